From an optimization exercise on the open Yosys and OpenROAD flow, aimed at small area; shortcuts taken in it are not production practice.
Where RTL was checked, it was by simulation tests only, not by an equivalence proof against the original.
Order is by start time. A run may have started before the one above it ended, and the first run may already hold edits.
Some runs may be left out. An edit can pass the tests and still lose a function that they never use.
The RTL of runs 6 and 7 was laid out without a check of its function.
The clock cells of runs 8 to 21 come from the design's own scripts or RTL, not from TritonCTS.
No driver is modelled on the clock port, so clock power and skew are understated where the tree is cut down; a real chip needs a root buffer or a tree.
Power and IR drop assume default switching activity.

==> flow/design.v <==
module uartwb_top #(
  parameter [7:0] ADDR_WID = 32,
  parameter [7:0] DATA_WID = 32,
  parameter       BAUD_PER = 99
  )(
  input  wire clk_i,
  input  wire nrst_i,
  input  wire uart_rx,
  output wire uart_tx,
  output wire [ADDR_WID-1:0] m_wb_addr_o,
  output wire [DATA_WID-1:0] m_wb_data_o,
  input  wire [DATA_WID-1:0] m_wb_data_i,
  output wire                m_wb_we_o,
  output wire                m_wb_cyc_o,
  output wire                m_wb_stb_o,
  input  wire                m_wb_ack_i
  );
  wire [DATA_WID-1 : 0] uartwb_data_o;  
  wire [DATA_WID-1 : 0] uartwb_data_i;  
  wire [ADDR_WID-1 : 0] uartwb_addr_o;  
  wire wrapper_valid_o;
  wire wrapper_en_i;
  wire wrapper_wr_i;
  wire fifo_push_i;
  wire [7:0] fifo_data_i;
  wire [7:0] uartrx_data_o;
  wire uartrx_valid_o;
  uartrx #(
    .BAUD_PER (BAUD_PER)
    ) RX(
    .clk   (clk_i),
    .nrst  (nrst_i),
    .en    (1'b1),
    .rx    (uart_rx),
    .dout  (uartrx_data_o),
    .valid (uartrx_valid_o)
    );
  uartwb_control #(
    .ADDR_WID (ADDR_WID),
    .DATA_WID (DATA_WID)
    ) CONTROL(
    .clk_i           (clk_i),
    .nrst_i          (nrst_i),
    .uartrx_valid_i  (uartrx_valid_o),
    .uartrx_data_i   (uartrx_data_o),
    .uarttx_en_o     (fifo_push_i),
    .uarttx_data_o   (fifo_data_i),
    .wrapper_wr_o    (wrapper_wr_i),
    .wrapper_en_o    (wrapper_en_i),
    .wrapper_valid_i (wrapper_valid_o),
    .wrapper_addr_o  (uartwb_addr_o),
    .wrapper_data_o  (uartwb_data_o),
    .wrapper_data_i  (uartwb_data_i)
    );
  wb_wrapper_master #(
    .ADDR_WID (ADDR_WID),
    .DATA_WID (DATA_WID)
    ) WB(
    .clk_i       (clk_i),
    .nrst_i      (nrst_i),
    .wr          (wrapper_wr_i),
    .en          (wrapper_en_i),
    .addr        (uartwb_addr_o),
    .dout        (uartwb_data_o),
    .din         (uartwb_data_i),
    .valid       (wrapper_valid_o),
    .m_wb_clk_o  (),
    .m_wb_addr_o (m_wb_addr_o),
    .m_wb_data_o (m_wb_data_o),
    .m_wb_data_i (m_wb_data_i),
    .m_wb_we_o   (m_wb_we_o),
    .m_wb_cyc_o  (m_wb_cyc_o),
    .m_wb_stb_o  (m_wb_stb_o),
    .m_wb_ack_i  (m_wb_ack_i)
    );
  wire fifo_full_o;
  wire fifo_empty_o;
  wire [7:0] fifo_data_o;
  reg fifo_pop_i;
  fifo #(
    .DATA_WID (8),
    .DEPTH    (16),
    .DEPL2    (4)
    ) FIFO_TX( 
    .clk      (clk_i),
    .nrst     (nrst_i),
    .push     (fifo_push_i),
    .pop      (fifo_pop_i),
    .data_in  (fifo_data_i),
    .data_out (fifo_data_o),
    .full     (fifo_full_o),
    .empty    (fifo_empty_o)
    );
  wire uarttx_ready_o;
  reg uarttx_en_i;
  reg [1:0] txfifo_state;
  localparam TS_IDLE = 0;
  localparam TS_TXEN = 1;
  localparam TS_BUSY = 2;
  always@(posedge clk_i)
    if (!nrst_i)
      txfifo_state <= TS_IDLE;
    else
      case(txfifo_state)
        TS_IDLE:
          if (!fifo_empty_o && uarttx_ready_o)
            txfifo_state <= TS_TXEN;
          else
            txfifo_state <= TS_IDLE;
        TS_TXEN:
          txfifo_state <= TS_BUSY;
        TS_BUSY:
          if (uarttx_ready_o)
            txfifo_state <= TS_IDLE;
          else
            txfifo_state <= TS_BUSY;
        default:
          txfifo_state <= TS_IDLE;
      endcase
  always@(*)
    if ((txfifo_state == TS_IDLE) && uarttx_ready_o)
      fifo_pop_i <= 1'b1;
    else
      fifo_pop_i <= 0;
  always@(*)
    if (txfifo_state == TS_TXEN)
      uarttx_en_i <= 1'b1;
    else
      uarttx_en_i <= 0;
  uarttx #(
    .BAUD_PER (BAUD_PER)
    ) TX(
    .clk    (clk_i),
    .nrst   (nrst_i),
    .en     (uarttx_en_i),
    .din    (fifo_data_o),
    .tx     (uart_tx),
    .ready  (uarttx_ready_o)
    );
endmodule
module uartwb_control #(
  parameter [7:0] ADDR_WID = 32,
  parameter [7:0] DATA_WID = 32
  )(
  input  wire                  clk_i,
  input  wire                  nrst_i,
  input  wire                  uartrx_valid_i,   
  input  wire [7:0]            uartrx_data_i,
  output reg                   uarttx_en_o,      
  output reg  [7:0]            uarttx_data_o,
  output wire                  wrapper_wr_o,
  output reg                   wrapper_en_o,
  input  wire                  wrapper_valid_i,
  output wire [ADDR_WID-1 : 0] wrapper_addr_o,
  output wire [DATA_WID-1 : 0] wrapper_data_o,
  input  wire [DATA_WID-1 : 0] wrapper_data_i,
  output reg  [7:0]            cmdrx_ctr
  );
  localparam [4:0] ADDR_BYTES = ADDR_WID[7:3];
  localparam [4:0] DATA_BYTES = DATA_WID[7:3];
  reg [4:0] byte_ctr;
  reg [7:0] cmd;
  reg [ADDR_WID-1 : 0] addr;
  reg [DATA_WID-1 : 0] dout, din;
  reg [7:0] chksum, chksum_calc;
  reg wr;
  reg uartrx_valid_q;
  always@(posedge clk_i)
    if (!nrst_i)
      uartrx_valid_q <= 1'b1;
    else
      uartrx_valid_q <= uartrx_valid_i;
  wire uartrx_en;
  assign uartrx_en = (uartrx_valid_i & !uartrx_valid_q)? 1'b1 : 0;
  reg [2:0] state;
  localparam S_IDLE    = 0;
  localparam S_RX_ADDR = 1;
  localparam S_RX_DATA = 2;
  localparam S_RX_CHK  = 6;
  localparam S_CHK1    = 7;
  localparam S_CHK2    = 8;
  localparam S_WB_REQ  = 3;
  localparam S_TX_CMD  = 4;
  localparam S_TX_DATA = 5;
  always@(posedge clk_i)
    if (!nrst_i)
      state <= S_IDLE;
    else
      case(state)
        S_IDLE:
          if (uartrx_en)
            state <= S_RX_ADDR;
          else
            state <= S_IDLE;
        S_RX_ADDR:
          if (uartrx_en && (byte_ctr == (ADDR_BYTES-1)))
            state <= S_RX_DATA;
          else
            state <= S_RX_ADDR;
        S_RX_DATA:
          if (uartrx_en && (byte_ctr == (DATA_BYTES-1)))
            state <= S_RX_CHK;
          else
            state <= S_RX_DATA;
        S_RX_CHK:
          if (uartrx_en)
            state <= S_CHK1;
          else
            state <= S_RX_CHK;
        S_CHK1:
          if (chksum != chksum_calc)
            state <= S_TX_CMD;
          else
            state <= S_WB_REQ;
        S_WB_REQ:
          if (wrapper_valid_i)
            state <= S_TX_CMD;
          else
            state <= S_WB_REQ;
        S_TX_CMD:
          if (!wr)
            state <= S_TX_DATA;
          else
            state <= S_IDLE;
        S_TX_DATA:
          if (byte_ctr == (DATA_BYTES-1))
            state <= S_IDLE;
          else
            state <= S_TX_DATA;
        default:
          state <= S_IDLE;
      endcase
  always@(posedge clk_i)
    if (!nrst_i)
      byte_ctr <= 0;
    else
      case(state)
        S_RX_ADDR:
          if (uartrx_en)
            if (byte_ctr == (ADDR_BYTES-1))
              byte_ctr <= 0;
            else
              byte_ctr <= byte_ctr + 1;
          else
            byte_ctr <= byte_ctr;
        S_RX_DATA:
          if (uartrx_en)
            if (byte_ctr == (DATA_BYTES-1))
              byte_ctr <= 0;
            else
              byte_ctr <= byte_ctr + 1;
        S_TX_DATA:
          if (byte_ctr == (DATA_BYTES-1))
            byte_ctr <= 0;
          else
            byte_ctr <= byte_ctr + 1;
        default:
          byte_ctr <= 0;
      endcase
  always@(posedge clk_i)
    if (!nrst_i)
      wr <= 0;
    else
      if ((state == S_IDLE) && uartrx_en)
        if (uartrx_data_i == 8'd1)
          wr <= 1'b1;
        else
          wr <= 0;
      else if ((state == S_CHK1) && (chksum != chksum_calc))
        wr <= 1'b1;  
      else
        wr <= wr;
  always@(posedge clk_i)
    if (!nrst_i)
      cmd <= 0;
    else
      case(state)
        S_IDLE:
          if (uartrx_en)
            cmd <= uartrx_data_i;
          else
            cmd <= cmd;
        S_CHK1:
          if (chksum != chksum_calc)
            cmd <= 8'hff;
          else
            cmd <= cmd;
        default:
          cmd <= cmd;
      endcase
  always@(posedge clk_i)
    if (!nrst_i)
      addr <= 0;
    else
      if ((state == S_RX_ADDR) && uartrx_en)
        addr <= {addr[ADDR_WID-9 : 0], uartrx_data_i};
      else
        addr <= addr;
  always@(posedge clk_i)
    if (!nrst_i)
      dout <= 0;
    else
      if ((state == S_RX_DATA) && uartrx_en)
        dout <= {dout[DATA_WID-9 : 0], uartrx_data_i};
      else
        dout <= dout;
  always@(posedge clk_i)
    if (!nrst_i)
      chksum <= 0;
    else
      if ((state == S_RX_CHK) && uartrx_en)
        chksum <= uartrx_data_i;
      else
        chksum <= chksum;
  always@(posedge clk_i)
    if (!nrst_i)
      din <= 0;
    else
      case(state)
        S_WB_REQ:
          if (wrapper_valid_i)
            din <= wrapper_data_i;
        S_TX_DATA:
          din <= {din[DATA_WID-9 : 0], 8'd0};
        default:
          din <= din;
      endcase
  always@(*)
    case(state)
      S_TX_CMD:
        uarttx_data_o <= cmd;
      S_TX_DATA:
        uarttx_data_o <= din[DATA_WID-1 : DATA_WID-8]; 
      default:
        uarttx_data_o <= 0;
    endcase
  always@(*)
    case(state)
      S_TX_CMD, S_TX_DATA:
        uarttx_en_o <= 1'b1;
      default:
        uarttx_en_o <= 0;
    endcase
  assign wrapper_wr_o   = wr;
  assign wrapper_addr_o = addr;
  assign wrapper_data_o = dout;
  always@(posedge clk_i)
    if (!nrst_i)
      wrapper_en_o <= 0;
    else
      if ((state == S_CHK1) && (chksum == chksum_calc))
        wrapper_en_o <= 1'b1;
      else
        wrapper_en_o <= 0;
  always@(posedge clk_i)
    if (!nrst_i)
      cmdrx_ctr <= 0;
    else
      if ((state == S_IDLE) && uartrx_en)
        cmdrx_ctr <= cmdrx_ctr + 1;
      else
        cmdrx_ctr <= cmdrx_ctr;
  always@(posedge clk_i)
    if (!nrst_i)
      chksum_calc <= 8'hff;
    else
      case(state)
        S_IDLE, S_RX_ADDR, S_RX_DATA:
          if (uartrx_en)
            chksum_calc <= chksum_calc ^ uartrx_data_i;
          else
            chksum_calc <= chksum_calc;
        S_RX_CHK, S_CHK1, S_CHK2:
          chksum_calc <= chksum_calc;
        default:
          chksum_calc <= 8'hff;
      endcase
endmodule
module uartrx #(
  parameter [13:0] BAUD_PER = 99  
  )(
  input  wire       clk,
  input  wire       nrst,
  input  wire       en,
  input  wire       rx,
  output wire [7:0] dout,
  output wire       valid
  );
  reg [13:0] baud_ctr;
  reg baud_ctr_en;
  always@(posedge clk)
    if (!nrst) begin
      baud_ctr    <= 0;
      baud_ctr_en <= 0;
    end
    else if (baud_ctr < BAUD_PER) begin
      baud_ctr    <= baud_ctr + 1;
      baud_ctr_en <= 0;
    end
    else begin
      baud_ctr    <= 0;
      baud_ctr_en <= 1'b1;
    end
  wire en_sample;
  assign en_sample = en & baud_ctr_en;
  localparam [13:0] BAUD_HALF = {1'b0, BAUD_PER[13:1]};
  reg [13:0] rx_ctr;
  always@(posedge clk)
    if (!nrst)
      rx_ctr <= BAUD_PER;
    else
      if (rx)  
        if (rx_ctr == BAUD_PER)
          rx_ctr <= rx_ctr;
        else
          rx_ctr <= rx_ctr + 1;
      else     
        if (rx_ctr == 0)
          rx_ctr <= rx_ctr;
        else
          rx_ctr <= rx_ctr - 1;
  reg rx_filtered;
  always@(*)
    if (rx_ctr > BAUD_HALF)
      rx_filtered <= 1'b1;
    else
      rx_filtered <= 0;
  reg state;
  parameter S_IDLE = 1'd0;
  parameter S_SAMPLE = 1'd1;
  reg [2:0] sample_ctr;
  always@(posedge clk)
    if (!nrst)
      state <= S_IDLE;
    else
      if (en_sample)
        case(state)
          S_IDLE:
            if (rx_filtered == 0)
              state <= S_SAMPLE;
            else
              state <= S_IDLE;
          S_SAMPLE:
            if (sample_ctr == 3'd7)
              state <= S_IDLE;
            else
              state <= S_SAMPLE;
        endcase
  always@(posedge clk)
    if (!nrst)
      sample_ctr <= 0;
    else
      if (en_sample)
        case(state)
          S_SAMPLE:
            sample_ctr <= sample_ctr + 1;
          default:
            sample_ctr <= sample_ctr;
        endcase
  reg [7:0] rxsr;
  always@(posedge clk)
    if (!nrst)
      rxsr <= 0;
    else
      if (en_sample && (state == S_SAMPLE))
        rxsr <= {rx_filtered, rxsr[7:1]};
  assign dout  = rxsr;
  assign valid = (state == S_IDLE)? 1'b1 : 0;
endmodule
module uarttx #(
  parameter BAUD_PER = 99
  )(
  input  wire       clk,
  input  wire       nrst,
  input  wire       en,
  input  wire [7:0] din,
  output reg        tx,
  output wire       ready
  );
  reg [13:0] baud_ctr;
  reg baud_ctr_en;
  always@(posedge clk)
    if (!nrst) begin
      baud_ctr    <= 0;
      baud_ctr_en <= 0;
    end
    else if (baud_ctr < BAUD_PER) begin
      baud_ctr    <= baud_ctr + 1;
      baud_ctr_en <= 0;
    end
    else begin
      baud_ctr    <= 0;
      baud_ctr_en <= 1'b1;
    end
  reg [1:0] state;
  reg [2:0] bit_ctr;
  parameter S_IDLE  = 0;
  parameter S_SYNC  = 1;
  parameter S_START = 2;
  parameter S_DATA  = 3;
  always@(posedge clk)
    if (!nrst)
      state <= S_IDLE;
    else
      case(state)
        S_IDLE:
          if (en)
            state <= S_SYNC;
          else
            state <= S_IDLE;
        S_SYNC:
          if (baud_ctr_en)
            state <= S_START;
          else
            state <= S_SYNC;
        S_START:
          if (baud_ctr_en)
            state <= S_DATA;
          else
            state <= S_START;
        S_DATA:
          if (baud_ctr_en)
            if (bit_ctr == 3'd7)
              state <= S_IDLE;
            else
              state <= S_DATA;
          else
            state <= S_DATA;
        default:
          state <= S_IDLE;
      endcase
  always@(posedge clk)
    if (!nrst)
      bit_ctr <= 0;
    else
      case(state)
        S_DATA:
          if (baud_ctr_en)
            bit_ctr <= bit_ctr + 1;
          else
            bit_ctr <= bit_ctr;
        default:
          bit_ctr <= 0;
      endcase
  reg [7:0] sr;
  always@(posedge clk)
    if (!nrst)
      sr <= 0;
    else
      case(state)
        S_IDLE:
          if (en)
            sr <= din;
          else
            sr <= sr;
        S_DATA:
          if (baud_ctr_en)
            sr <= {1'b0, sr[7:1]};
          else
            sr <= sr;
        default:
          sr <= sr;
      endcase
  always@(*)
    case(state)
      S_START:
        tx <= 0;
      S_DATA:
        tx <= sr[0];
      default:
        tx <= 1'b1;
    endcase
  assign ready = (state == S_IDLE)? 1'b1 : 0;
endmodule
module fifo #(
  parameter DATA_WID = 8,
  parameter DEPTH    = 8,
  parameter DEPL2    = 3
  )(
  input  wire                  clk,
  input  wire                  nrst,
  input  wire                  push,
  input  wire                  pop,
  input  wire [DATA_WID-1 : 0] data_in,
  output reg  [DATA_WID-1 : 0] data_out,
  output reg                   full,
  output reg                   empty
);
  reg                   wr_en;
  reg  [DEPL2-1:0]      rd_addr,wr_addr;
  wire [DATA_WID-1 : 0] rf_out;
  reg [DATA_WID-1 : 0] store [0 : DEPTH-1];
  always@(posedge clk)
    if (wr_en)
      store[wr_addr] <= data_in;
  assign rf_out = store[rd_addr];
  wire [DEPL2-1:0] next_wr_addr, next_rd_addr;
  assign next_wr_addr = wr_addr + 1;
  assign next_rd_addr = rd_addr + 1;
  always@(*)
    if (!full && push)
      wr_en <= 1'b1;
  	else
      wr_en <= 0;
  always@(posedge clk)
    if (!nrst)
      wr_addr <= 0;
  	else
      if (!full && push)
        wr_addr <= next_wr_addr;
  always@(*)
    if (next_wr_addr == rd_addr)
      full <= 1'b1;
  	else
      full <= 0;
  always@(posedge clk)
    if (!nrst)
      rd_addr <= 0;
  	else
      if (!empty && pop)
        rd_addr <= next_rd_addr;
  always@(*)
    if (wr_addr == rd_addr)
      empty <= 1'b1;
  	else
      empty <= 0;
  always@(posedge clk)
    if (!nrst)
      data_out <= 0;
  	else
      if (!empty && pop)
        data_out <= rf_out;
endmodule
module wb_wrapper_master #(
  parameter CLKSCALE = 10,  
  parameter ADDR_WID = 32,
  parameter DATA_WID = 32
  )(
  input  wire                clk_i,
  input  wire                nrst_i,
  input  wire                wr,
  input  wire                en,
  input  wire [ADDR_WID-1:0] addr, 
  input  wire [DATA_WID-1:0] dout,
  output reg  [DATA_WID-1:0] din,
  output reg                 valid,
  output wire                m_wb_clk_o,  
  output wire [ADDR_WID-1:0] m_wb_addr_o,
  output wire [DATA_WID-1:0] m_wb_data_o,
  input  wire [DATA_WID-1:0] m_wb_data_i,
  output wire                m_wb_we_o,
  output wire                m_wb_cyc_o,
  output wire                m_wb_stb_o,
  input  wire                m_wb_ack_i
  );
  reg [2:0] state;
  localparam S_IDLE = 3'd0;
  localparam S_RD1  = 3'd2;
  localparam S_RD2  = 3'd3;
  localparam S_WR1   = 3'd1; 
  localparam S_WR2 = 3'd4;
  always@(posedge clk_i)
    if (!nrst_i)
      state <= S_IDLE;
    else
      case(state)
        S_IDLE:
          if (en)
            if (wr)
              state <= S_WR1;
            else
              state <= S_RD1;
          else
            state <= S_IDLE;
        S_WR1:
          if (m_wb_ack_i)
            state <= S_WR2;
          else
            state <= S_WR1;
        S_RD1:
          if (m_wb_ack_i)
            state <= S_RD2;
          else
            state <= S_RD1;
        default:
          state <= S_IDLE;
      endcase
  reg [ADDR_WID-1 : 0] m_wb_addr;
  reg [DATA_WID-1 : 0] m_wb_data;
  always@(posedge clk_i)
    if (!nrst_i) begin
      m_wb_addr <= 0;
      m_wb_data <= 0;
    end
    else
      if ((state == S_IDLE) && en) begin
        m_wb_addr <= addr;
        if (wr)
          m_wb_data <= dout;
        else
          m_wb_data <= m_wb_data;
      end
      else begin
        m_wb_addr <= m_wb_addr;
        m_wb_data <= m_wb_data;
      end
  reg m_wb_we;
  always@(posedge clk_i)
    if (!nrst_i)
      m_wb_we <= 0;
    else
      if ((state == S_IDLE) && en)
        m_wb_we <= wr;
      else
        m_wb_we <= m_wb_we;
  reg m_wb_cyc, m_wb_stb;
  always@(*)
    case(state)
      S_RD1, S_WR1: begin
        m_wb_cyc <= 1'b1;
        m_wb_stb <= 1'b1;
      end
      default: begin
        m_wb_cyc <= 0;
        m_wb_stb <= 0;
      end
    endcase
  always@(posedge clk_i)
    if (!nrst_i) begin
      din   <= 0;
      valid <= 0;
    end
    else
      if (((state == S_RD1) || (state == S_WR1)) && m_wb_ack_i) begin
        din   <= m_wb_data_i;
        valid <= 1'b1;
      end
      else begin
        din   <= din;
        valid <= 0;
      end
  assign m_wb_addr_o = m_wb_addr;
  assign m_wb_data_o = m_wb_data;
  assign m_wb_we_o   = m_wb_we;
  assign m_wb_cyc_o  = m_wb_cyc;
  assign m_wb_stb_o  = m_wb_stb;
  assign m_wb_clk_o  = clk_i;
endmodule
==> flow/run.sh <==
#!/bin/bash
# synth_recipe.tcl (not shown) runs the flow's synth.tcl, then flattens the netlist and writes it again
# the make line also repeats each setting of config.mk as NAME=value (left out here)
make -C /OpenROAD-flow-scripts/flow DESIGN_CONFIG=/design/flow/config.mk WORK_HOME=/design/flow/orfs CLKGATE_MAP_FILE= SYNTH_SCRIPT=/design/flow/synth_recipe.tcl finish
==> flow/config.mk <==
export PLATFORM = sky130hd
export DESIGN_NAME = uartwb_top
export DESIGN_NICKNAME = uartwb_top
export VERILOG_FILES = /design/flow/design.v
export SDC_FILE = /design/flow/constraint.sdc
export NUM_CORES = 4
export LEC_CHECK = 0
export CAP_MARGIN = 20
export CORE_MARGIN = 2
export CORE_UTILIZATION = 40
export SLEW_MARGIN = 20
==> flow/constraint.sdc <==
create_clock -name core_clock -period 10.0 [get_ports {clk_i}]
set_input_delay 2.0000 -clock core_clock [delete_from_list [all_inputs] [get_ports {clk_i}]]
set_output_delay 2.0000 -clock core_clock [all_outputs]
set_load 0.01 [all_outputs]
==> summary.log, run 1 <==
INFO  run_status     result_of_the_run=timing/DRC/antenna clean
INFO  worst_setup_path cpMaxStageDelayCell=ha_1
INFO  power          max-vdd-ir-drop=0.1177mV
INFO  floorplanning  io_pins=104
INFO  placement      dp_hpwl=23890um
INFO  synth          yosys-top-cells-count=nand2_1, dfxtp_1, a21boi_0
INFO  synth          synth_simple_gate_area_share=15.06%
INFO  floorplanning  initial_core_util=40.21%
INFO  clock_network  tritoncts=done
INFO  sta            skew=0.02604ns
INFO  synth          fraction_of_the_mapped_netlist_area_in_compound_gates=14.84%
INFO  route          detail_route.vias_per_cell=5.028
INFO  synth          synth_mux_area_share=6.046%
INFO  placement      port_buffers=103
INFO  route          vias=12100
INFO  synth          synth-adder-area-share=2.112%
INFO  sta            slew-limit-headroom=29.86%
INFO  worst_setup_path required_arrival_time_at_the_worst_endpoint=8.00ns
INFO  synth          synth_ff_type=dfxtp_1
INFO  synth          yosysUniqueCellTypes=71
INFO  power          p_total=3.969mW
INFO  sta            final_max_slew_viol_count=0
INFO  power          static-leakage-power=6.955nW
INFO  placement      finalWeightedCongestion=0.7871
INFO  synth          synth_top_area_cells=dfxtp_1, edfxtp_1, nand2_1
INFO  worst_setup_path worstSetupEndpointType=output pin
INFO  grt            first_global_vias=11820
INFO  grt            grt_antenna_before_repair=0
INFO  route          first_iter_violations=820
INFO  synth          synth_enable_flop_cells=128
INFO  synth          synthesis.area_per_instance=10.65um^2
INFO  sta            final_min_period_over_clock_period=43.86%
INFO  worst_setup_path maximum_cell_stage_delay_along_the_critical_path=0.59ns
INFO  synth          flops_latches_synth=447
INFO  sta            report.final.setup_viol=0
INFO  worst_setup_path crit_path_start_kind=flop
INFO  clock_network  clk_latency=0.58ns
INFO  synth          synth-seq-area-share=56.43%
INFO  synth          yosys.cell_count.top_type=nand2_1
INFO  worst_setup_path timing.rr.end=FIFO_TX.store[5][6]$_DFFE_PP_
INFO  clock_network  cts-hold-fix-buffers=0
INFO  clock_network  cts_buffers=46
INFO  min_path       min-delay-path-class=flop to flop
INFO  synth          synth-warning-count=6
INFO  worst_setup_path worstSetupEndpoint=uart_tx
INFO  clock_network  ctsRootBufferMaster=clkbuf_16
INFO  cells_and_area final_nets=1836
INFO  synth          synth_top_family_by_area=simple AND/OR/NAND/NOR gates
INFO  worst_setup_path worstPathMaxFanout=14
INFO  route          total_drc_errors_in_the_routed_layout=0
INFO  job            drv_cap=0
INFO  clock_network  clock_path_buffers=3
INFO  route          route.detailed.wl_per_inst=15.57um
INFO  route          postRouteAntennaNets=0
INFO  clock_network  postCtsSetupBuffers=0
INFO  floorplanning  coreArea=0.04509mm^2
INFO  synth          synth.largest_area_cell=dfxtp_1
INFO  clock_network  clock-sinks=447
INFO  worst_setup_path worstPathCellList=ha_1, mux2i_1, clkdlybuf4s50_1
INFO  route          drt_pre_antenna_iters=5
INFO  sta            worstMarginPinSlew=1.043ns
INFO  power          power_per_cell_area=188.3mW/mm^2
INFO  route          met3RoutedLength=1457um
INFO  worst_setup_path worst-setup-path-type=flop to output pin
INFO  grt            pin_count_of_the_biggest_net_entering_global_routing=138
INFO  synth          synth-async-reset-ratio=0%
INFO  cells_and_area drive_gt1_share=8.250%
INFO  synth          xor_xnor_cell_area_share_of_the_yosys_netlist=2.202%
INFO  route          totalWireLength=37470um
INFO  worst_setup_path cp-startpoint=TX.state[1]$_SDFF_PN0_
INFO  route          met2_wirelength=17460um
INFO  floorplanning  fp.dieW=216.9um
INFO  sta            setup_repair_after_global_routing_missed_its_margin=no
INFO  floorplanning  die-area=0.04704mm^2
INFO  cells_and_area finalNonFillerCells=2406
INFO  worst_setup_path cp_data_arrival_time=2.39ns
INFO  sta            maxClockFrequency=228.0MHz
INFO  sta            setup_total_negative_slack=0ns
INFO  placement      numPlacedInstances=2322
INFO  worst_setup_path reg2reg_from=CONTROL.state[2]$_SDFF_PN0_
INFO  synth          synth_area=0.01813mm^2
INFO  floorplanning  die_y=216.9um
INFO  synth          post_synth_inst_count=1702
INFO  grt            global_route_wire_length_before_repair=61780um
INFO  worst_setup_path r2r_cell_count=4
INFO  clock_network  cts_resized=0
INFO  sta            min_period=4.386ns
INFO  grt            grt_overflow_total=0
INFO  route          route.top_layer_used=met4
INFO  sta            timing_hold_violations_final=0
INFO  clock_network  worst_setup_hold_path_clk_slew=0.06ns
INFO  floorplanning  floorplan.rows=78
INFO  worst_setup_path setup.reg_to_reg.worst_slack=7.17ns
INFO  synth          post-synth-top-area-fraction=35.23%
INFO  route          drt-met1-wl=17970um
INFO  cells_and_area antennaDiodeCount=0
INFO  cells_and_area area_delta_synth_final=16.25%
INFO  grt            gr-usage-all-layers=16.03%
INFO  clock_network  htree_num_levels=2
[worst max-delay path, delay by kind of cell, from the launching register on]
kind	cells	cell delay [ns]
DFF	1	0.36
buffers and inverters	1	0.57
adders and majority gates	1	0.59
muxes	1	0.31
[stage by stage]
| stage | hold WS [ns] | cell area [um^2] | setup WS [ns] | utilization (%) |
|---|---|---|---|---|
| finish | 0.4380 | 21080 | 5.614 | 46.74 |
| global route | 0.4683 | 21080 | 5.457 | 46.74 |
| CTS | 0.4470 | 21050 | 5.523 | 46.69 |
| detailed placement | 0.4376 | 19560 | 5.319 | 43.38 |
| global placement | 0.4285 | 19550 | 5.366 | 43.35 |
| floorplan | 0.4112 | 18180 | 6.229 | - |
[layout by cell type, fill, tap and decap left out, types with 6 or more instances in the layout]
cell type / synthesis / routed
clkbuf_1: 61 / 8
buf_4: 10 / 11
and3_1: 29 / 29
o22ai_1: 8 / 8
mux4_2: 28 / 28
inv_1: 16 / 16
xor2_1: 19 / 19
clkinv_1: 0 / 6
clkbuf_8: 0 / 11
edfxtp_1: 128 / 128
mux2i_1: 36 / 36
and2_1: 11 / 11
xnor2_1: 24 / 24
conb_1: 1 / 14
nand2b_1: 8 / 8
a22oi_1: 24 / 24
nor3_1: 10 / 10
a21oi_1: 34 / 34
nand3_1: 25 / 25
nor2_2: 0 / 7
a21boi_1: 48 / 48
nor2_1: 58 / 51
a22o_1: 8 / 8
a21boi_0: 156 / 156
a21o_1: 9 / 9
o21ai_0: 21 / 21
ha_1: 29 / 29
nor4_1: 11 / 11
dfxtp_1: 319 / 318
a221oi_2: 7 / 7
clkdlybuf4s50_1: 0 / 102
o211a_1: 8 / 8
nor2b_1: 20 / 20
clkbuf_16: 0 / 47
nand2_1: 426 / 424
[registers in the layout, indices dropped and copies added (netlist names), 32 cells and up]
name / count
WB.m_wb_addr: 32
CONTROL.addr: 32
CONTROL.din: 32
CONTROL.dout: 32
FIFO_TX.store: 128
WB.din: 32
WB.m_wb_data: 32
[layer usage]
metal | up-vias | track usage (%)
li1 | 6070 | -
met1 | 5784 | 21.86
met2 | 188 | 26.52
met3 | 55 | 3.075
met4 | 0 | 3.539
met5 | - | 0
[final cells by class]
cell class              count  area (um^2)
inverters                  16        60.06
well taps                 600        750.7
repair buffers            116         1141
clock buffers              67         1363
multi-input cells        1143         7401
fillers                  4228        24010
clock inverters            17        128.9
flip-flops and latches    447        10230
[power by group]
| group | internal [mW] | switching (mW) | total, mW |
|---|---|---|---|
| Clock | 0.972 | 0.696 | 1.67 |
| Sequential | 1.89 | 0.0402 | 1.94 |
| Combinational | 0.177 | 0.189 | 0.366 |
[logic make-up (layout without fill, tap and decap cells)]
| family | count (synthesis) | after routing |
|---|---|---|
| buffers and inverters | 125 | 216 |
| AND/OR/NAND/NOR | 625 | 625 |
| AO/OA/AOI/OAI | 362 | 362 |
| other | 1 | 14 |
| XOR/XNOR | 44 | 44 |
| adder cells (fa/ha/maj) | 30 | 30 |
| flip-flops | 447 | 447 |
| multiplexers | 68 | 68 |
[worst min path at each step]
stage	start	end	slack [ns]	cells past startpoint
final	TX.baud_ctr[0]$_SDFF_PN0_	TX.baud_ctr[0]$_SDFF_PN0_	0.44	1
after detailed placement	TX.baud_ctr[0]$_SDFF_PN0_	TX.baud_ctr[0]$_SDFF_PN0_	0.44	1
after floorplan	RX.state$_SDFFE_PN0P_	CONTROL.uartrx_valid_q$_SDFF_PN1_	0.41	1
after global routing	TX.baud_ctr[0]$_SDFF_PN0_	TX.baud_ctr[0]$_SDFF_PN0_	0.47	1
after CTS	TX.baud_ctr[0]$_SDFF_PN0_	TX.baud_ctr[0]$_SDFF_PN0_	0.45	1
after global placement	TX.baud_ctr[0]$_SDFF_PN0_	TX.baud_ctr[0]$_SDFF_PN0_	0.43	1
==> run 2, diff against run 1 <==
==> flow/design.v (replaced) <==
module uartwb_top (
  input  wire        clk_i,
  input  wire        nrst_i,
  input  wire        uart_rx,
  output wire        uart_tx,
  output wire [31:0] m_wb_addr_o,
  output wire [31:0] m_wb_data_o,
  input  wire [31:0] m_wb_data_i,
  output wire        m_wb_we_o,
  output wire        m_wb_cyc_o,
  output wire        m_wb_stb_o,
  input  wire        m_wb_ack_i
  );
  reg  [5:0] tmr;
  reg        ph;
  wire       half = tmr[5] & tmr[4] & tmr[0];    
  wire       full = half & ph;
  always @(posedge clk_i)
    if (!nrst_i) begin
      tmr <= 6'd0;
      ph  <= 1'b0;
    end else begin
      tmr <= half ? 6'd0 : tmr + 6'd1;
      ph  <= ph ^ half;
    end
  reg  [4:0] rc;
  reg  [3:0] bc;       
  reg  [7:0] acc;      
  reg  [7:0] cseg;     
  reg [31:0] aseg;     
  reg [31:0] wseg;     
  reg  [7:0] txsr;
  reg        cyc;
  reg  [3:0] txc;      
  reg  [2:0] left;     
  wire rc_end  = rc[4] & rc[0];                  
  wire samp    = half & ~rc[0] & (rc[4:1] != 4'd0);
  wire ok      = &acc;
  wire we      = (cseg == 8'h01);
  wire done    = half & rc_end & (bc == 4'd9);
  wire tx_go   = full & (bc == 4'd10) & ~cyc;
  wire ack     = cyc & m_wb_ack_i;
  wire txsh    = full & txc[3];
  always @(posedge clk_i)
    if (!nrst_i)
      rc <= 5'd0;
    else if (half)
      rc <= (((rc[4:1] == 4'd0) & uart_rx) | rc_end) ? 5'd0 : rc + 5'd1;
  always @(posedge clk_i)
    if (!nrst_i | tx_go)
      bc <= 4'd0;
    else if (half & rc_end & (bc != 4'd10))
      bc <= bc + 4'd1;
  always @(posedge clk_i)
    if (!nrst_i | tx_go)
      acc <= 8'd0;
    else if (samp)
      acc <= {acc[0] ^ uart_rx, acc[7:1]};
  always @(posedge clk_i)
    if (samp & (bc == 4'd0))
      cseg <= {uart_rx, cseg[7:1]};
  always @(posedge clk_i)
    if (samp & (bc >= 4'd1) & (bc <= 4'd4))
      aseg <= {uart_rx, aseg[31:1]};
  always @(posedge clk_i)
    if (ack)
      wseg <= {m_wb_data_i[7:0], m_wb_data_i[15:8], m_wb_data_i[23:16], m_wb_data_i[31:24]};
    else if ((samp & (bc >= 4'd5) & (bc <= 4'd8)) | txsh)
      wseg <= {uart_rx, wseg[31:1]};
  always @(posedge clk_i)
    if (!nrst_i)
      cyc <= 1'b0;
    else if (done)
      cyc <= ok;
    else if (m_wb_ack_i)
      cyc <= 1'b0;
  always @(posedge clk_i)
    if (tx_go)
      txsr <= cseg | {8{~ok}};
    else if (txsh)
      txsr <= {wseg[0], txsr[7:1]};
  always @(posedge clk_i)
    if (!nrst_i) begin
      txc  <= 4'd0;
      left <= 3'd0;
    end else if (full) begin
      if (txc != 4'd0)
        txc <= txc + 4'd1;
      else if (tx_go) begin
        txc  <= 4'd7;
        left <= (ok & ~we) ? 3'd4 : 3'd0;
      end else if (left != 3'd0) begin
        txc  <= 4'd7;
        left <= left - 3'd1;
      end
    end
  assign uart_tx     = txc[3] ? txsr[0] : (txc != 4'd7);
  assign m_wb_addr_o = {aseg[7:0], aseg[15:8], aseg[23:16], aseg[31:24]};
  assign m_wb_data_o = {wseg[7:0], wseg[15:8], wseg[23:16], wseg[31:24]};
  assign m_wb_we_o   = we;
  assign m_wb_cyc_o  = cyc;
  assign m_wb_stb_o  = cyc;
endmodule
==> summary.log, run 2 <==
INFO  cells_and_area drive_gt1_share=14.29%
INFO  synth          synthesis.area_per_instance=15.01um^2
INFO  synth          post_synth_inst_count=300
INFO  clock_network  worst_setup_hold_path_clk_slew=0.11ns
INFO  worst_setup_path required_arrival_time_at_the_worst_endpoint=8.00ns
INFO  placement      dp_hpwl=6153um
INFO  clock_network  clock_path_buffers=2
INFO  route          totalWireLength=8672um
INFO  sta            timing_hold_violations_final=0
INFO  clock_network  clk_latency=0.37ns
INFO  synth          synth_area=0.004502mm^2
INFO  sta            min_period=3.923ns
INFO  placement      dp_slack=6.189ns
INFO  worst_setup_path worst-setup-path-type=flop to output pin
INFO  sta            final_min_period_over_clock_period=39.23%
INFO  clock_network  clock-sinks=112
INFO  floorplanning  coreArea=0.01089mm^2
INFO  cells_and_area final_cell_mix=clkdlybuf4s50_1, edfxtp_1, mux2_2
INFO  grt            global_route_wire_length_before_repair=13470um
INFO  synth          synth-seq-area-share=67.59%
INFO  sta            report.final.setup_viol=0
INFO  cells_and_area mostFrequentLayoutCell=clkdlybuf4s50_1
INFO  sta            slew-limit-headroom=68.79%
INFO  sta            worstMarginPinSlew=0.4682ns
INFO  synth          synth_top_area_cells=edfxtp_1, dfxtp_1, mux2_2
INFO  floorplanning  initial_core_util=41.35%
INFO  route          drt_pre_antenna_iters=4
INFO  worst_setup_path cp_data_arrival_time=1.92ns
INFO  cells_and_area final_nets=456
INFO  sta            timing.final.ws_setup=6.077ns
INFO  floorplanning  die_y=110.1um
INFO  cells_and_area sequential_cell_area=0.003043mm^2
INFO  cells_and_area area_delta_synth_final=30.88%
INFO  floorplanning  io_pins=104
INFO  worst_setup_path crit_path_start_kind=flop
INFO  sta            skew=0.01386ns
INFO  worst_setup_path cpMaxStageDelayCell=clkdlybuf4s50_1
INFO  grt            gr-usage-all-layers=14.60%
INFO  clock_network  postCtsSetupBuffers=0
INFO  sta            maxClockFrequency=254.9MHz
INFO  synth          synth-warning-count=1
INFO  route          detail_route.vias_per_cell=5.018
INFO  min_path       hold_path_startpoint=aseg[9]$_DFFE_PP_
INFO  synth          synth-async-reset-ratio=0%
INFO  cells_and_area antennaDiodeCount=0
INFO  clock_network  cts_buffers=9
INFO  route          postRouteAntennaNets=0
INFO  route          first_iter_violations=111
INFO  worst_setup_path setup.reg_to_reg.worst_slack=7.77ns
INFO  grt            grt_antenna_before_repair=0
INFO  worst_setup_path timing.rr.end=wseg[0]$_DFFE_PP_
INFO  route          total_drc_errors_in_the_routed_layout=0
INFO  clock_network  cts-hold-fix-buffers=0
INFO  clock_network  tritoncts=done
INFO  clock_network  cts_resized=0
INFO  grt            first_global_vias=2729
INFO  worst_setup_path worstPathCellList=nor4_1, and4b_1, clkdlybuf4s50_1
INFO  synth          synth_ff_type=edfxtp_1
INFO  clock_network  htree_num_levels=3
INFO  sta            setup_repair_after_global_routing_missed_its_margin=no
INFO  synth          synth.largest_area_cell=edfxtp_1
INFO  job            drv_cap=0
INFO  floorplanning  fp.dieW=110.1um
INFO  synth          flops_latches_synth=112
INFO  worst_setup_path r2r_cell_count=5
INFO  cells_and_area filler_cell_count=937
INFO  floorplanning  floorplan.rows=38
INFO  run_status     result_of_the_run=timing/DRC/antenna clean
INFO  grt            pin_count_of_the_biggest_net_entering_global_routing=34
INFO  route          route.detailed.wl_per_inst=15.68um
INFO  synth          yosys.cell_count.top_type=edfxtp_1
INFO  floorplanning  die-area=0.01212mm^2
INFO  placement      numPlacedInstances=537
INFO  synth          yosysUniqueCellTypes=50
INFO  worst_setup_path worstSetupEndpointType=output pin
INFO  cells_and_area finalNonFillerCells=553
INFO  min_path       min-delay-path-class=flop to flop
INFO  cells_and_area largestRegisters=aseg x32, wseg x32
INFO  min_path       whs_path_depth=0
INFO  cells_and_area total_area_of_multi_input_combinational_cells=0.001370mm^2
INFO  synth          synth_enable_flop_cells=80
INFO  synth          yosys-top-cells-count=edfxtp_1, mux2_2, dfxtp_1
INFO  sta            final_max_slew_viol_count=0
INFO  min_path       hold_critical_path_endpoint=aseg[8]$_DFFE_PP_
INFO  worst_setup_path worstPathMaxFanout=3
INFO  placement      port_buffers=103
INFO  sta            setup_total_negative_slack=0ns
INFO  synth          post-synth-top-area-fraction=53.36%
INFO  route          vias=2775
INFO  clock_network  ctsRootBufferMaster=clkbuf_8
INFO  worst_setup_path maximum_cell_stage_delay_along_the_critical_path=0.56ns
INFO  placement      finalWeightedCongestion=0.7481
INFO  grt            grt_overflow_total=0
INFO  worst_setup_path reg2reg_from=tmr[0]$_SDFF_PP0_
run 2: changes by cell type in the layout (fill, tap and decap cells not counted), sizes merged, moves of 24 or more:
cell | before | now
a21boi | 208 | 0
a21oi | 34 | 3
a22oi | 24 | 0
and3 | 29 | 4
clkbuf | 67 | 9
dfxtp | 319 | 32
edfxtp | 128 | 80
mux2 | 0 | 33
mux2i | 36 | 10
mux4 | 32 | 0
nand2 | 427 | 9
nor2 | 59 | 25
o21ai | 25 | 1
run 2: metrics by stage:
| step | hold slack, ns | cell area, um^2 | util [%] |
|---|---|---|---|
| floorplan | 0.4258 | 4502 | - |
| global placement | 0.4321 | 5683 | 52.19 |
| detailed placement | 0.4311 | 5683 | 52.19 |
| CTS | 0.4595 | 5892 | 54.11 |
| global route | 0.4652 | 5892 | 54.11 |
| finish | 0.4580 | 5892 | 54.11 |
run 2: kinds of logic after synthesis:
kind of cell | share of synthesized area [%]
flops | 67.59
compound gates | 4.697
buf+inv | 2.084
fa+ha+maj | 3.335
simple gates | 9.477
mux | 10.48
xor+xnor | 2.335
run 2: layer usage:
metal	share of wire [%]	track usage, %
met1	46	19.30
met3	4.4	4.292
met5	0	0
met2	49	23.36
met4	1.2	4.250
run 2: how the worst max path moves through the flow:
stage	startpoint	to	slack, ns
finish	cseg[1]$_DFFE_PP_	m_wb_we_o	6.08
global route	cseg[2]$_DFFE_PP_	m_wb_we_o	6.01
CTS	cseg[2]$_DFFE_PP_	m_wb_we_o	6.05
detailed placement	m_wb_ack_i	wseg[17]$_DFFE_PP_	6.19
global placement	m_wb_ack_i	wseg[17]$_DFFE_PP_	6.21
floorplan	tmr[4]$_SDFF_PP0_	aseg[0]$_DFFE_PP_	6.09
run 2: cell type report:
class / count / share of cell area (%)
Clock buffer: 9 / 2.102
Sequential cell: 112 / 51.65
Multi-Input combinational cell: 169 / 23.25
Inverter: 9 / 0.5734
Clock inverter: 7 / 1.444
Timing Repair Buffer: 107 / 18.01
Tap cell: 140 / 2.973
run 2: worst max-delay path: cells and delay by family, from the launching register on:
family | cells | cell delay (ns)
AND/OR/NAND/NOR | 2 | 0.54
buffers and inverters | 1 | 0.56
flip-flops | 1 | 0.44
Power of run 2 is not shown: the default activity estimate is doubtful for this run.
==> run 3, diff against run 2 <==
==> flow/flow/run.sh (new file) <==
#!/bin/bash
set -e
cp standard.sh standard_sh.txt
export BUFFER_PORTS_ARGS="-buffer_cell sky130_fd_sc_hd__buf_1"
export CTS_ARGS="-sink_clustering_enable -repair_clock_nets -dont_use_dummy_load"
bash standard.sh > standard.log 2>&1
==> flow/standard.sh (new file) <==
#!/bin/bash
# synth_recipe.tcl (not shown) runs the flow's synth.tcl, then flattens the netlist and writes it again
# the make line also repeats each setting of config.mk as NAME=value (left out here)
make -C /OpenROAD-flow-scripts/flow DESIGN_CONFIG=/design/flow/config.mk WORK_HOME=/design/flow/orfs CLKGATE_MAP_FILE= SYNTH_SCRIPT=/design/flow/synth_recipe.tcl "${@:-finish}"
removed: flow/run.sh
==> summary.log, run 3 <==
INFO  run_status     result_of_the_run=timing/DRC/antenna clean
INFO  cells_and_area filler_cell_count=991
INFO  synth          synthesis.area_per_instance=15.01um^2
INFO  sta            final_min_period_over_clock_period=35.29%
INFO  synth          synth.largest_area_cell=edfxtp_1
INFO  floorplanning  fp.dieW=110.1um
INFO  synth          synth_enable_flop_cells=80
INFO  worst_setup_path crit_path_start_kind=flop
INFO  clock_network  postCtsSetupBuffers=0
INFO  sta            maxClockFrequency=283.4MHz
INFO  synth          fraction_of_the_mapped_netlist_area_in_compound_gates=4.697%
INFO  clock_network  clk_latency=0.39ns
INFO  clock_network  tritoncts=done
INFO  floorplanning  die-area=0.01212mm^2
INFO  sta            worstMarginPinSlew=0.4630ns
INFO  synth          xor_xnor_cell_area_share_of_the_yosys_netlist=2.335%
INFO  synth          post-synth-top-area-fraction=53.36%
INFO  clock_network  clock_path_buffers=2
INFO  clock_network  clock-sinks=112
INFO  synth          synth_simple_gate_area_share=9.477%
INFO  synth          post_synth_inst_count=300
INFO  sta            timing_hold_violations_final=0
INFO  placement      finalWeightedCongestion=0.7530
INFO  floorplanning  io_pins=104
INFO  sta            report.final.setup_viol=0
INFO  route          vias=2691
INFO  synth          synth-adder-area-share=3.335%
INFO  grt            grt_antenna_before_repair=0
INFO  grt            first_global_vias=2607
INFO  synth          synth_mux_area_share=10.48%
INFO  clock_network  cts_buffers=9
INFO  synth          synth_area=0.004502mm^2
INFO  placement      port_buffers=103
INFO  cells_and_area largestRegisters=aseg x32, wseg x32
INFO  route          drt_pre_antenna_iters=4
INFO  synth          yosysUniqueCellTypes=50
INFO  floorplanning  initial_core_util=41.35%
INFO  worst_setup_path worstPathMaxFanout=3
INFO  grt            grt_overflow_total=0
INFO  clock_network  cts-hold-fix-buffers=0
INFO  sta            final_max_slew_viol_count=0
INFO  grt            gr-usage-all-layers=13.84%
INFO  sta            setup_repair_after_global_routing_missed_its_margin=no
INFO  cells_and_area drive_gt1_share=12.81%
INFO  synth          synth_top_area_cells=edfxtp_1, dfxtp_1, mux2_2
INFO  sta            min_period=3.529ns
INFO  min_path       min-delay-path-class=flop to flop
INFO  cells_and_area final_cell_mix=buf_1, edfxtp_1, mux2_2
INFO  sta            skew=0.03425ns
INFO  job            drv_cap=0
INFO  synth          flops_latches_synth=112
INFO  grt            pin_count_of_the_biggest_net_entering_global_routing=34
INFO  synth          synth_ff_type=edfxtp_1
INFO  grt            global_route_wire_length_before_repair=12580um
INFO  synth          synth-seq-area-share=67.59%
INFO  cells_and_area antennaDiodeCount=0
INFO  floorplanning  die_y=110.1um
INFO  worst_setup_path cp_data_arrival_time=1.53ns
INFO  route          total_drc_errors_in_the_routed_layout=0
INFO  route          first_iter_violations=147
INFO  route          route.detailed.wl_per_inst=14.99um
INFO  placement      dp_hpwl=5772um
INFO  cells_and_area area_delta_synth_final=14.67%
INFO  floorplanning  floorplan.rows=38
INFO  worst_setup_path worst-setup-path-type=flop to output pin
INFO  clock_network  htree_num_levels=3
INFO  synth          synth_top_family_by_area=multiplexers
INFO  synth          yosys.cell_count.top_type=edfxtp_1
INFO  clock_network  ctsRootBufferMaster=clkbuf_8
INFO  sta            setup_total_negative_slack=0ns
INFO  cells_and_area total_area_of_multi_input_combinational_cells=0.001370mm^2
INFO  worst_setup_path setup.reg_to_reg.worst_slack=7.76ns
INFO  synth          yosys-top-cells-count=edfxtp_1, mux2_2, dfxtp_1
INFO  synth          synth-async-reset-ratio=0%
INFO  route          postRouteAntennaNets=0
INFO  cells_and_area sequential_cell_area=0.003043mm^2
INFO  cells_and_area mostFrequentLayoutCell=buf_1
INFO  route          totalWireLength=8182um
INFO  sta            slew-limit-headroom=68.85%
INFO  floorplanning  coreArea=0.01089mm^2
INFO  cells_and_area final_nets=456
INFO  worst_setup_path required_arrival_time_at_the_worst_endpoint=8.00ns
INFO  synth          synth-warning-count=1
INFO  clock_network  cts_resized=0
INFO  worst_setup_path worstSetupEndpointType=output pin
INFO  clock_network  worst_setup_hold_path_clk_slew=0.10ns
INFO  route          detail_route.vias_per_cell=4.929
==> run 3: cell counts after synthesis <==
No cell type changed its count.
==> run 3: per-layer routing <==
| metal | global-route usage, % | vias to the layer above | share of wire (%) |
|---|---|---|---|
| met5 | 0 | - | 0 |
| met4 | 5.425 | 0 | 1.3 |
| met3 | 4.468 | 10 | 5.0 |
| met2 | 21.47 | 64 | 48 |
| met1 | 18.01 | 1284 | 46 |
| li1 | - | 1333 | - |
==> run 3: layout make-up <==
type / count / area share (%)
Sequential cell: 112 / 58.94
Multi-Input combinational cell: 169 / 26.54
Timing Repair Buffer: 107 / 8.071
Tap cell: 140 / 3.393
Clock buffer: 9 / 2.399
Inverter: 9 / 0.6544
==> run 3: final timing paths <==
check | from | cells past startpoint | end
max reg2reg | tmr[4]$_SDFF_PP0_ | 6 | acc[7]$_SDFFE_PP0P_
min | aseg[31]$_DFFE_PP_ | 0 | aseg[30]$_DFFE_PP_
min reg2reg | aseg[31]$_DFFE_PP_ | 0 | aseg[30]$_DFFE_PP_
max | cseg[2]$_DFFE_PP_ | 3 | m_wb_we_o
==> run 3: logic make-up after synthesis <==
family,count (synthesis)
AND/OR/NAND/NOR,76
AO/OA/AOI/OAI,26
XOR/XNOR,12
flip-flops,112
adder cells (fa/ha/maj),12
multiplexers,43
buffers and inverters,19
==> run 3: worst max-delay path: stages, from the launching register on <==
cell and delay, ns:
edfxtp_1 0.43, nor4_1 0.27, and4b_1 0.30, buf_1 0.17
==> run 3: stage by stage <==
| step | setup slack (ns) | area, um^2 | utilization, % | hold WS, ns | std cells |
|---|---|---|---|---|---|
| after global placement | 6.587 | 5039 | 46.28 | 0.4293 | 537 |
| after detailed placement | 6.577 | 5039 | 46.28 | 0.4349 | 537 |
| after global routing | 6.381 | 5162 | 47.41 | 0.4444 | 546 |
| after CTS | 6.445 | 5162 | 47.41 | 0.4388 | 546 |
| final | 6.471 | 5162 | 47.41 | 0.4355 | 546 |
| after floorplan | 6.094 | 4502 | - | 0.4258 | 300 |
Power of run 3 is not shown: the default activity estimate is doubtful for this run.
==> run 4, diff against run 3 <==
==> flow/flow/run.sh (replaced) <==
#!/bin/bash
set -e
cp standard.sh standard_sh.txt
export BUFFER_PORTS_ARGS="-buffer_cell sky130_fd_sc_hd__buf_1"
export CTS_ARGS="-sink_clustering_enable -repair_clock_nets -dont_use_dummy_load -sink_clustering_size 40 -sink_clustering_max_diameter 300"
bash standard.sh > standard.log 2>&1
==> summary.log, run 4 <==
INFO  synth          post_synth_inst_count=300
INFO  grt            grt_antenna_before_repair=0
INFO  sta            worstMarginPinSlew=0.4630ns
INFO  run_status     result_of_the_run=timing/DRC/antenna clean
INFO  worst_setup_path required_arrival_time_at_the_worst_endpoint=8.00ns
INFO  synth          fraction_of_the_mapped_netlist_area_in_compound_gates=4.697%
INFO  synth          synth_simple_gate_area_share=9.477%
INFO  cells_and_area fin_util=47.41%
INFO  sta            finalHoldWorstSlack=0.4355ns
INFO  sta            skew=0.03425ns
INFO  synth          synthesis.area_per_instance=15.01um^2
INFO  floorplanning  die_y=110.1um
INFO  route          route.detailed.wl_per_inst=14.99um
INFO  placement      port_buffers=103
INFO  synth          flops_latches_synth=112
INFO  floorplanning  io_pins=104
INFO  cells_and_area largestRegisters=aseg x32, wseg x32
INFO  clock_network  tritoncts=done
INFO  worst_setup_path setup.reg_to_reg.worst_slack=7.76ns
INFO  floorplanning  initial_core_util=41.35%
INFO  sta            maxClockFrequency=283.4MHz
INFO  worst_setup_path worstSetupEndpoint=m_wb_we_o
INFO  sta            report.final.setup_viol=0
INFO  clock_network  postCtsSetupBuffers=0
INFO  synth          yosys.cell_count.top_type=edfxtp_1
INFO  clock_network  cts_resized=0
INFO  floorplanning  die-area=0.01212mm^2
INFO  cells_and_area area_delta_synth_final=14.67%
INFO  cells_and_area final_cell_mix=buf_1, edfxtp_1, mux2_2
INFO  cells_and_area postLayoutCellArea=0.005162mm^2
INFO  synth          synth-warning-count=1
INFO  placement      placement.cell_area=0.005039mm^2
INFO  placement      dp_hpwl=5772um
INFO  sta            timing_hold_violations_final=0
INFO  route          totalWireLength=8182um
INFO  sta            final_max_slew_viol_count=0
INFO  floorplanning  floorplan.rows=38
INFO  synth          xor_xnor_cell_area_share_of_the_yosys_netlist=2.335%
INFO  route          total_drc_errors_in_the_routed_layout=0
INFO  route          vias=2691
INFO  synth          synth-seq-area-share=67.59%
INFO  synth          synth_enable_flop_cells=80
INFO  route          detail_route.vias_per_cell=4.929
INFO  cells_and_area drive_gt1_share=12.81%
INFO  synth          synth_top_family_by_area=multiplexers
INFO  worst_setup_path crit_path_start_kind=flop
INFO  sta            setup_repair_after_global_routing_missed_its_margin=no
INFO  synth          synth_area=0.004502mm^2
INFO  sta            min_period=3.529ns
INFO  clock_network  htree_num_levels=3
INFO  sta            final_min_period_over_clock_period=35.29%
INFO  synth          synth_mux_area_share=10.48%
INFO  clock_network  clk_latency=0.39ns
INFO  cells_and_area antennaDiodeCount=0
INFO  grt            first_global_vias=2607
INFO  clock_network  clock_path_buffers=2
INFO  min_path       min-delay-path-class=flop to flop
INFO  grt            grt_overflow_total=0
INFO  route          postRouteAntennaNets=0
INFO  clock_network  ctsRootBufferMaster=clkbuf_8
INFO  min_path       hold_path_startpoint=aseg[31]$_DFFE_PP_
INFO  sta            setup_total_negative_slack=0ns
INFO  clock_network  cts-hold-fix-buffers=0
INFO  synth          synth-adder-area-share=3.335%
INFO  synth          synth_ff_type=edfxtp_1
INFO  worst_setup_path r2r_cell_count=6
INFO  grt            pin_count_of_the_biggest_net_entering_global_routing=34
INFO  synth          yosys-top-cells-count=edfxtp_1, mux2_2, dfxtp_1
INFO  route          first_iter_violations=147
INFO  synth          synth_top_area_cells=edfxtp_1, dfxtp_1, mux2_2
INFO  synth          yosysUniqueCellTypes=50
INFO  worst_setup_path worst-setup-path-type=flop to output pin
INFO  synth          synth-async-reset-ratio=0%
INFO  worst_setup_path cp_data_arrival_time=1.53ns
INFO  cells_and_area final_nets=456
INFO  placement      finalWeightedCongestion=0.7530
INFO  floorplanning  fp.dieW=110.1um
INFO  job            drv_cap=0
INFO  grt            global_route_wire_length_before_repair=12580um
INFO  sta            slew-limit-headroom=68.85%
INFO  clock_network  worst_setup_hold_path_clk_slew=0.10ns
INFO  worst_setup_path reg2reg_from=tmr[4]$_SDFF_PP0_
INFO  worst_setup_path worstPathMaxFanout=3
INFO  route          drt_pre_antenna_iters=4
INFO  clock_network  cts_buffers=9
INFO  grt            gr-usage-all-layers=13.84%
INFO  clock_network  clock-sinks=112
INFO  floorplanning  coreArea=0.01089mm^2
INFO  cells_and_area mostFrequentLayoutCell=buf_1
INFO  worst_setup_path worstSetupEndpointType=output pin
INFO  worst_setup_path timing.rr.end=acc[7]$_SDFFE_PP0P_
INFO  synth          post-synth-top-area-fraction=53.36%
INFO  worst_setup_path cp-startpoint=cseg[2]$_DFFE_PP_
INFO  synth          synth.largest_area_cell=edfxtp_1
==> run 4: cell counts in the layout (fill, tap and decap cells not counted) <==
No cell type changed its count.
==> run 4: worst max-delay path, stage by stage (launching register included) <==
cell and delay [ns]:
edfxtp_1 0.43, nor4_1 0.27, and4b_1 0.30, buf_1 0.17
==> run 4: per-layer routing <==
metal  vias to the layer above  global-route usage (%)  routed length (um)
li1                       1333                       -                   -
met3                        10                   4.468                 409
met1                      1284                   18.01                3738
met2                        64                   21.47                3929
met5                         -                       0                   0
met4                         0                   5.425                 105
==> run 4: logic make-up (layout without fill, tap and decap cells) <==
logic type / after synthesis / count (layout)
simple gates: 76 / 76
buf+inv: 19 / 125
fa+ha+maj: 12 / 12
compound gates: 26 / 26
flops: 112 / 112
mux: 43 / 43
xor+xnor: 12 / 12
==> run 4: how the worst min path moves through the flow <==
stage               slack (ns)  cells past startpoint                 end
detailed placement        0.43                      0  aseg[29]$_DFFE_PP_
global placement          0.43                      0  aseg[25]$_DFFE_PP_
global route              0.44                      0  aseg[30]$_DFFE_PP_
CTS                       0.44                      0  aseg[30]$_DFFE_PP_
floorplan                 0.43                      1   tmr[0]$_SDFF_PP0_
finish                    0.44                      0  aseg[30]$_DFFE_PP_
==> run 4: layout make-up <==
type / count / area [um^2]
inverter: 9 / 33.78
fill: 991 / 5725
tap: 140 / 175.2
timing repair buffer: 107 / 416.7
sequential: 112 / 3043
clock buffer: 9 / 123.9
multi-input combinational: 169 / 1370
==> run 4: through the flow <==
stage	std cells	setup WS [ns]
global route	546	6.381
detailed placement	537	6.577
global placement	537	6.587
finish	546	6.471
floorplan	300	6.094
CTS	546	6.445
Power of run 4 is not shown: the default activity estimate is doubtful for this run.
==> run 5, diff against run 4 <==
==> flow/flow/run.sh (replaced) <==
#!/bin/bash
set -e
cp standard.sh standard_sh.txt
export BUFFER_PORTS_ARGS="-buffer_cell sky130_fd_sc_hd__buf_1"
export CTS_ARGS="-sink_clustering_enable -repair_clock_nets -dont_use_dummy_load -sink_clustering_size 60 -sink_clustering_max_diameter 300 -buf_list sky130_fd_sc_hd__clkbuf_16"
bash standard.sh > standard.log 2>&1
==> summary.log, run 5 <==
INFO  synth          synth-warning-count=1
INFO  synth          synthesis.area_per_instance=15.01um^2
INFO  cells_and_area antennaDiodeCount=0
INFO  placement      numPlacedInstances=537
INFO  run_status     result_of_the_run=timing/DRC/antenna clean
INFO  route          route.detailed.wl_per_inst=15.14um
INFO  clock_network  clock-sinks=112
INFO  synth          synth_top_family_by_area=multiplexers
INFO  floorplanning  fp.dieW=110.1um
INFO  floorplanning  io_pins=104
INFO  route          detail_route.vias_per_cell=4.938
INFO  worst_setup_path worstPathMaxFanout=3
INFO  synth          synth_top_area_cells=edfxtp_1, dfxtp_1, mux2_2
INFO  worst_setup_path worstSetupEndpointType=output pin
INFO  floorplanning  die_y=110.1um
INFO  min_path       whs_path_depth=0
INFO  worst_setup_path required_arrival_time_at_the_worst_endpoint=8.00ns
INFO  synth          post-synth-top-area-fraction=53.36%
INFO  worst_setup_path cp-startpoint=cseg[2]$_DFFE_PP_
INFO  grt            gr-usage-all-layers=13.98%
INFO  clock_network  cts_buffers=9
INFO  route          first_iter_violations=133
INFO  synth          flops_latches_synth=112
INFO  sta            skew=0.02176ns
INFO  synth          xor_xnor_cell_area_share_of_the_yosys_netlist=2.335%
INFO  sta            final_max_slew_viol_count=0
INFO  placement      dp_hpwl=5772um
INFO  synth          synth-seq-area-share=67.59%
INFO  worst_setup_path reg2reg_from=tmr[4]$_SDFF_PP0_
INFO  grt            grt_overflow_total=0
INFO  clock_network  clk_latency=0.36ns
INFO  clock_network  htree_num_levels=3
INFO  min_path       min-delay-path-class=flop to flop
INFO  placement      port_buffers=103
INFO  job            drv_cap=0
INFO  sta            timing_hold_violations_final=0
INFO  cells_and_area fin_util=48.35%
INFO  sta            maxClockFrequency=286.8MHz
INFO  grt            grt_antenna_before_repair=0
INFO  sta            setup_repair_after_global_routing_missed_its_margin=no
INFO  min_path       hold_path_startpoint=aseg[31]$_DFFE_PP_
INFO  clock_network  worst_setup_hold_path_clk_slew=0.07ns
INFO  floorplanning  initial_core_util=41.35%
INFO  cells_and_area largestRegisters=aseg x32, wseg x32
INFO  synth          yosys-top-cells-count=edfxtp_1, mux2_2, dfxtp_1
INFO  synth          synth_enable_flop_cells=80
INFO  clock_network  tritoncts=done
INFO  cells_and_area sequential_cell_area=0.003043mm^2
INFO  clock_network  ctsRootBufferMaster=clkbuf_16
INFO  clock_network  clock_path_buffers=2
INFO  synth          synth_ff_type=edfxtp_1
INFO  sta            worstMarginPinSlew=0.4852ns
INFO  worst_setup_path crit_path_start_kind=flop
INFO  cells_and_area area_delta_synth_final=16.93%
INFO  synth          synth_area=0.004502mm^2
INFO  worst_setup_path cp_data_arrival_time=1.49ns
INFO  sta            final_min_period_over_clock_period=34.87%
INFO  synth          post_synth_inst_count=300
INFO  clock_network  postCtsSetupBuffers=0
INFO  cells_and_area mostFrequentLayoutCell=buf_1
INFO  cells_and_area final_cell_mix=buf_1, edfxtp_1, mux2_2
INFO  route          drt_pre_antenna_iters=4
INFO  sta            setup_total_negative_slack=0ns
INFO  sta            min_period=3.487ns
INFO  synth          yosys.cell_count.top_type=edfxtp_1
INFO  worst_setup_path r2r_cell_count=6
INFO  synth          synth_simple_gate_area_share=9.477%
INFO  synth          synth.largest_area_cell=edfxtp_1
INFO  route          vias=2696
INFO  cells_and_area postLayoutCellArea=0.005264mm^2
INFO  cells_and_area total_area_of_multi_input_combinational_cells=0.001370mm^2
INFO  cells_and_area final_nets=456
INFO  floorplanning  coreArea=0.01089mm^2
INFO  floorplanning  floorplan.rows=38
INFO  grt            first_global_vias=2625
INFO  synth          synth_mux_area_share=10.48%
INFO  cells_and_area filler_cell_count=988
INFO  worst_setup_path worst-setup-path-type=flop to output pin
INFO  clock_network  cts-hold-fix-buffers=0
INFO  placement      finalWeightedCongestion=0.7530
INFO  placement      placement.cell_area=0.005039mm^2
INFO  synth          fraction_of_the_mapped_netlist_area_in_compound_gates=4.697%
INFO  floorplanning  die-area=0.01212mm^2
INFO  synth          synth-async-reset-ratio=0%
INFO  synth          yosysUniqueCellTypes=50
INFO  clock_network  cts_resized=0
INFO  grt            global_route_wire_length_before_repair=12650um
INFO  cells_and_area drive_gt1_share=12.81%
INFO  route          postRouteAntennaNets=0
INFO  route          totalWireLength=8268um
INFO  cells_and_area finalNonFillerCells=546
INFO  grt            pin_count_of_the_biggest_net_entering_global_routing=34
INFO  sta            slew-limit-headroom=67.65%
INFO  sta            report.final.setup_viol=0
INFO  route          total_drc_errors_in_the_routed_layout=0
INFO  synth          synth-adder-area-share=3.335%
[run 5: cell types whose count changed in the layout (fill, tap and decap cells not counted)]
cell / before / now
clkbuf_16: 0 / 9
clkbuf_8: 9 / 0
[run 5: path summary, 6_finish.rpt]
check	slack [ns]	to
setup / recovery	6.51	m_wb_we_o
hold / removal	0.44	aseg[30]$_DFFE_PP_
setup reg to reg	7.77	acc[7]$_SDFFE_PP0P_
hold reg to reg	0.44	aseg[30]$_DFFE_PP_
[run 5: final cells by class]
cell class | count | area share, %
repair buffers | 107 | 7.915
well taps | 140 | 3.328
multi-input cells | 169 | 26.03
clock buffers | 9 | 4.279
flip-flops and latches | 112 | 57.81
inverters | 9 | 0.6418
[run 5: metrics by stage]
step / setup slack (ns) / hold WS, ns
floorplan: 6.094 / 0.4258
global placement: 6.587 / 0.4293
detailed placement: 6.577 / 0.4349
CTS: 6.494 / 0.4437
global route: 6.423 / 0.4483
finish: 6.513 / 0.4436
[run 5: cell families (layout without fill, tap and decap cells)]
group           Yosys count  in the layout
compound gates           26             26
xor+xnor                 12             12
buf+inv                  19            125
flops                   112            112
simple gates             76             76
fa+ha+maj                12             12
mux                      43             43
[run 5: metal layers]
| layer | vias up | share of wire (%) | track usage [%] |
|---|---|---|---|
| met1 | 1301 | 46 | 18.05 |
| met3 | 10 | 4.3 | 5.173 |
| li1 | 1330 | - | - |
| met2 | 55 | 48 | 21.65 |
| met5 | - | 0 | 0 |
| met4 | 0 | 1.9 | 4.882 |
[run 5: critical path, cell delays in order, from the launching register on]
cell and delay [ns]:
edfxtp_1 0.42, nor4_1 0.27, and4b_1 0.29, buf_1 0.17
Power of run 5 is not shown: the default activity estimate is doubtful for this run.
==> run 6, diff against run 5 <==
==> flow/design.v (replaced) <==
module uartwb_top (
  input  wire        clk_i,
  input  wire        nrst_i,
  input  wire        uart_rx,
  output wire        uart_tx,
  output wire [31:0] m_wb_addr_o,
  output wire [31:0] m_wb_data_o,
  input  wire [31:0] m_wb_data_i,
  output wire        m_wb_we_o,
  output wire        m_wb_cyc_o,
  output wire        m_wb_stb_o,
  input  wire        m_wb_ack_i
  );
  reg  [5:0] tmr;
  reg        ph;
  wire       half = tmr[5] & tmr[4] & tmr[0];    
  wire       full = half & ph;
  always @(posedge clk_i)
    if (!nrst_i) begin
      tmr <= 6'd0;
      ph  <= 1'b0;
    end else begin
      tmr <= half ? 6'd0 : tmr + 6'd1;
      ph  <= ph ^ half;
    end
  reg  [4:0] rc;
  reg  [3:0] bc;       
  reg  [7:0] acc;      
  reg [39:0] xs;       
  reg [31:0] ws;       
  reg        cyc;
  reg  [3:0] txc;      
  reg  [2:0] bs;       
  reg        txbit;    
  reg        pflag;    
  wire rc_end = rc[4] & rc[0];                   
  wire samp   = half & ~rc[0] & (rc[4:1] != 4'd0);
  wire ok     = &acc;
  wire we     = (xs[7:0] == 8'h01);
  wire done   = half & rc_end & (bc == 4'd9);
  wire tx_go  = full & (bc == 4'd10) & ~cyc & (txc == 4'd0);
  wire ack    = cyc & m_wb_ack_i;
  wire srcx   = bs[2] & (bs[1] ^ bs[0]);         
  wire srcw   = ~bs[2] & (bs[1:0] != 2'd0) | (bs == 3'd4);  
  wire txlat  = full & ((txc == 4'd7) | (txc[3] & (txc != 4'd15)));
  wire push   = samp & (bc <= 4'd4);
  wire pop    = full & srcx & txc[3] & ~pflag & ~push;
  wire xsh    = push | pop;
  always @(posedge clk_i)
    if (!nrst_i)
      rc <= 5'd0;
    else if (half)
      rc <= (((rc[4:1] == 4'd0) & uart_rx) | rc_end) ? 5'd0 : rc + 5'd1;
  always @(posedge clk_i)
    if (!nrst_i | tx_go)
      bc <= 4'd0;
    else if (half & rc_end & (bc != 4'd10))
      bc <= bc + 4'd1;
  always @(posedge clk_i)
    if (!nrst_i | tx_go)
      acc <= 8'd0;
    else if (samp)
      acc <= {acc[0] ^ uart_rx, acc[7:1]};
  always @(posedge clk_i)
    if (xsh)
      xs <= {uart_rx, xs[39:1]};
  wire wsh = (samp & (bc >= 4'd5) & (bc <= 4'd8)) | (txlat & srcw);
  always @(posedge clk_i)
    if (ack)
      ws <= {m_wb_data_i[7:0], m_wb_data_i[15:8], m_wb_data_i[23:16], m_wb_data_i[31:24]};
    else if (wsh)
      ws <= {uart_rx, ws[31:1]};
  always @(posedge clk_i)
    if (!nrst_i)
      cyc <= 1'b0;
    else if (done)
      cyc <= ok;
    else if (m_wb_ack_i)
      cyc <= 1'b0;
  always @(posedge clk_i)
    if (full & (txc != 4'd0))
      pflag <= 1'b0;
    else if (push)
      pflag <= 1'b1;
  always @(posedge clk_i)
    if (txlat)
      txbit <= srcx ? (xsh ? xs[1] : xs[0]) : ws[0];
  always @(posedge clk_i)
    if (!nrst_i) begin
      txc <= 4'd0;
      bs  <= 3'd0;
    end else if (full) begin
      if (txc == 4'd7)
        txc <= (bs != 3'd0) ? 4'd8 : 4'd0;
      else if (txc != 4'd0) begin
        txc <= txc + 4'd1;
        if (txc == 4'd15)
          bs <= (bs == 3'd6) ? 3'd0 : bs - 3'd1;
      end else if (tx_go) begin
        txc <= 4'd7;
        bs  <= ok ? (we ? 3'd6 : 3'd5) : 3'd0;
      end else if (bs != 3'd0)
        txc <= 4'd7;
    end
  assign uart_tx     = (txc == 4'd7) ? 1'b0 : (txc[3] ? txbit : 1'b1);
  assign m_wb_addr_o = {xs[15:8], xs[23:16], xs[31:24], xs[39:32]};
  assign m_wb_data_o = {ws[7:0], ws[15:8], ws[23:16], ws[31:24]};
  assign m_wb_we_o   = we;
  assign m_wb_cyc_o  = cyc;
  assign m_wb_stb_o  = cyc;
endmodule
==> flow/flow/run.sh (replaced) <==
#!/bin/bash
set -e
cp standard.sh standard_sh.txt
export BUFFER_PORTS_ARGS="-buffer_cell sky130_fd_sc_hd__buf_1"
export CTS_ARGS="-sink_clustering_enable -repair_clock_nets -dont_use_dummy_load"
bash standard.sh > standard.log 2>&1
==> summary.log, run 6 <==
INFO  run_status     result_of_the_run=timing/DRC/antenna clean
INFO  cells_and_area regMostFlops=xs
INFO  clock_network  tritoncts=done
INFO  clock_network  worst_setup_hold_path_clk_slew=0.06ns
INFO  floorplanning  io_pins=104
INFO  sta            final_max_slew_viol_count=0
INFO  grt            pin_count_of_the_biggest_net_entering_global_routing=41
INFO  grt            grt_antenna_before_repair=0
INFO  grt            gr-usage-all-layers=13.96%
INFO  sta            skew=0.01716ns
INFO  sta            finalHoldWorstSlack=0.4530ns
INFO  cells_and_area final_cell_mix=buf_1, edfxtp_1, dfxtp_1
INFO  sta            timing_hold_violations_final=0
INFO  placement      port_buffers=103
INFO  job            drv_cap=0
INFO  worst_setup_path required_arrival_time_at_the_worst_endpoint=8.00ns
INFO  synth          synth-async-reset-ratio=0%
INFO  route          vias=2780
INFO  clock_network  cts-hold-fix-buffers=0
INFO  synth          post_synth_inst_count=352
INFO  route          total_drc_errors_in_the_routed_layout=0
INFO  grt            global_route_wire_length_before_repair=13680um
INFO  route          route.detailed.wl_per_inst=14.62um
INFO  clock_network  ctsRootBufferMaster=clkbuf_16
INFO  sta            setup_total_negative_slack=0ns
INFO  worst_setup_path worstSetupEndpointType=output pin
INFO  cells_and_area area_delta_synth_final=10.89%
INFO  placement      finalWeightedCongestion=0.7398
INFO  synth          yosys-top-cells-count=edfxtp_1, buf_4, dfxtp_1
INFO  clock_network  clock-sinks=106
INFO  clock_network  cts_buffers=9
INFO  synth          synth-warning-count=1
INFO  grt            first_global_vias=2710
INFO  route          drt-met1-wl=4034um
INFO  worst_setup_path crit_path_start_kind=flop
INFO  sta            report.final.setup_viol=0
INFO  route          detail_route.vias_per_cell=4.903
INFO  cells_and_area sequential_cell_area=0.002853mm^2
INFO  worst_setup_path worst-setup-path-type=flop to output pin
INFO  synth          synth_area=0.004654mm^2
INFO  cells_and_area mostFrequentLayoutCell=buf_1
INFO  min_path       min-delay-path-class=flop to flop
INFO  route          first_iter_violations=140
INFO  cells_and_area filler_cell_count=1072
INFO  clock_network  clk_latency=0.35ns
INFO  synth          synth-seq-area-share=61.29%
INFO  placement      placement.cell_area=0.004936mm^2
INFO  cells_and_area drive_gt1_share=12.03%
INFO  floorplanning  coreArea=0.01137mm^2
INFO  floorplanning  die_y=111.9um
INFO  route          route.top_layer_used=met4
INFO  cells_and_area total_area_of_multi_input_combinational_cells=0.001443mm^2
INFO  synth          flops_latches_synth=106
INFO  sta            slew-limit-headroom=33.74%
INFO  cells_and_area largestRegisters=xs x40, ws x32, acc x8
INFO  route          met2_wirelength=3452um
INFO  cells_and_area final_nets=476
INFO  cells_and_area fin_util=45.39%
INFO  route          drt_pre_antenna_iters=4
INFO  route          postRouteAntennaNets=0
INFO  synth          synth_enable_flop_cells=73
INFO  route          totalWireLength=8287um
INFO  clock_network  postCtsSetupBuffers=0
INFO  sta            final_min_period_over_clock_period=35.27%
INFO  floorplanning  die-area=0.01251mm^2
INFO  clock_network  cts_resized=0
INFO  synth          yosys.cell_count.top_type=edfxtp_1
INFO  synth          synth_top_area_cells=edfxtp_1, dfxtp_1, mux2_2
INFO  route          met3RoutedLength=624um
INFO  worst_setup_path worstPathMaxFanout=3
INFO  sta            min_period=3.527ns
INFO  synth          synth.largest_area_cell=edfxtp_1
INFO  sta            worstMarginPinSlew=0.9939ns
INFO  placement      dp_hpwl=5758um
INFO  floorplanning  floorplan.rows=39
INFO  synth          synthesis.area_per_instance=13.22um^2
INFO  floorplanning  initial_core_util=40.94%
INFO  sta            maxClockFrequency=283.5MHz
INFO  grt            grt_overflow_total=0
INFO  synth          post-synth-top-area-fraction=47.10%
INFO  synth          synth_ff_type=edfxtp_1
INFO  floorplanning  fp.dieW=111.9um
INFO  worst_setup_path cp_data_arrival_time=1.53ns
INFO  cells_and_area postLayoutCellArea=0.005161mm^2
INFO  clock_network  clock_path_buffers=2
INFO  cells_and_area antennaDiodeCount=0
INFO  synth          yosysUniqueCellTypes=50
INFO  sta            setup_repair_after_global_routing_missed_its_margin=no
INFO  clock_network  htree_num_levels=3
INFO  cells_and_area largest_register_ff_count=40
run 6: cell types whose count changed after synthesis, sizes merged, moves of 6 or more:
cell | before | now
a21oi | 3 | 12
nand3 | 3 | 11
nand2 | 9 | 15
edfxtp | 80 | 73
inv | 7 | 14
o22a | 8 | 0
buf | 8 | 41
run 6: path summary, 6_finish.rpt:
check               startpoint          endpoint  slack [ns]  cells past startpoint
max            xs[5]$_DFFE_PP_         m_wb_we_o        6.47                      3
min           xs[15]$_DFFE_PP_  xs[14]$_DFFE_PP_        0.45                      0
max reg2reg  tmr[0]$_SDFF_PP0_   xs[8]$_DFFE_PP_        7.17                      6
min reg2reg   xs[15]$_DFFE_PP_  xs[14]$_DFFE_PP_        0.45                      0
run 6: cells by family after synthesis:
logic type	Yosys count	synth area share [%]
DFF	106	61.29
and+or+nand+nor	87	9.812
buffers and inverters	57	7.715
muxes	43	10.11
AOI/OAI and AO/OA	35	5.430
adders and majority gates	14	3.763
xor gates and xnor gates	10	1.882
run 6: per-layer routing:
layer	vias to the layer above	track usage [%]
li1	1386	-
met5	-	0
met1	1301	18.86
met2	82	19.39
met3	11	5.498
met4	0	7.160
run 6: metrics by stage:
stage	setup slack, ns	std cells
finish	6.473	567
global route	6.286	567
CTS	6.407	567
detailed placement	6.602	558
global placement	6.642	558
floorplan	6.384	352
run 6: critical path: stages (launching register included):
cell and delay, ns:
edfxtp_1 0.40, nor4_1 0.30, and4b_1 0.29, buf_1 0.20
run 6: layout make-up:
type | count | area share [%]
Tap cell | 143 | 3.467
Clock buffer | 9 | 4.364
Inverter | 14 | 1.018
Timing Repair Buffer | 106 | 7.927
Sequential cell | 106 | 55.27
Multi-Input combinational cell | 189 | 27.95
Power of run 6 is not shown: the default activity estimate is doubtful for this run.
==> run 7, diff against run 6 <==
==> flow/flow/run.sh (replaced) <==
#!/bin/bash
set -e
export BUFFER_PORTS_ARGS="-buffer_cell sky130_fd_sc_hd__buf_1"
export CTS_ARGS="-sink_clustering_enable -repair_clock_nets -dont_use_dummy_load"
export PRE_CTS_TCL="$PWD/flow/clock_tree.tcl"
export MY_CLK_NBUF=${MY_CLK_NBUF:-4}
export MY_CLK_CELL=${MY_CLK_CELL:-sky130_fd_sc_hd__clkbuf_16}
bash standard.sh > standard.log 2>&1
==> flow/flow/clock_tree.tcl (new file) <==
# One-level clock tree: clk_i drives nb buffers, each driving the flip-flops
# of one region (sinks split into 2 columns by x, then rows by y).
proc my_clock_tree { nb cell } {
  set block [ord::get_db_block]
  set dbu [$block getDbUnitsPerMicron]
  set sinks {}
  foreach pin [get_pins -of_objects [get_nets clk_i]] {
    if {[get_property $pin direction] ne "input"} continue
    set it [sta::sta_to_db_pin $pin]
    if {$it eq "NULL" || $it eq ""} continue
    set loc [[$it getInst] getLocation]
    lappend sinks [list [lindex $loc 0] [lindex $loc 1] $pin]
  }
  set n [llength $sinks]
  set cols [expr {$nb >= 2 ? 2 : 1}]
  set rows [expr {$nb / $cols}]
  set byx [lsort -integer -index 0 $sinks]
  set per [expr {int(ceil(double($n) / $cols))}]
  set g 0
  for {set c 0} {$c < $cols} {incr c} {
    set col [lsort -integer -index 1 [lrange $byx [expr {$c*$per}] [expr {($c+1)*$per-1}]]]
    set pr [expr {int(ceil(double([llength $col]) / $rows))}]
    for {set r 0} {$r < $rows} {incr r} {
      set grp [lrange $col [expr {$r*$pr}] [expr {($r+1)*$pr-1}]]
      if {[llength $grp] == 0} continue
      set pins {}; set sx 0; set sy 0
      foreach s $grp { lappend pins [lindex $s 2]; set sx [expr {$sx + [lindex $s 0]}]; set sy [expr {$sy + [lindex $s 1]}] }
      set cx [expr {double($sx) / [llength $grp] / $dbu}]
      set cy [expr {double($sy) / [llength $grp] / $dbu}]
      puts "clock buffer $g: [llength $grp] sinks at $cx $cy"
      insert_buffer -buffer_cell $cell -net clk_i -load_pins $pins -location [list $cx $cy] -buffer_name clkleaf$g -net_name clknet$g
      incr g
    }
  }
}

# Run before ORFS's clock_tree_synthesis, which then leaves clk_i alone
# (its nets already have clock buffers).
my_clock_tree $::env(MY_CLK_NBUF) $::env(MY_CLK_CELL)
==> summary.log, run 7 <==
INFO  cells_and_area mostFrequentLayoutCell=buf_1
INFO  route          postRouteAntennaNets=0
INFO  cells_and_area drive_gt1_share=10.98%
INFO  run_status     result_of_the_run=timing/DRC/antenna clean
INFO  route          first_iter_violations=141
INFO  worst_setup_path cpMaxStageDelayCell=edfxtp_1
INFO  worst_setup_path worstPathCellList=nor4_1, and4b_1, buf_1
INFO  worst_setup_path required_arrival_time_at_the_worst_endpoint=8.00ns
INFO  worst_setup_path worstSetupEndpointType=output pin
INFO  synth          flops_latches_synth=106
INFO  placement      dp_hpwl=5758um
INFO  cells_and_area area_delta_synth_final=8.199%
INFO  floorplanning  io_pins=104
INFO  min_path       min-delay-path-class=flop to flop
INFO  grt            gr-max-usage-layer=met2
INFO  synth          post-synth-top-area-fraction=47.10%
INFO  job            drv_cap=0
INFO  cells_and_area antennaDiodeCount=0
INFO  floorplanning  die-area=0.01251mm^2
INFO  synth          synth-async-reset-ratio=0%
INFO  clock_network  postCtsSetupBuffers=0
INFO  clock_network  clk_latency=0.16ns
INFO  placement      port_buffers=103
INFO  cells_and_area final_nets=471
INFO  floorplanning  coreArea=0.01137mm^2
INFO  clock_network  cts_resized=0
INFO  grt            gr-usage-all-layers=12.53%
INFO  sta            setup_repair_after_global_routing_missed_its_margin=no
INFO  cells_and_area fin_util=44.29%
INFO  synth          synth_area=0.004654mm^2
INFO  clock_network  cts-hold-fix-buffers=0
INFO  sta            skew=0.007862ns
INFO  sta            worstMarginPinSlew=1.001ns
INFO  sta            maxClockFrequency=298.3MHz
INFO  sta            min_period=3.352ns
INFO  grt            grtUsageMet3=3.157%
INFO  grt            grtUsageMet2=19.72%
INFO  worst_setup_path worst-setup-path-type=flop to output pin
INFO  sta            finalHoldWorstSlack=0.4568ns
INFO  synth          synth_ff_type=edfxtp_1
INFO  synth          yosys-top-cells-count=edfxtp_1, buf_4, dfxtp_1
INFO  grt            grt_overflow_total=0
INFO  grt            pin_count_of_the_biggest_net_entering_global_routing=41
INFO  synth          synthesis.area_per_instance=13.22um^2
INFO  synth          post_synth_inst_count=352
INFO  worst_setup_path cp_data_arrival_time=1.35ns
INFO  floorplanning  fp.dieW=111.9um
INFO  route          totalWireLength=8096um
INFO  synth          yosys.cell_count.top_type=edfxtp_1
INFO  sta            report.final.setup_viol=0
INFO  grt            grt_antenna_before_repair=0
INFO  worst_setup_path maximum_cell_stage_delay_along_the_critical_path=0.41ns
INFO  route          vias=2746
INFO  synth          synth_enable_flop_cells=73
INFO  synth          synth-seq-area-share=61.29%
INFO  floorplanning  die_y=111.9um
INFO  placement      finalWeightedCongestion=0.7398
INFO  grt            first_global_vias=2672
INFO  synth          yosysUniqueCellTypes=50
INFO  sta            timing_hold_violations_final=0
INFO  sta            slew-limit-headroom=33.26%
INFO  synth          synth-warning-count=1
INFO  cells_and_area regMostFlops=xs
INFO  worst_setup_path worstPathMaxFanout=3
INFO  grt            global_route_wire_length_before_repair=13470um
INFO  cells_and_area largestRegisters=xs x40, ws x32, acc x8
INFO  floorplanning  floorplan.rows=39
INFO  cells_and_area filler_cell_count=1074
INFO  route          drt_pre_antenna_iters=4
INFO  route          detail_route.vias_per_cell=4.886
INFO  cells_and_area final_cell_mix=buf_1, edfxtp_1, dfxtp_1
INFO  route          route.detailed.wl_per_inst=14.41um
INFO  worst_setup_path crit_path_start_kind=flop
INFO  cells_and_area largest_register_ff_count=40
INFO  sta            final_max_slew_viol_count=0
INFO  route          total_drc_errors_in_the_routed_layout=0
INFO  cells_and_area sequential_cell_area=0.002853mm^2
INFO  clock_network  worst_setup_hold_path_clk_slew=0.10ns
INFO  grt            global_route.usage.met1=18.37%
INFO  synth          synth_top_area_cells=edfxtp_1, dfxtp_1, mux2_2
INFO  sta            final_min_period_over_clock_period=33.52%
INFO  floorplanning  initial_core_util=40.94%
INFO  synth          synth.largest_area_cell=edfxtp_1
INFO  cells_and_area total_area_of_multi_input_combinational_cells=0.001443mm^2
INFO  sta            setup_total_negative_slack=0ns
[run 7: cell counts after synthesis]
Identical to the previous run, type by type.
[run 7: logic make-up after synthesis]
kind of cell             count (synthesis)  synth area share, %
flip-flops                             106                61.29
AND/OR/NAND/NOR                         87                9.812
buffers and inverters                   57                7.715
multiplexers                            43                10.11
AO/OA/AOI/OAI                           35                5.430
adder cells (fa/ha/maj)                 14                3.763
XOR/XNOR                                10                1.882
[run 7: area by class of cell, clock buffers not listed]
| cell class | instances | area share (%) |
|---|---|---|
| repair buffers | 106 | 8.124 |
| well taps | 143 | 3.553 |
| inverters | 14 | 1.043 |
| multi-input cells | 189 | 28.65 |
| flip-flops and latches | 106 | 56.65 |
[run 7: per-layer routing]
| layer | vias to the layer above | wire [um] |
|---|---|---|
| li1 | 1378 | - |
| met1 | 1283 | 3902 |
| met2 | 80 | 3475 |
| met3 | 5 | 634 |
| met4 | 0 | 83 |
| met5 | - | 0 |
[run 7: path summary, 6_finish.rpt]
check / slack (ns) / end / cells after the start / startpoint
max: 6.65 / m_wb_we_o / 3 / xs[5]$_DFFE_PP_
min: 0.46 / xs[9]$_DFFE_PP_ / 0 / xs[10]$_DFFE_PP_
max reg2reg: 7.15 / xs[10]$_DFFE_PP_ / 6 / tmr[0]$_SDFF_PP0_
min reg2reg: 0.46 / xs[9]$_DFFE_PP_ / 0 / xs[10]$_DFFE_PP_
[run 7: worst max-delay path: cells and delay by family, from the launching register on]
family	cells	cell delay, ns
simple gates	2	0.58
flops	1	0.41
buf+inv	1	0.20
[run 7: per-stage QoR]
step / area, um^2 / instances / setup WS (ns)
after floorplan: 4654 / 352 / 6.384
after CTS: 5036 / 562 / 6.590
after global routing: 5036 / 562 / 6.464
after detailed placement: 4936 / 558 / 6.602
after global placement: 4936 / 558 / 6.642
final: 5036 / 562 / 6.648
Power of run 7 is not shown: the default activity estimate is doubtful for this run.
==> run 8, diff against run 7 <==
--- a/flow/design.v
+++ b/flow/design.v
@@ -13,16 +13,18 @@
   );
   reg  [5:0] tmr;
   reg        ph;
-  wire       half = tmr[5] & tmr[4] & tmr[0];    
+  wire       half = tmr[0] & tmr[1] & tmr[4] & tmr[5];
   wire       full = half & ph;
   always @(posedge clk_i)
-    if (!nrst_i) begin
+    if (!nrst_i | half)
       tmr <= 6'd0;
-      ph  <= 1'b0;
-    end else begin
-      tmr <= half ? 6'd0 : tmr + 6'd1;
-      ph  <= ph ^ half;
-    end
+    else
+      tmr <= {tmr[4:0], ~(tmr[0] ^ tmr[5])};
+  always @(posedge clk_i)
+    if (!nrst_i)
+      ph <= 1'b0;
+    else
+      ph <= ph ^ half;
   reg  [4:0] rc;
   reg  [3:0] bc;       
   reg  [7:0] acc;      
@@ -56,20 +58,18 @@
       bc <= 4'd0;
     else if (half & rc_end & (bc != 4'd10))
       bc <= bc + 4'd1;
+  wire aclr = (bc == 4'd0) & (rc == 5'd0);
   always @(posedge clk_i)
-    if (!nrst_i | tx_go)
-      acc <= 8'd0;
-    else if (samp)
-      acc <= {acc[0] ^ uart_rx, acc[7:1]};
+    if (samp | aclr)
+      acc <= {(acc[0] ^ uart_rx) & ~aclr, acc[7:1]};
   always @(posedge clk_i)
     if (xsh)
       xs <= {uart_rx, xs[39:1]};
   wire wsh = (samp & (bc >= 4'd5) & (bc <= 4'd8)) | (txlat & srcw);
   always @(posedge clk_i)
-    if (ack)
-      ws <= {m_wb_data_i[7:0], m_wb_data_i[15:8], m_wb_data_i[23:16], m_wb_data_i[31:24]};
-    else if (wsh)
-      ws <= {uart_rx, ws[31:1]};
+    if (ack | wsh)
+      ws <= ({m_wb_data_i[7:0], m_wb_data_i[15:8], m_wb_data_i[23:16], m_wb_data_i[31:24]} & {32{ack}})
+          | ({uart_rx, ws[31:1]} & {32{wsh}});
   always @(posedge clk_i)
     if (!nrst_i)
       cyc <= 1'b0;
==> flow/flow/run.sh (replaced) <==
#!/bin/bash
set -e
export BUFFER_PORTS_ARGS="-buffer_cell sky130_fd_sc_hd__buf_1"
export PRE_CTS_TCL="$PWD/flow/clock_tree.tcl"
export MY_CLK_NBUF=4
export MY_CLK_CELL=sky130_fd_sc_hd__buf_12
export MY_CLK_ROOT=
bash standard.sh > standard.log 2>&1
==> flow/flow/clock_tree.tcl (replaced) <==
# Clock tree built by hand, before ORFS's clock tree step (which then skips
# clk_i, whose nets already have buffers).  The flip-flops are split by
# position into nb groups (2 columns, each cut into nb/2 rows); each group is
# driven by one leaf cell placed at its centre.  With an inverting leaf cell,
# clk_i drives one inverting root cell that drives the leaves, so the
# flip-flops see clk_i's polarity.
proc my_clock_tree { nb leaf_cell {root_cell ""} } {
  set block [ord::get_db_block]
  set dbu [$block getDbUnitsPerMicron]
  set clk [$block findNet clk_i]
  set sinks {}
  foreach it [$clk getITerms] {
    if {![$it isInputSignal] && [$it getIoType] ne "INPUT"} continue
    set loc [[$it getInst] getLocation]
    lappend sinks [list [lindex $loc 0] [lindex $loc 1] $it]
  }
  set n [llength $sinks]
  set cols [expr {$nb >= 2 ? 2 : 1}]
  set rows [expr {$nb / $cols}]
  set byx [lsort -integer -index 0 $sinks]
  set per [expr {int(ceil(double($n) / $cols))}]
  set lmaster [[ord::get_db] findMaster $leaf_cell]
  set src $clk
  if {$root_cell ne ""} {
    set rmaster [[ord::get_db] findMaster $root_cell]
    set root [odb::dbInst_create $block $rmaster clkroot]
    set src [odb::dbNet_create $block clknet_root]
    $src setSigType CLOCK
    [$root findITerm A] connect $clk
    [$root findITerm [expr {[$root findITerm Y] ne "NULL" ? "Y" : "X"}]] connect $src
  }
  set g 0
  set ax 0; set ay 0
  for {set c 0} {$c < $cols} {incr c} {
    set col [lsort -integer -index 1 [lrange $byx [expr {$c*$per}] [expr {($c+1)*$per-1}]]]
    set pr [expr {int(ceil(double([llength $col]) / $rows))}]
    for {set r 0} {$r < $rows} {incr r} {
      set grp [lrange $col [expr {$r*$pr}] [expr {($r+1)*$pr-1}]]
      if {[llength $grp] == 0} continue
      set sx 0; set sy 0
      foreach s $grp { set sx [expr {$sx + [lindex $s 0]}]; set sy [expr {$sy + [lindex $s 1]}] }
      set cx [expr {$sx / [llength $grp]}]
      set cy [expr {$sy / [llength $grp]}]
      set ax [expr {$ax + $cx}]; set ay [expr {$ay + $cy}]
      set leaf [odb::dbInst_create $block $lmaster clkleaf$g]
      set net [odb::dbNet_create $block clknet_leaf$g]
      $net setSigType CLOCK
      foreach s $grp { set it [lindex $s 2]; $it disconnect; $it connect $net }
      set out [expr {[$leaf findITerm Y] ne "NULL" ? "Y" : "X"}]
      [$leaf findITerm A] connect $src
      [$leaf findITerm $out] connect $net
      $leaf setLocation $cx $cy
      $leaf setPlacementStatus PLACED
      puts "clock leaf $g: [llength $grp] sinks at [expr {$cx/$dbu}] [expr {$cy/$dbu}]"
      incr g
    }
  }
  if {$root_cell ne ""} {
    $root setLocation [expr {$ax / $g}] [expr {$ay / $g}]
    $root setPlacementStatus PLACED
  }
}

# Sourced by ORFS's cts.tcl (PRE_CTS_TCL) just before its clock_tree_synthesis
# call: build the tree here, then let that call only mark the clock propagated.
my_clock_tree $::env(MY_CLK_NBUF) $::env(MY_CLK_CELL) $::env(MY_CLK_ROOT)
rename clock_tree_synthesis orfs_clock_tree_synthesis
proc clock_tree_synthesis {args} {
  puts "clock tree built by flow/clock_tree.tcl"
  set_propagated_clock [all_clocks]
}
==> summary.log, run 8 <==
INFO  worst_setup_path worst-setup-path-type=input port to flop
INFO  clock_network  postCtsSetupBuffers=0
INFO  route          postRouteAntennaNets=0
INFO  sta            slew-limit-headroom=50.97%
INFO  synth          flops_latches_synth=106
INFO  sta            timing.final.ws_setup=6.528ns
INFO  synth          post_synth_inst_count=336
INFO  cells_and_area filler_cell_count=1029
INFO  worst_setup_path worstPathMaxFanout=4
INFO  synth          synth.largest_area_cell=edfxtp_1
INFO  sta            skew=0.01182ns
INFO  route          total_drc_errors_in_the_routed_layout=0
INFO  cells_and_area area_delta_synth_final=7.343%
INFO  sta            min_period=3.472ns
INFO  worst_setup_path setup.reg_to_reg.worst_slack=6.64ns
INFO  cells_and_area postLayoutCellArea=0.004883mm^2
INFO  synth          yosys-top-cells-count=edfxtp_1, buf_4, a22o_1
INFO  grt            grt_overflow_total=0
INFO  route          route.detailed.wl_per_inst=15.92um
INFO  grt            first_global_vias=2680
INFO  synth          synthesis.area_per_instance=13.54um^2
INFO  grt            global_route_wire_length_before_repair=13790um
INFO  sta            worstMarginPinSlew=0.7354ns
INFO  synth          yosysUniqueCellTypes=51
INFO  synth          synth_area=0.004549mm^2
INFO  synth          synth_ff_type=edfxtp_1
INFO  cells_and_area fin_util=44.46%
INFO  cells_and_area mostFrequentLayoutCell=buf_1
INFO  clock_network  clk_latency=0.14ns
INFO  synth          synth-async-reset-ratio=0%
INFO  cells_and_area final_nets=448
INFO  min_path       hold_critical_path_endpoint=xs[33]$_DFFE_PP_
INFO  route          drt_pre_antenna_iters=4
INFO  cells_and_area drive_gt1_share=4.030%
INFO  worst_setup_path cp_data_arrival_time=3.49ns
INFO  sta            final_min_period_over_clock_period=34.72%
INFO  placement      placement.cell_area=0.004802mm^2
INFO  clock_network  cts-hold-fix-buffers=0
INFO  worst_setup_path crit_path_start_kind=input port
INFO  worst_setup_path reg2reg_from=tmr[0]$_SDFF_PP0_
INFO  sta            timing_hold_violations_final=0
INFO  cells_and_area largest_register_ff_count=40
INFO  synth          synth_enable_flop_cells=81
INFO  job            drv_cap=0
INFO  cells_and_area final_cell_mix=buf_1, edfxtp_1, a22o_1
INFO  floorplanning  floorplan.rows=38
INFO  synth          yosys.cell_count.top_type=edfxtp_1
INFO  sta            setup_repair_after_global_routing_missed_its_margin=no
INFO  run_status     result_of_the_run=timing/DRC/antenna clean
INFO  cells_and_area regMostFlops=xs
INFO  clock_network  cts_resized=0
INFO  floorplanning  coreArea=0.01098mm^2
INFO  route          totalWireLength=8551um
INFO  worst_setup_path worstSetupEndpointType=flop
INFO  worst_setup_path r2r_cell_count=6
INFO  floorplanning  die_y=110.6um
INFO  sta            report.final.setup_viol=0
INFO  synth          synth-warning-count=1
INFO  sta            maxClockFrequency=288.1MHz
INFO  min_path       whs_path_depth=0
INFO  placement      dp_hpwl=6045um
INFO  clock_network  worst_setup_hold_path_clk_slew=0.10ns
INFO  cells_and_area antennaDiodeCount=0
INFO  synth          synth_top_area_cells=edfxtp_1, dfxtp_1, a22o_1
INFO  placement      dp_slack=6.230ns
INFO  route          vias=2796
INFO  synth          post-synth-top-area-fraction=53.47%
INFO  floorplanning  initial_core_util=41.42%
INFO  floorplanning  io_pins=104
INFO  cells_and_area largestRegisters=xs x40, ws x32, acc x8
INFO  min_path       hold_path_startpoint=xs[34]$_DFFE_PP_
INFO  synth          synth-seq-area-share=64.47%
INFO  route          detail_route.vias_per_cell=5.207
INFO  grt            gr-usage-all-layers=13.16%
INFO  placement      finalWeightedCongestion=0.8161
INFO  cells_and_area sequential_cell_area=0.002933mm^2
INFO  worst_setup_path required_arrival_time_at_the_worst_endpoint=10.02ns
INFO  cells_and_area total_area_of_multi_input_combinational_cells=0.001245mm^2
INFO  placement      port_buffers=103
INFO  floorplanning  die-area=0.01224mm^2
INFO  worst_setup_path cp-startpoint=uart_rx
INFO  grt            pin_count_of_the_biggest_net_entering_global_routing=34
INFO  sta            final_max_slew_viol_count=0
INFO  grt            grt_antenna_before_repair=0
INFO  sta            setup_total_negative_slack=0ns
INFO  min_path       min-delay-path-class=flop to flop
INFO  worst_setup_path timing.rr.end=ws[13]$_DFFE_PP_
INFO  route          first_iter_violations=71
INFO  floorplanning  fp.dieW=110.6um
## run 8: changes by cell type in the layout (fill, tap and decap cells not counted), moves of 6 or more
cell | before | now
nor2_1 | 26 | 14
a22o_1 | 0 | 32
dfxtp_1 | 33 | 25
mux2i_1 | 11 | 5
mux2_2 | 32 | 0
edfxtp_1 | 73 | 81
nand3_1 | 11 | 4
## run 8: cells by family (layout without fill, tap and decap cells)
kind of cell | count (synthesis) | count (layout) | synth area share [%]
DFF | 106 | 106 | 64.47
xor gates and xnor gates | 7 | 7 | 1.348
and+or+nand+nor | 73 | 73 | 8.829
buffers and inverters | 61 | 122 | 8.443
AOI/OAI and AO/OA | 71 | 71 | 12.24
muxes | 5 | 5 | 1.100
adders and majority gates | 13 | 13 | 3.575
## run 8: how the worst max path moves through the flow
stage                               to  cells after the start
finish              rc[3]$_SDFFE_PN0N_                      5
global route          ws[13]$_DFFE_PP_                      6
CTS                   ws[13]$_DFFE_PP_                      6
detailed placement    ws[29]$_DFFE_PP_                      6
global placement      ws[29]$_DFFE_PP_                      6
floorplan              xs[0]$_DFFE_PP_                      5
## run 8: area by class of cell
class | count | share of cell area, %
multi-input cells | 169 | 25.49
plain buffers | 4 | 1.640
well taps | 140 | 3.587
flip-flops and latches | 106 | 60.06
repair buffers | 105 | 8.224
inverters | 13 | 0.9992
## run 8: metal layers
metal / GRT usage [%] / vias up / routed length [um]
li1: - / 1343 / -
met1: 19.85 / 1359 / 4099
met2: 21.27 / 91 / 3913
met3: 1.756 / 3 / 501
met4: 1.000 / 0 / 38
met5: 0 / - / 0
## run 8: worst max-delay path: stages
cell and delay, ns:
buf_1 0.24, or4b_2 0.66, o21a_1 0.20, o21ai_0 0.30
nor2_1 0.09
## run 8: stage by stage
stage,hold slack (ns),std cells
detailed placement,0.4308,533
finish,0.4534,537
global route,0.4702,537
global placement,0.4322,533
CTS,0.4560,537
floorplan,0.4260,336
Power of run 8 is not shown: the default activity estimate is doubtful for this run.
==> run 9, diff against run 8 <==
--- a/flow/design.v
+++ b/flow/design.v
@@ -27,17 +27,16 @@
       ph <= ph ^ half;
   reg  [4:0] rc;
   reg  [3:0] bc;       
-  reg  [7:0] acc;      
+  reg        bad;      
   reg [39:0] xs;       
   reg [31:0] ws;       
   reg        cyc;
   reg  [3:0] txc;      
   reg  [2:0] bs;       
   reg        txbit;    
-  reg        pflag;    
   wire rc_end = rc[4] & rc[0];                   
   wire samp   = half & ~rc[0] & (rc[4:1] != 4'd0);
-  wire ok     = &acc;
+  wire ok     = ~bad;
   wire we     = (xs[7:0] == 8'h01);
   wire done   = half & rc_end & (bc == 4'd9);
   wire tx_go  = full & (bc == 4'd10) & ~cyc & (txc == 4'd0);
@@ -46,7 +45,8 @@
   wire srcw   = ~bs[2] & (bs[1:0] != 2'd0) | (bs == 3'd4);  
   wire txlat  = full & ((txc == 4'd7) | (txc[3] & (txc != 4'd15)));
   wire push   = samp & (bc <= 4'd4);
-  wire pop    = full & srcx & txc[3] & ~pflag & ~push;
+  wire pflag  = rc[0] & (rc[4:1] != 4'd0);
+  wire pop    = full & srcx & txc[3] & ~pflag;
   wire xsh    = push | pop;
   always @(posedge clk_i)
     if (!nrst_i)
@@ -58,18 +58,23 @@
       bc <= 4'd0;
     else if (half & rc_end & (bc != 4'd10))
       bc <= bc + 4'd1;
-  wire aclr = (bc == 4'd0) & (rc == 5'd0);
+  wire rot  = samp & (bc == 4'd9);
+  wire colx = xs[0] ^ xs[8] ^ xs[16] ^ xs[24] ^ xs[32] ^ ws[0] ^ ws[8] ^ ws[16] ^ ws[24];
   always @(posedge clk_i)
-    if (samp | aclr)
-      acc <= {(acc[0] ^ uart_rx) & ~aclr, acc[7:1]};
+    if ((bc == 4'd0) & (rc == 5'd0))
+      bad <= 1'b0;
+    else if (rot & ~(colx ^ uart_rx))
+      bad <= 1'b1;
   always @(posedge clk_i)
-    if (xsh)
-      xs <= {uart_rx, xs[39:1]};
+    if (xsh | rot)
+      xs <= rot ? {xs[32], xs[39:33], xs[24], xs[31:25], xs[16], xs[23:17], xs[8], xs[15:9], xs[0], xs[7:1]}
+                : {uart_rx, xs[39:1]};
   wire wsh = (samp & (bc >= 4'd5) & (bc <= 4'd8)) | (txlat & srcw);
   always @(posedge clk_i)
-    if (ack | wsh)
+    if (ack | wsh | rot)
       ws <= ({m_wb_data_i[7:0], m_wb_data_i[15:8], m_wb_data_i[23:16], m_wb_data_i[31:24]} & {32{ack}})
-          | ({uart_rx, ws[31:1]} & {32{wsh}});
+          | ({uart_rx, ws[31:1]} & {32{wsh}})
+          | ({ws[24], ws[31:25], ws[16], ws[23:17], ws[8], ws[15:9], ws[0], ws[7:1]} & {32{rot}});
   always @(posedge clk_i)
     if (!nrst_i)
       cyc <= 1'b0;
@@ -77,11 +82,6 @@
       cyc <= ok;
     else if (m_wb_ack_i)
       cyc <= 1'b0;
-  always @(posedge clk_i)
-    if (full & (txc != 4'd0))
-      pflag <= 1'b0;
-    else if (push)
-      pflag <= 1'b1;
   always @(posedge clk_i)
     if (txlat)
       txbit <= srcx ? (xsh ? xs[1] : xs[0]) : ws[0];
==> summary.log, run 9 <==
INFO  run_status     result_of_the_run=timing/DRC/antenna clean
INFO  cells_and_area filler_cell_count=1052
INFO  route          totalWireLength=8447um
INFO  worst_setup_path cp_data_arrival_time=3.51ns
INFO  worst_setup_path worstPathCellList=nand4_1, inv_1, ha_1, o21a_1, nand2_1, nand2_1, or2_2
INFO  floorplanning  die-area=0.01181mm^2
INFO  cells_and_area final_nets=447
INFO  synth          synth-async-reset-ratio=0%
INFO  route          detail_route.vias_per_cell=5.099
INFO  synth          synth_top_family_by_area=compound AO/OA/AOI/OAI gates
INFO  cells_and_area largestRegisters=xs x40, ws x32, tmr x6
INFO  job            drv_cap=0
INFO  cells_and_area final_cell_mix=buf_1, edfxtp_1, a22o_1
INFO  grt            first_global_vias=2608
INFO  route          postRouteAntennaNets=0
INFO  cells_and_area antennaDiodeCount=0
INFO  worst_setup_path worst-setup-path-type=flop to flop
INFO  route          total_drc_errors_in_the_routed_layout=0
INFO  synth          synth-seq-area-share=61.42%
INFO  route          route.detailed.wl_per_inst=15.73um
INFO  cells_and_area largest_register_ff_count=40
INFO  placement      dp_hpwl=6042um
INFO  synth          synth_top_area_cells=edfxtp_1, dfxtp_1, a22o_1
INFO  worst_setup_path crit_path_start_kind=flop
INFO  sta            min_period=3.738ns
INFO  cells_and_area sequential_cell_area=0.002693mm^2
INFO  synth          synthesis.area_per_instance=13.05um^2
INFO  worst_setup_path required_arrival_time_at_the_worst_endpoint=9.77ns
INFO  clock_network  cts-hold-fix-buffers=0
INFO  worst_setup_path worstPathMaxFanout=32
INFO  synth          synth_area=0.004384mm^2
INFO  clock_network  cts_resized=0
INFO  sta            final_min_period_over_clock_period=37.38%
INFO  synth          yosys.cell_count.top_type=edfxtp_1
INFO  synth          xor_xnor_cell_area_share_of_the_yosys_netlist=3.311%
INFO  worst_setup_path maximum_cell_stage_delay_along_the_critical_path=0.76ns
INFO  synth          post_synth_inst_count=336
INFO  worst_setup_path critical-path-top-cell-by-count=nand2_1
INFO  grt            global_route.usage.met1=21.13%
INFO  cells_and_area drive_gt1_share=4.030%
INFO  worst_setup_path cpMaxStageDelayCell=or2_2
INFO  synth          post-synth-top-area-fraction=50.00%
INFO  placement      finalWeightedCongestion=0.8295
INFO  grt            global_route_wire_length_before_repair=13210um
INFO  clock_network  worst_setup_hold_path_clk_slew=0.10ns
INFO  synth          yosys-top-cells-count=edfxtp_1, a22o_1, buf_4
INFO  route          first_iter_violations=172
INFO  synth          synth-adder-area-share=3.425%
INFO  synth          synth_ff_type=edfxtp_1
INFO  grt            grt_overflow_total=0
INFO  sta            worstMarginPinSlew=0.9819ns
INFO  grt            pin_count_of_the_biggest_net_entering_global_routing=41
INFO  sta            report.final.setup_viol=0
INFO  floorplanning  die_y=108.7um
INFO  floorplanning  io_pins=104
INFO  synth          synth_mux_area_share=1.998%
INFO  worst_setup_path setup.reg_to_reg.worst_slack=6.26ns
INFO  synth          synth_simple_gate_area_share=9.503%
INFO  cells_and_area total_area_of_multi_input_combinational_cells=0.001329mm^2
INFO  sta            setup_total_negative_slack=0ns
INFO  floorplanning  fp.dieW=108.7um
INFO  synth          flops_latches_synth=98
INFO  synth          yosysUniqueCellTypes=48
INFO  grt            grtUsageMet2=21.88%
INFO  grt            grtUsageMet3=1.255%
INFO  floorplanning  coreArea=0.01075mm^2
INFO  clock_network  postCtsSetupBuffers=0
INFO  cells_and_area regMostFlops=xs
INFO  route          vias=2738
INFO  min_path       min-delay-path-class=flop to flop
INFO  route          drt_pre_antenna_iters=4
INFO  synth          synth.largest_area_cell=edfxtp_1
INFO  cells_and_area mostFrequentLayoutCell=buf_1
INFO  synth          synth-warning-count=1
INFO  sta            setup_repair_after_global_routing_missed_its_margin=no
INFO  floorplanning  floorplan.rows=38
INFO  synth          fraction_of_the_mapped_netlist_area_in_compound_gates=12.01%
INFO  floorplanning  initial_core_util=40.80%
INFO  sta            final_max_slew_viol_count=0
INFO  worst_setup_path worstSetupEndpointType=flop
INFO  grt            gr-max-usage-layer=met2
INFO  grt            gr-usage-all-layers=13.81%
INFO  clock_network  clk_latency=0.13ns
INFO  placement      port_buffers=103
INFO  sta            slew-limit-headroom=34.38%
INFO  synth          synth_enable_flop_cells=73
INFO  sta            skew=0.006322ns
INFO  sta            timing_hold_violations_final=0
INFO  cells_and_area area_delta_synth_final=7.563%
INFO  grt            grt_antenna_before_repair=0
INFO  sta            maxClockFrequency=267.5MHz
-- run 9: cell types whose count changed after synthesis, moves of 4 or more --
cell,change
a21oi_1,-6
edfxtp_1,-8
mux2_2,+6
nor2_1,+8
o21ai_0,+4
xnor2_1,+4
-- run 9: cell type report --
type                    count  share of cell area [%]
flip-flops and latches     98                   57.10
multi-input cells         179                   28.18
repair buffers            104                   8.358
well taps                 140                   3.715
plain buffers               4                   1.698
inverters                  12                  0.9552
-- run 9: routing by layer --
metal / wire (um) / vias to the layer above
met1: 4000 / 1324
li1: - / 1329
met5: 0 / -
met2: 3866 / 77
met3: 438 / 8
met4: 142 / 0
-- run 9: critical path: cells and delay by family, from the launching register on --
| kind | cells | cell delay, ns |
|---|---|---|
| AO/OA/AOI/OAI | 1 | 0.20 |
| adder cells (fa/ha/maj) | 1 | 0.38 |
| buffers and inverters | 1 | 0.36 |
| flip-flops | 1 | 0.37 |
| AND/OR/NAND/NOR | 4 | 2.04 |
-- run 9: final timing paths --
check | startpoint | endpoint | cells past startpoint
worst min register to register | xs[30]$_DFFE_PP_ | xs[29]$_DFFE_PP_ | 0
worst max register to register | tmr[0]$_SDFF_PP0_ | ws[30]$_DFFE_PP_ | 7
worst min-delay path | xs[30]$_DFFE_PP_ | xs[29]$_DFFE_PP_ | 0
worst max-delay path | tmr[0]$_SDFF_PP0_ | ws[30]$_DFFE_PP_ | 7
-- run 9: logic make-up (layout without fill, tap and decap cells) --
| family | Yosys count | in the layout |
|---|---|---|
| adder cells (fa/ha/maj) | 12 | 12 |
| flip-flops | 98 | 98 |
| buffers and inverters | 59 | 120 |
| multiplexers | 8 | 8 |
| AND/OR/NAND/NOR | 75 | 75 |
| AO/OA/AOI/OAI | 69 | 69 |
| XOR/XNOR | 15 | 15 |
-- run 9: stage by stage --
step | instances | utilization [%] | worst slack [ns] | hold slack [ns] | area, um^2
after global routing | 537 | 43.89 | 5.933 | 0.4696 | 4716
final | 537 | 43.89 | 6.262 | 0.4564 | 4716
after detailed placement | 533 | 43.14 | 6.312 | 0.4356 | 4636
after global placement | 533 | 43.14 | 6.420 | 0.4264 | 4636
after CTS | 537 | 43.89 | 6.304 | 0.4590 | 4716
after floorplan | 336 | - | 6.538 | 0.4268 | 4384
Power of run 9 is not shown: the default activity estimate is doubtful for this run.
==> run 10, diff against run 9 <==
--- a/flow/flow/run.sh
+++ b/flow/flow/run.sh
@@ -1,5 +1,9 @@
 #!/bin/bash
 set -e
+rm -rf orfs_scripts
+cp -r "$FLOW_HOME/scripts" orfs_scripts
+cp flow/abc.script orfs_scripts/abc_speed.script
+export SCRIPTS_DIR="$PWD/orfs_scripts"
 export BUFFER_PORTS_ARGS="-buffer_cell sky130_fd_sc_hd__buf_1"
 export PRE_CTS_TCL="$PWD/flow/clock_tree.tcl"
 export MY_CLK_NBUF=4
==> flow/flow/abc.script (new file) <==
strash
dch
amap
strash
dch
amap
==> summary.log, run 10 <==
INFO  run_status     result_of_the_run=timing/DRC/antenna clean
INFO  sta            worstMarginPinSlew=1.003ns
INFO  cells_and_area area_delta_synth_final=9.488%
INFO  placement      dp_hpwl=5996um
INFO  sta            report.final.setup_viol=0
INFO  sta            finalHoldWorstSlack=0.4333ns
INFO  synth          synth_top_area_cells=edfxtp_1, dfxtp_1, buf_4
INFO  route          first_iter_violations=135
INFO  clock_network  postCtsSetupBuffers=0
INFO  floorplanning  floorplan.rows=37
INFO  sta            slew-limit-headroom=33.00%
INFO  synth          synthesis.area_per_instance=12.19um^2
INFO  route          route.detailed.wl_per_inst=14.76um
INFO  placement      finalWeightedCongestion=0.7778
INFO  grt            grt_overflow_total=0
INFO  grt            gr-usage-all-layers=14.28%
INFO  placement      port_buffers=103
INFO  worst_setup_path r2r_cell_count=7
INFO  worst_setup_path worstSetupEndpointType=flop
INFO  route          met3RoutedLength=518um
INFO  clock_network  cts_resized=0
INFO  placement      placement.cell_area=0.004526mm^2
INFO  worst_setup_path critical_path_buffers_and_inverters=2
INFO  worst_setup_path path_delay_family=buffers and inverters
INFO  worst_setup_path timing.rr.end=ws[2]$_DFFE_PP_
INFO  synth          synth-warning-count=1
INFO  sta            timing_hold_violations_final=0
INFO  worst_setup_path cp_data_arrival_time=3.39ns
INFO  synth          synth_ff_type=edfxtp_1
INFO  cells_and_area mostFrequentLayoutCell=buf_1
INFO  worst_setup_path maximum_cell_stage_delay_along_the_critical_path=0.69ns
INFO  route          route.top_layer_used=met4
INFO  route          detail_route.vias_per_cell=5.182
INFO  route          drt_pre_antenna_iters=4
INFO  grt            grt_antenna_before_repair=0
INFO  synth          post_synth_inst_count=345
INFO  min_path       hold_path_startpoint=tmr[1]$_SDFF_PP0_
INFO  job            drv_cap=0
INFO  floorplanning  fp.dieW=106.6um
INFO  worst_setup_path cpMaxStageDelayCell=clkinv_1
INFO  sta            min_period=3.502ns
INFO  cells_and_area postLayoutCellArea=0.004606mm^2
INFO  worst_setup_path setup.reg_to_reg.worst_slack=6.64ns
INFO  floorplanning  die-area=0.01135mm^2
INFO  route          met2_wirelength=3733um
INFO  cells_and_area final_nets=470
INFO  synth          yosys-top-cells-count=edfxtp_1, clkinv_1, buf_4
INFO  floorplanning  initial_core_util=40.93%
INFO  cells_and_area antennaDiodeCount=0
INFO  grt            pin_count_of_the_biggest_net_entering_global_routing=41
INFO  synth          synth_area=0.004207mm^2
INFO  sta            skew=0.01068ns
INFO  cells_and_area total_area_of_multi_input_combinational_cells=0.001126mm^2
INFO  sta            final_min_period_over_clock_period=35.02%
INFO  floorplanning  die_y=106.6um
INFO  worst_setup_path required_arrival_time_at_the_worst_endpoint=9.89ns
INFO  worst_setup_path worst-setup-path-type=input port to flop
INFO  worst_setup_path worstPathCellList=buf_1, nand2_1, clkinv_1, a22o_1
INFO  min_path       whs_path_depth=2
INFO  floorplanning  coreArea=0.01028mm^2
INFO  worst_setup_path worstPathMaxFanout=32
INFO  sta            setup_total_negative_slack=0ns
INFO  synth          synth.largest_area_cell=edfxtp_1
INFO  route          drt-met1-wl=3874um
INFO  cells_and_area final_cell_mix=buf_1, edfxtp_1, clkinv_1
INFO  grt            global_route_wire_length_before_repair=13470um
INFO  route          totalWireLength=8208um
INFO  worst_setup_path crit_path_start_kind=input port
INFO  synth          synth_enable_flop_cells=73
INFO  route          vias=2881
INFO  sta            maxClockFrequency=285.6MHz
INFO  cells_and_area regMostFlops=xs
INFO  min_path       min-delay-path-class=flop to flop
INFO  clock_network  cts-hold-fix-buffers=0
INFO  route          total_drc_errors_in_the_routed_layout=0
INFO  min_path       hold_critical_path_endpoint=tmr[2]$_SDFF_PP0_
INFO  cells_and_area drive_gt1_share=1.429%
INFO  cells_and_area largestRegisters=xs x40, ws x32, tmr x6
INFO  synth          synth-async-reset-ratio=0%
INFO  synth          post-synth-top-area-fraction=52.11%
INFO  cells_and_area largest_register_ff_count=40
INFO  worst_setup_path reg2reg_from=tmr[0]$_SDFF_PP0_
INFO  synth          synth-seq-area-share=64.01%
INFO  cells_and_area filler_cell_count=1020
INFO  cells_and_area sequential_cell_area=0.002693mm^2
INFO  synth          flops_latches_synth=98
INFO  route          postRouteAntennaNets=0
INFO  floorplanning  io_pins=104
INFO  synth          yosysUniqueCellTypes=31
INFO  synth          yosys.cell_count.top_type=edfxtp_1
INFO  clock_network  worst_setup_hold_path_clk_slew=0.10ns
INFO  cells_and_area fin_util=44.81%
INFO  grt            first_global_vias=2759
INFO  sta            setup_repair_after_global_routing_missed_its_margin=no
INFO  sta            final_max_slew_viol_count=0
INFO  clock_network  clk_latency=0.13ns
-- run 10: changes by cell type in the layout (fill, tap and decap cells not counted), moves of 7 or more --
cell / change
nand2_1: +10
clkinv_1: +37
o22ai_1: +11
inv_1: -11
nor2_1: +8
xnor2_1: -7
-- run 10: final cells by class --
cell class                      count  share of cell area (%)
Sequential cell                    98                   58.46
Timing Repair Buffer              104                   8.557
Inverter                           38                   3.097
Multi-Input combinational cell    176                   24.45
Buffer                              4                   1.739
Tap cell                          136                   3.695
-- run 10: how the worst max path moves through the flow --
stage | from | to | slack (ns) | cells past startpoint
floorplan | m_wb_ack_i | ws[0]$_DFFE_PP_ | 6.63 | 2
global placement | m_wb_ack_i | ws[20]$_DFFE_PP_ | 6.36 | 4
detailed placement | m_wb_ack_i | ws[5]$_DFFE_PP_ | 6.28 | 4
CTS | m_wb_ack_i | ws[2]$_DFFE_PP_ | 6.45 | 4
global route | tmr[0]$_SDFF_PP0_ | ws[2]$_DFFE_PP_ | 6.24 | 7
finish | m_wb_ack_i | ws[2]$_DFFE_PP_ | 6.50 | 4
-- run 10: logic make-up (layout without fill, tap and decap cells) --
group / Yosys count / after routing / share of synthesized area, %
DFF: 98 / 98 / 64.01
AOI/OAI and AO/OA: 83 / 83 / 14.66
and+or+nand+nor: 80 / 80 / 8.269
buffers and inverters: 71 / 146 / 9.280
adders and majority gates: 12 / 12 / 3.569
xor gates and xnor gates: 1 / 1 / 0.2082
-- run 10: routing by layer --
metal  vias to the layer above  track usage, %
met1                      1387           20.53
met5                         -               0
met2                        97           24.13
li1                       1391               -
met3                         6           1.962
met4                         0           1.113
-- run 10: worst register-to-register path: cells and delay by family (launching register included) --
kind | cells | cell delay [ns]
DFF | 1 | 0.35
and+or+nand+nor | 5 | 2.16
AOI/OAI and AO/OA | 1 | 0.27
buffers and inverters | 1 | 0.45
-- run 10: per-stage QoR --
stage	worst slack [ns]	cells
floorplan	6.625	345
global placement	6.358	552
detailed placement	6.280	552
CTS	6.446	556
global route	6.239	556
finish	6.498	556
Power of run 10 is not shown: the default activity estimate is doubtful for this run.
==> run 11, diff against run 10 <==
--- a/flow/design.v
+++ b/flow/design.v
@@ -67,14 +67,12 @@
       bad <= 1'b1;
   always @(posedge clk_i)
     if (xsh | rot)
-      xs <= rot ? {xs[32], xs[39:33], xs[24], xs[31:25], xs[16], xs[23:17], xs[8], xs[15:9], xs[0], xs[7:1]}
-                : {uart_rx, xs[39:1]};
+      xs <= {rot ? xs[8] : uart_rx, xs[39:9], rot ? xs[0] : xs[8], xs[7:1]};
   wire wsh = (samp & (bc >= 4'd5) & (bc <= 4'd8)) | (txlat & srcw);
   always @(posedge clk_i)
     if (ack | wsh | rot)
       ws <= ({m_wb_data_i[7:0], m_wb_data_i[15:8], m_wb_data_i[23:16], m_wb_data_i[31:24]} & {32{ack}})
-          | ({uart_rx, ws[31:1]} & {32{wsh}})
-          | ({ws[24], ws[31:25], ws[16], ws[23:17], ws[8], ws[15:9], ws[0], ws[7:1]} & {32{rot}});
+          | ({rot ? ws[0] : uart_rx, ws[31:1]} & {32{wsh | rot}});
   always @(posedge clk_i)
     if (!nrst_i)
       cyc <= 1'b0;
@@ -103,8 +101,8 @@
         txc <= 4'd7;
     end
   assign uart_tx     = (txc == 4'd7) ? 1'b0 : (txc[3] ? txbit : 1'b1);
-  assign m_wb_addr_o = {xs[15:8], xs[23:16], xs[31:24], xs[39:32]};
-  assign m_wb_data_o = {ws[7:0], ws[15:8], ws[23:16], ws[31:24]};
+  assign m_wb_addr_o = {xs[39:32], xs[15:8], xs[23:16], xs[31:24]};
+  assign m_wb_data_o = {ws[31:24], ws[7:0], ws[15:8], ws[23:16]};
   assign m_wb_we_o   = we;
   assign m_wb_cyc_o  = cyc;
   assign m_wb_stb_o  = cyc;
==> summary.log, run 11 <==
INFO  worst_setup_path crit_path_start_kind=flop
INFO  cells_and_area finalNonFillerCells=550
INFO  synth          synth_area=0.004187mm^2
INFO  worst_setup_path r2r_cell_count=8
INFO  sta            report.final.setup_viol=0
INFO  synth          synth-warning-count=1
INFO  placement      numPlacedInstances=546
INFO  sta            min_period=3.612ns
INFO  clock_network  cts-hold-fix-buffers=0
INFO  route          drt_pre_antenna_iters=4
INFO  cells_and_area final_cell_mix=buf_1, edfxtp_1, clkinv_1
INFO  route          first_iter_violations=94
INFO  floorplanning  die-area=0.01130mm^2
INFO  sta            skew=0.008615ns
INFO  route          totalWireLength=7907um
INFO  grt            grt_antenna_before_repair=0
INFO  grt            gr-usage-all-layers=13.46%
INFO  worst_setup_path worstSetupEndpointType=flop
INFO  worst_setup_path cp_data_arrival_time=3.42ns
INFO  cells_and_area mostFrequentLayoutCell=buf_1
INFO  cells_and_area total_area_of_multi_input_combinational_cells=0.001122mm^2
INFO  synth          synth_enable_flop_cells=73
INFO  sta            worstMarginPinSlew=0.8529ns
INFO  synth          synth-async-reset-ratio=0%
INFO  route          vias=2761
INFO  cells_and_area fin_util=44.98%
INFO  cells_and_area filler_cell_count=963
INFO  cells_and_area area_delta_synth_final=9.922%
INFO  synth          yosys.cell_count.top_type=edfxtp_1
INFO  sta            timing_hold_violations_final=0
INFO  worst_setup_path worstPathMaxFanout=27
INFO  sta            maxClockFrequency=276.8MHz
INFO  grt            pin_count_of_the_biggest_net_entering_global_routing=33
INFO  worst_setup_path required_arrival_time_at_the_worst_endpoint=9.81ns
INFO  sta            setup_total_negative_slack=0ns
INFO  grt            first_global_vias=2629
INFO  synth          synth-seq-area-share=64.32%
INFO  worst_setup_path worst-setup-path-type=flop to flop
INFO  route          detail_route.vias_per_cell=5.020
INFO  worst_setup_path maximum_cell_stage_delay_along_the_critical_path=0.61ns
INFO  run_status     result_of_the_run=timing/DRC/antenna clean
INFO  worst_setup_path cpMaxStageDelayCell=nor3_1
INFO  cells_and_area antennaDiodeCount=0
INFO  synth          synthesis.area_per_instance=12.42um^2
INFO  clock_network  cts_resized=0
INFO  route          postRouteAntennaNets=0
INFO  floorplanning  coreArea=0.01023mm^2
INFO  cells_and_area drive_gt1_share=1.932%
INFO  floorplanning  io_pins=104
INFO  placement      finalWeightedCongestion=0.8158
INFO  route          total_drc_errors_in_the_routed_layout=0
INFO  synth          synth_ff_type=edfxtp_1
INFO  synth          yosys-top-cells-count=edfxtp_1, clkinv_1, buf_4
INFO  clock_network  clk_latency=0.13ns
INFO  route          route.detailed.wl_per_inst=14.38um
INFO  synth          post_synth_inst_count=337
INFO  grt            grt_overflow_total=0
INFO  worst_setup_path worstPathCellList=clkinv_1, nor3_1, clkinv_1, or3_1, nor2_1, clkinv_1, nand2_1, buf_4
INFO  sta            final_max_slew_viol_count=0
INFO  cells_and_area regMostFlops=xs
INFO  sta            final_min_period_over_clock_period=36.12%
INFO  cells_and_area final_nets=464
INFO  synth          post-synth-top-area-fraction=52.36%
INFO  sta            slew-limit-headroom=42.79%
INFO  clock_network  worst_setup_hold_path_clk_slew=0.10ns
INFO  floorplanning  die_y=106.3um
INFO  cells_and_area sequential_cell_area=0.002693mm^2
INFO  clock_network  postCtsSetupBuffers=0
INFO  cells_and_area largestRegisters=xs x40, ws x32, tmr x6
INFO  job            drv_cap=0
INFO  synth          synth.largest_area_cell=edfxtp_1
INFO  cells_and_area largest_register_ff_count=40
INFO  floorplanning  initial_core_util=40.92%
INFO  sta            setup_repair_after_global_routing_missed_its_margin=no
INFO  placement      port_buffers=103
INFO  placement      dp_hpwl=5782um
INFO  floorplanning  floorplan.rows=37
INFO  floorplanning  fp.dieW=106.3um
INFO  min_path       whs_path_depth=2
INFO  synth          yosysUniqueCellTypes=30
INFO  synth          synth_top_area_cells=edfxtp_1, dfxtp_1, a22o_1
INFO  grt            global_route_wire_length_before_repair=12760um
INFO  worst_setup_path critical-path-top-cell-by-count=clkinv_1
INFO  min_path       min-delay-path-class=flop to flop
INFO  synth          flops_latches_synth=98
[run 11: critical path: cells and delay by family, from the launching register on]
family                 cells  cell delay [ns]
and+or+nand+nor            4             1.87
buffers and inverters      4             1.07
DFF                        1             0.34
[run 11: area by class of cell]
type	count	share of cell area, %
sequential	98	58.51
multi-input combinational	172	24.39
tap	136	3.698
timing repair buffer	106	8.891
inverter	34	2.773
buffer	4	1.740
[run 11: per-layer routing]
metal  wire [um]  track usage (%)  up-vias  share of wire (%)
met5           0                0        -                  0
met4          82            1.128        0                1.0
met3         488            1.349        7                6.2
met2        3457            21.66      100                 44
met1        3879            20.58     1284                 49
li1            -                -     1370                  -
[run 11: path summary, 6_finish.rpt]
check	startpoint	slack, ns	endpoint
setup / recovery	tmr[4]$_SDFF_PP0_	6.39	xs[28]$_DFFE_PP_
hold / removal	tmr[1]$_SDFF_PP0_	0.43	tmr[2]$_SDFF_PP0_
setup reg to reg	tmr[4]$_SDFF_PP0_	6.39	xs[28]$_DFFE_PP_
hold reg to reg	tmr[1]$_SDFF_PP0_	0.43	tmr[2]$_SDFF_PP0_
[run 11: metrics by stage]
| step | setup slack (ns) | area (um^2) | hold WS [ns] |
|---|---|---|---|
| after detailed placement | 6.335 | 4522 | 0.4167 |
| after CTS | 6.360 | 4602 | 0.4304 |
| after floorplan | 5.211 | 4187 | 0.4039 |
| after global placement | 6.377 | 4522 | 0.4152 |
| after global routing | 5.943 | 4602 | 0.4437 |
| final | 6.388 | 4602 | 0.4276 |
[run 11: cell families (layout without fill, tap and decap cells)]
logic type / after synthesis / count (layout) / share of synthesized area [%]
compound gates: 82 / 82 / 14.38
simple gates: 75 / 75 / 8.129
fa+ha+maj: 12 / 12 / 3.586
xor+xnor: 3 / 3 / 0.6277
flops: 98 / 98 / 64.32
buf+inv: 67 / 144 / 8.966
Power of run 11 is not shown: the default activity estimate is doubtful for this run.
==> run 12, diff against run 11 <==
--- a/flow/design.v
+++ b/flow/design.v
@@ -26,11 +26,10 @@
     else
       ph <= ph ^ half;
   reg  [4:0] rc;
-  reg  [3:0] bc;       
+  reg  [3:0] bc;
   reg        bad;      
   reg [39:0] xs;       
   reg [31:0] ws;       
-  reg        cyc;
   reg  [3:0] txc;      
   reg  [2:0] bs;       
   reg        txbit;    
@@ -38,13 +37,14 @@
   wire samp   = half & ~rc[0] & (rc[4:1] != 4'd0);
   wire ok     = ~bad;
   wire we     = (xs[7:0] == 8'h01);
-  wire done   = half & rc_end & (bc == 4'd9);
-  wire tx_go  = full & (bc == 4'd10) & ~cyc & (txc == 4'd0);
+  wire done   = half & rc_end & (bc == 4'd12);
+  wire cyc    = (bc == 4'd13);
+  wire tx_go  = full & (bc == 4'd14) & (txc == 4'd0);
   wire ack    = cyc & m_wb_ack_i;
   wire srcx   = bs[2] & (bs[1] ^ bs[0]);         
   wire srcw   = ~bs[2] & (bs[1:0] != 2'd0) | (bs == 3'd4);  
   wire txlat  = full & ((txc == 4'd7) | (txc[3] & (txc != 4'd15)));
-  wire push   = samp & (bc <= 4'd4);
+  wire push   = samp & ~bc[3];
   wire pflag  = rc[0] & (rc[4:1] != 4'd0);
   wire pop    = full & srcx & txc[3] & ~pflag;
   wire xsh    = push | pop;
@@ -55,31 +55,28 @@
       rc <= (((rc[4:1] == 4'd0) & uart_rx) | rc_end) ? 5'd0 : rc + 5'd1;
   always @(posedge clk_i)
     if (!nrst_i | tx_go)
-      bc <= 4'd0;
-    else if (half & rc_end & (bc != 4'd10))
+      bc <= 4'd3;
+    else if (done)
+      bc <= {2'b11, ~ok, ok};
+    else if (half & rc_end & ~(bc[3] & bc[2]))
       bc <= bc + 4'd1;
-  wire rot  = samp & (bc == 4'd9);
+    else if (ack)
+      bc <= 4'd14;
+  wire rot  = samp & (bc == 4'd12);
   wire colx = xs[0] ^ xs[8] ^ xs[16] ^ xs[24] ^ xs[32] ^ ws[0] ^ ws[8] ^ ws[16] ^ ws[24];
   always @(posedge clk_i)
-    if ((bc == 4'd0) & (rc == 5'd0))
+    if ((bc == 4'd3) & (rc == 5'd0))
       bad <= 1'b0;
     else if (rot & ~(colx ^ uart_rx))
       bad <= 1'b1;
   always @(posedge clk_i)
     if (xsh | rot)
       xs <= {rot ? xs[8] : uart_rx, xs[39:9], rot ? xs[0] : xs[8], xs[7:1]};
-  wire wsh = (samp & (bc >= 4'd5) & (bc <= 4'd8)) | (txlat & srcw);
+  wire wsh = (samp & bc[3] & ~bc[2]) | (txlat & srcw);
   always @(posedge clk_i)
     if (ack | wsh | rot)
       ws <= ({m_wb_data_i[7:0], m_wb_data_i[15:8], m_wb_data_i[23:16], m_wb_data_i[31:24]} & {32{ack}})
           | ({rot ? ws[0] : uart_rx, ws[31:1]} & {32{wsh | rot}});
-  always @(posedge clk_i)
-    if (!nrst_i)
-      cyc <= 1'b0;
-    else if (done)
-      cyc <= ok;
-    else if (m_wb_ack_i)
-      cyc <= 1'b0;
   always @(posedge clk_i)
     if (txlat)
       txbit <= srcx ? (xsh ? xs[1] : xs[0]) : ws[0];
==> flow/flow/abc.script (replaced) <==
strash
ifraig
balance -l
resub -K 6 -l
rewrite -l
resub -K 6 -N 2 -l
refactor -l
resub -K 8 -l
balance -l
resub -K 8 -N 2 -l
rewrite -l
resub -K 10 -l
rewrite -z -l
resub -K 10 -N 2 -l
balance -l
resub -K 12 -l
refactor -z -l
resub -K 12 -N 2 -l
rewrite -z -l
balance -l
dch -f
amap
strash
dch
amap
--- a/flow/config.mk
+++ b/flow/config.mk
@@ -5,7 +5,7 @@
 export SDC_FILE = /design/flow/constraint.sdc
 export NUM_CORES = 4
 export LEC_CHECK = 0
-export CAP_MARGIN = 20
+export CAP_MARGIN = 0
 export CORE_MARGIN = 2
 export CORE_UTILIZATION = 40
-export SLEW_MARGIN = 20
+export SLEW_MARGIN = 0
==> summary.log, run 12 <==
INFO  sta            slew-limit-headroom=29.82%
INFO  cells_and_area mostFrequentLayoutCell=buf_1
INFO  run_status     result_of_the_run=timing/DRC/antenna clean
INFO  route          route.detailed.wl_per_inst=14.10um
INFO  floorplanning  floorplan.rows=37
INFO  synth          synth-async-reset-ratio=0%
INFO  route          postRouteAntennaNets=0
INFO  floorplanning  die-area=0.01119mm^2
INFO  synth          yosys-top-cells-count=edfxtp_1, nor2_1, clkinv_1
INFO  clock_network  worst_setup_hold_path_clk_slew=0.10ns
INFO  cells_and_area area_delta_synth_final=10.11%
INFO  placement      port_buffers=103
INFO  grt            gr-usage-all-layers=13.37%
INFO  clock_network  cts_resized=0
INFO  grt            gr-max-usage-layer=met2
INFO  sta            worstMarginPinSlew=1.045ns
INFO  synth          flops_latches_synth=97
INFO  route          first_iter_violations=112
INFO  clock_network  cts-hold-fix-buffers=0
INFO  route          total_drc_errors_in_the_routed_layout=0
INFO  floorplanning  fp.dieW=105.8um
INFO  sta            timing.final.ws_setup=6.400ns
INFO  floorplanning  coreArea=0.01018mm^2
INFO  worst_setup_path worstPathMaxFanout=32
INFO  cells_and_area drive_gt1_share=1.928%
INFO  route          drt_pre_antenna_iters=6
INFO  synth          synth-warning-count=1
INFO  synth          post_synth_inst_count=338
INFO  cells_and_area final_nets=466
INFO  cells_and_area final_cell_mix=buf_1, edfxtp_1, nor2_1
INFO  cells_and_area fin_util=44.80%
INFO  synth          synth-seq-area-share=64.49%
INFO  clock_network  clk_latency=0.13ns
INFO  worst_setup_path cpMaxStageDelayCell=nor3_1
INFO  synth          synth_ff_type=edfxtp_1
INFO  grt            grtUsageMet2=20.97%
INFO  route          vias=2733
INFO  sta            setup_repair_after_global_routing_missed_its_margin=no
INFO  worst_setup_path worstPathCellList=nand2_1, nor3_1, nand3_1, nor2_1, clkinv_1, o311ai_2, buf_4, clkinv_1, nand2_1, buf_4
INFO  cells_and_area largestRegisters=xs x40, ws x32, tmr x6
INFO  route          totalWireLength=7771um
INFO  sta            final_min_period_over_clock_period=36.00%
INFO  placement      dp_slack=6.368ns
INFO  worst_setup_path path_delay_family=simple AND/OR/NAND/NOR gates
INFO  min_path       min-delay-path-class=flop to flop
INFO  route          detail_route.vias_per_cell=4.960
INFO  sta            final_max_slew_viol_count=0
INFO  grt            grtUsageMet3=1.546%
INFO  sta            setup_total_negative_slack=0ns
INFO  grt            grt_antenna_before_repair=0
INFO  worst_setup_path maximum_cell_stage_delay_along_the_critical_path=0.83ns
INFO  worst_setup_path worst-setup-path-type=flop to flop
INFO  floorplanning  die_y=105.8um
INFO  synth          synth_top_area_cells=edfxtp_1, dfxtp_1, a22o_1
INFO  placement      finalWeightedCongestion=0.7653
INFO  grt            pin_count_of_the_biggest_net_entering_global_routing=41
INFO  floorplanning  initial_core_util=40.69%
INFO  worst_setup_path required_arrival_time_at_the_worst_endpoint=9.79ns
INFO  sta            maxClockFrequency=277.7MHz
INFO  clock_network  postCtsSetupBuffers=0
INFO  synth          synth_area=0.004144mm^2
INFO  sta            report.final.setup_viol=0
INFO  sta            skew=0.01137ns
INFO  cells_and_area regMostFlops=xs
INFO  grt            global_route.usage.met1=20.68%
INFO  grt            grt_overflow_total=0
INFO  synth          synth_enable_flop_cells=73
INFO  worst_setup_path critical_path_buffers_and_inverters=4
INFO  worst_setup_path cp_data_arrival_time=3.39ns
INFO  sta            min_period=3.600ns
INFO  synth          synth.largest_area_cell=edfxtp_1
INFO  cells_and_area antennaDiodeCount=0
INFO  floorplanning  io_pins=104
INFO  cells_and_area filler_cell_count=985
INFO  job            drv_cap=0
INFO  synth          yosysUniqueCellTypes=31
INFO  worst_setup_path crit_path_start_kind=flop
INFO  cells_and_area largest_register_ff_count=40
INFO  synth          synthesis.area_per_instance=12.26um^2
INFO  sta            timing_hold_violations_final=0
INFO  synth          post-synth-top-area-fraction=52.90%
INFO  grt            global_route_wire_length_before_repair=12540um
INFO  worst_setup_path worstSetupEndpointType=flop
INFO  grt            first_global_vias=2513
INFO  placement      dp_hpwl=5640um
INFO  synth          yosys.cell_count.top_type=edfxtp_1
## run 12: cell types whose count changed after synthesis, moves of 3 or more
| cell | delta |
|---|---|
| nor4_1 | -3 |
| nor2_1 | +12 |
| nand4_1 | +3 |
| o21ai_0 | -3 |
| or3_1 | -3 |
## run 12: path summary, 6_finish.rpt
check | startpoint | endpoint | slack [ns] | cells past startpoint
worst min register to register | tmr[4]$_SDFF_PP0_ | tmr[5]$_SDFF_PP0_ | 0.43 | 2
worst max-delay path | tmr[0]$_SDFF_PP0_ | ws[0]$_DFFE_PP_ | 6.40 | 10
worst min-delay path | tmr[4]$_SDFF_PP0_ | tmr[5]$_SDFF_PP0_ | 0.43 | 2
worst max register to register | tmr[0]$_SDFF_PP0_ | ws[0]$_DFFE_PP_ | 6.40 | 10
## run 12: worst min-delay path, stage by stage (launching register included)
cell,delay (ns)
dfxtp_1,0.31
clkinv_1,0.05
nor2_1,0.04
## run 12: cells by family (layout without fill, tap and decap cells)
kind of cell | after synthesis | after routing | synth area share, %
xor gates and xnor gates | 1 | 1 | 0.2114
buffers and inverters | 68 | 145 | 9.149
adders and majority gates | 13 | 13 | 3.925
and+or+nand+nor | 83 | 83 | 8.666
DFF | 97 | 97 | 64.49
AOI/OAI and AO/OA | 76 | 76 | 13.56
## run 12: cell type report
type                            count  area, um^2  area share (%)
Multi-Input combinational cell    173        1100           24.10
Inverter                           35       131.4           2.879
Sequential cell                    97        2673           58.57
Timing Repair Buffer              106       409.1           8.966
Tap cell                          136       170.2           3.729
Buffer                              4       80.08           1.755
## run 12: metrics by stage
stage / hold WS [ns] / cell area [um^2] / std cells
2_1_floorplan: 0.4039 / 4144 / 338
3_3_place_gp: 0.4188 / 4483 / 547
3_5_place_dp: 0.4251 / 4483 / 547
4_1_cts: 0.4398 / 4563 / 551
5_1_grt: 0.4685 / 4563 / 551
6_report: 0.4345 / 4563 / 551
## run 12: routing by layer
layer | share of wire [%] | vias to the layer above
li1 | - | 1360
met1 | 47 | 1279
met2 | 45 | 88
met3 | 7.0 | 6
met4 | 1.2 | 0
met5 | 0 | -
Power of run 12 is not shown: the default activity estimate is doubtful for this run.
==> run 13, diff against run 12 <==
--- a/flow/config.mk
+++ b/flow/config.mk
@@ -5,7 +5,7 @@
 export SDC_FILE = /design/flow/constraint.sdc
 export NUM_CORES = 4
 export LEC_CHECK = 0
-export CAP_MARGIN = 0
+export CAP_MARGIN = 20
 export CORE_MARGIN = 2
 export CORE_UTILIZATION = 40
-export SLEW_MARGIN = 0
+export SLEW_MARGIN = 20
==> summary.log, run 13 <==
INFO  synth          flops_latches_synth=97
INFO  worst_setup_path worstSetupEndpointType=flop
INFO  sta            setup_repair_after_global_routing_missed_its_margin=no
INFO  sta            final_max_slew_viol_count=0
INFO  sta            maxClockFrequency=289.4MHz
INFO  cells_and_area mostFrequentLayoutCell=buf_1
INFO  cells_and_area total_area_of_multi_input_combinational_cells=0.001105mm^2
INFO  cells_and_area filler_cell_count=984
INFO  route          route.detailed.wl_per_inst=14.10um
INFO  route          postRouteAntennaNets=0
INFO  sta            timing_hold_violations_final=0
INFO  route          drt_pre_antenna_iters=6
INFO  grt            pin_count_of_the_biggest_net_entering_global_routing=41
INFO  cells_and_area postLayoutCellArea=0.004568mm^2
INFO  grt            grt_overflow_total=0
INFO  cells_and_area sequential_cell_area=0.002673mm^2
INFO  sta            slew-limit-headroom=43.05%
INFO  sta            final_min_period_over_clock_period=34.55%
INFO  synth          synth_top_area_cells=edfxtp_1, dfxtp_1, a22o_1
INFO  cells_and_area antennaDiodeCount=0
INFO  worst_setup_path cp_data_arrival_time=3.34ns
INFO  route          detail_route.vias_per_cell=4.953
INFO  synth          yosysUniqueCellTypes=31
INFO  route          totalWireLength=7769um
INFO  clock_network  postCtsSetupBuffers=0
INFO  floorplanning  floorplan.rows=37
INFO  clock_network  cts-hold-fix-buffers=0
INFO  clock_network  clk_latency=0.13ns
INFO  sta            setup_total_negative_slack=0ns
INFO  synth          synthesis.area_per_instance=12.26um^2
INFO  placement      finalWeightedCongestion=0.7653
INFO  synth          synth.largest_area_cell=edfxtp_1
INFO  floorplanning  die_y=105.8um
INFO  synth          post_synth_inst_count=338
INFO  grt            gr-usage-all-layers=13.37%
INFO  route          first_iter_violations=111
INFO  grt            first_global_vias=2513
INFO  cells_and_area regMostFlops=xs
INFO  synth          synth_ff_type=edfxtp_1
INFO  sta            min_period=3.455ns
INFO  synth          post-synth-top-area-fraction=52.90%
INFO  sta            report.final.setup_viol=0
INFO  synth          synth-async-reset-ratio=0%
INFO  run_status     result_of_the_run=timing/DRC/antenna clean
INFO  cells_and_area largestRegisters=xs x40, ws x32, tmr x6
INFO  cells_and_area drive_gt1_share=2.169%
INFO  grt            global_route_wire_length_before_repair=12540um
INFO  worst_setup_path maximum_cell_stage_delay_along_the_critical_path=0.68ns
INFO  sta            finalHoldWorstSlack=0.4449ns
INFO  cells_and_area fin_util=44.85%
INFO  placement      placement.cell_area=0.004483mm^2
INFO  placement      port_buffers=103
INFO  synth          synth_area=0.004144mm^2
INFO  placement      dp_hpwl=5640um
INFO  route          total_drc_errors_in_the_routed_layout=0
INFO  cells_and_area area_delta_synth_final=10.24%
INFO  worst_setup_path worst-setup-path-type=input port to flop
INFO  worst_setup_path worstPathMaxFanout=32
INFO  floorplanning  io_pins=104
INFO  job            drv_cap=0
INFO  min_path       min-delay-path-class=flop to flop
INFO  worst_setup_path required_arrival_time_at_the_worst_endpoint=9.89ns
INFO  floorplanning  coreArea=0.01018mm^2
INFO  cells_and_area final_nets=466
INFO  grt            grt_antenna_before_repair=0
INFO  worst_setup_path cpMaxStageDelayCell=clkinv_1
INFO  synth          yosys.cell_count.top_type=edfxtp_1
INFO  clock_network  cts_resized=0
INFO  synth          synth_enable_flop_cells=73
INFO  floorplanning  initial_core_util=40.69%
INFO  synth          synth-seq-area-share=64.49%
INFO  synth          yosys-top-cells-count=edfxtp_1, nor2_1, clkinv_1
INFO  worst_setup_path worstPathCellList=buf_1, nand2_1, clkinv_1, a22o_1
INFO  cells_and_area final_cell_mix=buf_1, edfxtp_1, nor2_1
INFO  sta            skew=0.01170ns
INFO  floorplanning  die-area=0.01119mm^2
INFO  floorplanning  fp.dieW=105.8um
INFO  clock_network  worst_setup_hold_path_clk_slew=0.10ns
INFO  synth          synth-warning-count=1
INFO  sta            worstMarginPinSlew=0.8491ns
INFO  route          vias=2729
INFO  worst_setup_path crit_path_start_kind=input port
INFO  cells_and_area largest_register_ff_count=40
[run 13: changes by cell type in the layout (fill, tap and decap cells not counted)]
cell,previous run,this run
nor3_1,6,5
nor3_2,0,1
[run 13: cell type report]
cell class / count / share of cell area (%)
Timing Repair Buffer: 106 / 8.956
Tap cell: 136 / 3.725
Buffer: 4 / 1.753
Sequential cell: 97 / 58.50
Inverter: 35 / 2.876
Multi-Input combinational cell: 173 / 24.19
[run 13: path summary, 6_finish.rpt]
kind	startpoint	end	slack (ns)	cells after the start
setup / recovery	m_wb_ack_i	ws[14]$_DFFE_PP_	6.54	4
hold / removal	tmr[4]$_SDFF_PP0_	tmr[5]$_SDFF_PP0_	0.44	2
setup reg to reg	tmr[0]$_SDFF_PP0_	ws[0]$_DFFE_PP_	6.78	10
hold reg to reg	tmr[4]$_SDFF_PP0_	tmr[5]$_SDFF_PP0_	0.44	2
[run 13: per-layer routing]
metal	part of all wire, %	track usage (%)	vias up
met5	0	0	-
met4	1.2	1.410	0
met3	6.7	1.546	6
met2	45	20.97	90
met1	47	20.68	1273
li1	-	-	1360
[run 13: metrics by stage]
| stage | worst slack, ns | std cells |
|---|---|---|
| finish | 6.545 | 551 |
| global route | 6.342 | 551 |
| CTS | 6.395 | 551 |
| detailed placement | 6.368 | 547 |
| global placement | 6.443 | 547 |
| floorplan | 4.217 | 338 |
[run 13: worst max-delay path, delay by kind of cell]
family	cells	cell delay, ns
buffers and inverters	2	0.75
and+or+nand+nor	1	0.11
AOI/OAI and AO/OA	1	0.47
[run 13: cell families after synthesis]
| kind of cell | share of synthesized area (%) |
|---|---|
| flip-flops | 64.49 |
| AND/OR/NAND/NOR | 8.666 |
| XOR/XNOR | 0.2114 |
| adder cells (fa/ha/maj) | 3.925 |
| AO/OA/AOI/OAI | 13.56 |
| buffers and inverters | 9.149 |
Power of run 13 is not shown: the default activity estimate is doubtful for this run.
==> run 14, diff against run 13 <==
--- a/flow/config.mk
+++ b/flow/config.mk
@@ -7,5 +7,5 @@
 export LEC_CHECK = 0
 export CAP_MARGIN = 20
 export CORE_MARGIN = 2
-export CORE_UTILIZATION = 40
+export CORE_UTILIZATION = 55
 export SLEW_MARGIN = 20
==> summary.log, run 14 <==
INFO  route          totalWireLength=7315um
INFO  route          met2_wirelength=3355um
INFO  clock_network  clk_latency=0.13ns
INFO  min_path       whs_path_depth=2
INFO  floorplanning  coreArea=0.007292mm^2
INFO  synth          yosys.cell_count.top_type=edfxtp_1
INFO  route          route.detailed.wl_per_inst=14.20um
INFO  job            drv_cap=0
INFO  sta            report.final.setup_viol=0
INFO  worst_setup_path timing.rr.end=ws[15]$_DFFE_PP_
INFO  route          route.top_layer_used=met4
INFO  route          first_iter_violations=69
INFO  sta            final_min_period_over_clock_period=34.07%
INFO  cells_and_area area_delta_synth_final=9.179%
INFO  grt            pin_count_of_the_biggest_net_entering_global_routing=41
INFO  floorplanning  die-area=0.008245mm^2
INFO  sta            min_period=3.407ns
INFO  worst_setup_path setup.reg_to_reg.worst_slack=6.94ns
INFO  synth          synth_area=0.004144mm^2
INFO  min_path       min-delay-path-class=flop to flop
INFO  cells_and_area antennaDiodeCount=0
INFO  cells_and_area final_cell_mix=buf_1, edfxtp_1, nor2_1
INFO  synth          synthesis.area_per_instance=12.26um^2
INFO  synth          yosysUniqueCellTypes=31
INFO  placement      port_buffers=103
INFO  route          drt-met1-wl=3497um
INFO  grt            grt_overflow_total=0
INFO  worst_setup_path required_arrival_time_at_the_worst_endpoint=9.89ns
INFO  sta            slew-limit-headroom=44.78%
INFO  placement      finalWeightedCongestion=0.8226
INFO  route          detail_route.vias_per_cell=5.204
INFO  worst_setup_path worst-setup-path-type=input port to flop
INFO  synth          synth-warning-count=1
INFO  clock_network  worst_setup_hold_path_clk_slew=0.10ns
INFO  route          total_drc_errors_in_the_routed_layout=0
INFO  sta            final_max_slew_viol_count=0
INFO  synth          post_synth_inst_count=338
INFO  floorplanning  floorplan.rows=31
INFO  placement      dp_hpwl=5285um
INFO  synth          synth_ff_type=edfxtp_1
INFO  grt            grt_antenna_before_repair=0
INFO  worst_setup_path crit_path_start_kind=input port
INFO  cells_and_area largestRegisters=xs x40, ws x32, tmr x6
INFO  cells_and_area regMostFlops=xs
INFO  floorplanning  io_pins=104
INFO  grt            global_route_wire_length_before_repair=11970um
INFO  worst_setup_path worstSetupEndpointType=flop
INFO  synth          synth.largest_area_cell=edfxtp_1
INFO  worst_setup_path r2r_cell_count=11
INFO  min_path       hold_critical_path_endpoint=tmr[2]$_SDFF_PP0_
INFO  worst_setup_path cp_data_arrival_time=3.29ns
INFO  clock_network  postCtsSetupBuffers=0
INFO  sta            setup_total_negative_slack=0ns
INFO  worst_setup_path reg2reg_from=tmr[0]$_SDFF_PP0_
INFO  synth          post-synth-top-area-fraction=52.90%
INFO  clock_network  cts_resized=0
INFO  cells_and_area filler_cell_count=614
INFO  synth          synth_top_area_cells=edfxtp_1, dfxtp_1, a22o_1
INFO  cells_and_area final_nets=467
INFO  synth          synth-seq-area-share=64.49%
INFO  sta            skew=0.01349ns
INFO  synth          synth_enable_flop_cells=73
INFO  floorplanning  fp.dieW=90.80um
INFO  cells_and_area drive_gt1_share=2.163%
INFO  sta            worstMarginPinSlew=0.8232ns
INFO  route          postRouteAntennaNets=0
INFO  synth          flops_latches_synth=97
INFO  worst_setup_path worstPathMaxFanout=32
INFO  cells_and_area largest_register_ff_count=40
INFO  grt            first_global_vias=2472
INFO  cells_and_area mostFrequentLayoutCell=buf_1
INFO  synth          yosys-top-cells-count=edfxtp_1, nor2_1, clkinv_1
INFO  sta            timing_hold_violations_final=0
INFO  clock_network  cts-hold-fix-buffers=0
INFO  route          vias=2680
INFO  grt            gr-usage-all-layers=17.24%
INFO  sta            setup_repair_after_global_routing_missed_its_margin=no
INFO  min_path       hold_path_startpoint=tmr[1]$_SDFF_PP0_
INFO  floorplanning  die_y=90.80um
INFO  sta            maxClockFrequency=293.5MHz
INFO  route          met3RoutedLength=387um
INFO  run_status     result_of_the_run=timing/DRC/antenna clean
INFO  floorplanning  initial_core_util=56.83%
INFO  route          drt_pre_antenna_iters=4
INFO  synth          synth-async-reset-ratio=0%
-- run 14: area by class of cell --
| cell class | instances | area, um^2 | share of cell area (%) |
|---|---|---|---|
| inverters | 35 | 131.4 | 2.904 |
| repair buffers | 107 | 416.7 | 9.209 |
| multi-input cells | 173 | 1100 | 24.31 |
| well taps | 99 | 123.9 | 2.738 |
| flip-flops and latches | 97 | 2673 | 59.07 |
| plain buffers | 4 | 80.08 | 1.770 |
-- run 14: worst max path at each step --
stage,slack [ns],end,start,cells past startpoint
4_1_cts,6.57,ws[6]$_DFFE_PP_,m_wb_ack_i,4
5_1_grt,6.45,ws[6]$_DFFE_PP_,m_wb_ack_i,4
3_3_place_gp,6.45,ws[1]$_DFFE_PP_,m_wb_ack_i,4
3_5_place_dp,6.41,ws[6]$_DFFE_PP_,m_wb_ack_i,4
2_1_floorplan,4.22,ws[0]$_DFFE_PP_,tmr[0]$_SDFF_PP0_,6
6_report,6.59,ws[6]$_DFFE_PP_,m_wb_ack_i,4
-- run 14: critical path: stages --
cell and delay [ns]:
buf_1 0.08, nand2_1 0.09, clkinv_1 0.66, a22o_1 0.46
-- run 14: per-stage QoR --
step / cells / util, % / hold WS, ns / setup slack (ns) / cell area [um^2]
final: 515 / 62.05 / 0.4279 / 6.593 / 4524
after floorplan: 338 / - / 0.4039 / 4.217 / 4144
after detailed placement: 511 / 60.95 / 0.4164 / 6.412 / 4444
after global routing: 515 / 62.05 / 0.4556 / 6.451 / 4524
after CTS: 515 / 62.05 / 0.4316 / 6.566 / 4524
after global placement: 511 / 60.95 / 0.4175 / 6.449 / 4444
-- run 14: routing by layer --
metal | up-vias | global-route usage (%)
met5 | - | 0
met4 | 0 | 1.515
met3 | 6 | 2.337
met2 | 75 | 27.92
met1 | 1237 | 26.08
li1 | 1362 | -
-- run 14: logic make-up (layout without fill, tap and decap cells) --
| kind of cell | count (synthesis) | after routing | synth area share [%] |
|---|---|---|---|
| xor+xnor | 1 | 1 | 0.2114 |
| buf+inv | 68 | 146 | 9.149 |
| simple gates | 83 | 83 | 8.666 |
| flops | 97 | 97 | 64.49 |
| compound gates | 76 | 76 | 13.56 |
| fa+ha+maj | 13 | 13 | 3.925 |
Power of run 14 is not shown: the default activity estimate is doubtful for this run.
==> run 15, diff against run 14 <==
--- a/flow/config.mk
+++ b/flow/config.mk
@@ -7,5 +7,5 @@
 export LEC_CHECK = 0
 export CAP_MARGIN = 20
 export CORE_MARGIN = 2
-export CORE_UTILIZATION = 55
+export CORE_UTILIZATION = 70
 export SLEW_MARGIN = 20
==> summary.log, run 15 <==
INFO  run_status     result_of_the_run=timing/DRC/antenna clean
INFO  route          detail_route.vias_per_cell=5.884
INFO  synth          yosysUniqueCellTypes=31
INFO  worst_setup_path cp-startpoint=m_wb_ack_i
INFO  clock_network  worst_setup_hold_path_clk_slew=0.09ns
INFO  worst_setup_path worstPathMaxFanout=32
INFO  cells_and_area fin_util=77.28%
INFO  synth          yosys-top-cells-count=edfxtp_1, nor2_1, clkinv_1
INFO  worst_setup_path critical_path_buffers_and_inverters=2
INFO  min_path       hold_path_startpoint=tmr[4]$_SDFF_PP0_
INFO  grt            gr-usage-all-layers=23.78%
INFO  worst_setup_path worst-setup-path-type=input port to flop
INFO  placement      dp_hpwl=6120um
INFO  sta            report.final.setup_viol=0
INFO  worst_setup_path path_delay_family=buffers and inverters
INFO  cells_and_area area_delta_synth_final=8.454%
INFO  grt            grt_antenna_before_repair=0
INFO  clock_network  cts_resized=0
INFO  route          postRouteAntennaNets=0
INFO  sta            setup_repair_after_global_routing_missed_its_margin=no
INFO  sta            slew-limit-headroom=45.43%
INFO  worst_setup_path reg2reg_from=tmr[0]$_SDFF_PP0_
INFO  synth          synth_ff_type=edfxtp_1
INFO  cells_and_area mostFrequentLayoutCell=buf_1
INFO  worst_setup_path maximum_cell_stage_delay_along_the_critical_path=0.65ns
INFO  synth          synth-async-reset-ratio=0%
INFO  floorplanning  fp.dieW=80.94um
INFO  min_path       min-delay-path-class=flop to flop
INFO  floorplanning  coreArea=0.005816mm^2
INFO  synth          synth_area=0.004144mm^2
INFO  floorplanning  floorplan.rows=28
INFO  synth          synth_enable_flop_cells=73
INFO  cells_and_area final_cell_mix=buf_1, edfxtp_1, nor2_1
INFO  cells_and_area finalNonFillerCells=491
INFO  worst_setup_path r2r_cell_count=11
INFO  worst_setup_path depth_of_the_critical_timing_path_with_buffers_and_inverters_included=4
INFO  job            drv_cap=0
INFO  placement      finalWeightedCongestion=0.8848
INFO  grt            first_global_vias=2542
INFO  cells_and_area largestRegisters=xs x40, ws x32, tmr x6
INFO  cells_and_area drive_gt1_share=2.163%
INFO  route          route.detailed.wl_per_inst=16.65um
INFO  cells_and_area regMostFlops=xs
INFO  sta            final_max_slew_viol_count=0
INFO  placement      numPlacedInstances=487
INFO  floorplanning  die-area=0.006551mm^2
INFO  route          drt_pre_antenna_iters=5
INFO  synth          post-synth-top-area-fraction=52.90%
INFO  route          first_iter_violations=149
INFO  synth          yosys.cell_count.top_type=edfxtp_1
INFO  worst_setup_path crit_path_start_kind=input port
INFO  grt            grt_overflow_total=0
INFO  sta            maxClockFrequency=293.6MHz
INFO  floorplanning  die_y=80.94um
INFO  worst_setup_path setup.reg_to_reg.worst_slack=7.07ns
INFO  worst_setup_path required_arrival_time_at_the_worst_endpoint=9.88ns
INFO  synth          synthesis.area_per_instance=12.26um^2
INFO  synth          post_synth_inst_count=338
INFO  grt            global_route_wire_length_before_repair=12140um
INFO  clock_network  cts-hold-fix-buffers=0
INFO  cells_and_area largest_register_ff_count=40
INFO  worst_setup_path worstPathCellList=buf_1, nand2_1, clkinv_1, a22o_1
INFO  route          total_drc_errors_in_the_routed_layout=0
INFO  synth          synth.largest_area_cell=edfxtp_1
INFO  route          totalWireLength=8174um
INFO  worst_setup_path cp_data_arrival_time=3.29ns
INFO  sta            timing_hold_violations_final=0
INFO  cells_and_area antennaDiodeCount=0
INFO  sta            final_min_period_over_clock_period=34.06%
INFO  synth          synth-warning-count=1
INFO  route          vias=2889
INFO  synth          flops_latches_synth=97
INFO  clock_network  postCtsSetupBuffers=0
INFO  placement      port_buffers=103
INFO  sta            setup_total_negative_slack=0ns
INFO  floorplanning  initial_core_util=71.26%
INFO  cells_and_area final_nets=467
INFO  clock_network  clk_latency=0.13ns
INFO  sta            worstMarginPinSlew=0.8135ns
INFO  min_path       whs_path_depth=2
INFO  synth          synth_top_area_cells=edfxtp_1, dfxtp_1, a22o_1
INFO  synth          synth-seq-area-share=64.49%
INFO  worst_setup_path worstSetupEndpointType=flop
INFO  grt            pin_count_of_the_biggest_net_entering_global_routing=41
INFO  worst_setup_path cpMaxStageDelayCell=clkinv_1
INFO  floorplanning  io_pins=104
INFO  sta            min_period=3.406ns
INFO  sta            skew=0.008670ns
==> run 15: worst reg2reg max path, stage by stage, from the launching register on <==
cell	delay, ns
dfxtp_1	0.36
nand2_1	0.08
nor3_1	0.18
buf_4	0.20
nand3_1	0.14
nor2_1	0.31
clkinv_1	0.24
o311ai_2	0.13
buf_4	0.36
clkinv_1	0.15
nand2_1	0.08
buf_4	0.35
==> run 15: kinds of logic after synthesis <==
group / Yosys count / share of synthesized area [%]
DFF: 97 / 64.49
AOI/OAI and AO/OA: 76 / 13.56
and+or+nand+nor: 83 / 8.666
xor gates and xnor gates: 1 / 0.2114
buffers and inverters: 68 / 9.149
adders and majority gates: 13 / 3.925
==> run 15: through the flow <==
step / hold slack [ns] / area [um^2] / worst slack (ns)
after global routing: 0.4600 / 4494 / 6.486
after floorplan: 0.4039 / 4144 / 4.217
after CTS: 0.4281 / 4494 / 6.570
final: 0.4373 / 4494 / 6.594
after detailed placement: 0.4303 / 4414 / 6.405
after global placement: 0.4138 / 4414 / 6.464
==> run 15: layer usage <==
layer	track usage, %	share of wire, %	vias up
met5	0	0	-
met4	4.915	2.0	0
met3	1.889	6.8	13
met2	40.83	49	127
met1	33.79	42	1386
li1	-	-	1363
==> run 15: layout make-up <==
cell class                      instances  area (um^2)
Tap cell                               75        93.84
Sequential cell                        97         2673
Inverter                               35        131.4
Timing Repair Buffer                  107        416.7
Buffer                                  4        80.08
Multi-Input combinational cell        173         1100
Fill cell                             391         1321
==> run 15: worst paths after layout <==
path | endpoint
worst max-delay path | ws[9]$_DFFE_PP_
worst min-delay path | tmr[5]$_SDFF_PP0_
worst max register to register | ws[13]$_DFFE_PP_
worst min register to register | tmr[5]$_SDFF_PP0_
Power of run 15 is not shown: the default activity estimate is doubtful for this run.
==> run 16, diff against run 15 <==
--- a/flow/config.mk
+++ b/flow/config.mk
@@ -7,5 +7,6 @@
 export LEC_CHECK = 0
 export CAP_MARGIN = 20
 export CORE_MARGIN = 2
-export CORE_UTILIZATION = 70
+export CORE_UTILIZATION = 40
+export GPL_TIMING_DRIVEN = 0
 export SLEW_MARGIN = 20
==> summary.log, run 16 <==
INFO  run_status     result_of_the_run=timing/DRC/antenna clean
INFO  sta            final_min_period_over_clock_period=35.16%
INFO  floorplanning  io_pins=104
INFO  clock_network  cts-hold-fix-buffers=0
INFO  synth          synth_ff_type=edfxtp_1
INFO  sta            setup_repair_after_global_routing_missed_its_margin=no
INFO  route          first_iter_violations=138
INFO  synth          flops_latches_synth=97
INFO  synth          synth_enable_flop_cells=73
INFO  cells_and_area final_nets=500
INFO  worst_setup_path setup.reg_to_reg.worst_slack=6.48ns
INFO  min_path       min-delay-path-class=flop to flop
INFO  cells_and_area regMostFlops=xs
INFO  sta            final_max_slew_viol_count=0
INFO  grt            pin_count_of_the_biggest_net_entering_global_routing=33
INFO  grt            grt_antenna_before_repair=0
INFO  grt            global_route.usage.met1=20.36%
INFO  sta            timing_hold_violations_final=0
INFO  sta            maxClockFrequency=284.4MHz
INFO  cells_and_area largest_register_ff_count=40
INFO  floorplanning  fp.dieW=105.8um
INFO  synth          synth_top_area_cells=edfxtp_1, dfxtp_1, a22o_1
INFO  cells_and_area area_delta_synth_final=16.70%
INFO  worst_setup_path required_arrival_time_at_the_worst_endpoint=9.77ns
INFO  route          total_drc_errors_in_the_routed_layout=0
INFO  clock_network  clk_latency=0.14ns
INFO  sta            skew=0.01593ns
INFO  worst_setup_path worstPathMaxFanout=32
INFO  worst_setup_path worstSetupEndpoint=ws[8]$_DFFE_PP_
INFO  route          drt_pre_antenna_iters=4
INFO  worst_setup_path cp-startpoint=tmr[0]$_SDFF_PP0_
INFO  synth          synth.largest_area_cell=edfxtp_1
INFO  synth          synth_area=0.004144mm^2
INFO  clock_network  worst_setup_hold_path_clk_slew=0.11ns
INFO  cells_and_area postLayoutCellArea=0.004836mm^2
INFO  grt            grt_overflow_total=0
INFO  synth          synthesis.area_per_instance=12.26um^2
INFO  cells_and_area drive_gt1_share=9.800%
INFO  floorplanning  initial_core_util=40.69%
INFO  grt            gr-usage-all-layers=13.21%
INFO  placement      placement.cell_area=0.004756mm^2
INFO  route          detail_route.vias_per_cell=4.892
INFO  worst_setup_path worstPathCellList=nand2_1, nor3_1, nand3_1, nor2_1, clkinv_1, o311ai_2, clkinv_1, nand2_2
INFO  synth          yosys-top-cells-count=edfxtp_1, nor2_1, clkinv_1
INFO  placement      port_buffers=103
INFO  worst_setup_path cp_data_arrival_time=3.28ns
INFO  synth          synth-warning-count=1
INFO  sta            setup_total_negative_slack=0ns
INFO  route          route.detailed.wl_per_inst=13.31um
INFO  placement      dp_hpwl=5724um
INFO  cells_and_area mostFrequentLayoutCell=buf_1
INFO  sta            worstMarginPinSlew=1.052ns
INFO  grt            first_global_vias=2509
INFO  worst_setup_path path_delay_family=simple AND/OR/NAND/NOR gates
INFO  synth          yosys.cell_count.top_type=edfxtp_1
INFO  cells_and_area antennaDiodeCount=0
INFO  clock_network  postCtsSetupBuffers=0
INFO  route          vias=2862
INFO  job            drv_cap=0
INFO  cells_and_area final_cell_mix=buf_1, edfxtp_1, nor2_1, buf_4, clkinv_1
INFO  cells_and_area largestRegisters=xs x40, ws x32, tmr x6
INFO  grt            gr-max-usage-layer=met2
INFO  floorplanning  die_y=105.8um
INFO  synth          post_synth_inst_count=338
INFO  sta            report.final.setup_viol=0
INFO  floorplanning  die-area=0.01119mm^2
INFO  worst_setup_path worst-setup-path-type=flop to flop
INFO  sta            slew-limit-headroom=29.33%
INFO  grt            global_route_wire_length_before_repair=12410um
INFO  sta            min_period=3.516ns
INFO  worst_setup_path cpMaxStageDelayCell=nor3_1
INFO  worst_setup_path maximum_cell_stage_delay_along_the_critical_path=0.84ns
INFO  route          postRouteAntennaNets=0
INFO  worst_setup_path crit_path_start_kind=flop
INFO  route          totalWireLength=7788um
INFO  worst_setup_path timing.rr.end=ws[8]$_DFFE_PP_
INFO  worst_setup_path depth_of_the_critical_timing_path_with_buffers_and_inverters_included=8
INFO  placement      finalWeightedCongestion=0.8152
INFO  worst_setup_path critical_path_buffers_and_inverters=2
INFO  grt            grtUsageMet3=1.546%
INFO  clock_network  cts_resized=0
INFO  synth          synth-seq-area-share=64.49%
INFO  synth          yosysUniqueCellTypes=31
INFO  worst_setup_path critical-path-top-cell-by-count=clkinv_1
INFO  floorplanning  coreArea=0.01018mm^2
INFO  grt            grtUsageMet2=20.88%
INFO  synth          post-synth-top-area-fraction=52.90%
INFO  synth          synth-async-reset-ratio=0%
INFO  floorplanning  floorplan.rows=37
INFO  worst_setup_path reg2reg_from=tmr[0]$_SDFF_PP0_
INFO  sta            finalHoldWorstSlack=0.4367ns
INFO  worst_setup_path r2r_cell_count=8
INFO  cells_and_area fin_util=47.48%
INFO  worst_setup_path worstSetupEndpointType=flop
[run 16: cell counts after synthesis]
Identical to the previous run, type by type.
[run 16: final cells by class]
| cell class | count | area [um^2] |
|---|---|---|
| plain buffers | 37 | 327.8 |
| fillers | 973 | 5349 |
| inverters | 35 | 131.4 |
| multi-input cells | 173 | 1105 |
| flip-flops and latches | 97 | 2673 |
| well taps | 136 | 170.2 |
| repair buffers | 107 | 429.2 |
[run 16: worst min path at each step]
stage / startpoint / end / slack [ns] / depth (start not counted)
floorplan: tmr[1]$_SDFF_PP0_ / tmr[2]$_SDFF_PP0_ / 0.40 / 2
global route: tmr[4]$_SDFF_PP0_ / tmr[5]$_SDFF_PP0_ / 0.46 / 2
detailed placement: tmr[4]$_SDFF_PP0_ / tmr[5]$_SDFF_PP0_ / 0.42 / 2
global placement: tmr[4]$_SDFF_PP0_ / tmr[5]$_SDFF_PP0_ / 0.41 / 2
finish: tmr[4]$_SDFF_PP0_ / tmr[5]$_SDFF_PP0_ / 0.44 / 2
CTS: tmr[4]$_SDFF_PP0_ / tmr[5]$_SDFF_PP0_ / 0.44 / 2
[run 16: worst register-to-register path, stage by stage (launching register included)]
cell and delay, ns:
dfxtp_1 0.37, nand2_1 0.08, nor3_1 0.84, nand3_1 0.28
nor2_1 0.33, clkinv_1 0.25, o311ai_2 0.21, clkinv_1 0.18
nand2_2 0.59
[run 16: metrics by stage]
step | setup WS (ns) | std cells
3_3_place_gp | 1.916 | 577
2_1_floorplan | 4.217 | 338
4_1_cts | 6.438 | 585
3_5_place_dp | 6.354 | 581
5_1_grt | 6.062 | 585
6_report | 6.484 | 585
[run 16: cell families (layout without fill, tap and decap cells)]
group | after synthesis | in the layout | synth area share (%)
flip-flops | 97 | 97 | 64.49
AND/OR/NAND/NOR | 83 | 83 | 8.666
AO/OA/AOI/OAI | 76 | 76 | 13.56
buffers and inverters | 68 | 179 | 9.149
adder cells (fa/ha/maj) | 13 | 13 | 3.925
XOR/XNOR | 1 | 1 | 0.2114
[run 16: layer usage]
metal  share of wire (%)  wire length [um]  up-vias
met2                  44              3426       76
met5                   0                 0        -
met1                  50              3862     1352
met4                 1.0                80        0
met3                 5.4               418        6
li1                    -                 -     1428
Power of run 16 is not shown: the default activity estimate is doubtful for this run.
==> run 17, diff against run 16 <==
--- a/flow/flow/run.sh
+++ b/flow/flow/run.sh
@@ -6,6 +6,7 @@
 export SCRIPTS_DIR="$PWD/orfs_scripts"
 export BUFFER_PORTS_ARGS="-buffer_cell sky130_fd_sc_hd__buf_1"
 export PRE_CTS_TCL="$PWD/flow/clock_tree.tcl"
+export PRE_GLOBAL_PLACE_TCL="$PWD/flow/pre_gpl.tcl"
 export MY_CLK_NBUF=4
 export MY_CLK_CELL=sky130_fd_sc_hd__buf_12
 export MY_CLK_ROOT=
==> flow/flow/pre_gpl.tcl (new file) <==
remove_buffers
==> summary.log, run 17 <==
INFO  run_status     result_of_the_run=timing/DRC/antenna clean
INFO  synth          synth_area=0.004144mm^2
INFO  worst_setup_path setup.reg_to_reg.worst_slack=6.73ns
INFO  route          totalWireLength=7634um
INFO  synth          synth-seq-area-share=64.49%
INFO  worst_setup_path path_delay_family=buffers and inverters
INFO  worst_setup_path reg2reg_from=tmr[0]$_SDFF_PP0_
INFO  synth          flops_latches_synth=97
INFO  job            drv_cap=0
INFO  grt            grt_antenna_before_repair=0
INFO  placement      dp_slack=6.352ns
INFO  placement      finalWeightedCongestion=0.7976
INFO  synth          synth_enable_flop_cells=73
INFO  grt            pin_count_of_the_biggest_net_entering_global_routing=35
INFO  sta            slew-limit-headroom=42.65%
INFO  route          postRouteAntennaNets=0
INFO  cells_and_area mostFrequentLayoutCell=buf_1
INFO  synth          synth-async-reset-ratio=0%
INFO  floorplanning  floorplan.rows=37
INFO  worst_setup_path worst-setup-path-type=input port to flop
INFO  route          detail_route.vias_per_cell=4.971
INFO  worst_setup_path required_arrival_time_at_the_worst_endpoint=9.89ns
INFO  synth          yosys-top-cells-count=edfxtp_1, nor2_1, clkinv_1
INFO  floorplanning  die_y=105.8um
INFO  synth          synth_simple_gate_area_share=8.665%
INFO  sta            final_max_slew_viol_count=0
INFO  min_path       min-delay-path-class=flop to flop
INFO  sta            final_min_period_over_clock_period=35.09%
INFO  worst_setup_path timing.rr.end=ws[1]$_DFFE_PP_
INFO  sta            skew=0.01451ns
INFO  worst_setup_path crit_path_start_kind=input port
INFO  sta            setup_repair_after_global_routing_missed_its_margin=no
INFO  sta            setup_total_negative_slack=0ns
INFO  clock_network  worst_setup_hold_path_clk_slew=0.10ns
INFO  worst_setup_path worstPathCellList=buf_1, nand2_1, clkinv_1, a22o_1
INFO  route          vias=2744
INFO  synth          fraction_of_the_mapped_netlist_area_in_compound_gates=13.56%
INFO  route          route.detailed.wl_per_inst=13.83um
INFO  placement      dp_hpwl=5631um
INFO  route          drt_pre_antenna_iters=4
INFO  worst_setup_path critical_path_buffers_and_inverters=2
INFO  sta            timing_hold_violations_final=0
INFO  synth          synth.largest_area_cell=edfxtp_1
INFO  clock_network  cts_resized=0
INFO  synth          synth_top_family_by_area=compound AO/OA/AOI/OAI gates
INFO  clock_network  postCtsSetupBuffers=0
INFO  sta            report.final.setup_viol=0
INFO  worst_setup_path depth_of_the_critical_timing_path_with_buffers_and_inverters_included=4
INFO  sta            worstMarginPinSlew=0.8550ns
INFO  floorplanning  initial_core_util=40.69%
INFO  floorplanning  fp.dieW=105.8um
INFO  synth          synthesis.area_per_instance=12.26um^2
INFO  worst_setup_path worstSetupEndpointType=flop
INFO  grt            gr-usage-all-layers=13.16%
INFO  synth          xor_xnor_cell_area_share_of_the_yosys_netlist=0.2114%
INFO  worst_setup_path worstPathMaxFanout=32
INFO  sta            maxClockFrequency=285.0MHz
INFO  cells_and_area antennaDiodeCount=0
INFO  grt            global_route_wire_length_before_repair=12430um
INFO  synth          synth-warning-count=1
INFO  floorplanning  coreArea=0.01018mm^2
INFO  cells_and_area largestRegisters=xs x40, ws x32, tmr x6
INFO  cells_and_area drive_gt1_share=2.885%
INFO  synth          post_synth_inst_count=338
INFO  worst_setup_path cp-startpoint=m_wb_ack_i
INFO  worst_setup_path r2r_cell_count=9
INFO  cells_and_area final_cell_mix=buf_1, edfxtp_1, nor2_1
INFO  cells_and_area largest_register_ff_count=40
INFO  worst_setup_path cpMaxStageDelayCell=clkinv_1
INFO  sta            timing.final.ws_setup=6.491ns
INFO  cells_and_area area_delta_synth_final=10.93%
INFO  synth          yosysUniqueCellTypes=31
INFO  synth          synth_ff_type=edfxtp_1
INFO  placement      port_buffers=103
INFO  floorplanning  io_pins=104
INFO  cells_and_area regMostFlops=xs
INFO  floorplanning  die-area=0.01119mm^2
INFO  cells_and_area final_nets=467
INFO  synth          synth-adder-area-share=3.925%
INFO  min_path       hold_path_startpoint=tmr[4]$_SDFF_PP0_
INFO  sta            min_period=3.509ns
INFO  worst_setup_path cp_data_arrival_time=3.40ns
INFO  clock_network  cts-hold-fix-buffers=0
INFO  grt            first_global_vias=2507
INFO  route          total_drc_errors_in_the_routed_layout=0
INFO  synth          yosys.cell_count.top_type=edfxtp_1
INFO  clock_network  clk_latency=0.14ns
INFO  synth          synth_top_area_cells=edfxtp_1, dfxtp_1, a22o_1
INFO  synth          synth_mux_area_share=0%
INFO  worst_setup_path worstSetupEndpoint=ws[6]$_DFFE_PP_
INFO  route          first_iter_violations=146
INFO  worst_setup_path maximum_cell_stage_delay_along_the_critical_path=0.70ns
INFO  grt            grt_overflow_total=0
INFO  synth          post-synth-top-area-fraction=52.90%
-- run 17: cell types whose count changed in the layout (fill, tap and decap cells not counted) --
cell,delta
nor3_1,-1
nor3_2,+1
buf_6,+1
buf_4,-34
-- run 17: area by class of cell --
class | instances | area (um^2)
Timing Repair Buffer | 107 | 432.9
Fill cell | 960 | 5588
Tap cell | 136 | 170.2
Inverter | 35 | 131.4
Multi-Input combinational cell | 173 | 1110
Sequential cell | 97 | 2673
Buffer | 4 | 80.08
-- run 17: logic make-up (layout without fill, tap and decap cells) --
kind of cell / count (synthesis) / in the layout
compound gates: 76 / 76
flops: 97 / 97
fa+ha+maj: 13 / 13
simple gates: 83 / 83
buf+inv: 68 / 146
xor+xnor: 1 / 1
-- run 17: how the worst min path moves through the flow --
stage                                    to  cells past startpoint
after global routing      tmr[5]$_SDFF_PP0_                      2
after global placement    tmr[5]$_SDFF_PP0_                      2
after detailed placement  tmr[5]$_SDFF_PP0_                      2
after floorplan           tmr[2]$_SDFF_PP0_                      2
after CTS                 tmr[5]$_SDFF_PP0_                      2
final                     tmr[5]$_SDFF_PP0_                      2
-- run 17: layer usage --
layer | part of all wire [%] | wire length, um | vias up | track usage [%]
met5 | 0 | 0 | - | 0
met3 | 6.4 | 492 | 10 | 1.793
li1 | - | - | 1362 | -
met4 | 1.3 | 102 | 0 | 1.786
met1 | 48 | 3659 | 1285 | 19.84
met2 | 44 | 3379 | 87 | 20.83
-- run 17: tightest hold or removal path: cells and delay by family, from the launching register on --
family	cells	cell delay, ns
buffers and inverters	1	0.06
AND/OR/NAND/NOR	1	0.04
flip-flops	1	0.31
-- run 17: per-stage QoR --
stage | area (um^2) | hold slack (ns) | std cells | utilization (%)
finish | 4597 | 0.4375 | 552 | 45.14
global route | 4597 | 0.4656 | 552 | 45.14
CTS | 4592 | 0.4165 | 552 | 45.09
detailed placement | 4512 | 0.4137 | 548 | 44.30
global placement | 4453 | 0.4083 | 544 | 43.72
floorplan | 4144 | 0.4039 | 338 | -
Power of run 17 is not shown: the default activity estimate is doubtful for this run.
==> run 18, diff against run 17 <==
--- a/flow/design.v
+++ b/flow/design.v
@@ -25,7 +25,8 @@
       ph <= 1'b0;
     else
       ph <= ph ^ half;
-  reg  [4:0] rc;
+  reg  [3:0] rn;
+  reg        rp;
   reg  [3:0] bc;
   reg        bad;      
   reg [39:0] xs;       
@@ -33,8 +34,9 @@
   reg  [3:0] txc;      
   reg  [2:0] bs;       
   reg        txbit;    
-  wire rc_end = rc[4] & rc[0];                   
-  wire samp   = half & ~rc[0] & (rc[4:1] != 4'd0);
+  wire ridle  = (rn[2:0] == 3'd0);
+  wire rc_end = rn[1] & rn[2] & rp;
+  wire samp   = half & ~rp & ~ridle;
   wire ok     = ~bad;
   wire we     = (xs[7:0] == 8'h01);
   wire done   = half & rc_end & (bc == 4'd12);
@@ -45,14 +47,18 @@
   wire srcw   = ~bs[2] & (bs[1:0] != 2'd0) | (bs == 3'd4);  
   wire txlat  = full & ((txc == 4'd7) | (txc[3] & (txc != 4'd15)));
   wire push   = samp & ~bc[3];
-  wire pflag  = rc[0] & (rc[4:1] != 4'd0);
+  wire pflag  = rp & ~ridle;
   wire pop    = full & srcx & txc[3] & ~pflag;
   wire xsh    = push | pop;
   always @(posedge clk_i)
-    if (!nrst_i)
-      rc <= 5'd0;
-    else if (half)
-      rc <= (((rc[4:1] == 4'd0) & uart_rx) | rc_end) ? 5'd0 : rc + 5'd1;
+    if (!nrst_i | (half & ((ridle & uart_rx) | rc_end))) begin
+      rn <= 4'd0;
+      rp <= 1'b0;
+    end else if (half) begin
+      rp <= ~rp;
+      if (rp)
+        rn <= {rn[2:0], ~(rn[3] ^ rn[0])};
+    end
   always @(posedge clk_i)
     if (!nrst_i | tx_go)
       bc <= 4'd3;
@@ -65,7 +71,7 @@
   wire rot  = samp & (bc == 4'd12);
   wire colx = xs[0] ^ xs[8] ^ xs[16] ^ xs[24] ^ xs[32] ^ ws[0] ^ ws[8] ^ ws[16] ^ ws[24];
   always @(posedge clk_i)
-    if ((bc == 4'd3) & (rc == 5'd0))
+    if ((bc == 4'd3) & ridle & ~rp)
       bad <= 1'b0;
     else if (rot & ~(colx ^ uart_rx))
       bad <= 1'b1;
--- a/flow/flow/run.sh
+++ b/flow/flow/run.sh
@@ -6,7 +6,6 @@
 export SCRIPTS_DIR="$PWD/orfs_scripts"
 export BUFFER_PORTS_ARGS="-buffer_cell sky130_fd_sc_hd__buf_1"
 export PRE_CTS_TCL="$PWD/flow/clock_tree.tcl"
-export PRE_GLOBAL_PLACE_TCL="$PWD/flow/pre_gpl.tcl"
 export MY_CLK_NBUF=4
 export MY_CLK_CELL=sky130_fd_sc_hd__buf_12
 export MY_CLK_ROOT=
--- a/flow/config.mk
+++ b/flow/config.mk
@@ -8,5 +8,4 @@
 export CAP_MARGIN = 20
 export CORE_MARGIN = 2
 export CORE_UTILIZATION = 40
-export GPL_TIMING_DRIVEN = 0
 export SLEW_MARGIN = 20
removed: flow/flow/pre_gpl.tcl
==> summary.log, run 18 <==
INFO  run_status     result_of_the_run=timing/DRC/antenna clean
INFO  worst_setup_path timing.rr.end=ws[10]$_DFFE_PP_
INFO  synth          post_synth_inst_count=328
INFO  synth          synth-async-reset-ratio=0%
INFO  floorplanning  die_y=105.1um
INFO  grt            grt_overflow_total=0
INFO  placement      numPlacedInstances=534
INFO  worst_setup_path cp_data_arrival_time=1.75ns
INFO  cells_and_area antennaDiodeCount=0
INFO  placement      dp_hpwl=5704um
INFO  grt            pin_count_of_the_biggest_net_entering_global_routing=41
INFO  worst_setup_path r2r_cell_count=11
INFO  job            drv_cap=0
INFO  sta            setup_repair_after_global_routing_missed_its_margin=no
INFO  cells_and_area fin_util=45.64%
INFO  synth          synth_area=0.004086mm^2
INFO  sta            setup_total_negative_slack=0ns
INFO  route          drt_pre_antenna_iters=4
INFO  route          first_iter_violations=122
INFO  synth          yosys-top-cells-count=edfxtp_1, buf_4, nor2_1
INFO  sta            min_period=3.746ns
INFO  cells_and_area area_delta_synth_final=10.17%
INFO  placement      dp_slack=6.325ns
INFO  synth          synth_enable_flop_cells=73
INFO  cells_and_area final_nets=454
INFO  cells_and_area drive_gt1_share=1.975%
INFO  min_path       hold_path_startpoint=tmr[4]$_SDFF_PP0_
INFO  worst_setup_path worstPathMaxFanout=3
INFO  cells_and_area sequential_cell_area=0.002673mm^2
INFO  synth          yosys.cell_count.top_type=edfxtp_1
INFO  cells_and_area total_area_of_multi_input_combinational_cells=0.001057mm^2
INFO  grt            first_global_vias=2463
INFO  synth          synth.largest_area_cell=edfxtp_1
INFO  placement      port_buffers=103
INFO  floorplanning  floorplan.rows=36
INFO  synth          synth_ff_type=edfxtp_1
INFO  clock_network  postCtsSetupBuffers=0
INFO  floorplanning  die-area=0.01104mm^2
INFO  worst_setup_path worst-setup-path-type=flop to output pin
INFO  route          postRouteAntennaNets=0
INFO  sta            skew=0.01295ns
INFO  grt            global_route_wire_length_before_repair=12300um
INFO  synth          synthesis.area_per_instance=12.46um^2
INFO  cells_and_area filler_cell_count=917
INFO  cells_and_area finalNonFillerCells=538
INFO  cells_and_area mostFrequentLayoutCell=buf_1
INFO  grt            gr-usage-all-layers=13.31%
INFO  floorplanning  initial_core_util=41.43%
INFO  synth          post-synth-top-area-fraction=53.64%
INFO  cells_and_area regMostFlops=xs
INFO  sta            report.final.setup_viol=0
INFO  route          route.detailed.wl_per_inst=14.67um
INFO  synth          yosysUniqueCellTypes=30
INFO  clock_network  cts_resized=0
INFO  synth          synth-warning-count=1
INFO  placement      finalWeightedCongestion=0.8237
INFO  min_path       whs_path_depth=2
INFO  min_path       hold_critical_path_endpoint=tmr[5]$_SDFF_PP0_
INFO  sta            timing.final.ws_setup=6.254ns
INFO  route          totalWireLength=7891um
INFO  cells_and_area largest_register_ff_count=40
INFO  route          total_drc_errors_in_the_routed_layout=0
INFO  sta            worstMarginPinSlew=0.8563ns
INFO  worst_setup_path setup.reg_to_reg.worst_slack=6.28ns
INFO  worst_setup_path worstSetupEndpointType=output pin
INFO  clock_network  cts-hold-fix-buffers=0
INFO  sta            timing_hold_violations_final=0
INFO  sta            maxClockFrequency=266.9MHz
INFO  sta            slew-limit-headroom=42.56%
INFO  floorplanning  coreArea=0.009864mm^2
INFO  cells_and_area final_cell_mix=buf_1, edfxtp_1, nor2_1
INFO  route          detail_route.vias_per_cell=5.015
INFO  sta            final_min_period_over_clock_period=37.46%
INFO  synth          flops_latches_synth=97
INFO  worst_setup_path crit_path_start_kind=flop
INFO  floorplanning  io_pins=104
INFO  cells_and_area largestRegisters=xs x40, ws x32, tmr x6
INFO  sta            final_max_slew_viol_count=0
INFO  clock_network  worst_setup_hold_path_clk_slew=0.10ns
INFO  synth          synth-seq-area-share=65.40%
INFO  worst_setup_path reg2reg_from=tmr[0]$_SDFF_PP0_
INFO  worst_setup_path required_arrival_time_at_the_worst_endpoint=8.00ns
INFO  grt            grt_antenna_before_repair=0
INFO  floorplanning  fp.dieW=105.1um
INFO  route          vias=2698
INFO  synth          synth_top_area_cells=edfxtp_1, dfxtp_1, a22o_1
INFO  worst_setup_path cp-startpoint=xs[4]$_DFFE_PP_
INFO  min_path       min-delay-path-class=flop to flop
INFO  clock_network  clk_latency=0.13ns
==> run 18: changes by cell type after synthesis, moves of 2 or more <==
cell and change:
and3_1 +3, nand4_1 -3, nor2_1 -4, nor2b_1 -4
clkinv_1 -4, or3_1 +2, nand3_1 -2, ha_1 -2
nor3_1 +2
==> run 18: per-layer routing <==
metal | track usage (%) | vias up | routed length, um
li1 | - | 1329 | -
met1 | 19.27 | 1273 | 3715
met2 | 22.17 | 82 | 3659
met3 | 0.9981 | 14 | 361
met4 | 2.476 | 0 | 154
met5 | 0 | - | 0
==> run 18: worst max path at each step <==
stage | end | slack, ns
finish | m_wb_we_o | 6.25
global route | ws[0]$_DFFE_PP_ | 5.86
CTS | m_wb_we_o | 6.18
detailed placement | ws[10]$_DFFE_PP_ | 6.33
global placement | m_wb_we_o | 6.38
floorplan | ws[0]$_DFFE_PP_ | 4.08
==> run 18: area by class of cell <==
| class | instances | share of cell area, % |
|---|---|---|
| plain buffers | 4 | 1.779 |
| well taps | 133 | 3.697 |
| multi-input cells | 167 | 23.49 |
| inverters | 31 | 2.585 |
| repair buffers | 106 | 9.088 |
| flip-flops and latches | 97 | 59.37 |
==> run 18: worst max-delay path, cell delays in order, from the launching register on <==
cell	delay [ns]
edfxtp_1	0.38
or4_1	0.52
nor4b_1	0.51
buf_1	0.21
==> run 18: cells by family (layout without fill, tap and decap cells) <==
group / Yosys count / count (layout) / share of synthesized area (%)
buf+inv: 64 / 141 / 8.910
compound gates: 76 / 76 / 13.66
fa+ha+maj: 11 / 11 / 3.368
simple gates: 80 / 80 / 8.666
flops: 97 / 97 / 65.40
==> run 18: stage by stage <==
stage / area, um^2 / hold slack (ns)
6_report: 4502 / 0.4313
3_5_place_dp: 4422 / 0.4212
3_3_place_gp: 4422 / 0.4155
5_1_grt: 4502 / 0.4440
4_1_cts: 4502 / 0.4372
2_1_floorplan: 4086 / 0.4039
Power of run 18 is not shown: the default activity estimate is doubtful for this run.
==> run 19, diff against run 18 <==
==> flow/design.v (replaced) <==
module uartwb_top (
  input  wire        clk_i,
  input  wire        nrst_i,
  input  wire        uart_rx,
  output wire        uart_tx,
  output wire [31:0] m_wb_addr_o,
  output wire [31:0] m_wb_data_o,
  input  wire [31:0] m_wb_data_i,
  output wire        m_wb_we_o,
  output wire        m_wb_cyc_o,
  output wire        m_wb_stb_o,
  input  wire        m_wb_ack_i
  );
  reg  [5:0] tmr;
  reg        ph;
  wire       half = tmr[0] & tmr[1] & tmr[4] & tmr[5];
  wire       full = half & ph;
  always @(posedge clk_i)
    if (!nrst_i | half)
      tmr <= 6'd0;
    else
      tmr <= {tmr[4:0], ~(tmr[0] ^ tmr[5])};
  always @(posedge clk_i)
    if (!nrst_i)
      ph <= 1'b0;
    else
      ph <= ph ^ half;
  reg  [3:0] rn;
  reg        rp;
  reg  [3:0] bc;
  reg        bad;      
  reg [39:0] xs;       
  reg [31:0] ws;       
  reg  [3:0] txc;
  reg  [2:0] bs;
  reg        txbit;    
  wire tidle  = (txc[2:0] == 3'd0);
  wire tdata  = (txc[3:1] != 3'd0);
  wire tstart = ~tdata & txc[0];
  wire tlast  = txc[3] & txc[2];
  wire ridle  = (rn[2:0] == 3'd0);
  wire rc_end = rn[1] & rn[2] & rp;
  wire samp   = half & ~rp & ~ridle;
  wire ok     = ~bad;
  wire we     = (xs[7:0] == 8'h01);
  wire done   = half & rc_end & (bc == 4'd11);
  wire cyc    = (bc == 4'd7);
  wire tx_go  = full & (bc == 4'd14) & tidle;
  wire ack    = cyc & m_wb_ack_i;
  wire srcx   = ~bs[2] & ~(bs[1] ^ bs[0]);       
  wire srcw   = bs[2] | (bs[1] & ~bs[0]);        
  wire bnone  = (bs == 3'b001);
  wire txlat  = full & ~tidle & ~tlast;
  wire push   = samp & ((bc == 4'd1) | (bc == 4'd2) | (bc == 4'd5) | (bc == 4'd10) | (bc == 4'd4));   
  wire pflag  = rp & ~ridle;
  wire pop    = full & srcx & tdata & ~pflag;
  wire xsh    = push | pop;
  always @(posedge clk_i)
    if (!nrst_i | (half & ((ridle & uart_rx) | rc_end))) begin
      rn <= 4'd0;
      rp <= 1'b0;
    end else if (half) begin
      rp <= ~rp;
      if (rp)
        rn <= {rn[2:0], ~(rn[3] ^ rn[0])};
    end
  always @(posedge clk_i)
    if (!nrst_i | tx_go)
      bc <= 4'd1;
    else if (done)
      bc <= ok ? 4'd7 : 4'd14;
    else if ((half & rc_end & ~((bc == 4'd11) | (bc == 4'd7) | (bc == 4'd14))) | ack)
      bc <= {bc[2:0], ~(bc[3] ^ bc[0])};
  wire rot  = samp & (bc == 4'd11);
  wire colx = xs[0] ^ xs[8] ^ xs[16] ^ xs[24] ^ xs[32] ^ ws[0] ^ ws[8] ^ ws[16] ^ ws[24];
  always @(posedge clk_i)
    if ((bc == 4'd1) & ridle & ~rp)
      bad <= 1'b0;
    else if (rot & ~(colx ^ uart_rx))
      bad <= 1'b1;
  always @(posedge clk_i)
    if (xsh | rot)
      xs <= {rot ? xs[8] : uart_rx, xs[39:9], rot ? xs[0] : xs[8], xs[7:1]};
  wire wsh = (samp & ((bc == 4'd9) | (bc == 4'd3) | (bc == 4'd6) | (bc == 4'd13))) | (txlat & srcw);
  always @(posedge clk_i)
    if (ack | wsh | rot)
      ws <= ({m_wb_data_i[7:0], m_wb_data_i[15:8], m_wb_data_i[23:16], m_wb_data_i[31:24]} & {32{ack}})
          | ({rot ? ws[0] : uart_rx, ws[31:1]} & {32{wsh | rot}});
  always @(posedge clk_i)
    if (txlat)
      txbit <= srcx ? (xsh ? xs[1] : xs[0]) : ws[0];
  always @(posedge clk_i)
    if (!nrst_i | (full & (tlast | (tstart & bnone))))
      txc <= 4'd0;
    else if (full & (~tidle | tx_go | ~bnone))
      txc <= {txc[2:0], ~(txc[3] ^ txc[0])};
  always @(posedge clk_i)
    if (!nrst_i)
      bs <= 3'b001;
    else if (tx_go)
      bs <= {1'b0, ok & ~we, ~(ok & we)};
    else if (full & tlast)
      bs <= {bs[1:0], ~bs[0] & (bs[2] | ~bs[1])};
  assign uart_tx     = tstart ? 1'b0 : (tdata ? txbit : 1'b1);
  assign m_wb_addr_o = {xs[39:32], xs[15:8], xs[23:16], xs[31:24]};
  assign m_wb_data_o = {ws[31:24], ws[7:0], ws[15:8], ws[23:16]};
  assign m_wb_we_o   = we;
  assign m_wb_cyc_o  = cyc;
  assign m_wb_stb_o  = cyc;
endmodule
==> summary.log, run 19 <==
INFO  run_status     result_of_the_run=timing/DRC/antenna clean
INFO  route          total_drc_errors_in_the_routed_layout=0
INFO  worst_setup_path cp_data_arrival_time=1.78ns
INFO  floorplanning  die_y=103.3um
INFO  sta            timing_hold_violations_final=0
INFO  clock_network  cts_resized=0
INFO  clock_network  cts-hold-fix-buffers=0
INFO  cells_and_area drive_gt1_share=2.089%
INFO  min_path       min-delay-path-class=flop to flop
INFO  floorplanning  coreArea=0.009684mm^2
INFO  cells_and_area area_delta_synth_final=10.43%
INFO  floorplanning  io_pins=104
INFO  worst_setup_path reg2reg_from=tmr[0]$_SDFF_PP0_
INFO  sta            timing.final.ws_setup=6.224ns
INFO  synth          flops_latches_synth=97
INFO  worst_setup_path r2r_cell_count=10
INFO  worst_setup_path setup.reg_to_reg.worst_slack=6.91ns
INFO  route          postRouteAntennaNets=0
INFO  placement      finalWeightedCongestion=0.7670
INFO  floorplanning  fp.dieW=103.3um
INFO  sta            worstMarginPinSlew=0.9619ns
INFO  cells_and_area largestRegisters=xs x40, ws x32, tmr x6
INFO  synth          synth_area=0.003945mm^2
INFO  grt            grt_antenna_before_repair=0
INFO  synth          synth_ff_type=edfxtp_1
INFO  sta            final_max_slew_viol_count=0
INFO  sta            slew-limit-headroom=35.06%
INFO  min_path       hold_critical_path_endpoint=tmr[5]$_SDFF_PP0_
INFO  grt            gr-usage-all-layers=13.36%
INFO  cells_and_area mostFrequentLayoutCell=buf_1
INFO  cells_and_area antennaDiodeCount=0
INFO  worst_setup_path required_arrival_time_at_the_worst_endpoint=8.00ns
INFO  min_path       hold_path_startpoint=tmr[4]$_SDFF_PP0_
INFO  worst_setup_path timing.rr.end=ws[25]$_DFFE_PP_
INFO  cells_and_area regMostFlops=xs
INFO  cells_and_area final_cell_mix=buf_1, edfxtp_1, nor2_1
INFO  synth          synth_top_area_cells=edfxtp_1, dfxtp_1, a22o_1
INFO  grt            pin_count_of_the_biggest_net_entering_global_routing=41
INFO  worst_setup_path worstPathMaxFanout=3
INFO  clock_network  postCtsSetupBuffers=0
INFO  worst_setup_path crit_path_start_kind=flop
INFO  synth          synth-async-reset-ratio=0%
INFO  synth          yosysUniqueCellTypes=30
INFO  placement      dp_slack=6.337ns
INFO  route          totalWireLength=7479um
INFO  cells_and_area final_nets=424
INFO  min_path       whs_path_depth=2
INFO  sta            final_min_period_over_clock_period=37.76%
INFO  synth          yosys.cell_count.top_type=edfxtp_1
INFO  synth          yosys-top-cells-count=edfxtp_1, nor2_1, buf_4
INFO  sta            maxClockFrequency=264.8MHz
INFO  synth          synth-warning-count=1
INFO  worst_setup_path worstSetupEndpointType=output pin
INFO  floorplanning  initial_core_util=40.74%
INFO  sta            skew=0.01234ns
INFO  clock_network  clk_latency=0.14ns
INFO  route          route.detailed.wl_per_inst=14.49um
INFO  route          first_iter_violations=118
INFO  grt            grt_overflow_total=0
INFO  placement      dp_hpwl=5359um
INFO  synth          synth.largest_area_cell=edfxtp_1
INFO  synth          post_synth_inst_count=306
INFO  sta            setup_repair_after_global_routing_missed_its_margin=no
INFO  cells_and_area filler_cell_count=933
INFO  grt            first_global_vias=2337
INFO  synth          synthesis.area_per_instance=12.89um^2
INFO  route          vias=2563
INFO  floorplanning  die-area=0.01067mm^2
INFO  route          drt_pre_antenna_iters=4
INFO  synth          synth-seq-area-share=67.75%
INFO  clock_network  worst_setup_hold_path_clk_slew=0.10ns
INFO  synth          post-synth-top-area-fraction=55.57%
INFO  sta            report.final.setup_viol=0
INFO  job            drv_cap=0
INFO  synth          synth_enable_flop_cells=73
INFO  route          detail_route.vias_per_cell=4.967
INFO  worst_setup_path worst-setup-path-type=flop to output pin
INFO  cells_and_area largest_register_ff_count=40
INFO  grt            global_route_wire_length_before_repair=11540um
INFO  sta            min_period=3.776ns
INFO  sta            setup_total_negative_slack=0ns
INFO  floorplanning  floorplan.rows=36
INFO  placement      port_buffers=103
## run 19: final cells by class
class                           instances  area (um^2)  share of cell area [%]
Multi-Input combinational cell        152        938.4                   21.54
Timing Repair Buffer                  106        409.1                   9.391
Buffer                                  4        80.08                   1.838
Sequential cell                        97         2673                   61.34
Inverter                               24        90.09                   2.068
Tap cell                              133        166.4                   3.820
## run 19: cells by family after synthesis
| logic type | count (synthesis) | synth area share (%) |
|---|---|---|
| AOI/OAI and AO/OA | 80 | 14.78 |
| xor gates and xnor gates | 2 | 0.4441 |
| adders and majority gates | 3 | 0.9516 |
| buffers and inverters | 57 | 8.563 |
| DFF | 97 | 67.74 |
| and+or+nand+nor | 67 | 7.517 |
## run 19: through the flow
| step | util (%) | std cells | hold slack, ns | instance area, um^2 |
|---|---|---|---|---|
| floorplan | - | 306 | 0.4039 | 3945 |
| global placement | 44.16 | 512 | 0.4130 | 4277 |
| detailed placement | 44.16 | 512 | 0.4210 | 4277 |
| CTS | 44.99 | 516 | 0.4395 | 4357 |
| global route | 44.99 | 516 | 0.4528 | 4357 |
| finish | 44.99 | 516 | 0.4421 | 4357 |
## run 19: how the worst max path moves through the flow
| stage | startpoint | end | slack [ns] | depth (start not counted) |
|---|---|---|---|---|
| 2_1_floorplan | tmr[0]$_SDFF_PP0_ | ws[0]$_DFFE_PP_ | 5.50 | 8 |
| 3_3_place_gp | m_wb_ack_i | ws[30]$_DFFE_PP_ | 6.37 | 4 |
| 3_5_place_dp | xs[4]$_DFFE_PP_ | m_wb_we_o | 6.34 | 3 |
| 4_1_cts | xs[4]$_DFFE_PP_ | m_wb_we_o | 6.17 | 3 |
| 5_1_grt | xs[4]$_DFFE_PP_ | m_wb_we_o | 6.07 | 3 |
| 6_report | xs[7]$_DFFE_PP_ | m_wb_we_o | 6.22 | 3 |
## run 19: routing by layer
layer	wire length [um]	GRT usage, %
met4	100	1.518
met2	3404	22.28
met1	3664	19.91
met5	0	0
met3	311	0.9409
## run 19: worst max-delay path: stages (launching register included)
cell and delay [ns]:
edfxtp_1 0.40, or4_1 0.53, nor4b_1 0.51, buf_1 0.21
Power of run 19 is not shown: the default activity estimate is doubtful for this run.
==> run 20, diff against run 19 <==
--- a/flow/design.v
+++ b/flow/design.v
@@ -47,9 +47,9 @@
   wire cyc    = (bc == 4'd7);
   wire tx_go  = full & (bc == 4'd14) & tidle;
   wire ack    = cyc & m_wb_ack_i;
-  wire srcx   = ~bs[2] & ~(bs[1] ^ bs[0]);       
-  wire srcw   = bs[2] | (bs[1] & ~bs[0]);        
-  wire bnone  = (bs == 3'b001);
+  wire srcx   = bs[2];                           
+  wire srcw   = ~bs[2];                          
+  wire bnone  = bs[2] & ~bs[0];                  
   wire txlat  = full & ~tidle & ~tlast;
   wire push   = samp & ((bc == 4'd1) | (bc == 4'd2) | (bc == 4'd5) | (bc == 4'd10) | (bc == 4'd4));   
   wire pflag  = rp & ~ridle;
@@ -74,7 +74,7 @@
   wire rot  = samp & (bc == 4'd11);
   wire colx = xs[0] ^ xs[8] ^ xs[16] ^ xs[24] ^ xs[32] ^ ws[0] ^ ws[8] ^ ws[16] ^ ws[24];
   always @(posedge clk_i)
-    if ((bc == 4'd1) & ridle & ~rp)
+    if (!nrst_i | tx_go)
       bad <= 1'b0;
     else if (rot & ~(colx ^ uart_rx))
       bad <= 1'b1;
@@ -96,11 +96,11 @@
       txc <= {txc[2:0], ~(txc[3] ^ txc[0])};
   always @(posedge clk_i)
     if (!nrst_i)
-      bs <= 3'b001;
+      bs <= 3'd4;
     else if (tx_go)
-      bs <= {1'b0, ok & ~we, ~(ok & we)};
+      bs <= {1'b1, ok & ~we, ok};
     else if (full & tlast)
-      bs <= {bs[1:0], ~bs[0] & (bs[2] | ~bs[1])};
+      bs <= {bs[0] & ~bs[1], ~bs[0], bs[1] & ~bs[2]};
   assign uart_tx     = tstart ? 1'b0 : (tdata ? txbit : 1'b1);
   assign m_wb_addr_o = {xs[39:32], xs[15:8], xs[23:16], xs[31:24]};
   assign m_wb_data_o = {ws[31:24], ws[7:0], ws[15:8], ws[23:16]};
==> summary.log, run 20 <==
INFO  run_status     result_of_the_run=timing/DRC/antenna clean
INFO  worst_setup_path timing.rr.end=ws[15]$_DFFE_PP_
INFO  sta            final_max_slew_viol_count=0
INFO  synth          yosys.cell_count.top_type=edfxtp_1
INFO  cells_and_area regMostFlops=xs
INFO  synth          post-synth-top-area-fraction=56.15%
INFO  cells_and_area largest_register_ff_count=40
INFO  synth          yosys-top-cells-count=edfxtp_1, buf_4, a22o_1, nor2_1, clkinv_1
INFO  worst_setup_path r2r_cell_count=7
INFO  grt            grt_antenna_before_repair=0
INFO  clock_network  cts-hold-fix-buffers=0
INFO  synth          synth-warning-count=1
INFO  synth          synth_ff_type=edfxtp_1
INFO  sta            timing_hold_violations_final=0
INFO  floorplanning  die_y=102.8um
INFO  worst_setup_path cpMaxStageDelayCell=clkinv_1
INFO  floorplanning  coreArea=0.009639mm^2
INFO  sta            worstMarginPinSlew=0.9310ns
INFO  route          first_iter_violations=168
INFO  job            drv_cap=0
INFO  synth          synth_area=0.003904mm^2
INFO  cells_and_area final_cell_mix=buf_1, edfxtp_1, nor2_1, a22o_1, clkinv_1
INFO  cells_and_area drive_gt1_share=1.583%
INFO  floorplanning  initial_core_util=40.50%
INFO  worst_setup_path crit_path_start_kind=input port
INFO  synth          post_synth_inst_count=303
INFO  min_path       min-delay-path-class=flop to flop
INFO  synth          synthesis.area_per_instance=12.88um^2
INFO  floorplanning  floorplan.rows=36
INFO  grt            global_route_wire_length_before_repair=11670um
INFO  cells_and_area area_delta_synth_final=10.26%
INFO  sta            report.final.setup_viol=0
INFO  route          postRouteAntennaNets=0
INFO  clock_network  clk_latency=0.14ns
INFO  grt            pin_count_of_the_biggest_net_entering_global_routing=41
INFO  worst_setup_path reg2reg_from=rn[0]$_SDFFE_PP0P_
INFO  cells_and_area largestRegisters=xs x40, ws x32, tmr x6
INFO  worst_setup_path cp_data_arrival_time=3.98ns
INFO  min_path       hold_critical_path_endpoint=tmr[5]$_SDFF_PP0_
INFO  clock_network  worst_setup_hold_path_clk_slew=0.10ns
INFO  cells_and_area antennaDiodeCount=0
INFO  sta            setup_total_negative_slack=0ns
INFO  worst_setup_path maximum_cell_stage_delay_along_the_critical_path=0.71ns
INFO  synth          yosysUniqueCellTypes=29
INFO  min_path       hold_path_startpoint=tmr[4]$_SDFF_PP0_
INFO  floorplanning  io_pins=104
INFO  synth          synth-seq-area-share=68.46%
INFO  synth          synth.largest_area_cell=edfxtp_1
INFO  cells_and_area final_nets=418
INFO  sta            final_min_period_over_clock_period=39.07%
INFO  worst_setup_path path_delay_family=buffers and inverters
INFO  route          total_drc_errors_in_the_routed_layout=0
INFO  placement      dp_hpwl=5287um
INFO  synth          synth_top_area_cells=edfxtp_1, dfxtp_1, a22o_1
INFO  route          drt_pre_antenna_iters=4
INFO  synth          flops_latches_synth=97
INFO  worst_setup_path worstPathCellList=buf_1, nand2_1, clkinv_1, a21oi_1, clkinv_1, o31ai_1, o21ai_0, a21oi_1
INFO  placement      port_buffers=103
INFO  route          detail_route.vias_per_cell=5.045
INFO  cells_and_area filler_cell_count=923
INFO  worst_setup_path required_arrival_time_at_the_worst_endpoint=10.07ns
INFO  worst_setup_path worstSetupEndpointType=flop
INFO  sta            slew-limit-headroom=37.14%
INFO  worst_setup_path setup.reg_to_reg.worst_slack=6.96ns
INFO  route          vias=2583
INFO  min_path       whs_path_depth=2
INFO  sta            maxClockFrequency=255.9MHz
INFO  grt            gr-usage-all-layers=13.47%
INFO  grt            first_global_vias=2341
INFO  synth          synth-async-reset-ratio=0%
INFO  floorplanning  die-area=0.01057mm^2
INFO  route          totalWireLength=7385um
INFO  route          route.detailed.wl_per_inst=14.42um
INFO  placement      finalWeightedCongestion=0.9207
INFO  clock_network  cts_resized=0
INFO  synth          synth_enable_flop_cells=73
INFO  worst_setup_path critical_path_buffers_and_inverters=3
INFO  floorplanning  fp.dieW=102.8um
INFO  sta            min_period=3.907ns
INFO  sta            setup_repair_after_global_routing_missed_its_margin=no
INFO  clock_network  postCtsSetupBuffers=0
INFO  worst_setup_path worst-setup-path-type=input port to flop
INFO  grt            grt_overflow_total=0
INFO  worst_setup_path worstPathMaxFanout=33
INFO  cells_and_area mostFrequentLayoutCell=buf_1
INFO  sta            skew=0.01328ns
run 20: layout make-up:
type	instances	area, um^2	area share, %
Inverter	27	101.3	2.355
Timing Repair Buffer	105	401.6	9.331
Buffer	4	80.08	1.860
Multi-Input combinational cell	146	882.1	20.49
Sequential cell	97	2673	62.09
Tap cell	133	166.4	3.866
run 20: metal layers:
layer,part of all wire (%),global-route usage [%],up-vias
li1,-,-,1262
met1,45,19.89,1229
met2,48,22.47,88
met3,6.1,1.492,4
met4,0.95,1.316,0
met5,0,0,-
run 20: through the flow:
| step | setup WS (ns) | utilization (%) | hold slack (ns) | std cells | instance area, um^2 |
|---|---|---|---|---|---|
| after floorplan | 6.601 | - | 0.4039 | 303 | 3904 |
| after global placement | 6.055 | 43.82 | 0.4250 | 508 | 4224 |
| after detailed placement | 5.929 | 43.82 | 0.4217 | 508 | 4224 |
| after CTS | 6.089 | 44.65 | 0.4381 | 512 | 4304 |
| after global routing | 5.810 | 44.65 | 0.4534 | 512 | 4304 |
| final | 6.093 | 44.65 | 0.4333 | 512 | 4304 |
run 20: kinds of logic (layout without fill, tap and decap cells):
logic type               count (synthesis)  in the layout  synth area share, %
adder cells (fa/ha/maj)                  1              1               0.3205
AND/OR/NAND/NOR                         68             68                7.693
flip-flops                              97             97                68.46
buffers and inverters                   60            136                8.942
AO/OA/AOI/OAI                           77             77                14.58
run 20: how the worst max path moves through the flow:
| stage | startpoint | endpoint | slack [ns] | cells after the start |
|---|---|---|---|---|
| floorplan | m_wb_ack_i | bc[3]$_SDFFE_PP0P_ | 6.60 | 7 |
| global placement | m_wb_ack_i | bc[3]$_SDFFE_PP0P_ | 6.06 | 8 |
| detailed placement | m_wb_ack_i | bc[3]$_SDFFE_PP0P_ | 5.93 | 8 |
| CTS | m_wb_ack_i | bc[3]$_SDFFE_PP0P_ | 6.09 | 8 |
| global route | m_wb_ack_i | bc[3]$_SDFFE_PP0P_ | 5.81 | 8 |
| finish | m_wb_ack_i | bc[3]$_SDFFE_PP0P_ | 6.09 | 8 |
run 20: worst min-delay path: cells and delay by family, from the launching register on:
kind | cells | cell delay, ns
DFF | 1 | 0.32
buffers and inverters | 1 | 0.05
and+or+nand+nor | 1 | 0.04
Power of run 20 is not shown: the default activity estimate is doubtful for this run.
==> run 21, diff against run 20 <==
--- a/flow/design.v
+++ b/flow/design.v
@@ -43,15 +43,15 @@
   wire samp   = half & ~rp & ~ridle;
   wire ok     = ~bad;
   wire we     = (xs[7:0] == 8'h01);
-  wire done   = half & rc_end & (bc == 4'd11);
-  wire cyc    = (bc == 4'd7);
-  wire tx_go  = full & (bc == 4'd14) & tidle;
+  wire done   = half & rc_end & ((bc[0] & bc[1] & bc[2] & ~bc[3]));
+  wire cyc    = ((bc[0] & bc[1] & bc[2] & bc[3]));
+  wire tx_go  = full & ((~bc[0] & bc[2] & bc[3])) & tidle;
   wire ack    = cyc & m_wb_ack_i;
   wire srcx   = bs[2];                           
   wire srcw   = ~bs[2];                          
   wire bnone  = bs[2] & ~bs[0];                  
   wire txlat  = full & ~tidle & ~tlast;
-  wire push   = samp & ((bc == 4'd1) | (bc == 4'd2) | (bc == 4'd5) | (bc == 4'd10) | (bc == 4'd4));   
+  wire push   = samp & (~((bc[0] & bc[2]) | (bc[1] & bc[3])));   
   wire pflag  = rp & ~ridle;
   wire pop    = full & srcx & tdata & ~pflag;
   wire xsh    = push | pop;
@@ -66,12 +66,12 @@
     end
   always @(posedge clk_i)
     if (!nrst_i | tx_go)
-      bc <= 4'd1;
+      bc <= 4'd2;
     else if (done)
-      bc <= ok ? 4'd7 : 4'd14;
-    else if ((half & rc_end & ~((bc == 4'd11) | (bc == 4'd7) | (bc == 4'd14))) | ack)
-      bc <= {bc[2:0], ~(bc[3] ^ bc[0])};
-  wire rot  = samp & (bc == 4'd11);
+      bc <= ok ? 4'd15 : 4'd14;
+    else if ((half & rc_end & ~((~bc[0] & bc[2] & bc[3]) | (bc[0] & bc[1] & bc[2]))) | ack)
+      bc <= {bc[2:0], (bc[3] ^ bc[2])};
+  wire rot  = samp & ((bc[0] & bc[1] & bc[2] & ~bc[3]));
   wire colx = xs[0] ^ xs[8] ^ xs[16] ^ xs[24] ^ xs[32] ^ ws[0] ^ ws[8] ^ ws[16] ^ ws[24];
   always @(posedge clk_i)
     if (!nrst_i | tx_go)
@@ -81,7 +81,7 @@
   always @(posedge clk_i)
     if (xsh | rot)
       xs <= {rot ? xs[8] : uart_rx, xs[39:9], rot ? xs[0] : xs[8], xs[7:1]};
-  wire wsh = (samp & ((bc == 4'd9) | (bc == 4'd3) | (bc == 4'd6) | (bc == 4'd13))) | (txlat & srcw);
+  wire wsh = (samp & ((bc[0] & ~bc[1] & bc[2]) | (bc[1] & ~bc[2] & bc[3]))) | (txlat & srcw);
   always @(posedge clk_i)
     if (ack | wsh | rot)
       ws <= ({m_wb_data_i[7:0], m_wb_data_i[15:8], m_wb_data_i[23:16], m_wb_data_i[31:24]} & {32{ack}})
==> summary.log, run 21 <==
INFO  run_status     result_of_the_run=timing/DRC/antenna clean
INFO  synth          yosysUniqueCellTypes=31
INFO  placement      finalWeightedCongestion=0.8165
INFO  synth          synth_enable_flop_cells=73
INFO  grt            global_route_wire_length_before_repair=11470um
INFO  placement      port_buffers=103
INFO  route          first_iter_violations=112
INFO  route          postRouteAntennaNets=0
INFO  route          drt_pre_antenna_iters=4
INFO  synth          yosys-top-cells-count=edfxtp_1, buf_4, a22o_1
INFO  synth          synth_ff_type=edfxtp_1
INFO  placement      dp_hpwl=5294um
INFO  clock_network  cts_resized=0
INFO  sta            min_period=3.491ns
INFO  sta            timing_hold_violations_final=0
INFO  synth          synthesis.area_per_instance=13.17um^2
INFO  sta            final_max_slew_viol_count=0
INFO  grt            grt_antenna_before_repair=0
INFO  synth          synth-async-reset-ratio=0%
INFO  sta            maxClockFrequency=286.5MHz
INFO  synth          synth_top_area_cells=edfxtp_1, dfxtp_1, a22o_1
INFO  floorplanning  coreArea=0.009328mm^2
INFO  min_path       hold_critical_path_endpoint=tmr[5]$_SDFF_PP0_
INFO  job            drv_cap=0
INFO  route          totalWireLength=7414um
INFO  floorplanning  die-area=0.01051mm^2
INFO  floorplanning  io_pins=104
INFO  sta            report.final.setup_viol=0
INFO  sta            timing.final.ws_setup=6.510ns
INFO  cells_and_area largestRegisters=xs x40, ws x32, tmr x6
INFO  worst_setup_path timing.rr.end=bc[0]$_SDFFE_PP0P_
INFO  synth          synth-warning-count=1
INFO  min_path       min-delay-path-class=flop to flop
INFO  sta            setup_repair_after_global_routing_missed_its_margin=no
INFO  cells_and_area mostFrequentLayoutCell=buf_1
INFO  sta            worstMarginPinSlew=0.9196ns
INFO  grt            gr-usage-all-layers=13.44%
INFO  route          detail_route.vias_per_cell=5.068
INFO  floorplanning  initial_core_util=41.64%
INFO  synth          post-synth-top-area-fraction=56.44%
INFO  grt            grt_overflow_total=0
INFO  clock_network  postCtsSetupBuffers=0
INFO  sta            final_min_period_over_clock_period=34.90%
INFO  grt            pin_count_of_the_biggest_net_entering_global_routing=41
INFO  worst_setup_path cpMaxStageDelayCell=nor4bb_1
INFO  floorplanning  floorplan.rows=35
INFO  synth          flops_latches_synth=97
INFO  worst_setup_path reg2reg_from=tmr[0]$_SDFF_PP0_
INFO  min_path       whs_path_depth=2
INFO  cells_and_area antennaDiodeCount=0
INFO  cells_and_area drive_gt1_share=2.156%
INFO  floorplanning  die_y=102.5um
INFO  grt            first_global_vias=2303
INFO  min_path       hold_path_startpoint=tmr[4]$_SDFF_PP0_
INFO  worst_setup_path cp_data_arrival_time=1.49ns
INFO  worst_setup_path worstPathCellList=clkinv_1, nor3_1, nor4bb_1, buf_1
INFO  cells_and_area regMostFlops=xs
INFO  clock_network  worst_setup_hold_path_clk_slew=0.10ns
INFO  synth          yosys.cell_count.top_type=edfxtp_1
INFO  worst_setup_path r2r_cell_count=8
INFO  route          vias=2534
INFO  worst_setup_path crit_path_start_kind=flop
INFO  sta            finalHoldWorstSlack=0.4290ns
INFO  route          route.detailed.wl_per_inst=14.83um
INFO  synth          post_synth_inst_count=295
INFO  synth          synth.largest_area_cell=edfxtp_1
INFO  placement      dp_slack=6.363ns
INFO  floorplanning  fp.dieW=102.5um
INFO  sta            skew=0.01039ns
INFO  sta            slew-limit-headroom=37.91%
INFO  worst_setup_path worst-setup-path-type=flop to output pin
INFO  worst_setup_path worstSetupEndpointType=output pin
INFO  cells_and_area final_nets=410
INFO  sta            setup_total_negative_slack=0ns
INFO  placement      numPlacedInstances=496
INFO  cells_and_area area_delta_synth_final=10.34%
INFO  synth          synth_area=0.003884mm^2
INFO  cells_and_area largest_register_ff_count=40
INFO  clock_network  clk_latency=0.13ns
INFO  worst_setup_path worstPathMaxFanout=3
INFO  worst_setup_path setup.reg_to_reg.worst_slack=7.13ns
INFO  cells_and_area final_cell_mix=buf_1, edfxtp_1, a22o_1
INFO  worst_setup_path maximum_cell_stage_delay_along_the_critical_path=0.46ns
INFO  route          total_drc_errors_in_the_routed_layout=0
INFO  clock_network  cts-hold-fix-buffers=0
INFO  worst_setup_path required_arrival_time_at_the_worst_endpoint=8.00ns
INFO  synth          synth-seq-area-share=68.81%
INFO  cells_and_area finalNonFillerCells=500
-- run 21: cell types whose count changed in the layout (fill, tap and decap cells not counted), sizes merged, moves of 2 or more --
cell	change
o21ai	-2
nor2	-6
nand2	+2
xor2	+3
nand3	-3
a21oi	-4
-- run 21: worst max-delay path: cells and delay by family (launching register included) --
kind          cells  cell delay (ns)
buf+inv           2             0.33
flops             1             0.40
simple gates      2             0.63
-- run 21: how the worst max path moves through the flow --
stage / from / end / cells after the start
final: xs[0]$_DFFE_PP_ / m_wb_we_o / 4
after global routing: m_wb_ack_i / ws[13]$_DFFE_PP_ / 4
after CTS: xs[0]$_DFFE_PP_ / m_wb_we_o / 4
after detailed placement: m_wb_ack_i / ws[9]$_DFFE_PP_ / 4
after global placement: m_wb_ack_i / ws[28]$_DFFE_PP_ / 4
after floorplan: tmr[0]$_SDFF_PP0_ / ws[0]$_DFFE_PP_ / 6
-- run 21: per-stage QoR --
stage          utilization, %  instance area, um^2
2_1_floorplan               -                 3884
3_3_place_gp            45.08                 4205
4_1_cts                 45.94                 4285
3_5_place_dp            45.08                 4205
5_1_grt                 45.94                 4285
6_report                45.94                 4285
-- run 21: area by class of cell --
type                    count  area, um^2
flip-flops and latches     97        2673
inverters                  28       105.1
repair buffers            105       401.6
plain buffers               4       80.08
well taps                 129       161.4
fillers                   898        5042
multi-input cells         137       864.6
-- run 21: routing by layer --
layer,track usage [%],vias to the layer above,wire (um)
met2,21.67,90,3354
met1,19.96,1206,3500
li1,-,1228,-
met3,1.356,10,393
met4,2.667,0,167
met5,0,-,0
-- run 21: kinds of logic (layout without fill, tap and decap cells) --
group	count (synthesis)	after routing	share of synthesized area [%]
adders and majority gates	1	1	0.3221
xor gates and xnor gates	3	3	0.6767
buffers and inverters	61	137	9.085
AOI/OAI and AO/OA	73	73	14.27
DFF	97	97	68.81
and+or+nand+nor	60	60	6.830
Power of run 21 is not shown: the default activity estimate is doubtful for this run.

## what the ideal ports hide
No port has a modelled driver above. Below, the same layouts with a new extraction and two added sets of constraints. Step 1 sets driving cells, clkbuf_16 on the clock port and buf_2 on the other inputs (assumed; they add their load-dependent delay and slew). Step 2 adds t to the input delays and takes it off the output delays; t is the mean of the earliest and latest rising clock arrival at the registers after step 1. Input paths then give back, and output paths get back, about the clock's delay inside the block. a / b / c = no drivers / after step 1 / after step 2; a / b = the first two.
run	shift t [ns]	setup WS [ns]	worst setup path at the end	pins driven straight from the clock port
run 1	0.622	5.614 / 5.559 / 5.309	input to register	1
run 2	0.401	6.077 / 6.043 / 6.226	input to register	1
run 3	0.404	6.471 / 6.434 / 6.576	input to register	1
run 4	0.404	6.471 / 6.434 / 6.576	input to register	1
run 5	0.385	6.513 / 6.474 / 6.573	input to register	1
run 6	0.375	6.473 / 6.434 / 6.564	input to register	1
run 7	0.240	6.648 / 6.566 / 6.572	input to register	4
run 8	0.221	6.528 / 6.487 / 6.361	input to register	4
run 9	0.211	6.262 / 6.262 / 6.262	register to register	4
run 10	0.212	6.498 / 6.562 / 6.350	input to register	4
run 11	0.208	6.388 / 6.388 / 6.380	input to register	4
run 12	0.212	6.400 / 6.399 / 6.399	register to register	4
run 13	0.212	6.545 / 6.507 / 6.395	input to register	4
run 14	0.210	6.593 / 6.610 / 6.446	input to register	4
run 15	0.207	6.594 / 6.574 / 6.448	input to register	4
run 16	0.213	6.484 / 6.484 / 6.375	input to register	4
run 17	0.214	6.491 / 6.551 / 6.337	input to register	4
run 18	0.212	6.254 / 6.170 / 6.284	register to register	4
run 19	0.214	6.224 / 6.140 / 6.354	register to output	4
run 20	0.211	6.093 / 6.151 / 5.940	input to register	4
run 21	0.213	6.509 / 6.424 / 6.405	input to register	4
After both steps setup and hold are still met in every run listed. The setup slack of run 1, which loses most, moves by -0.055 ns with the drivers and by -0.305 ns with both steps.
